Background: an optimization exercise with open tools, aiming at small area, a short achievable clock period and few clock cycles. Do not read the settings as production practice. Function was checked by simulation only, so behaviour that the tests miss may differ from the original. Runs are listed by start time; runs that overlapped did not see each other's results, and the first one shown may already differ from the original design. Some runs may be left out. An edit can pass the tests and still lose a function that they never use. Power figures rest on the tool's default switching activity, not on a simulated workload.

### flow/run.sh
#!/bin/bash
# synth_recipe.tcl (not shown) runs the flow's synth.tcl, then flattens the netlist and writes it again
# the make line also repeats each setting of config.mk as NAME=value (left out here)
make -C /OpenROAD-flow-scripts/flow DESIGN_CONFIG=/design/flow/config.mk WORK_HOME=/design/flow/orfs CLKGATE_MAP_FILE= SYNTH_SCRIPT=/design/flow/synth_recipe.tcl finish
### flow/config.mk
export PLATFORM = sky130hd
export DESIGN_NAME = LASER
export DESIGN_NICKNAME = LASER
export VERILOG_FILES = /design/flow/design.v
export SDC_FILE = /design/flow/constraint.sdc
export NUM_CORES = 4
export LEC_CHECK = 0
export CAP_MARGIN = 20
export CORE_MARGIN = 2
export CORE_UTILIZATION = 40
export SLEW_MARGIN = 20
### flow/constraint.sdc
create_clock -name core_clock -period 13.0 [get_ports {CLK}]
set_input_delay 2.6000 -clock core_clock [delete_from_list [all_inputs] [get_ports {CLK}]]
set_output_delay 2.6000 -clock core_clock [all_outputs]
set_load 0.01 [all_outputs]
### flow/design.v
module LASER (
input CLK,
input RST,
input [3:0] X,
input [3:0] Y,
output reg [3:0] C1X,
output reg [3:0] C1Y,
output reg [3:0] C2X,
output reg [3:0] C2Y,
output reg DONE
);
parameter           LOAD    = 0;
parameter           FIND_C1 = 1;
parameter           FIND_C2 = 2;
parameter           RE_C1   = 3;
parameter           RE_C2   = 4;
parameter           FINISH  = 5;
reg         [4:0]   state, next_state;
reg         [5:0]   cnt, next_cnt;
reg	    	[3:0]	pointX	[0:39], pointY	[0:39], next_pointX	[0:39], next_pointY	[0:39];
reg         [3:0]   next_C1X, next_C2X, next_C1Y, next_C2Y;
reg         [3:0]   ptr_x, ptr_y, next_ptr_x, next_ptr_y;
reg         [5:0]   inside_number, next_inside_number, max_number, next_max_number;
reg         [3:0]   tmp_C1X, tmp_C1Y, tmp_C2X, tmp_C2Y;
reg         [3:0]   times;
wire signed [10:0]  product, product_C1, product_C2;
wire                is_inside, is_inside_C1, is_inside_C2;
integer             i;
always @ (posedge CLK or posedge RST)
    if (RST)
        state <= LOAD;
    else
        state <= next_state;
always @ (*) begin
    next_state = state;
    case (state)
        LOAD:    next_state = (cnt == 39)? FIND_C1 : LOAD;
        FIND_C1: next_state = ((cnt == 39) && (ptr_x == 13) && (ptr_y == 13))? FIND_C2 : FIND_C1;
        FIND_C2: next_state = ((cnt == 39) && (ptr_x == 13) && (ptr_y == 13))? RE_C1   : FIND_C2;
        RE_C1:   next_state = ((cnt == 39) && (ptr_x == 13) && (ptr_y == 13))? RE_C2   : RE_C1;
        RE_C2:   next_state = ((cnt == 39) && (ptr_x == 13) && (ptr_y == 13))? ((times == 1)? FINISH : RE_C1)  : RE_C2;
        FINISH: next_state = LOAD;
    endcase
end
always @ (posedge CLK or posedge RST)
	if (RST)
		for (i=0; i<40; i=i+1) begin
			pointX[i] <= 4'd0;
            pointY[i] <= 4'd0;
        end
	else
		for (i=0; i<40; i=i+1) begin
			pointX[i] <= next_pointX[i];
            pointY[i] <= next_pointY[i];
        end
always @ (*) begin
    for (i=0; i<40; i=i+1) begin
        next_pointX[i] = pointX[i];
        next_pointY[i] = pointY[i];
    end
    if (state == LOAD) begin
        next_pointX[cnt] = X;
        next_pointY[cnt] = Y;
    end
end
always @ (posedge CLK or posedge RST)
    if (RST)
        cnt <= 1'b0;
    else
        cnt <= (DONE)? 0 : next_cnt;
always @ (*) begin
    next_cnt = cnt;
    case (state)
        LOAD:    next_cnt = (cnt == 39)? 0 : cnt + 1;
        FIND_C1: next_cnt = (cnt == 39)? 0 : cnt + 1;
        FIND_C2: next_cnt = (cnt == 39)? 0 : cnt + 1;
        RE_C1:   next_cnt = (cnt == 39)? 0 : cnt + 1;
        RE_C2:   next_cnt = (cnt == 39)? 0 : cnt + 1;
        FINISH:  next_cnt = 0;
    endcase
end
always @ (posedge CLK or posedge RST)
    if (RST) begin
        C1X <= 4'd0;
        C1Y <= 4'd0;
        C2X <= 4'd0;
        C2Y <= 4'd0;
        DONE <= 1'b0;
    end else begin
        C1X <= next_C1X;
        C1Y <= next_C1Y;
        C2X <= next_C2X;
        C2Y <= next_C2Y;
        DONE <= (state == FINISH);
    end
always @ (*) begin
    next_C1X = C1X;
    next_C1Y = C1Y;
    next_C2X = C2X;
    next_C2Y = C2Y;
    case (state)
        LOAD: begin
            next_C1X = 4'd0;
            next_C1Y = 4'd0;
            next_C2X = 4'd0;
            next_C2Y = 4'd0;
        end
        FIND_C1: begin
            next_C1X = (cnt == 39)? (((inside_number + is_inside) >= max_number)? ptr_x : C1X) : C1X;
            next_C1Y = (cnt == 39)? (((inside_number + is_inside) >= max_number)? ptr_y : C1Y) : C1Y;
        end
        FIND_C2: begin
            next_C2X = (cnt == 39)? (((inside_number + (is_inside || is_inside_C1)) >= max_number)? ptr_x : C2X) : C2X;
            next_C2Y = (cnt == 39)? (((inside_number + (is_inside || is_inside_C1)) >= max_number)? ptr_y : C2Y) : C2Y;
        end
        RE_C1: begin
            next_C1X = (cnt == 39)? (((inside_number + (is_inside || is_inside_C2)) >= max_number)? ptr_x : C1X) : C1X;
            next_C1Y = (cnt == 39)? (((inside_number + (is_inside || is_inside_C2)) >= max_number)? ptr_y : C1Y) : C1Y;
        end
        RE_C2: begin
            next_C2X = (cnt == 39)? (((inside_number + (is_inside || is_inside_C1)) >= max_number)? ptr_x : C2X) : C2X;
            next_C2Y = (cnt == 39)? (((inside_number + (is_inside || is_inside_C1)) >= max_number)? ptr_y : C2Y) : C2Y;
        end
    endcase
end
always @ (posedge CLK or posedge RST)
    if (RST) begin
        ptr_x <= 4'd0;
        ptr_y <= 4'd0;
        inside_number <= 6'd0;
        max_number <= 6'd0;
    end else begin
        ptr_x <= next_ptr_x;
        ptr_y <= next_ptr_y;
        inside_number <= next_inside_number;
        max_number <= next_max_number;
    end
always @ (*) begin
    next_ptr_x = ptr_x;
    next_ptr_y = ptr_y;
    next_inside_number = inside_number;
    next_max_number = max_number;
    case (state)
        LOAD, FINISH: begin
            next_ptr_x = 2;
            next_ptr_y = 2;
            next_inside_number = 0;
            next_max_number = 0;
        end
        FIND_C1: begin
            next_ptr_x = (cnt == 39)? ((ptr_x == 13)? 2 : ptr_x + 1) : ptr_x;
            next_ptr_y = (cnt == 39)? ((ptr_x == 13)? ((ptr_y == 13)? 2 : ptr_y + 1) : ptr_y) : ptr_y;
            next_inside_number = (cnt == 39)? 0 : ((is_inside)? inside_number + 1 : inside_number);
            next_max_number = ((cnt == 39) && (ptr_x == 13) && (ptr_y == 13))? 0 : ((cnt == 39)? (((inside_number + is_inside) > max_number)? inside_number + is_inside : max_number) : max_number);
        end
        FIND_C2: begin
            next_ptr_x = (cnt == 39)? ((ptr_x == 13)? 2 : ptr_x + 1) : ptr_x;
            next_ptr_y = (cnt == 39)? ((ptr_x == 13)? ((ptr_y == 13)? 2 : ptr_y + 1) : ptr_y) : ptr_y;
            next_inside_number = (cnt == 39)? 0 : ((is_inside || is_inside_C1)? inside_number + 1 : inside_number);
            next_max_number = ((cnt == 39) && (ptr_x == 13) && (ptr_y == 13))? 0 : ((cnt == 39)? (((inside_number + (is_inside || is_inside_C1)) > max_number)? inside_number + (is_inside || is_inside_C1) : max_number) : max_number);
        end
        RE_C1: begin
            next_ptr_x = (cnt == 39)? ((ptr_x == 13)? 2 : ptr_x + 1) : ptr_x;
            next_ptr_y = (cnt == 39)? ((ptr_x == 13)? ((ptr_y == 13)? 2 : ptr_y + 1) : ptr_y) : ptr_y;
            next_inside_number = (cnt == 39)? 0 : ((is_inside || is_inside_C2)? inside_number + 1 : inside_number);
            next_max_number = ((cnt == 39) && (ptr_x == 13) && (ptr_y == 13))? 0 : ((cnt == 39)? (((inside_number + (is_inside || is_inside_C2)) > max_number)? inside_number + (is_inside || is_inside_C2) : max_number) : max_number);
        end
        RE_C2: begin
            next_ptr_x = (cnt == 39)? ((ptr_x == 13)? 2 : ptr_x + 1) : ptr_x;
            next_ptr_y = (cnt == 39)? ((ptr_x == 13)? ((ptr_y == 13)? 2 : ptr_y + 1) : ptr_y) : ptr_y;
            next_inside_number = (cnt == 39)? 0 : ((is_inside || is_inside_C1)? inside_number + 1 : inside_number);
            next_max_number = ((cnt == 39) && (ptr_x == 13) && (ptr_y == 13))? 0 : ((cnt == 39)? (((inside_number + (is_inside || is_inside_C1)) > max_number)? inside_number + (is_inside || is_inside_C1) : max_number) : max_number);
        end
    endcase
end
assign product = $signed({1'b0, ptr_x} - {1'b0, pointX[cnt]}) * $signed({1'b0, ptr_x} - {1'b0, pointX[cnt]}) + $signed({1'b0, ptr_y} - {1'b0, pointY[cnt]}) * $signed({1'b0, ptr_y} - {1'b0, pointY[cnt]});
assign product_C1 = $signed({1'b0, C1X} - {1'b0, pointX[cnt]}) * $signed({1'b0, C1X} - {1'b0, pointX[cnt]}) + $signed({1'b0, C1Y} - {1'b0, pointY[cnt]}) * $signed({1'b0, C1Y} - {1'b0, pointY[cnt]});
assign product_C2 = $signed({1'b0, C2X} - {1'b0, pointX[cnt]}) * $signed({1'b0, C2X} - {1'b0, pointX[cnt]}) + $signed({1'b0, C2Y} - {1'b0, pointY[cnt]}) * $signed({1'b0, C2Y} - {1'b0, pointY[cnt]});
assign is_inside    = ~(product > 16);
assign is_inside_C1 = ~(product_C1 > 16);
assign is_inside_C2 = ~(product_C2 > 16);
always @ (posedge CLK or posedge RST)
    if (RST) begin
        tmp_C1X <= 4'd0;
        tmp_C1Y <= 4'd0;
        tmp_C2X <= 4'd0;
        tmp_C2Y <= 4'd0;
        times <= 0;
    end else begin
        tmp_C1X <= (state == FIND_C2)? C1X : tmp_C1X;
        tmp_C1Y <= (state == FIND_C2)? C1Y : tmp_C1Y;
        tmp_C2X <= (state == RE_C2)?   C2X : tmp_C2X;
        tmp_C2Y <= (state == RE_C2)?   C2Y : tmp_C2Y;
        times <= (DONE)? 0 : ((cnt == 39) && (ptr_x == 13) && (ptr_y == 13) && (state == RE_C2))? times + 1 : times;
    end
endmodule
==> results.txt, run 1 <==
- Power spread over the standard cell area amounts to 233.5 mW/mm^2.
- In this run the horizontal extent of the chip is around 250 um.
- Post-synthesis share of cell area spent on and, or, nand and nor gates: between 8 and 9%
- DR vias: around 17,000
- Primary FF master, synth: sky130_fd_sc_hd__dfrtp_1
* Synth Area in Adders: about 18%
* Clock slew at reported path FFs: 0.06 ns
* Total routing resource utilization after global routing: ~23%
* CTS Hold Bufs: 0
- Top area cells in the synthesized netlist: sky130_fd_sc_hd__dfrtp_1 (39%), sky130_fd_sc_hd__mux2_2 (15%), sky130_fd_sc_hd__fa_1 (10%), sky130_fd_sc_hd__ha_1 (7.8%), sky130_fd_sc_hd__inv_1 (4.4%)
* Number of buffers between clock root and the deepest sink: 3
* Final Cycle Share: 92.98%
- In this run the most critical hold path is launched from pointY[32][0].
- Following the worst setup path forward leads to its endpoint at C1Y[1].
- Area of the placeable core: approximately 0.06 mm^2
* Clock root buffer: sky130_fd_sc_hd__clkbuf_16
- Top-area cell type share of the netlist area: 38.97%
- Dominant combinational cell family by area after synthesis: adder cells
* Timing startpoint of the critical path: cnt[5]
* Detailed-route vias per instance: 5.737
* Relative slew slack: 22.14%
- For this run, the post-layout net count is between 2,000 and 2,500.
- Area fraction in compound gates after synthesis: between 9 and 10%
* Type of the worst setup path: flop to flop
- Die height: between 200 and 250 um
- Worst path most repeated cell: sky130_fd_sc_hd__fa_1
- Detailed router's first-iteration violation count: 1,411
- At the worst endpoint, the required time is approximately 13 ns.
* TritonCTS clock tree: yes
* Antenna fix cells: 0
- Placement Cell Area: 0.02505 mm^2
- Worst path slowest cell: sky130_fd_sc_hd__nor4_1
* Yosys Warn Count: 5
- Row generation in the floorplan step produced 89 rows.
- Yosys mapped a number of flops with a built-in enable equal to 0.
- The worst hold path belongs to the class flop to flop.
- In this run the critical register-to-register path is captured at C1Y[1].
* Final worst path period need: roughly 12 ns
- For this design the top-level I/O count stands at 27.
- RSZ-0062 raised after global routing: false
- Delay of the slowest critical-path stage: 0.77 ns
- The startpoint identified for the worst register-to-register timing path is cnt[5].
* Sink Count: 370
- Number of setup buffers added after CTS: 0
* Post-synth net total: about 2,400
- The commonest cells after synthesis are sky130_fd_sc_hd__dfrtp_1 (370), sky130_fd_sc_hd__mux2_2 (323), sky130_fd_sc_hd__inv_1 (277).
* Worst Reg2Reg Path Length in Cells: between 40 and 50
- For the worst-skew pair, the clock arrives at the later sink with an insertion delay of 0.58 ns.
- Remaining antenna violation count after routing: 0
* Area of the mapped netlist: 0.02376 mm^2
* Global-route wire length before repair: ~110,000 um
* Setup crit end kind: flop
- DP HPWL: slightly below 50,000 um
- The die covers 0.06136 mm^2.
* Library cells used by synthesis: between 60 and 70
* Async S/R FF share, synth: 100.0%
* Setup violations, final: 0
* Total global routing overflow: 0
* Final Wtd Congestion: between 0.9 and 1
- The most common cell in the synthesized netlist is sky130_fd_sc_hd__dfrtp_1.
* Worst supply voltage drop on vdd: between 0.6 and 0.7 mV
- The filler cells instantiated in the layout total between 5,000 and 6,000.
* Worst hold slack: 0.5028 ns
- First-pass DRT Iterations: 6
- Relative to the synthesized area, the layout overhead comes to 11.22%.
- Synthesis handed over a netlist of 2,144 instances.
- Number of port buffers: 26
- In the synthesized netlist, mux cells make up roughly 16% of the area.
- After detailed routing, the average wire length per cell comes to between 20 and 25 um.
- STA classifies the critical path startpoint as a flop.
- Synthesized-area fraction occupied by xor and xnor cells: roughly 2.4%
- For the pin with the worst max-slew slack, the measured transition is 1.162 ns.
* Summed negative setup slack over all endpoints: 0 ns
* Arrival @ worst endpoint: between 10 and 15 ns
* Layout cell share with drive strength beyond 1: between 20% and 30%
- Between clock sinks in the finished design, the worst skew comes to around 0.025 ns.
- The tool flagged a number of max-cap violations equal to 0.
- Remaining DRCs: 0
- CTS H-tree lvls: 2
- Number of pins exceeding their max-slew limit in the final report: 0
- Starting utilization of the core area: 40.33%
- In this run the worst path has a maximum fanout of 14.
- The flow ran to the end and the layout has no timing, DRC or antenna violations.
- The final count of hold timing violations came to 0.
* Total CTS buffers: 42
- Share of the yosys chip area belonging to registers: between 30% and 40%
* Highest clock frequency the design can meet: ~83 MHz
- For flop-to-flop paths, the worst setup slack is 0.91 ns.
* Post-cts gate resize count: 0
- Flip-flop and latch count after synthesis: between 300 and 400
* Cell type with the highest aggregate area in the netlist: sky130_fd_sc_hd__dfrtp_1
- Syn avg cell area: between 10 and 15 um^2
- The initial antenna violation count came to 0.
- Cell area after layout: about 0.026 mm^2
- For this block, the routed nets add up to around 69,000 um of wire.
* Vias in the first global route: 17,882
- Maximum number of pins on one net before global-route repair: between 150 and 200
- The analysis attributes to cell leakage a power of 11.79 nW.
==> where the power goes <==
part,switching (mW),total (mW),internal [mW]
registers,0.0436,1.26,1.21
clock network,0.491,1.18,0.689
logic,2.11,3.73,1.62
total,2.65,6.17,3.52
==> registers in the layout (all words and copies together), names as in the netlist <==
signal / flops
max_number: 6
C2Y: 4
ptr_x: 4
pointX: 160
inside_number: 6
C1Y: 4
C1X: 4
ptr_y: 4
DONE: 1
times: 4
state: 3
pointY: 160
C2X: 4
cnt: 6
==> how the worst min path moves through the flow <==
| stage | end | slack, ns | depth (start not counted) |
|---|---|---|---|
| after floorplan | pointX[16][3] | 0.48 | 1 |
| after global placement | pointY[29][2] | 0.49 | 1 |
| after detailed placement | pointY[35][3] | 0.49 | 1 |
| after CTS | pointY[26][1] | 0.51 | 1 |
| after global routing | pointX[35][2] | 0.51 | 1 |
| final | pointY[32][0] | 0.50 | 1 |
==> area by class of cell <==
class,count,area [um^2],share of cell area (%)
multi-input combinational,1418,13180,49.89
sequential,370,9259,35.04
clock buffer,56,1164,4.404
inverter,277,1052,3.983
tap,773,967.2,3.661
timing repair buffer,74,618.1,2.339
clock inverter,15,180.2,0.6819
==> layer usage <==
| layer | global-route usage [%] | wire length [um] | up-vias |
|---|---|---|---|
| li1 | - | - | 7517 |
| met1 | 29.68 | 28970 | 8848 |
| met2 | 38.97 | 33090 | 593 |
| met3 | 3.644 | 4271 | 156 |
| met4 | 9.052 | 2892 | 0 |
| met5 | 0 | 0 | - |
==> kinds of logic after synthesis <==
| logic type | count (synthesis) |
|---|---|
| AOI/OAI and AO/OA | 322 |
| xor gates and xnor gates | 60 |
| adders and majority gates | 273 |
| buffers and inverters | 356 |
| DFF | 370 |
| muxes | 339 |
| and+or+nand+nor | 424 |
==> placed cells by master, fill, tap and decap left out, types with 12 or more instances in the layout <==
cell type and count:
sky130_fd_sc_hd__mux2_2 323, sky130_fd_sc_hd__xor2_1 21, sky130_fd_sc_hd__mux2i_1 16, sky130_fd_sc_hd__and3_1 15
sky130_fd_sc_hd__nor3_1 13, sky130_fd_sc_hd__clkdlybuf4s50_1 23, sky130_fd_sc_hd__nand2b_1 21, sky130_fd_sc_hd__a22oi_1 108
sky130_fd_sc_hd__a22o_1 23, sky130_fd_sc_hd__nand2_1 122, sky130_fd_sc_hd__nor2b_1 16, sky130_fd_sc_hd__nand3_1 29
sky130_fd_sc_hd__buf_4 47, sky130_fd_sc_hd__fa_1 123, sky130_fd_sc_hd__nand4_1 39, sky130_fd_sc_hd__a21oi_1 35
sky130_fd_sc_hd__clkbuf_16 42, sky130_fd_sc_hd__inv_1 276, sky130_fd_sc_hd__o21ai_0 53, sky130_fd_sc_hd__a221oi_1 18
sky130_fd_sc_hd__nor4_1 13, sky130_fd_sc_hd__nor2_1 98, sky130_fd_sc_hd__and2_1 12, sky130_fd_sc_hd__xnor2_1 35
sky130_fd_sc_hd__ha_1 149, sky130_fd_sc_hd__dfrtp_1 370, sky130_fd_sc_hd__a21o_1 13
==> worst max-delay path: cells and delay by family, from the launching register on <==
family,cells,cell delay (ns)
DFF,1,0.55
muxes,1,0.28
adders and majority gates,11,4.65
xor gates and xnor gates,1,0.42
and+or+nand+nor,12,2.66
buffers and inverters,8,0.99
AOI/OAI and AO/OA,11,2.41
==> through the flow <==
stage | power, mW | setup WS (ns) | utilization [%] | std cells
2_1_floorplan | 4.148 | 0.1261 | - | 2144
3_3_place_gp | 4.907 | 0.7356 | 42.51 | 2912
3_5_place_dp | 4.994 | 0.5718 | 42.52 | 2912
4_1_cts | 6.210 | 0.5077 | 44.80 | 2983
5_1_grt | 6.784 | 0.09027 | 44.85 | 2983
6_report | 6.169 | 0.9129 | 44.85 | 2983
Testbench counts, summed over its fixed seeds: cycles 4,429,056.
==> run 2, diff against run 1 <==
==> flow/design.v (replaced) <==
module LASER (
input CLK,
input RST,
input [3:0] X,
input [3:0] Y,
output reg [3:0] C1X,
output reg [3:0] C1Y,
output reg [3:0] C2X,
output reg [3:0] C2Y,
output reg DONE
);
integer i;
genvar gi, gj;
reg         ld;          
reg  [5:0]  lcnt;
reg         run;         
reg         mcyc;        
reg  [2:0]  pass;        
reg  [3:0]  row;
reg  [3:0]  mgx;
reg  [159:0] RX, RY;
reg  [39:0]  MK;
wire [39:0]  cov;
always @ (posedge CLK) begin
    RX <= {RX[155:0], ld ? X : RX[159:156]};
    RY <= {RY[155:0], ld ? Y : RY[159:156]};
    MK <= mcyc ? {cov[38:0], cov[39]} : {MK[38:0], MK[39] & ~ld};
end
localparam NC = 12;
wire [NC-1:0] colsel;
assign colsel = 12'd1 << (mgx - 4'd2);
wire [NC*40-1:0] hit;     
generate
for (gi = 0; gi < 40; gi = gi + 1) begin : pt
    wire [3:0] px = RX[4*gi+3:4*gi];
    wire [3:0] py = RY[4*gi+3:4*gi];
    wire [4:0] dy = {1'b0, py} - {1'b0, row};
    wire r4 = (dy == 5'd0);
    wire r3 = (dy == 5'd1) | (dy == 5'd2) | (dy == 5'd31) | (dy == 5'd30);
    wire r2 = (dy == 5'd3) | (dy == 5'd29);
    wire r0 = (dy == 5'd4) | (dy == 5'd28);
    wire [NC-1:0] ind;
    for (gj = 0; gj < NC; gj = gj + 1) begin : col
        localparam integer CX = gj + 2;
        assign ind[gj] = (r4 & ({1'b0, px} + 5'd4 >= CX) & ({1'b0, px} <= CX + 4)) |
                         (r3 & ({1'b0, px} + 5'd3 >= CX) & ({1'b0, px} <= CX + 3)) |
                         (r2 & ({1'b0, px} + 5'd2 >= CX) & ({1'b0, px} <= CX + 2)) |
                         (r0 & (px == CX));
        assign hit[gj*40+gi] = ind[gj] & ~MK[gi];
    end
    assign cov[gi] = |(ind & colsel);
end
endgenerate
wire [5:0] cnt [0:NC-1];
generate
for (gj = 0; gj < NC; gj = gj + 1) begin : pc
    laser_pc40 u (.in(hit[gj*40+39:gj*40]), .cnt(cnt[gj]));
end
endgenerate
reg  [5:0]  CNT [0:NC-1];
reg  [3:0]  r1row;
reg         r1v, r1first, r1last, r1eq;
always @ (posedge CLK)
    for (i = 0; i < NC; i = i + 1)
        CNT[i] <= cnt[i];
wire [3:0] oldx = pass[0] ? C2X : C1X;
wire [3:0] oldy = pass[0] ? C2Y : C1Y;
always @ (posedge CLK) begin
    r1row <= row;
    r1eq  <= (row == oldy);
end
always @ (posedge CLK or posedge RST)
    if (RST) begin
        r1v <= 1'b0;
        r1first <= 1'b0;
        r1last <= 1'b0;
    end else begin
        r1v <= run;
        r1first <= run & (row == 4'd2);
        r1last <= run & (row == 4'd13);
    end
wire [5:0] m1c [0:5];
wire [3:0] m1x [0:5];
generate
for (gj = 0; gj < 6; gj = gj + 1) begin : t1
    wire hi = CNT[2*gj+1] >= CNT[2*gj];
    assign m1c[gj] = hi ? CNT[2*gj+1] : CNT[2*gj];
    assign m1x[gj] = hi ? (2*gj+3) : (2*gj+2);
end
endgenerate
wire [5:0] m2c [0:2];
wire [3:0] m2x [0:2];
generate
for (gj = 0; gj < 3; gj = gj + 1) begin : t2
    wire hi = m1c[2*gj+1] >= m1c[2*gj];
    assign m2c[gj] = hi ? m1c[2*gj+1] : m1c[2*gj];
    assign m2x[gj] = hi ? m1x[2*gj+1] : m1x[2*gj];
end
endgenerate
wire       h3 = m2c[1] >= m2c[0];
wire [5:0] m3c = h3 ? m2c[1] : m2c[0];
wire [3:0] m3x = h3 ? m2x[1] : m2x[0];
wire       h4 = m2c[2] >= m3c;
wire [5:0] bestc = h4 ? m2c[2] : m3c;
wire [3:0] bestx = h4 ? m2x[2] : m3x;
reg  [5:0]  gmax;
reg  [3:0]  gx, gy;
reg         geq;
wire        upd   = r1v & (r1first | (bestc >= gmax));
wire [3:0]  gx_n  = upd ? bestx : gx;
wire [3:0]  gy_n  = upd ? r1row : gy;
wire        geq_n = upd ? (r1eq & (bestx == oldx)) : geq;
always @ (posedge CLK) begin
    if (upd) gmax <= bestc;
    gx  <= gx_n;
    gy  <= gy_n;
    geq <= geq_n;
end
wire pend = mcyc & r1last;      
wire fin  = pend & ((pass == 3'd5) | (pass[2] | pass[1]) & geq_n);
always @ (posedge CLK) begin
    if (pend & ~pass[0]) begin
        C1X <= gx_n;
        C1Y <= gy_n;
    end
    if (pend & pass[0]) begin
        C2X <= gx_n;
        C2Y <= gy_n;
    end
end
always @ (posedge CLK or posedge RST)
    if (RST) begin
        ld   <= 1'b1;
        lcnt <= 6'd0;
        run  <= 1'b0;
        mcyc <= 1'b0;
        pass <= 3'd0;
        row  <= 4'd0;
        mgx  <= 4'd2;
        DONE <= 1'b0;
    end else begin
        DONE <= fin;
        if (DONE) begin
            ld   <= 1'b1;
            lcnt <= 6'd0;
        end else if (ld) begin
            lcnt <= lcnt + 6'd1;
            if (lcnt == 6'd39) begin
                ld   <= 1'b0;
                run  <= 1'b1;
                row  <= 4'd2;
                pass <= 3'd0;
            end
        end else if (run) begin
            if (row == 4'd13) begin
                run  <= 1'b0;
                mcyc <= 1'b1;
                row  <= gy_n;
                mgx  <= gx_n;
            end else
                row <= row + 4'd1;
        end else if (mcyc) begin
            if (fin) begin
                mcyc <= 1'b0;
            end else if (pend & upd) begin
                row  <= gy_n;
                mgx  <= gx_n;
                pass <= pass + 3'd1;
            end else begin
                mcyc <= 1'b0;
                run  <= 1'b1;
                row  <= 4'd2;
                if (pend) pass <= pass + 3'd1;
            end
        end
    end
endmodule
module laser_fa (input a, input b, input c, output s, output co);
    assign s  = a ^ b ^ c;
    assign co = (a & b) | (c & (a ^ b));
endmodule
module laser_ha (input a, input b, output s, output co);
    assign s  = a ^ b;
    assign co = a & b;
endmodule
module laser_pc40 (input [39:0] in, output [5:0] cnt);
  wire s0, c0; laser_fa u0 (.a(in[0]), .b(in[1]), .c(in[2]), .s(s0), .co(c0));
  wire s1, c1; laser_fa u1 (.a(in[3]), .b(in[4]), .c(in[5]), .s(s1), .co(c1));
  wire s2, c2; laser_fa u2 (.a(in[6]), .b(in[7]), .c(in[8]), .s(s2), .co(c2));
  wire s3, c3; laser_fa u3 (.a(in[9]), .b(in[10]), .c(in[11]), .s(s3), .co(c3));
  wire s4, c4; laser_fa u4 (.a(in[12]), .b(in[13]), .c(in[14]), .s(s4), .co(c4));
  wire s5, c5; laser_fa u5 (.a(in[15]), .b(in[16]), .c(in[17]), .s(s5), .co(c5));
  wire s6, c6; laser_fa u6 (.a(in[18]), .b(in[19]), .c(in[20]), .s(s6), .co(c6));
  wire s7, c7; laser_fa u7 (.a(in[21]), .b(in[22]), .c(in[23]), .s(s7), .co(c7));
  wire s8, c8; laser_fa u8 (.a(in[24]), .b(in[25]), .c(in[26]), .s(s8), .co(c8));
  wire s9, c9; laser_fa u9 (.a(in[27]), .b(in[28]), .c(in[29]), .s(s9), .co(c9));
  wire s10, c10; laser_fa u10 (.a(in[30]), .b(in[31]), .c(in[32]), .s(s10), .co(c10));
  wire s11, c11; laser_fa u11 (.a(in[33]), .b(in[34]), .c(in[35]), .s(s11), .co(c11));
  wire s12, c12; laser_fa u12 (.a(in[36]), .b(in[37]), .c(in[38]), .s(s12), .co(c12));
  wire s13, c13; laser_fa u13 (.a(s0), .b(s1), .c(s2), .s(s13), .co(c13));
  wire s14, c14; laser_fa u14 (.a(s3), .b(s4), .c(s5), .s(s14), .co(c14));
  wire s15, c15; laser_fa u15 (.a(s6), .b(s7), .c(s8), .s(s15), .co(c15));
  wire s16, c16; laser_fa u16 (.a(s9), .b(s10), .c(s11), .s(s16), .co(c16));
  wire s17, c17; laser_fa u17 (.a(c0), .b(c1), .c(c2), .s(s17), .co(c17));
  wire s18, c18; laser_fa u18 (.a(c3), .b(c4), .c(c5), .s(s18), .co(c18));
  wire s19, c19; laser_fa u19 (.a(c6), .b(c7), .c(c8), .s(s19), .co(c19));
  wire s20, c20; laser_fa u20 (.a(c9), .b(c10), .c(c11), .s(s20), .co(c20));
  wire s21, c21; laser_fa u21 (.a(s13), .b(s14), .c(s15), .s(s21), .co(c21));
  wire s22, c22; laser_fa u22 (.a(s16), .b(s12), .c(in[39]), .s(s22), .co(c22));
  wire s23, c23; laser_fa u23 (.a(c13), .b(c14), .c(c15), .s(s23), .co(c23));
  wire s24, c24; laser_fa u24 (.a(c16), .b(s17), .c(s18), .s(s24), .co(c24));
  wire s25, c25; laser_fa u25 (.a(s19), .b(s20), .c(c12), .s(s25), .co(c25));
  wire s26, c26; laser_fa u26 (.a(c17), .b(c18), .c(c19), .s(s26), .co(c26));
  wire s27, c27; laser_fa u27 (.a(c21), .b(c22), .c(s23), .s(s27), .co(c27));
  wire s28, c28; laser_fa u28 (.a(c23), .b(c24), .c(c25), .s(s28), .co(c28));
  wire s29, c29; laser_fa u29 (.a(s27), .b(s24), .c(s25), .s(s29), .co(c29));
  wire s30, c30; laser_fa u30 (.a(c27), .b(s28), .c(s26), .s(s30), .co(c30));
  wire s31, c31; laser_fa u31 (.a(c29), .b(s30), .c(c20), .s(s31), .co(c31));
  wire s32, c32; laser_fa u32 (.a(c30), .b(c28), .c(c26), .s(s32), .co(c32));
  wire s33, c33; laser_ha u33 (.a(s21), .b(s22), .s(s33), .co(c33));
  wire s34, c34; laser_ha u34 (.a(s29), .b(c33), .s(s34), .co(c34));
  wire s35, c35; laser_ha u35 (.a(s31), .b(c34), .s(s35), .co(c35));
  wire s36, c36; laser_fa u36 (.a(c31), .b(s32), .c(c35), .s(s36), .co(c36));
  wire s37, c37; laser_ha u37 (.a(c32), .b(c36), .s(s37), .co(c37));
  assign cnt[0] = s33;
  assign cnt[1] = s34;
  assign cnt[2] = s35;
  assign cnt[3] = s36;
  assign cnt[4] = s37;
  assign cnt[5] = c37;
endmodule
==> run 2 against run 1 <==
Sequential share of layout area shrank 23 points. Wire length grew to 5.0 times the previous value. Register-to-register slack gained 1.4 ns. Worst hold slack lost 0.15 ns. Sequential cell count grew 122. Worst setup slack gained 1.4 ns. Count of clock-buffer cells in the layout grew 37. Final area grew to 3.3 times the previous value. Highest routed layer is now met5.
==> results.txt, run 2 <==
* Detailed-route vias per instance: approximately 6.5
- In the routed design, unresolved DRC markers number 0.
- By instance count, the cell type seen most on the critical path is sky130_fd_sc_hd__a21oi_1.
- Most frequent cells after synthesis: sky130_fd_sc_hd__a21oi_1 (1,182), sky130_fd_sc_hd__nand2_1 (1,056), sky130_fd_sc_hd__ha_1 (988)
- Clock slew at reported path FFs: roughly 0.060 ns
- Vias in the first global route: 80,444
- Total global routing overflow: 0
- CTS H-tree lvls: 3
* Final Wtd Congestion: 1.047
- Maximum capacitance violations: 0
- Layout overhead on the synthesized area: 6.083%
* Most frequently used cell type in the post-synthesis netlist: sky130_fd_sc_hd__a21oi_1
- The die is roughly 460 um wide.
- Starting utilization of the core area: 40.34%
* Fill cell count: 20,157
- Counting both buffers and inverters, the worst setup path holds a total of 3.
- For this block, the initial DRC count from the detailed router was roughly 12,000.
- Setup violations, final: 0
- At the end of the flow, the number of nets in the layout was ~12,000.
- First-pass DRT Iterations: 12
* Global-route wire length before repair: between 500,000 and 600,000 um
- Largest regs: RX x160, RY x160, CNT x72
* Number of port buffers: 26
* Highest clock frequency the design can meet: around 94 MHz
- Most common library cell in the layout ignoring fill and taps: sky130_fd_sc_hd__a21oi_1
* Outcome: complete, no violations
- The initialized floorplan defines between 150 and 200 standard-cell rows.
- The synthesized design contains 492 register bits.
- DP HPWL: approximately 260,000 um
- After synthesis, the largest area contributor takes up ~15% of total cell area.
- The clock passes through at most 3 buffers.
- Cell type with the highest aggregate area in the netlist: sky130_fd_sc_hd__ha_1
- Worst path slowest cell: sky130_fd_sc_hd__a21oi_1
- In the synthesized netlist, the number of instances is approximately 11,000.
* Kind of launch point of the worst setup path: flop
* Slew @ Worst Pin: approximately 1.3 ns
- The worst pin sits at a relative slew slack of 13.55%.
* DR vias: roughly 87,000
- For this run, the number of Yosys warnings is 3.
- Post-synth net total: 12,374
* Clock root buffer: sky130_fd_sc_hd__clkbuf_16
- The min-delay analysis places its worst path in the category flop to flop.
- Skew final: between 0.05 and 0.06 ns
- FF+latch area: between 0.01 and 0.015 mm^2
* Final hold violations: 0
- The multi-input combinational cells in the finished layout cover a total of about 0.067 mm^2.
- Sorting the synthesized cells by area gives the leading types as sky130_fd_sc_hd__ha_1 (15%), sky130_fd_sc_hd__fa_1 (11%), sky130_fd_sc_hd__dfxtp_1 (11%), sky130_fd_sc_hd__a21oi_1 (7.2%), sky130_fd_sc_hd__nand2_1 (4.9%).
- The final critical path takes up between 80% and 90% of the cycle.
- Setup crit end kind: flop
* Most frequent cells in the layout: sky130_fd_sc_hd__a21oi_1 (1,182), sky130_fd_sc_hd__nand2_1 (1,053), sky130_fd_sc_hd__ha_1 (988)
- Delay of the slowest critical-path stage: about 0.7 ns
* Maximum number of pins on one net before global-route repair: between 50 and 60
* Final worst path period need: 10.65 ns
- Share of the yosys chip area belonging to registers: approximately 12%
* Remaining antenna violation count after routing: 0
* Number of pins exceeding their max-slew limit in the final report: 0
- Type of the worst setup path: flop to flop
- Each instance of the synthesized netlist takes up on average around 7.5 um^2.
- The mapped netlist covers a little over 0.08 mm^2.
* Number of top-level pins: 27
- Post-cts gate resize count: 0
* Primary FF master, synth: sky130_fd_sc_hd__dfxtp_1
* Clock insertion delay at the later pin of the skew report: 0.76 ns
* Post-detailed-route wirelength per cell: roughly 26 um
- Buffers inserted during clock tree synthesis total 76.
- Of all flip-flops after synthesis, the portion carrying an async set or reset was 4.878%.
* Area of the placeable core: approximately 0.20 mm^2
- Adding up every negative setup slack in the final design gives 0 ns.
* TritonCTS clock tree: yes
- In this run, post-CTS hold repair placed 0 buffers.
- For this block, the routed nets add up to about 340,000 um of wire.
- The die is 455.9 um tall.
* Cell type group with the largest total delay on the critical path: compound AO/OA/AOI/OAI gates
- Of the cells placed in the final design, the portion with a size suffix greater than 1 is 6.707%.
- Counting flops with a built-in enable in the synthesized netlist gives 22.
- Number of antenna violations at the first check in global routing: 10
* RSZ-0062 raised after global routing: false
* Arrival @ worst endpoint: around 11 ns
- For the worst setup path, the data required time is 13.63 ns.
- Area of the die: 0.2079 mm^2
- Sink Count: 492
- Of all nets on the critical path, the largest fanout is 18.
* Library cells used by synthesis: 98
- Total routing resource utilization after global routing: 31.41%
- Number of setup buffers added after CTS: 0
[run 2: cell count changes after synthesis, sizes merged, moves of 446 or more]
| cell | delta |
|---|---|
| ha | +839 |
| nand2 | +933 |
| clkbuf | +497 |
| dfxtp | +446 |
| a21oi | +1147 |
| nor2 | +723 |
| o21ai | +631 |
[run 2: kinds of logic (layout without fill, tap and decap cells)]
kind of cell / count (synthesis) / after routing / synth area share (%)
flops: 492 / 492 / 12.48
mux: 80 / 80 / 1.046
compound gates: 3788 / 3788 / 30.03
fa+ha+maj: 1436 / 1436 / 26.11
buf+inv: 1202 / 890 / 5.527
other cells: 0 / 1 / 0
xor+xnor: 287 / 287 / 3.094
simple gates: 3643 / 3643 / 21.72
[run 2: final cells by class]
| class | instances | share of cell area, % |
|---|---|---|
| antenna | 1 | 0.002888 |
| timing repair buffer | 122 | 1.155 |
| tap | 2672 | 3.858 |
| inverter | 629 | 2.733 |
| multi-input combinational | 9234 | 77.48 |
| sequential | 492 | 11.77 |
| clock buffer | 93 | 2.418 |
| clock inverter | 46 | 0.5862 |
[run 2: final timing paths]
check | start | end | slack, ns | cells past startpoint
worst max register to register | CNT[2][2] | mgx[0] | 2.35 | 46
max in group asynchronous | RST | ld | 10.38 | 3
worst max-delay path | CNT[2][2] | mgx[0] | 2.35 | 46
worst min-delay path | RY[64] | RY[68] | 0.35 | 0
min in group asynchronous | RST | lcnt[4] | 2.11 | 2
worst min register to register | RY[64] | RY[68] | 0.35 | 0
[run 2: per-stage QoR]
stage | instance area [um^2] | hold slack [ns] | instances | util (%) | setup slack (ns)
after global routing | 86660 | 0.3607 | 13288 | 42.79 | 1.562
after global placement | 84010 | 0.3376 | 13148 | 41.48 | 2.420
after CTS | 86640 | 0.3550 | 13287 | 42.78 | 2.403
final | 86660 | 0.3534 | 13289 | 42.79 | 2.350
after detailed placement | 84030 | 0.3404 | 13148 | 41.49 | 2.500
after floorplan | 81690 | 0.3308 | 10928 | - | 3.323
[run 2: per-layer routing]
| layer | wire length, um | track usage [%] | up-vias | part of all wire (%) |
|---|---|---|---|---|
| met5 | 22 | 0 | - | 0.0064 |
| met4 | 20140 | 15.71 | 4 | 5.9 |
| met3 | 36860 | 6.434 | 962 | 11 |
| met2 | 148500 | 48.57 | 5671 | 43 |
| met1 | 138600 | 41.39 | 41351 | 40 |
| li1 | - | - | 38829 | - |
[run 2: worst reg2reg max path: cells and delay by family (launching register included)]
| family | cells | cell delay [ns] |
|---|---|---|
| mux | 4 | 1.26 |
| compound gates | 22 | 5.02 |
| simple gates | 12 | 1.90 |
| buf+inv | 3 | 0.57 |
| fa+ha+maj | 5 | 1.41 |
| flops | 1 | 0.33 |
Testbench counts for the RTL of run 2, summed over its fixed seeds: cycles 10,880.
Power of run 2 is not shown: the default activity estimate is doubtful for this run.
==> run 3, diff against run 2 <==
--- a/flow/design.v
+++ b/flow/design.v
@@ -10,44 +10,51 @@
 output reg DONE
 );
+localparam NC = 12;
 integer i;
-genvar gi, gj;
+genvar gj, gk;
 reg         ld;          
 reg  [5:0]  lcnt;
 reg         run;         
 reg         mcyc;        
+reg         redo;        
 reg  [2:0]  pass;        
 reg  [3:0]  row;
 reg  [3:0]  mgx;
+reg  [3:0]  gx, gy;
 reg  [159:0] RX, RY;
 reg  [39:0]  MK;
+reg  [119:0] CL;         
 wire [39:0]  cov;
+wire [39:0]  mk_n = mcyc ? {cov[38:0], cov[39]} : {MK[38:0], MK[39] & ~ld};
+wire [3:0]   hx = ld ? X : RX[159:156];
+wire [3:0]   hy = ld ? Y : RY[159:156];
+wire [159:0] ry_n = {RY[155:0], hy};
 always @ (posedge CLK) begin
-    RX <= {RX[155:0], ld ? X : RX[159:156]};
-    RY <= {RY[155:0], ld ? Y : RY[159:156]};
-    MK <= mcyc ? {cov[38:0], cov[39]} : {MK[38:0], MK[39] & ~ld};
+    RX <= {RX[155:0], hx};
+    RY <= ry_n;
+    MK <= mk_n;
 end
-localparam NC = 12;
-wire [NC-1:0] colsel;
-assign colsel = 12'd1 << (mgx - 4'd2);
+wire        s0mask = (run & (row == 4'd2)) | redo;
+wire [3:0]  s0row  = s0mask ? gy : (run ? row - 4'd1 : 4'd13);
+wire [119:0] cl_n;
+generate
+for (gj = 0; gj < 40; gj = gj + 1) begin : s0
+    wire [2:0] c;
+    laser_cls u (.py(ry_n[4*gj +: 4]), .row(s0row), .cl(c));
+    assign cl_n[3*gj +: 3] = {c[2] & ~(mk_n[gj] & ~s0mask), c[1:0]};
+end
+endgenerate
+always @ (posedge CLK)
+    CL <= cl_n;
+wire [NC-1:0] colsel = 12'd1 << (mgx - 4'd2);
 wire [NC*40-1:0] hit;     
 generate
-for (gi = 0; gi < 40; gi = gi + 1) begin : pt
-    wire [3:0] px = RX[4*gi+3:4*gi];
-    wire [3:0] py = RY[4*gi+3:4*gi];
-    wire [4:0] dy = {1'b0, py} - {1'b0, row};
-    wire r4 = (dy == 5'd0);
-    wire r3 = (dy == 5'd1) | (dy == 5'd2) | (dy == 5'd31) | (dy == 5'd30);
-    wire r2 = (dy == 5'd3) | (dy == 5'd29);
-    wire r0 = (dy == 5'd4) | (dy == 5'd28);
+for (gj = 0; gj < 40; gj = gj + 1) begin : s1
     wire [NC-1:0] ind;
-    for (gj = 0; gj < NC; gj = gj + 1) begin : col
-        localparam integer CX = gj + 2;
-        assign ind[gj] = (r4 & ({1'b0, px} + 5'd4 >= CX) & ({1'b0, px} <= CX + 4)) |
-                         (r3 & ({1'b0, px} + 5'd3 >= CX) & ({1'b0, px} <= CX + 3)) |
-                         (r2 & ({1'b0, px} + 5'd2 >= CX) & ({1'b0, px} <= CX + 2)) |
-                         (r0 & (px == CX));
-        assign hit[gj*40+gi] = ind[gj] & ~MK[gi];
+    laser_ind u (.px(RX[4*gj +: 4]), .cl(CL[3*gj +: 3]), .ind(ind));
+    for (gk = 0; gk < NC; gk = gk + 1) begin : h
+        assign hit[gk*40+gj] = ind[gk];
     end
-    assign cov[gi] = |(ind & colsel);
+    assign cov[gj] = |(ind & colsel);
 end
 endgenerate
@@ -77,35 +84,51 @@
     end else begin
         r1v <= run;
-        r1first <= run & (row == 4'd2);
-        r1last <= run & (row == 4'd13);
+        r1first <= run & (row == 4'd13);
+        r1last <= run & (row == 4'd2);
     end
-wire [5:0] m1c [0:5];
-wire [3:0] m1x [0:5];
+function ge6;        
+    input [5:0] a, b;
+    reg lt;
+    integer k;
+    begin
+        lt = 1'b0;
+        for (k = 0; k < 6; k = k + 1)
+            lt = (~a[k] & b[k]) | (~(a[k] & ~b[k]) & lt);
+        ge6 = ~lt;
+    end
+endfunction
+wire [5:0] wc [0:5];
+wire [3:0] wx [0:5];
 generate
 for (gj = 0; gj < 6; gj = gj + 1) begin : t1
-    wire hi = CNT[2*gj+1] >= CNT[2*gj];
-    assign m1c[gj] = hi ? CNT[2*gj+1] : CNT[2*gj];
-    assign m1x[gj] = hi ? (2*gj+3) : (2*gj+2);
-end
-endgenerate
-wire [5:0] m2c [0:2];
-wire [3:0] m2x [0:2];
-generate
-for (gj = 0; gj < 3; gj = gj + 1) begin : t2
-    wire hi = m1c[2*gj+1] >= m1c[2*gj];
-    assign m2c[gj] = hi ? m1c[2*gj+1] : m1c[2*gj];
-    assign m2x[gj] = hi ? m1x[2*gj+1] : m1x[2*gj];
+    wire hi = ge6(CNT[2*gj+1], CNT[2*gj]);
+    assign wc[gj] = hi ? CNT[2*gj+1] : CNT[2*gj];
+    assign wx[gj] = hi ? (2*gj+3) : (2*gj+2);
 end
 endgenerate
-wire       h3 = m2c[1] >= m2c[0];
-wire [5:0] m3c = h3 ? m2c[1] : m2c[0];
-wire [3:0] m3x = h3 ? m2x[1] : m2x[0];
-wire       h4 = m2c[2] >= m3c;
-wire [5:0] bestc = h4 ? m2c[2] : m3c;
-wire [3:0] bestx = h4 ? m2x[2] : m3x;
 reg  [5:0]  gmax;
-reg  [3:0]  gx, gy;
-reg         geq;
-wire        upd   = r1v & (r1first | (bestc >= gmax));
+reg         geq, u_prev;
+reg  [5:0]  win;
+reg  [5:0]  bestc;
+reg  [3:0]  bestx;
+reg         beat;
+integer a, b;
+always @ (*) begin
+    for (a = 0; a < 6; a = a + 1) begin
+        win[a] = 1'b1;
+        for (b = 0; b < 6; b = b + 1)
+            if (b < a) win[a] = win[a] & ge6(wc[a], wc[b]);
+            else if (b > a) win[a] = win[a] & ~ge6(wc[b], wc[a]);
+    end
+    bestc = 6'd0;
+    bestx = 4'd0;
+    beat  = 1'b0;
+    for (a = 0; a < 6; a = a + 1) begin
+        bestc = bestc | ({6{win[a]}} & wc[a]);
+        bestx = bestx | ({4{win[a]}} & wx[a]);
+        beat  = beat  | (win[a] & ~ge6(gmax, wc[a]));
+    end
+end
+wire        upd   = r1v & (r1first | beat);
 wire [3:0]  gx_n  = upd ? bestx : gx;
 wire [3:0]  gy_n  = upd ? r1row : gy;
@@ -116,7 +139,9 @@
     gy  <= gy_n;
     geq <= geq_n;
+    u_prev <= upd;
 end
 wire pend = mcyc & r1last;      
 wire fin  = pend & ((pass == 3'd5) | (pass[2] | pass[1]) & geq_n);
+wire miss = u_prev | upd;       
 always @ (posedge CLK) begin
     if (pend & ~pass[0]) begin
@@ -135,4 +160,5 @@
         run  <= 1'b0;
         mcyc <= 1'b0;
+        redo <= 1'b0;
         pass <= 3'd0;
         row  <= 4'd0;
@@ -149,27 +175,30 @@
                 ld   <= 1'b0;
                 run  <= 1'b1;
-                row  <= 4'd2;
+                row  <= 4'd13;
                 pass <= 3'd0;
             end
         end else if (run) begin
-            if (row == 4'd13) begin
+            if (row == 4'd2) begin
                 run  <= 1'b0;
                 mcyc <= 1'b1;
-                row  <= gy_n;
-                mgx  <= gx_n;
+                row  <= gy;
+                mgx  <= gx;
             end else
-                row <= row + 4'd1;
+                row <= row - 4'd1;
+        end else if (redo) begin
+            redo <= 1'b0;
+            mcyc <= 1'b1;
+            row  <= gy;
+            mgx  <= gx;
         end else if (mcyc) begin
-            if (fin) begin
-                mcyc <= 1'b0;
-            end else if (pend & upd) begin
-                row  <= gy_n;
-                mgx  <= gx_n;
+            mcyc <= 1'b0;
+            if (pend)
                 pass <= pass + 3'd1;
-            end else begin
-                mcyc <= 1'b0;
-                run  <= 1'b1;
-                row  <= 4'd2;
-                if (pend) pass <= pass + 3'd1;
+            if (pend & fin) begin
+            end else if (pend & miss)
+                redo <= 1'b1;
+            else begin
+                run <= 1'b1;
+                row <= 4'd13;
             end
         end
@@ -184,4 +213,201 @@
     assign co = a & b;
 endmodule
+module laser_cls(py, row, cl);
+input [3:0] py;
+wire [3:0] py;
+input [3:0] row;
+wire [3:0] row;
+output [2:0] cl;
+wire [2:0] cl;
+wire _00_;
+wire _01_;
+wire _02_;
+wire _03_;
+wire _04_;
+wire _05_;
+wire _06_;
+wire _07_;
+wire _08_;
+wire _09_;
+wire _10_;
+wire _11_;
+wire _12_;
+wire _13_;
+wire _14_;
+wire _15_;
+wire _16_;
+wire _17_;
+wire _18_;
+wire _19_;
+wire _20_;
+wire _21_;
+wire _22_;
+wire _23_;
+wire _24_;
+wire _25_;
+wire _26_;
+wire _27_;
+wire _28_;
+wire _29_;
+  assign _00_ = (~(py[2]));
+  assign _01_ = (~(row[2])&~(_00_));
+  assign _02_ = (~(_00_)) | (~(row[2]));
+  assign _03_ = (~(_02_));
+  assign _04_ = (~(py[3]));
+  assign _05_ = (~(row[3])&~(_04_));
+  assign _06_ = (~(_05_));
+  assign _07_ = (~(_04_)) | (~(row[3]));
+  assign _08_ = (~(py[0]));
+  assign _09_ = (~(_01_)&~(_03_));
+  assign _10_ = (~(row[1]));
+  assign _11_ = (~(py[1])&~(_10_));
+  assign _12_ = (~(_10_)) | (~(py[1]));
+  assign _13_ = (~(_08_)&~(_11_)&~(_09_)) | (~(_12_)&~(_11_)&~(_09_));
+  assign _14_ = (~(_02_)&~(_05_)) | (~(_07_)&~(_05_));
+  assign _15_ = (~(row[0])&~(_08_));
+  assign _16_ = (~(_08_)) | (~(row[0]));
+  assign _17_ = (~(_16_));
+  assign _18_ = (~(_15_)&~(_17_));
+  assign _19_ = (~(py[1])&~(_10_)&~(_15_));
+  assign _20_ = (~(py[1])&~(_19_)) | (~(_10_)&~(_19_)) | (~(_16_)&~(_19_));
+  assign _21_ = (~(_18_)&~(_13_)) | (~(_18_)&~(_14_)) | (~(_20_)&~(_13_)) | (~(_20_)&~(_14_));
+  assign _22_ = (~(_13_)&~(_14_)) | (~(_21_));
+  assign _23_ = (~(_03_)&~(_06_)) | (~(_01_)&~(_07_)) | (~(_22_));
+  assign _24_ = (~(_01_)&~(_03_)&~(_18_));
+  assign _25_ = (~(_20_)) | (~(_09_));
+  assign _26_ = (~(_20_)&~(_24_)) | (~(_25_));
+  assign _27_ = (~(_26_));
+  assign cl[1] = (~(_27_)&~(_23_));
+  assign _28_ = (~(_20_)) | (~(_18_));
+  assign _29_ = (~(_09_)&~(_28_));
+  assign cl[0] = (~(_28_)&~(_29_)&~(_23_)) | (~(_26_)&~(_29_)&~(_23_));
+  assign cl[2] = (~(_23_));
+endmodule
+module laser_ind(px, cl, ind);
+input [3:0] px;
+wire [3:0] px;
+input [2:0] cl;
+wire [2:0] cl;
+output [11:0] ind;
+wire [11:0] ind;
+wire _000_;
+wire _001_;
+wire _002_;
+wire _003_;
+wire _004_;
+wire _005_;
+wire _006_;
+wire _007_;
+wire _008_;
+wire _009_;
+wire _010_;
+wire _011_;
+wire _012_;
+wire _013_;
+wire _014_;
+wire _015_;
+wire _016_;
+wire _017_;
+wire _018_;
+wire _019_;
+wire _020_;
+wire _021_;
+wire _022_;
+wire _023_;
+wire _024_;
+wire _025_;
+wire _026_;
+wire _027_;
+wire _028_;
+wire _029_;
+wire _030_;
+wire _031_;
+wire _032_;
+wire _033_;
+wire _034_;
+wire _035_;
+wire _036_;
+wire _037_;
+wire _038_;
+wire _039_;
+wire _040_;
+wire _041_;
+wire _042_;
+wire _043_;
+wire _044_;
+wire _045_;
+wire _046_;
+wire _047_;
+wire _048_;
+wire _049_;
+wire _050_;
+wire [31:0] dx;
+wire [31:0] j;
+  assign _000_ = (~(px[3]));
+  assign _001_ = (~(px[2]));
+  assign _002_ = (~(cl[0]));
+  assign _003_ = (~(cl[1]));
+  assign _004_ = (~(px[0]));
+  assign _005_ = (~(_002_)&~(_003_)) | (~(_004_)&~(_003_));
+  assign _006_ = (~(px[1])&~(_005_));
+  assign _007_ = (~(_006_)) | (~(_001_));
+  assign _008_ = (~(px[1]));
+  assign _009_ = (~(_008_)&~(_004_));
+  assign _010_ = (~(_009_)) | (~(px[2]));
+  assign _011_ = (~(cl[2]));
+  assign _012_ = (~(px[1])&~(px[0]));
+  assign _013_ = (~(_012_));
+  assign _014_ = (~(cl[0])&~(cl[1]));
+  assign _015_ = (~(_013_)&~(_011_)) | (~(_014_)&~(_011_));
+  assign _016_ = (~(cl[1])&~(_010_)) | (~(_015_)) | (~(_007_));
+  assign ind[10] = (~(_000_)&~(_016_));
+  assign _017_ = (~(cl[1])&~(_013_));
+  assign _018_ = (~(_017_));
+  assign _019_ = (~(_009_));
+  assign _020_ = (~(_019_)&~(_011_)) | (~(_014_)&~(_011_));
+  assign _021_ = (~(_020_));
+  assign _022_ = (~(_002_)&~(_003_)) | (~(px[0])&~(_003_));
+  assign _023_ = (~(_008_)&~(_022_));
+  assign _024_ = (~(_023_)&~(_021_)) | (~(px[2])&~(_021_));
+  assign _025_ = (~(px[2])&~(_018_)) | (~(_024_));
+  assign ind[9] = (~(_000_)&~(_025_)) | (~(_010_)&~(_025_));
+  assign _026_ = (~(_005_));
+  assign _027_ = (~(px[3])&~(_001_));
+  assign _028_ = (~(_009_)&~(px[2])&~(_000_)) | (~(_009_)&~(_013_)&~(_000_)) | (~(_003_)&~(px[2])&~(_000_)) | (~(_003_)&~(_013_)&~(_000_));
+  assign _029_ = (~(_027_)&~(_028_)) | (~(_015_));
+  assign _030_ = (~(px[0])&~(_008_)) | (~(_014_));
+  assign _031_ = (~(_002_)&~(px[0])&~(_023_));
+  assign _032_ = (~(cl[1])&~(_031_)) | (~(_008_)&~(_031_));
+  assign _033_ = (~(_001_)&(_032_)) | (~(_030_)&(_032_));
+  assign _034_ = (~(_000_)&~(_011_));
+  assign _035_ = (~(_034_));
+  assign ind[8] = (~(_008_)&~(_026_)&~(_029_)) | (~(_035_)&~(_033_));
+  assign _036_ = (~(_002_)&~(_004_)&~(_006_));
+  assign _037_ = (~(cl[1])&~(_036_)) | (~(px[1])&~(_036_));
+  assign _038_ = (~(_022_)) | (~(_008_));
+  assign _039_ = (~(_038_)) | (~(px[2]));
+  assign _040_ = (~(px[1])&~(_004_)) | (~(_014_));
+  assign _041_ = (~(_039_)) | (~(_034_)) | (~(_040_));
+  assign ind[7] = (~(_029_)&~(_037_)) | (~(_041_));
+  assign ind[6] = (~(px[2])&~(_029_)) | (~(_006_)&~(_029_));
+  assign _042_ = (~(_018_)) | (~(_027_));
+  assign _043_ = (~(_008_)&~(_022_)) | (~(px[3])&~(_009_)) | (~(_001_));
+  assign ind[5] = (~(_043_)&~(_021_)) | (~(_042_)&~(_021_));
+  assign _044_ = (~(_034_)) | (~(_001_));
+  assign _045_ = (~(_008_)&~(_026_)) | (~(_001_));
+  assign _046_ = (~(px[3])&~(_011_));
+  assign _047_ = (~(_045_)) | (~(_030_)) | (~(_046_));
+  assign ind[4] = (~(_044_)&~(_032_)) | (~(_047_));
+  assign _048_ = (~(_046_));
+  assign _049_ = (~(px[2])&(_037_)) | (~(_040_)&(_037_));
+  assign ind[3] = (~(_048_)&~(_049_)) | (~(_038_)&~(_044_));
+  assign _050_ = (~(_012_)&~(_000_)) | (~(_001_)&~(_000_));
+  assign ind[2] = (~(_050_)&~(_016_));
+  assign ind[11] = (~(_035_)&~(_049_));
+  assign ind[1] = (~(px[3])&~(_025_));
+  assign ind[0] = (~(_048_)&~(_033_));
+assign { dx[30:24], dx[22:16], dx[14:12], dx[10:8], dx[6] } = { dx[23], dx[23], dx[15], dx[23], dx[15], dx[15], dx[11], dx[15], dx[15], dx[11], dx[15], dx[11], dx[11], dx[7], dx[11], dx[11], dx[7], dx[7], dx[7], dx[5], dx[5] };
+assign j = 32'd12;
+endmodule
 module laser_pc40 (input [39:0] in, output [5:0] cnt);
   wire s0, c0; laser_fa u0 (.a(in[0]), .b(in[1]), .c(in[2]), .s(s0), .co(c0));
==> run 3 against run 2 <==
Still clean. Count of clock-buffer cells in the layout rose by 11. Worst hold slack improved by 0.018 ns. Sequential share of layout area rose by 9.4 points. Via count fell by 37%. Non-clock buffer count fell by 58. Largest cell class unchanged.
==> results.txt, run 3 <==
- The run finished with no timing, DRC or antenna violations.
- The slowest stage of the critical path is the sky130_fd_sc_hd__dfxtp_1 cell.
- Clock root buffer: sky130_fd_sc_hd__clkbuf_16
- FF+latch area: about 0.013 mm^2
- CTS H-tree lvls: 3
* Wire length reported by the detailed router: about 210,000 um
* Highest clock frequency the design can meet: about 160 MHz
* Worst min path class: flop to flop
* CTS Hold Bufs: 0
* DP HPWL: ~160,000 um
* Global-route wire length before repair: between 300,000 and 400,000 um
* Detailed router's first-iteration violation count: slightly below 7,000
* Relative slew slack: approximately 17%
- Maximum capacitance violations: 0
- Total routing resource utilization after global routing: about 29%
* Remaining DRCs: 0
- On the worst path, the slowest cell contributes a delay of roughly 0.65 ns.
- Post-layout instance count excluding filler cells: 8,902
- Final Net Count: approximately 7,600
- At the worst endpoint, the required time is approximately 14 ns.
* Timing startpoint of the critical path: CL[16]
* Slew @ Worst Pin: about 1.2 ns
- Type of the worst setup path: flop to flop
- Async S/R FF share, synth: 4.072%
* Core Util, Final: between 40% and 50%
* Final hold violations: 0
* Largest regs: RX x160, RY x160, CL x120
- The number of nets handed over by synthesis was roughly 8,000.
- Die height: approximately 380 um
- Most common library cell in the layout ignoring fill and taps: sky130_fd_sc_hd__nand2_1
- Among all cell types in the netlist, the one instantiated most often is sky130_fd_sc_hd__nand2_1.
- Skew final: 0.04044 ns
* Share of the yosys chip area belonging to registers: between 20 and 25%
* Primary FF master, synth: sky130_fd_sc_hd__dfxtp_1
- In this run the critical register-to-register path is captured at CNT[6][4].
- Detailed-route vias per instance: 6.144
* Final worst path period need: roughly 6.3 ns
- Area of the placeable core: 0.1394 mm^2
- TritonCTS built the clock tree.
* Number of pins exceeding their max-slew limit in the final report: 0
* Total CTS buffers: 77
- In this run the core area contains approximately 140 standard-cell rows.
- Total global routing overflow: 0
- Compared with the post-synthesis result, the final layout area differs by 6.649%.
* Area of the die: 0.1433 mm^2
- The detailed router placed 54,696 vias in this run.
- Setup violations remaining at the end of the flow were counted as 0.
- Number of port buffers: 26
- Largest driver fanout on the critical path: 17
- Die X-Extent: 378.5 um
* Top-area cell type share of the netlist area: approximately a fifth
- Setup crit end: CNT[6][4]
- The first TritonRoute pass finished after 8 iterations.
- Each instance of the synthesized netlist takes up on average between 7 and 8 um^2.
- Number of flops mapped to enable cells by yosys: 22
- Post-cts gate resize count: 0
- Most frequent cells after synthesis: sky130_fd_sc_hd__nand2_1 (812), sky130_fd_sc_hd__nor2_1 (735), sky130_fd_sc_hd__o21ai_0 (708)
- Post-synthesis instance total: 7,342
- The signal on the critical path passes through inv_1 -> a21oi_1 -> o211ai_1 -> o21ai_0 -> o311a_1 -> a21boi_0 -> fa_1 -> inv_1 -> fa_1 -> fa_1 -> fa_1 -> fa_1 -> fa_1 -> inv_1 -> ha_1 -> inv_1 -> fa_1 -> inv_1 -> ha_1.
- The netlist uses between 100 and 150 different library cells.
- Number of setup buffers added after CTS: 0
- Worst reg2reg startpoint: CL[16]
* Reg-to-reg setup timing slack: 6.71 ns
- Summed negative setup slack over all endpoints: 0 ns
* Arrival @ worst endpoint: between 6 and 7 ns
- Final Cycle Share: 48.41%
* Number of placed instances with taps included: slightly below 9,000
* Area of the mapped netlist: between 0.05 and 0.06 mm^2
* Top area cells in the synthesized netlist: sky130_fd_sc_hd__dfxtp_1 (20%), sky130_fd_sc_hd__fa_1 (15%), sky130_fd_sc_hd__o21ai_0 (6.3%), sky130_fd_sc_hd__a21oi_1 (6.0%), sky130_fd_sc_hd__nand2_1 (5.4%)
* Number of cells traversed by the worst hold path: 0
* Clock insertion delay at the later pin of the skew report: approximately 0.7 ns
- Sink Count: just over 600
- Worst path most repeated cell: sky130_fd_sc_hd__fa_1
* Kind of launch point of the worst setup path: flop
- For this run, the number of Yosys warnings is 3.
- Summing all multi-input logic gate instances after layout gives 0.03934 mm^2.
- In this run the remaining antenna-violating nets after routing total 0.
- The number of cells on the worst reg-to-reg path is 19.
- Post-detailed-route wirelength per cell: around 24 um
* Antenna fix cells: 0
* Final Wtd Congestion: 1.053
* Cell type with the highest aggregate area in the netlist: sky130_fd_sc_hd__dfxtp_1
- Maximum number of pins on one net before global-route repair: between 100 and 150
* Starting utilization of the core area: 40.27%
- After synthesis the netlist holds a flip-flop and latch count of around 610.
- Vias in the first global route: around 49,000
- Fill cell count: approximately 14,000
* Layout cell share with drive strength beyond 1: around 4.2%
- RSZ-0062 raised after global routing: false
* Number of buffers between clock root and the deepest sink: 3
- In the layout the commonest cells are sky130_fd_sc_hd__nand2_1 (812), sky130_fd_sc_hd__nor2_1 (733), sky130_fd_sc_hd__o21ai_0 (708).
* Number of antenna violations at the first check in global routing: 10
* Clock slew at reported path FFs: 0.06 ns
* Number of top-level pins: 27
- STA classifies the critical path endpoint as a flop.
[run 3: cell count changes after synthesis, sizes merged, moves of 88 or more]
cell	change
nand2	-244
nor2	-88
or2	-296
dfxtp	+121
nand3	-159
a32oi	-91
o22ai	-94
a21o	-156
a31oi	-165
a21oi	-509
xor2	-113
nor2b	-125
ha	-773
nand2b	-267
[run 3: worst min-delay path by stage]
stage | start | to | slack [ns]
floorplan | RX[97] | RX[101] | 0.33
global placement | RY[90] | RY[94] | 0.36
detailed placement | RY[90] | RY[94] | 0.36
CTS | RY[90] | RY[94] | 0.37
global route | RY[118] | RY[122] | 0.38
finish | RY[118] | RY[122] | 0.37
[run 3: kinds of logic after synthesis]
kind of cell,Yosys count,share of synthesized area [%]
compound gates,2493,28.32
xor+xnor,96,1.498
fa+ha+maj,689,20.55
buf+inv,1099,7.570
flops,614,22.52
mux,48,0.8830
simple gates,2303,18.66
[run 3: per-layer routing]
| layer | part of all wire, % | global-route usage [%] |
|---|---|---|
| met3 | 10 | 7.158 |
| met5 | 0.0061 | 0 |
| met4 | 4.7 | 12.41 |
| met1 | 42 | 39.54 |
| met2 | 43 | 43.14 |
[run 3: per-stage QoR]
| step | area (um^2) | setup WS (ns) | hold WS [ns] |
|---|---|---|---|
| after floorplan | 56110 | 7.667 | 0.3290 |
| after CTS | 59840 | 6.824 | 0.3723 |
| final | 59840 | 6.706 | 0.3710 |
| after global placement | 57080 | 6.805 | 0.3611 |
| after global routing | 59840 | 6.510 | 0.3790 |
| after detailed placement | 57080 | 6.843 | 0.3637 |
[run 3: critical path, delay by kind of cell (launching register included)]
kind                       cells  cell delay, ns
adders and majority gates      9            3.80
AOI/OAI and AO/OA              5            1.13
DFF                            1            0.65
buffers and inverters          5            0.55
[run 3: area by class of cell]
cell class,instances,area share (%)
clock inverter,32,0.9701
inverter,583,3.659
timing repair buffer,64,0.9534
multi-input combinational,5629,65.73
tap,1876,3.922
clock buffer,104,3.642
sequential,614,21.12
Testbench counts for the RTL of run 3, summed over its fixed seeds: cycles 10,951.
Power of run 3 is not shown: the default activity estimate is doubtful for this run.
==> run 4, diff against run 3 <==
--- a/flow/config.mk
+++ b/flow/config.mk
@@ -6,4 +6,5 @@
 export NUM_CORES = 4
 export LEC_CHECK = 0
+export ABC_AREA = 1
 export CAP_MARGIN = 20
 export CORE_MARGIN = 2
==> run 4 against run 3 <==
Still clean. Critical path depth rose by 1. Die area fell by 9.9%. Synthesized area fell by 10%. Final cell count fell by 1.2%. Global-route usage fell by 1.2 points. Clock skew fell by 0.0026 ns. Count of clock-buffer cells in the layout rose by 2. Sequential share of layout area rose by 1.8 points. Synthesized cell count fell by 3.2%. Non-clock buffer count fell by 4. Core utilization rose by 1.0 points. Fmax rose by 5.8%. Critical path type unchanged. Critical endpoint is now CNT[8][4]. Highest routed layer is now met4.
==> results.txt, run 4 <==
- CTS H-tree lvls: 3
- Number of placement rows: 130
- Maximum capacitance violations: 0
* Post-synth net total: 7,742
- Async S/R FF share, synth: under 10%
* Worst reg2reg startpoint: RX[36]
- Final worst path period need: about 6 ns
- Die X-Extent: around 360 um
- For the worst setup path, the data arrival time is 6.50 ns.
* CTS Hold Bufs: 0
* Number of cells traversed by the worst hold path: 0
- TritonCTS built the clock tree.
* Highest clock frequency the design can meet: ~170 MHz
- The area growth from synthesis to layout is 9.137%.
* Largest regs: RX x160, RY x160, CL x120
- A synthesized cell averages roughly 7.1 um^2.
- Most frequent cells in the layout: sky130_fd_sc_hd__inv_1 (1,458), sky130_fd_sc_hd__nand2_1 (1,386), sky130_fd_sc_hd__nor2_1 (663)
- In the post-synthesis netlist, the biggest area contributors are sky130_fd_sc_hd__dfxtp_1 (22%), sky130_fd_sc_hd__fa_1 (16%), sky130_fd_sc_hd__inv_1 (11%), sky130_fd_sc_hd__nand2_1 (10%), sky130_fd_sc_hd__ha_1 (5.3%).
- Summed over its instances, the top area cell type makes up between 20% and 30% of the synthesized netlist area.
* Die height: around 360 um
- Kind of launch point of the worst setup path: flop
- During synthesis, Yosys emitted a total of 3 warnings.
- Worst path most repeated cell: sky130_fd_sc_hd__fa_1
* Relative slew slack: between 30% and 40%
* Number of setup buffers added after CTS: 0
* Post-detailed-route wirelength per cell: approximately 21 um
- The layout has 12,780 filler cells.
- The critical path goes through inv_1 -> o21ai_0 -> nand2_1 -> nand3_1 -> o21ai_0 -> or2_2 -> o2bb2ai_1 -> fa_1 -> inv_1 -> fa_1 -> fa_1 -> fa_1 -> fa_1 -> fa_1 -> inv_1 -> ha_1 -> inv_1 -> fa_1 -> inv_1 -> ha_1.
- Slew @ Worst Pin: 1.028 ns
- The region available for standard cell placement spans around 0.13 mm^2.
* DR vias: just under 50,000
* Primary FF master, synth: sky130_fd_sc_hd__dfxtp_1
- Remaining DRCs: 0
- Summed over all layers, the routed wires come to between 150,000 and 200,000 um.
- Skew final: between 0.03 and 0.04 ns
* Starting utilization of the core area: between 40% and 50%
- Number of port buffers: 26
- The number of buffers and inverters on the critical path is 5.
* Post-synthesis instance total: about 7,000
- Most frequent cells after synthesis: sky130_fd_sc_hd__inv_1 (1,462), sky130_fd_sc_hd__nand2_1 (1,386), sky130_fd_sc_hd__nor2_1 (668)
- Number of flops mapped to enable cells by yosys: 22
- TritonCTS created 77 clock buffers.
- Summed negative setup slack over all endpoints: 0 ns
- Crit Reg-Reg Endpoint: CNT[8][4]
* Final Wtd Congestion: about 1
- DP HPWL: around 140,000 um
* Setup crit end: CNT[8][4]
- Detailed router's first-iteration violation count: slightly below 5,000
* Final Net Count: between 7,000 and 8,000
- For flop-to-flop paths, the worst setup slack is 7.05 ns.
- The library cell used most frequently in the layout, excluding fill and tap cells, is sky130_fd_sc_hd__inv_1.
- Number of top-level pins: 27
- Cell type group with the largest total delay on the critical path: adder cells
- The largest single stage delay on the critical path is between 0.6 and 0.7 ns.
* Final hold violations: 0
- Setup violations remaining at the end of the flow were counted as 0.
- Final Cycle Share: between 40 and 50%
- The synthesized netlist contains 72 unique library cells.
- Area of the die: about 0.13 mm^2
- Number of buffers between clock root and the deepest sink: 3
- In this run the number of cells on the critical path is 20.
* Worst path slowest cell: sky130_fd_sc_hd__fa_1
- Entering global routing, the biggest net connects 43 pins.
* Most frequently used cell type in the post-synthesis netlist: sky130_fd_sc_hd__inv_1
* Timing startpoint of the critical path: RX[36]
- Setup crit end kind: flop
- Remaining antenna violation count after routing: 0
- Cell type with the highest aggregate area in the netlist: sky130_fd_sc_hd__dfxtp_1
- Detailed-route vias per instance: between 5 and 6
- RSZ-0062 raised after global routing: false
* Worst min path class: flop to flop
- The first global-routing pass estimated between 200,000 and 300,000 um of wire.
* Total global routing overflow: 0
- Vias in the first global route: 45,781
- Number of pins exceeding their max-slew limit in the final report: 0
- Global routing used between 20% and 30% of the available tracks across all layers.
- The worst setup path is of the flop to flop kind.
* Sink Count: 614
* Flip-flop and latch count after synthesis: between 600 and 700
- The cell sitting at the root of the clock tree is a sky130_fd_sc_hd__clkbuf_16.
- Layout cell share with drive strength beyond 1: around 4.7%
- For the worst flop-to-flop path, the logic depth is 20.
* Largest driver fanout on the critical path: 7
* Share of the yosys chip area belonging to registers: between 20% and 30%
* Clock slew at reported path FFs: about 0.060 ns
- Gates resized during post-CTS repair numbered 0.
* Outcome: complete, no violations
* Area of the mapped netlist: slightly above 0.05 mm^2
- The first detailed-routing pass took 8 iterations.
- At the worst endpoint, the required time is around 14 ns.
* Clock insertion delay at the later pin of the skew report: roughly 0.7 ns
* Number of antenna violations at the first check in global routing: 5
==> run 4: per-stage QoR <==
step	utilization, %	hold WS (ns)	instances	worst slack [ns]	cell area, um^2
3_3_place_gp	41.86	0.3584	8651	7.083	52500
2_1_floorplan	-	0.3290	7109	7.235	50490
5_1_grt	43.93	0.3701	8793	6.736	55090
4_1_cts	43.89	0.3672	8791	7.112	55050
3_5_place_dp	41.86	0.3596	8651	7.147	52500
6_report	43.94	0.3615	8797	7.050	55100
==> run 4: logic make-up after synthesis <==
logic type | count (synthesis) | synth area share (%)
buf+inv | 1685 | 12.59
xor+xnor | 35 | 0.6072
mux | 2 | 0.04213
simple gates | 2535 | 20.66
compound gates | 1615 | 19.55
flops | 614 | 25.03
fa+ha+maj | 623 | 21.51
==> run 4: layer usage <==
layer / share of wire, % / routed length, um / track usage [%]
met3: 8.3 / 15170 / 4.902
met1: 42 / 77500 / 36.45
met2: 44 / 81330 / 44.65
met4: 5.0 / 9239 / 12.24
met5: 0 / 0 / 0
==> run 4: worst min-delay path by stage <==
| stage | endpoint | startpoint |
|---|---|---|
| final | RY[67] | RY[63] |
| after global routing | RY[67] | RY[63] |
| after CTS | RY[149] | RY[145] |
| after detailed placement | RY[149] | RY[145] |
| after global placement | RY[57] | RY[53] |
| after floorplan | RX[101] | RX[97] |
==> run 4: layout make-up <==
type	count	area (um^2)	area share [%]
Multi-Input combinational cell	4810	31580	57.31
Sequential cell	614	12640	22.94
Inverter	1519	5709	10.36
Clock buffer	106	2197	3.987
Tap cell	1650	2064	3.747
Timing Repair Buffer	60	548.0	0.9946
Clock inverter	34	352.8	0.6403
Antenna cell	4	10.01	0.01817
Power of run 4 is not shown: the default activity estimate is doubtful for this run.
==> run 5, diff against run 4 <==
--- a/flow/design.v
+++ b/flow/design.v
@@ -11,14 +11,35 @@
 );
 localparam NC = 12;
+localparam PW = 11;    
+localparam [3:0] LASTROW = 4'd5;
 integer i;
 genvar gj, gk;
+function [3:0] nextrow;
+    input [3:0] r;
+    case (r)
+        4'd13: nextrow = 4'd12;
+        4'd12: nextrow = 4'd11;
+        4'd11: nextrow = 4'd2;
+        4'd2:  nextrow = 4'd3;
+        4'd3:  nextrow = 4'd4;
+        4'd4:  nextrow = 4'd9;
+        4'd9:  nextrow = 4'd8;
+        4'd8:  nextrow = 4'd7;
+        4'd7:  nextrow = 4'd10;
+        4'd10: nextrow = 4'd6;
+        4'd6:  nextrow = 4'd5;
+        default: nextrow = 4'd13;
+    endcase
+endfunction
 reg         ld;          
 reg  [5:0]  lcnt;
+reg         srun;        
+reg         smask;       
+reg  [3:0]  row0;
 reg         run;         
 reg         mcyc;        
-reg         redo;        
-reg  [2:0]  pass;        
 reg  [3:0]  row;
-reg  [3:0]  mgx;
+reg  [NC-1:0] colsel;
+reg  [2:0]  pass;        
 reg  [3:0]  gx, gy;
 reg  [159:0] RX, RY;
@@ -35,17 +56,14 @@
     MK <= mk_n;
 end
-wire        s0mask = (run & (row == 4'd2)) | redo;
-wire [3:0]  s0row  = s0mask ? gy : (run ? row - 4'd1 : 4'd13);
 wire [119:0] cl_n;
 generate
 for (gj = 0; gj < 40; gj = gj + 1) begin : s0
     wire [2:0] c;
-    laser_cls u (.py(ry_n[4*gj +: 4]), .row(s0row), .cl(c));
-    assign cl_n[3*gj +: 3] = {c[2] & ~(mk_n[gj] & ~s0mask), c[1:0]};
+    laser_cls u (.py(ry_n[4*gj +: 4]), .row(row0), .cl(c));
+    assign cl_n[3*gj +: 3] = {c[2] & ~(mk_n[gj] & ~smask), c[1:0]};
 end
 endgenerate
 always @ (posedge CLK)
     CL <= cl_n;
-wire [NC-1:0] colsel = 12'd1 << (mgx - 4'd2);
 wire [NC*40-1:0] hit;     
 generate
@@ -59,21 +77,44 @@
 end
 endgenerate
-wire [5:0] cnt [0:NC-1];
+reg  [PW-1:0] P [0:NC-1];
+reg  [3:0]  p1row;
+reg         p1v, p1first, p1last;
+wire        squash;
 generate
-for (gj = 0; gj < NC; gj = gj + 1) begin : pc
-    laser_pc40 u (.in(hit[gj*40+39:gj*40]), .cnt(cnt[gj]));
+for (gj = 0; gj < NC; gj = gj + 1) begin : pa
+    wire [PW-1:0] part;
+    laser_pc40a u (.in(hit[gj*40+39:gj*40]), .out(part));
+    always @ (posedge CLK)
+        P[gj] <= part;
 end
 endgenerate
+always @ (posedge CLK)
+    p1row <= row;
+always @ (posedge CLK or posedge RST)
+    if (RST) begin
+        p1v <= 1'b0;
+        p1first <= 1'b0;
+        p1last <= 1'b0;
+    end else begin
+        p1v <= run & ~squash;
+        p1first <= run & (row == 4'd13);
+        p1last <= run & (row == LASTROW);
+    end
 reg  [5:0]  CNT [0:NC-1];
 reg  [3:0]  r1row;
 reg         r1v, r1first, r1last, r1eq;
-always @ (posedge CLK)
-    for (i = 0; i < NC; i = i + 1)
-        CNT[i] <= cnt[i];
+generate
+for (gj = 0; gj < NC; gj = gj + 1) begin : pb
+    wire [5:0] c;
+    laser_pc40b u (.in(P[gj]), .cnt(c));
+    always @ (posedge CLK)
+        CNT[gj] <= c;
+end
+endgenerate
 wire [3:0] oldx = pass[0] ? C2X : C1X;
 wire [3:0] oldy = pass[0] ? C2Y : C1Y;
 always @ (posedge CLK) begin
-    r1row <= row;
-    r1eq  <= (row == oldy);
+    r1row <= p1row;
+    r1eq  <= (p1row == oldy);
 end
 always @ (posedge CLK or posedge RST)
@@ -83,17 +124,17 @@
         r1last <= 1'b0;
     end else begin
-        r1v <= run;
-        r1first <= run & (row == 4'd13);
-        r1last <= run & (row == 4'd2);
+        r1v <= p1v;
+        r1first <= p1v & p1first;
+        r1last <= p1v & p1last;
     end
-function ge6;        
+function gt6;        
     input [5:0] a, b;
-    reg lt;
+    reg gt;
     integer k;
     begin
-        lt = 1'b0;
+        gt = 1'b0;
         for (k = 0; k < 6; k = k + 1)
-            lt = (~a[k] & b[k]) | (~(a[k] & ~b[k]) & lt);
-        ge6 = ~lt;
+            gt = (a[k] & ~b[k]) | (~(~a[k] & b[k]) & gt);
+        gt6 = gt;
     end
 endfunction
@@ -102,15 +143,16 @@
 generate
 for (gj = 0; gj < 6; gj = gj + 1) begin : t1
-    wire hi = ge6(CNT[2*gj+1], CNT[2*gj]);
-    assign wc[gj] = hi ? CNT[2*gj+1] : CNT[2*gj];
-    assign wx[gj] = hi ? (2*gj+3) : (2*gj+2);
+    wire lo = gt6(CNT[2*gj], CNT[2*gj+1]);
+    assign wc[gj] = lo ? CNT[2*gj] : CNT[2*gj+1];
+    assign wx[gj] = lo ? (2*gj+2) : (2*gj+3);
 end
 endgenerate
 reg  [5:0]  gmax;
-reg         geq, u_prev;
+reg         geq, usnap;
 reg  [5:0]  win;
 reg  [5:0]  bestc;
 reg  [3:0]  bestx;
 reg         beat;
+wire        rowgt = r1row > gy;
 integer a, b;
 always @ (*) begin
@@ -118,6 +160,6 @@
         win[a] = 1'b1;
         for (b = 0; b < 6; b = b + 1)
-            if (b < a) win[a] = win[a] & ge6(wc[a], wc[b]);
-            else if (b > a) win[a] = win[a] & ~ge6(wc[b], wc[a]);
+            if (b < a) win[a] = win[a] & ~gt6(wc[b], wc[a]);
+            else if (b > a) win[a] = win[a] & gt6(wc[a], wc[b]);
     end
     bestc = 6'd0;
@@ -127,5 +169,5 @@
         bestc = bestc | ({6{win[a]}} & wc[a]);
         bestx = bestx | ({4{win[a]}} & wx[a]);
-        beat  = beat  | (win[a] & ~ge6(gmax, wc[a]));
+        beat  = beat  | (win[a] & (gt6(wc[a], gmax) | rowgt & ~gt6(gmax, wc[a])));
     end
 end
@@ -139,9 +181,10 @@
     gy  <= gy_n;
     geq <= geq_n;
-    u_prev <= upd;
 end
-wire pend = mcyc & r1last;      
-wire fin  = pend & ((pass == 3'd5) | (pass[2] | pass[1]) & geq_n);
-wire miss = u_prev | upd;       
+wire pend   = r1v & r1last;     
+wire fin    = pend & ((pass == 3'd5) | (pass[2] | pass[1]) & geq_n);
+wire miss   = pend & (usnap | upd);   
+wire snap   = srun & (row0 == LASTROW);
+assign squash = fin | miss;
 always @ (posedge CLK) begin
     if (pend & ~pass[0]) begin
@@ -153,18 +196,27 @@
         C2Y <= gy_n;
     end
+    if (snap | miss)
+        colsel <= 12'd1 << (gx_n - 4'd2);
+    usnap <= ~snap & (usnap | upd);
 end
 always @ (posedge CLK or posedge RST)
     if (RST) begin
-        ld   <= 1'b1;
-        lcnt <= 6'd0;
-        run  <= 1'b0;
-        mcyc <= 1'b0;
-        redo <= 1'b0;
-        pass <= 3'd0;
-        row  <= 4'd0;
-        mgx  <= 4'd2;
-        DONE <= 1'b0;
+        ld    <= 1'b1;
+        lcnt  <= 6'd0;
+        srun  <= 1'b0;
+        smask <= 1'b0;
+        row0  <= 4'd13;
+        run   <= 1'b0;
+        mcyc  <= 1'b0;
+        row   <= 4'd13;
+        pass  <= 3'd0;
+        DONE  <= 1'b0;
     end else begin
         DONE <= fin;
+        run  <= (ld & (lcnt == 6'd39)) | (srun & ~squash);
+        mcyc <= smask & ~squash;
+        row  <= row0;
+        if (pend)
+            pass <= pass + 3'd1;
         if (DONE) begin
             ld   <= 1'b1;
@@ -174,33 +226,22 @@
             if (lcnt == 6'd39) begin
                 ld   <= 1'b0;
-                run  <= 1'b1;
-                row  <= 4'd13;
+                srun <= 1'b1;
+                row0 <= nextrow(4'd13);
                 pass <= 3'd0;
             end
-        end else if (run) begin
-            if (row == 4'd2) begin
-                run  <= 1'b0;
-                mcyc <= 1'b1;
-                row  <= gy;
-                mgx  <= gx;
-            end else
-                row <= row - 4'd1;
-        end else if (redo) begin
-            redo <= 1'b0;
-            mcyc <= 1'b1;
-            row  <= gy;
-            mgx  <= gx;
-        end else if (mcyc) begin
-            mcyc <= 1'b0;
-            if (pend)
-                pass <= pass + 3'd1;
-            if (pend & fin) begin
-            end else if (pend & miss)
-                redo <= 1'b1;
-            else begin
-                run <= 1'b1;
-                row <= 4'd13;
-            end
-        end
+        end else if (fin) begin
+            srun  <= 1'b0;
+            smask <= 1'b0;
+            row0  <= 4'd13;
+        end else if (miss | snap) begin
+            srun  <= 1'b0;
+            smask <= 1'b1;
+            row0  <= gy_n;
+        end else if (smask) begin
+            smask <= 1'b0;
+            srun  <= 1'b1;
+            row0  <= 4'd13;
+        end else if (srun)
+            row0 <= nextrow(row0);
     end
 endmodule
@@ -410,5 +451,5 @@
 assign j = 32'd12;
 endmodule
-module laser_pc40 (input [39:0] in, output [5:0] cnt);
+module laser_pc40a (input [39:0] in, output [10:0] out);
   wire s0, c0; laser_fa u0 (.a(in[0]), .b(in[1]), .c(in[2]), .s(s0), .co(c0));
   wire s1, c1; laser_fa u1 (.a(in[3]), .b(in[4]), .c(in[5]), .s(s1), .co(c1));
@@ -440,18 +481,31 @@
   wire s27, c27; laser_fa u27 (.a(c21), .b(c22), .c(s23), .s(s27), .co(c27));
   wire s28, c28; laser_fa u28 (.a(c23), .b(c24), .c(c25), .s(s28), .co(c28));
-  wire s29, c29; laser_fa u29 (.a(s27), .b(s24), .c(s25), .s(s29), .co(c29));
-  wire s30, c30; laser_fa u30 (.a(c27), .b(s28), .c(s26), .s(s30), .co(c30));
-  wire s31, c31; laser_fa u31 (.a(c29), .b(s30), .c(c20), .s(s31), .co(c31));
-  wire s32, c32; laser_fa u32 (.a(c30), .b(c28), .c(c26), .s(s32), .co(c32));
-  wire s33, c33; laser_ha u33 (.a(s21), .b(s22), .s(s33), .co(c33));
-  wire s34, c34; laser_ha u34 (.a(s29), .b(c33), .s(s34), .co(c34));
-  wire s35, c35; laser_ha u35 (.a(s31), .b(c34), .s(s35), .co(c35));
-  wire s36, c36; laser_fa u36 (.a(c31), .b(s32), .c(c35), .s(s36), .co(c36));
-  wire s37, c37; laser_ha u37 (.a(c32), .b(c36), .s(s37), .co(c37));
-  assign cnt[0] = s33;
-  assign cnt[1] = s34;
-  assign cnt[2] = s35;
-  assign cnt[3] = s36;
-  assign cnt[4] = s37;
-  assign cnt[5] = c37;
+  assign out[0] = s21;    
+  assign out[1] = s22;    
+  assign out[2] = s27;    
+  assign out[3] = s24;    
+  assign out[4] = s25;    
+  assign out[5] = c27;    
+  assign out[6] = s28;    
+  assign out[7] = s26;    
+  assign out[8] = c20;    
+  assign out[9] = c28;    
+  assign out[10] = c26;    
+endmodule
+module laser_pc40b (input [10:0] in, output [5:0] cnt);
+  wire s0, c0; laser_fa u0 (.a(in[2]), .b(in[3]), .c(in[4]), .s(s0), .co(c0));
+  wire s1, c1; laser_fa u1 (.a(in[5]), .b(in[6]), .c(in[7]), .s(s1), .co(c1));
+  wire s2, c2; laser_fa u2 (.a(c0), .b(s1), .c(in[8]), .s(s2), .co(c2));
+  wire s3, c3; laser_fa u3 (.a(c1), .b(in[9]), .c(in[10]), .s(s3), .co(c3));
+  wire s4, c4; laser_ha u4 (.a(in[0]), .b(in[1]), .s(s4), .co(c4));
+  wire s5, c5; laser_ha u5 (.a(s0), .b(c4), .s(s5), .co(c5));
+  wire s6, c6; laser_ha u6 (.a(s2), .b(c5), .s(s6), .co(c6));
+  wire s7, c7; laser_fa u7 (.a(c2), .b(s3), .c(c6), .s(s7), .co(c7));
+  wire s8, c8; laser_ha u8 (.a(c3), .b(c7), .s(s8), .co(c8));
+  assign cnt[0] = s4;
+  assign cnt[1] = s5;
+  assign cnt[2] = s6;
+  assign cnt[3] = s7;
+  assign cnt[4] = s8;
+  assign cnt[5] = c8;
 endmodule
==> run 5 against run 4 <==
Still clean on timing, DRC and antenna. Via count grew 5.0%. Count of clock-buffer cells in the layout grew 19. Wire length grew 7.8%. Final area grew 9.0%. Critical path type unchanged. Highest routed layer unchanged.
==> results.txt, run 5 <==
- Total global routing overflow: 0
* Sink Count: 766
- The worst setup path is launched from a flop.
- In this run the number of H-tree levels came out at 3.
- Pin placement for this block handled 27 I/O pins.
- For this run, the register share of the synthesized area comes to 28.99%.
- The count of nets left with antenna violations once routing finished came out at 0.
- Setup violations remaining at the end of the flow were counted as 0.
- The worst register-to-register path begins at CNT[5][1].
* Post-synthesis instance total: around 7,600
* Top routing layer in use: met4
- At the pin with the least slew margin, the transition time is 1.141 ns.
- Summed over all nets, the half-perimeter wirelength after detailed placement is about 150,000 um.
* Summed negative setup slack over all endpoints: 0 ns
- Number of setup buffers added after CTS: 0
- By startpoint and endpoint, the worst setup path is classified as flop to flop.
* CTS Hold Bufs: 0
- Counting along the longest clock path gives a buffer depth of 3.
- After synthesis, the largest family of logic cells by area is simple AND/OR/NAND/NOR gates.
* Cell depth of the worst setup path: 34
* Starting utilization of the core area: approximately 40%
- During placement, the flow inserted port buffers numbering 26.
- Total CTS buffers: roughly 90
* Post-detailed-route wirelength per cell: approximately 21 um
* Core Util, Final: around 44%
- In the synthesized netlist, the cells that appear most often are sky130_fd_sc_hd__nand2_1 (1,576), sky130_fd_sc_hd__inv_1 (1,558), sky130_fd_sc_hd__dfxtp_1 (703).
* Synthesized-area fraction occupied by xor and xnor cells: less than 1%
- Worst path most repeated cell: sky130_fd_sc_hd__nand2_1
* Post-synthesis share of cell area spent on and, or, nand and nor gates: approximately a fifth
- Number of flops mapped to enable cells by yosys: 34
- Summed over all nets, wire length on met3 after detailed routing comes to about 16,000 um.
* Number of placement rows: 135
- Entering global routing, the biggest net connects slightly below 50 pins.
- The kind of cell with the highest combined delay along the critical path is simple AND/OR/NAND/NOR gates.
* Die X-Extent: around 370 um
* Skew final: ~0.04 ns
- Area of the die: ~0.14 mm^2
- Final worst path period need: roughly 4.6 ns
- Crit path required time: ~14 ns
- The area growth from synthesis to layout is 9.998%.
- The die is 373.5 um tall.
- Total routing resource utilization after global routing: between 20% and 30%
- Vias in the first global route: approximately 48,000
- The largest individual stage delay along the critical path comes from the cell sky130_fd_sc_hd__dfxtp_1.
- Detailed router's first-iteration violation count: approximately 5,200
* Fill cell count: between 10,000 and 15,000
- The later pin in the worst-skew pair is clocked with a latency of around 0.73 ns.
* Cell type with the highest aggregate area in the netlist: sky130_fd_sc_hd__dfxtp_1
- Summed over all nets, wire length on met2 after detailed routing comes to between 80,000 and 90,000 um.
- Wire length the detailed router placed on met1: between 80,000 and 90,000 um
* Final Cycle Share: 35.10%
- WP buf/inv: 6
- Remaining DRCs: 0
- Yosys attributes the largest share of cell area to sky130_fd_sc_hd__dfxtp_1 (26%), sky130_fd_sc_hd__fa_1 (15%), sky130_fd_sc_hd__nand2_1 (11%), sky130_fd_sc_hd__inv_1 (11%), sky130_fd_sc_hd__a21oi_1 (5.3%).
* Yosys Warn Count: 5
* Most frequent cells in the layout: sky130_fd_sc_hd__nand2_1 (1,576), sky130_fd_sc_hd__inv_1 (1,554), sky130_fd_sc_hd__dfxtp_1 (703)
- The setup check on the worst reg-to-reg path leaves a slack of approximately 8.4 ns.
- Area of the placeable core: about 0.14 mm^2
- RSZ-0062 raised after global routing: false
- The first global-routing pass estimated between 200,000 and 300,000 um of wire.
- The final count of hold timing violations was 0.
- The number of cells on the worst reg-to-reg path is 34.
- Summing the areas of all fa, ha and maj instances in the mapped netlist gives between 20 and 25% of the synthesized area.
- In this run the worst setup path begins at CNT[5][1].
- Delay of the slowest critical-path stage: between 0.3 and 0.4 ns
* Clock root buffer: sky130_fd_sc_hd__clkbuf_16
* Maximum capacitance violations: 0
- Setup crit end kind: flop
- Number of antenna violations at the first check in global routing: 0
- In this run the worst setup path terminates at colsel[6].
- For this run, the detailed router's first-pass iteration total came to 6.
* Syn avg cell area: around 7 um^2
* Final Net Count: between 8,000 and 9,000
- For this run, the leading register cell type out of synthesis is sky130_fd_sc_hd__dfxtp_1.
* Wire length reported by the detailed router: approximately 200,000 um
- The largest registers in the layout are RX x160, RY x160, P x132.
* Layout cell share with drive strength beyond 1: between 4 and 5%
* TritonCTS clock tree: yes
* Relative slew slack: between 20% and 30%
- Async S/R FF share, synth: 3.786%
- Summing every instance area after synthesis gives about 0.055 mm^2.
- Arrival @ worst endpoint: ~5.1 ns
* Flip-flop and latch count after synthesis: 766
- Along the worst path, the maximum fanout reaches 15.
* Final Wtd Congestion: ~1.0
- Counting every net in the synthesized netlist gives slightly above 8,000.
* Detailed-route vias per instance: between 5 and 6
- DR vias: 50,420
- The final-report max-slew violation count is 0.
- By instance count, the leading cell after synthesis is sky130_fd_sc_hd__nand2_1.
- The run finished with no timing, DRC or antenna violations.
* Clock slew at reported path FFs: approximately 0.07 ns
- Proportion of synthesized area in mux cells: 0%
- The number of different library cells used by synthesis comes to 67.
- Top-area cell type share of the netlist area: between 20% and 30%
* Worst min path class: flop to flop
* Post-cts gate resize count: 0
- Highest clock frequency the design can meet: 219.2 MHz
* Crit Reg-Reg Endpoint: colsel[6]
- Most common library cell in the layout ignoring fill and taps: sky130_fd_sc_hd__nand2_1
* Area fraction in compound gates after synthesis: 17.26%
## run 5: cell types whose count changed in the layout (fill, tap and decap cells not counted), moves of 33 or more
| cell | delta |
|---|---|
| sky130_fd_sc_hd__dfxtp_1 | +136 |
| sky130_fd_sc_hd__o21ai_0 | +35 |
| sky130_fd_sc_hd__o31ai_1 | +33 |
| sky130_fd_sc_hd__a21oi_1 | +56 |
| sky130_fd_sc_hd__a211oi_1 | -33 |
| sky130_fd_sc_hd__nand2_1 | +190 |
| sky130_fd_sc_hd__nor2_1 | +37 |
| sky130_fd_sc_hd__inv_1 | +96 |
## run 5: how the worst min path moves through the flow
stage,start,to,slack [ns],cells past startpoint
floorplan,RX[97],RX[101],0.33,0
global placement,row[1],p1row[1],0.35,0
detailed placement,row[1],p1row[1],0.35,0
CTS,RY[51],RY[55],0.37,0
global route,RY[87],RY[91],0.38,0
finish,RY[51],RY[55],0.37,0
## run 5: layout make-up
type / count / area (um^2) / share of cell area [%]
antenna: 2 / 5.005 / 0.008333
sequential: 766 / 15830 / 26.36
multi-input combinational: 5050 / 32000 / 53.28
tap: 1781 / 2228 / 3.710
clock inverter: 44 / 698.2 / 1.163
inverter: 1627 / 6111 / 10.17
clock buffer: 125 / 2638 / 4.392
timing repair buffer: 64 / 545.5 / 0.9083
## run 5: logic make-up after synthesis
family	count (synthesis)
flip-flops	766
AND/OR/NAND/NOR	2794
adder cells (fa/ha/maj)	630
AO/OA/AOI/OAI	1600
buffers and inverters	1790
XOR/XNOR	26
## run 5: layer usage
metal	vias to the layer above	GRT usage, %
met5	-	0
met4	0	13.39
met3	444	5.330
met2	2143	44.05
met1	23679	36.52
li1	24154	-
## run 5: through the flow
stage	cells	setup WS, ns	hold slack, ns	area (um^2)
after detailed placement	9288	8.302	0.3527	56720
final	9459	8.437	0.3654	60060
after global routing	9457	7.942	0.3786	60050
after CTS	9457	8.474	0.3686	60050
after floorplan	7606	8.859	0.3290	54600
after global placement	9288	8.237	0.3542	56720
Testbench counts for the RTL of run 5, summed over its fixed seeds: cycles 11,210.
Power of run 5 is not shown: the default activity estimate is doubtful for this run.
==> run 6, diff against run 5 <==
--- a/flow/design.v
+++ b/flow/design.v
@@ -59,7 +59,5 @@
 generate
 for (gj = 0; gj < 40; gj = gj + 1) begin : s0
-    wire [2:0] c;
-    laser_cls u (.py(ry_n[4*gj +: 4]), .row(row0), .cl(c));
-    assign cl_n[3*gj +: 3] = {c[2] & ~(mk_n[gj] & ~smask), c[1:0]};
+    laser_cls u (.py(ry_n[4*gj +: 4]), .row(row0), .g(~(mk_n[gj] & ~smask)), .cl(cl_n[3*gj +: 3]));
 end
 endgenerate
@@ -254,9 +252,11 @@
     assign co = a & b;
 endmodule
-module laser_cls(py, row, cl);
+module laser_cls(py, row, g, cl);
 input [3:0] py;
 wire [3:0] py;
 input [3:0] row;
 wire [3:0] row;
+input g;
+wire g;
 output [2:0] cl;
 wire [2:0] cl;
@@ -291,37 +291,37 @@
 wire _28_;
 wire _29_;
-  assign _00_ = (~(py[2]));
-  assign _01_ = (~(row[2])&~(_00_));
-  assign _02_ = (~(_00_)) | (~(row[2]));
-  assign _03_ = (~(_02_));
-  assign _04_ = (~(py[3]));
-  assign _05_ = (~(row[3])&~(_04_));
-  assign _06_ = (~(_05_));
-  assign _07_ = (~(_04_)) | (~(row[3]));
-  assign _08_ = (~(py[0]));
-  assign _09_ = (~(_01_)&~(_03_));
-  assign _10_ = (~(row[1]));
-  assign _11_ = (~(py[1])&~(_10_));
-  assign _12_ = (~(_10_)) | (~(py[1]));
-  assign _13_ = (~(_08_)&~(_11_)&~(_09_)) | (~(_12_)&~(_11_)&~(_09_));
-  assign _14_ = (~(_02_)&~(_05_)) | (~(_07_)&~(_05_));
-  assign _15_ = (~(row[0])&~(_08_));
-  assign _16_ = (~(_08_)) | (~(row[0]));
-  assign _17_ = (~(_16_));
-  assign _18_ = (~(_15_)&~(_17_));
-  assign _19_ = (~(py[1])&~(_10_)&~(_15_));
-  assign _20_ = (~(py[1])&~(_19_)) | (~(_10_)&~(_19_)) | (~(_16_)&~(_19_));
-  assign _21_ = (~(_18_)&~(_13_)) | (~(_18_)&~(_14_)) | (~(_20_)&~(_13_)) | (~(_20_)&~(_14_));
-  assign _22_ = (~(_13_)&~(_14_)) | (~(_21_));
-  assign _23_ = (~(_03_)&~(_06_)) | (~(_01_)&~(_07_)) | (~(_22_));
-  assign _24_ = (~(_01_)&~(_03_)&~(_18_));
-  assign _25_ = (~(_20_)) | (~(_09_));
-  assign _26_ = (~(_20_)&~(_24_)) | (~(_25_));
-  assign _27_ = (~(_26_));
-  assign cl[1] = (~(_27_)&~(_23_));
-  assign _28_ = (~(_20_)) | (~(_18_));
-  assign _29_ = (~(_09_)&~(_28_));
-  assign cl[0] = (~(_28_)&~(_29_)&~(_23_)) | (~(_26_)&~(_29_)&~(_23_));
-  assign cl[2] = (~(_23_));
+  assign _00_ = (~(py[3]));
+  assign _01_ = (~(_00_)) | (~(row[3]));
+  assign _02_ = (~(py[2]));
+  assign _03_ = (~(row[2])&~(_02_));
+  assign _04_ = (~(row[3])&~(_00_));
+  assign _05_ = (~(_03_)&~(_04_)) | (~(_01_));
+  assign _06_ = (~(py[1]));
+  assign _07_ = (~(row[0]));
+  assign _08_ = (~(_07_)) | (~(py[0]));
+  assign _09_ = ((_06_)&(_08_)) | ((_06_)&(row[1])) | ((_08_)&(row[1]));
+  assign _10_ = (~(py[0])&~(_07_));
+  assign _11_ = (~(_06_)&~(row[1])&~(_10_));
+  assign _12_ = (~(_06_)&~(_11_)) | (~(row[1])&~(_11_)) | (~(_08_)&~(_11_));
+  assign _13_ = (~(_12_));
+  assign _14_ = (~(_08_));
+  assign _15_ = (~(_10_)&~(_14_));
+  assign _16_ = (~(_15_));
+  assign _17_ = (~(_16_)&~(_13_));
+  assign _18_ = (~(_17_));
+  assign _19_ = (~(_02_)) | (~(row[2]));
+  assign _20_ = (~(_19_));
+  assign _21_ = (~(_03_)&~(_20_)) | (~(_05_)) | (~(_09_)) | (~(_18_));
+  assign _22_ = (~(_01_)&~(_03_)) | (~(g));
+  assign _23_ = (~(_04_)&~(_22_)) | (~(_19_)&~(_22_));
+  assign _24_ = (~(_05_)&~(_09_)) | (~(_23_)) | (~(_21_));
+  assign _25_ = (~(_03_)&~(_20_));
+  assign _26_ = (~(_13_)) | (~(_16_)) | (~(_25_));
+  assign _27_ = (~(_13_)&~(_25_)) | (~(_26_));
+  assign cl[1] = (~(_27_)&~(_24_));
+  assign _28_ = (~(_17_)) | (~(_25_));
+  assign _29_ = (~(_18_)) | (~(_27_));
+  assign cl[0] = (~(_28_)&~(_24_)) | (~(_29_)&~(_24_));
+  assign cl[2] = (~(_24_));
 endmodule
 module laser_ind(px, cl, ind);
@@ -332,120 +332,102 @@
 output [11:0] ind;
 wire [11:0] ind;
-wire _000_;
-wire _001_;
-wire _002_;
-wire _003_;
-wire _004_;
-wire _005_;
-wire _006_;
-wire _007_;
-wire _008_;
-wire _009_;
-wire _010_;
-wire _011_;
-wire _012_;
-wire _013_;
-wire _014_;
-wire _015_;
-wire _016_;
-wire _017_;
-wire _018_;
-wire _019_;
-wire _020_;
-wire _021_;
-wire _022_;
-wire _023_;
-wire _024_;
-wire _025_;
-wire _026_;
-wire _027_;
-wire _028_;
-wire _029_;
-wire _030_;
-wire _031_;
-wire _032_;
-wire _033_;
-wire _034_;
-wire _035_;
-wire _036_;
-wire _037_;
-wire _038_;
-wire _039_;
-wire _040_;
-wire _041_;
-wire _042_;
-wire _043_;
-wire _044_;
-wire _045_;
-wire _046_;
-wire _047_;
-wire _048_;
-wire _049_;
-wire _050_;
+wire _00_;
+wire _01_;
+wire _02_;
+wire _03_;
+wire _04_;
+wire _05_;
+wire _06_;
+wire _07_;
+wire _08_;
+wire _09_;
+wire _10_;
+wire _11_;
+wire _12_;
+wire _13_;
+wire _14_;
+wire _15_;
+wire _16_;
+wire _17_;
+wire _18_;
+wire _19_;
+wire _20_;
+wire _21_;
+wire _22_;
+wire _23_;
+wire _24_;
+wire _25_;
+wire _26_;
+wire _27_;
+wire _28_;
+wire _29_;
+wire _30_;
+wire _31_;
+wire _32_;
+wire _33_;
+wire _34_;
+wire _35_;
+wire _36_;
+wire _37_;
+wire _38_;
+wire _39_;
+wire _40_;
+wire _41_;
 wire [31:0] dx;
 wire [31:0] j;
-  assign _000_ = (~(px[3]));
-  assign _001_ = (~(px[2]));
-  assign _002_ = (~(cl[0]));
-  assign _003_ = (~(cl[1]));
-  assign _004_ = (~(px[0]));
-  assign _005_ = (~(_002_)&~(_003_)) | (~(_004_)&~(_003_));
-  assign _006_ = (~(px[1])&~(_005_));
-  assign _007_ = (~(_006_)) | (~(_001_));
-  assign _008_ = (~(px[1]));
-  assign _009_ = (~(_008_)&~(_004_));
-  assign _010_ = (~(_009_)) | (~(px[2]));
-  assign _011_ = (~(cl[2]));
-  assign _012_ = (~(px[1])&~(px[0]));
-  assign _013_ = (~(_012_));
-  assign _014_ = (~(cl[0])&~(cl[1]));
-  assign _015_ = (~(_013_)&~(_011_)) | (~(_014_)&~(_011_));
-  assign _016_ = (~(cl[1])&~(_010_)) | (~(_015_)) | (~(_007_));
-  assign ind[10] = (~(_000_)&~(_016_));
-  assign _017_ = (~(cl[1])&~(_013_));
-  assign _018_ = (~(_017_));
-  assign _019_ = (~(_009_));
-  assign _020_ = (~(_019_)&~(_011_)) | (~(_014_)&~(_011_));
-  assign _021_ = (~(_020_));
-  assign _022_ = (~(_002_)&~(_003_)) | (~(px[0])&~(_003_));
-  assign _023_ = (~(_008_)&~(_022_));
-  assign _024_ = (~(_023_)&~(_021_)) | (~(px[2])&~(_021_));
-  assign _025_ = (~(px[2])&~(_018_)) | (~(_024_));
-  assign ind[9] = (~(_000_)&~(_025_)) | (~(_010_)&~(_025_));
-  assign _026_ = (~(_005_));
-  assign _027_ = (~(px[3])&~(_001_));
-  assign _028_ = (~(_009_)&~(px[2])&~(_000_)) | (~(_009_)&~(_013_)&~(_000_)) | (~(_003_)&~(px[2])&~(_000_)) | (~(_003_)&~(_013_)&~(_000_));
-  assign _029_ = (~(_027_)&~(_028_)) | (~(_015_));
-  assign _030_ = (~(px[0])&~(_008_)) | (~(_014_));
-  assign _031_ = (~(_002_)&~(px[0])&~(_023_));
-  assign _032_ = (~(cl[1])&~(_031_)) | (~(_008_)&~(_031_));
-  assign _033_ = (~(_001_)&(_032_)) | (~(_030_)&(_032_));
-  assign _034_ = (~(_000_)&~(_011_));
-  assign _035_ = (~(_034_));
-  assign ind[8] = (~(_008_)&~(_026_)&~(_029_)) | (~(_035_)&~(_033_));
-  assign _036_ = (~(_002_)&~(_004_)&~(_006_));
-  assign _037_ = (~(cl[1])&~(_036_)) | (~(px[1])&~(_036_));
-  assign _038_ = (~(_022_)) | (~(_008_));
-  assign _039_ = (~(_038_)) | (~(px[2]));
-  assign _040_ = (~(px[1])&~(_004_)) | (~(_014_));
-  assign _041_ = (~(_039_)) | (~(_034_)) | (~(_040_));
-  assign ind[7] = (~(_029_)&~(_037_)) | (~(_041_));
-  assign ind[6] = (~(px[2])&~(_029_)) | (~(_006_)&~(_029_));
-  assign _042_ = (~(_018_)) | (~(_027_));
-  assign _043_ = (~(_008_)&~(_022_)) | (~(px[3])&~(_009_)) | (~(_001_));
-  assign ind[5] = (~(_043_)&~(_021_)) | (~(_042_)&~(_021_));
-  assign _044_ = (~(_034_)) | (~(_001_));
-  assign _045_ = (~(_008_)&~(_026_)) | (~(_001_));
-  assign _046_ = (~(px[3])&~(_011_));
-  assign _047_ = (~(_045_)) | (~(_030_)) | (~(_046_));
-  assign ind[4] = (~(_044_)&~(_032_)) | (~(_047_));
-  assign _048_ = (~(_046_));
-  assign _049_ = (~(px[2])&(_037_)) | (~(_040_)&(_037_));
-  assign ind[3] = (~(_048_)&~(_049_)) | (~(_038_)&~(_044_));
-  assign _050_ = (~(_012_)&~(_000_)) | (~(_001_)&~(_000_));
-  assign ind[2] = (~(_050_)&~(_016_));
-  assign ind[11] = (~(_035_)&~(_049_));
-  assign ind[1] = (~(px[3])&~(_025_));
-  assign ind[0] = (~(_048_)&~(_033_));
+  assign _00_ = (~(cl[0]));
+  assign _01_ = (~(cl[1]));
+  assign _02_ = (~(px[0]));
+  assign _03_ = (~(_00_)&~(_01_)) | (~(_02_)&~(_01_));
+  assign _04_ = (~(px[2])&~(px[1]));
+  assign _05_ = (~(cl[0])&~(cl[1]));
+  assign _06_ = (~(_05_)&~(_04_)) | (~(px[1])&~(_04_));
+  assign _07_ = ((_03_)) | ((_06_));
+  assign _08_ = (~(px[2]));
+  assign _09_ = (~(_05_));
+  assign _10_ = (~(px[0])&~(_09_)) | (~(cl[2])&~(_09_));
+  assign _11_ = (~(_01_)&~(_10_)) | (~(_08_)&~(_10_)) | (~(_02_)&~(_10_));
+  assign _12_ = (~(_00_)&~(_01_)) | (~(px[0])&~(_01_));
+  assign _13_ = (~(px[1]));
+  assign _14_ = (~(_08_)&~(_13_));
+  assign _15_ = (~(_13_)&~(_14_)) | (~(_05_)&~(_14_));
+  assign _16_ = ((_12_)) | ((_15_));
+  assign _17_ = (~(_07_)&~(_11_)) | (~(_16_));
+  assign _18_ = (~(px[3])&~(_14_));
+  assign _19_ = (~(px[3])&~(px[0]));
+  assign ind[9] = (~(_18_)&~(_19_)&~(_17_));
+  assign _20_ = (~(_02_)&~(_09_)) | (~(cl[2])&~(_09_));
+  assign _21_ = (~(_01_)&~(_20_)) | (~(px[2])&~(_20_)) | (~(px[0])&~(_20_));
+  assign _22_ = (~(_03_)&~(_15_)) | (~(_21_));
+  assign _23_ = (~(px[3]));
+  assign _24_ = (~(_23_)&~(_02_));
+  assign ind[8] = (~(_14_)&~(_18_)&~(_22_)) | (~(_24_)&~(_18_)&~(_22_));
+  assign _25_ = (~(px[2])&~(_18_)) | (~(px[3])&~(_18_));
+  assign _26_ = (~(cl[1])&~(_25_)) | (~(px[2])&~(_25_)) | (~(_13_)&~(_25_));
+  assign _27_ = (~(_00_)&~(_19_)) | (~(px[0])&~(_19_));
+  assign _28_ = (~(_01_)&~(_13_)) | ((_04_));
+  assign _29_ = (~(_27_)&~(_28_));
+  assign ind[7] = (~(_10_)&~(_29_)&~(_26_));
+  assign _30_ = (~(_00_)&~(_24_)) | (~(_02_)&~(_24_));
+  assign _31_ = (~(_28_)&~(_30_));
+  assign ind[6] = (~(_20_)&~(_31_)&~(_26_));
+  assign _32_ = (~(_23_)&~(_04_));
+  assign _33_ = (~(_08_)&~(_32_)) | (~(_23_)&~(_32_));
+  assign _34_ = (~(cl[1])&~(_33_)) | (~(_08_)&~(_33_)) | (~(px[1])&~(_33_));
+  assign _35_ = (~(_01_)&~(px[1])) | ((_14_));
+  assign _36_ = (~(_27_)&~(_35_));
+  assign ind[5] = (~(_10_)&~(_36_)&~(_34_));
+  assign _37_ = (~(_30_)&~(_35_));
+  assign ind[4] = (~(_20_)&~(_37_)&~(_34_));
+  assign _38_ = (~(_06_)&~(_12_)) | (~(_11_));
+  assign ind[3] = (~(_04_)&~(_32_)&~(_38_)) | (~(_19_)&~(_32_)&~(_38_));
+  assign _39_ = (~(_21_)&~(_16_)) | (~(_07_));
+  assign ind[2] = (~(_24_)&~(_32_)&~(_39_));
+  assign ind[10] = (~(_23_)&~(_39_));
+  assign ind[1] = (~(px[3])&~(_17_));
+  assign _40_ = (~(_19_)&~(_18_));
+  assign ind[0] = (~(_40_)&~(_22_));
+  assign _41_ = (~(_24_)&~(_32_));
+  assign ind[11] = (~(_41_)&~(_38_));
 assign { dx[30:24], dx[22:16], dx[14:12], dx[10:8], dx[6] } = { dx[23], dx[23], dx[15], dx[23], dx[15], dx[15], dx[11], dx[15], dx[15], dx[11], dx[15], dx[11], dx[11], dx[7], dx[11], dx[11], dx[7], dx[7], dx[7], dx[5], dx[5] };
 assign j = 32'd12;
==> flow/flow/run.sh (new file) <==
#!/bin/bash
# The standard layout (standard.sh), except that synthesis swaps in
# cell netlists for the per-point blocks and the adders (swap.tcl).
set -euo pipefail
here=$(cd "$(dirname "$0")" && pwd)
work=$(dirname "$here")
cd "$work"
sed "s#^make -C #make SYNTH_CANONICALIZE_TCL=$here/swap.tcl -C #" standard.sh > swapped_standard.sh
grep -q "SYNTH_CANONICALIZE_TCL=" swapped_standard.sh
bash swapped_standard.sh > make.log 2>&1
==> flow/flow/gates.v (new file) <==
// Cell netlists of the per-point blocks and the adders, swapped in for the
// RTL modules of the same names (made by gen/premap.sh from gen/blocks.v).
module laser_fa (input a, input b, input c, output s, output co);
    sky130_fd_sc_hd__fa_1 u (.A(a), .B(b), .CIN(c), .SUM(s), .COUT(co));
endmodule

module laser_ha (input a, input b, output s, output co);
    sky130_fd_sc_hd__ha_1 u (.A(a), .B(b), .SUM(s), .COUT(co));
endmodule

module laser_cls(py, row, g, cl);
  input [3:0] py;
  wire [3:0] py;
  input [3:0] row;
  wire [3:0] row;
  input g;
  wire g;
  output [2:0] cl;
  wire [2:0] cl;
  wire _00_;
  wire _01_;
  wire _02_;
  wire _03_;
  wire _04_;
  wire _05_;
  wire _06_;
  wire _07_;
  wire _08_;
  wire _09_;
  wire _10_;
  wire _11_;
  wire _12_;
  wire _13_;
  wire _14_;
  wire _15_;
  wire _16_;
  wire _17_;
  wire _18_;
  wire _19_;
  wire _20_;
  wire _21_;
  wire _22_;
  wire _23_;
  wire _24_;
  wire _25_;
  wire _26_;
  wire _27_;
  wire _28_;
  wire _29_;
  sky130_fd_sc_hd__clkinv_1 _30_ (
    .A(py[3]),
    .Y(_00_)
  );
  sky130_fd_sc_hd__nand2_1 _31_ (
    .A(_00_),
    .B(row[3]),
    .Y(_01_)
  );
  sky130_fd_sc_hd__clkinv_1 _32_ (
    .A(py[2]),
    .Y(_02_)
  );
  sky130_fd_sc_hd__nor2_1 _33_ (
    .A(row[2]),
    .B(_02_),
    .Y(_03_)
  );
  sky130_fd_sc_hd__nor2_1 _34_ (
    .A(row[3]),
    .B(_00_),
    .Y(_04_)
  );
  sky130_fd_sc_hd__o21ai_0 _35_ (
    .A1(_03_),
    .A2(_04_),
    .B1(_01_),
    .Y(_05_)
  );
  sky130_fd_sc_hd__clkinv_1 _36_ (
    .A(py[1]),
    .Y(_06_)
  );
  sky130_fd_sc_hd__clkinv_1 _37_ (
    .A(row[0]),
    .Y(_07_)
  );
  sky130_fd_sc_hd__nand2_1 _38_ (
    .A(_07_),
    .B(py[0]),
    .Y(_08_)
  );
  sky130_fd_sc_hd__maj3_1 _39_ (
    .A(_06_),
    .B(_08_),
    .C(row[1]),
    .X(_09_)
  );
  sky130_fd_sc_hd__nor2_1 _40_ (
    .A(py[0]),
    .B(_07_),
    .Y(_10_)
  );
  sky130_fd_sc_hd__nor3_1 _41_ (
    .A(_06_),
    .B(row[1]),
    .C(_10_),
    .Y(_11_)
  );
  sky130_fd_sc_hd__a31oi_1 _42_ (
    .A1(_06_),
    .A2(row[1]),
    .A3(_08_),
    .B1(_11_),
    .Y(_12_)
  );
  sky130_fd_sc_hd__clkinv_1 _43_ (
    .A(_12_),
    .Y(_13_)
  );
  sky130_fd_sc_hd__clkinv_1 _44_ (
    .A(_08_),
    .Y(_14_)
  );
  sky130_fd_sc_hd__nor2_1 _45_ (
    .A(_10_),
    .B(_14_),
    .Y(_15_)
  );
  sky130_fd_sc_hd__clkinv_1 _46_ (
    .A(_15_),
    .Y(_16_)
  );
  sky130_fd_sc_hd__nor2_1 _47_ (
    .A(_16_),
    .B(_13_),
    .Y(_17_)
  );
  sky130_fd_sc_hd__clkinv_1 _48_ (
    .A(_17_),
    .Y(_18_)
  );
  sky130_fd_sc_hd__nand2_1 _49_ (
    .A(_02_),
    .B(row[2]),
    .Y(_19_)
  );
  sky130_fd_sc_hd__clkinv_1 _50_ (
    .A(_19_),
    .Y(_20_)
  );
  sky130_fd_sc_hd__o2111ai_1 _51_ (
    .A1(_03_),
    .A2(_20_),
    .B1(_05_),
    .C1(_09_),
    .D1(_18_),
    .Y(_21_)
  );
  sky130_fd_sc_hd__o21ai_0 _52_ (
    .A1(_01_),
    .A2(_03_),
    .B1(g),
    .Y(_22_)
  );
  sky130_fd_sc_hd__a21oi_1 _53_ (
    .A1(_04_),
    .A2(_19_),
    .B1(_22_),
    .Y(_23_)
  );
  sky130_fd_sc_hd__o211ai_1 _54_ (
    .A1(_05_),
    .A2(_09_),
    .B1(_23_),
    .C1(_21_),
    .Y(_24_)
  );
  sky130_fd_sc_hd__nor2_1 _55_ (
    .A(_03_),
    .B(_20_),
    .Y(_25_)
  );
  sky130_fd_sc_hd__nand3_1 _56_ (
    .A(_13_),
    .B(_16_),
    .C(_25_),
    .Y(_26_)
  );
  sky130_fd_sc_hd__o21ai_0 _57_ (
    .A1(_13_),
    .A2(_25_),
    .B1(_26_),
    .Y(_27_)
  );
  sky130_fd_sc_hd__nor2_1 _58_ (
    .A(_27_),
    .B(_24_),
    .Y(cl[1])
  );
  sky130_fd_sc_hd__nand2_1 _59_ (
    .A(_17_),
    .B(_25_),
    .Y(_28_)
  );
  sky130_fd_sc_hd__nand2_1 _60_ (
    .A(_18_),
    .B(_27_),
    .Y(_29_)
  );
  sky130_fd_sc_hd__a21oi_1 _61_ (
    .A1(_28_),
    .A2(_29_),
    .B1(_24_),
    .Y(cl[0])
  );
  sky130_fd_sc_hd__clkinv_1 _62_ (
    .A(_24_),
    .Y(cl[2])
  );
endmodule

module laser_ind(px, cl, ind);
  input [3:0] px;
  wire [3:0] px;
  input [2:0] cl;
  wire [2:0] cl;
  output [11:0] ind;
  wire [11:0] ind;
  wire _00_;
  wire _01_;
  wire _02_;
  wire _03_;
  wire _04_;
  wire _05_;
  wire _06_;
  wire _07_;
  wire _08_;
  wire _09_;
  wire _10_;
  wire _11_;
  wire _12_;
  wire _13_;
  wire _14_;
  wire _15_;
  wire _16_;
  wire _17_;
  wire _18_;
  wire _19_;
  wire _20_;
  wire _21_;
  wire _22_;
  wire _23_;
  wire _24_;
  wire _25_;
  wire _26_;
  wire _27_;
  wire _28_;
  wire _29_;
  wire _30_;
  wire _31_;
  wire _32_;
  wire _33_;
  wire _34_;
  wire _35_;
  wire _36_;
  wire _37_;
  wire _38_;
  wire _39_;
  wire _40_;
  wire _41_;
  wire [31:0] dx;
  wire [31:0] j;
  sky130_fd_sc_hd__clkinv_1 _42_ (
    .A(cl[0]),
    .Y(_00_)
  );
  sky130_fd_sc_hd__clkinv_1 _43_ (
    .A(cl[1]),
    .Y(_01_)
  );
  sky130_fd_sc_hd__clkinv_1 _44_ (
    .A(px[0]),
    .Y(_02_)
  );
  sky130_fd_sc_hd__a21oi_1 _45_ (
    .A1(_00_),
    .A2(_02_),
    .B1(_01_),
    .Y(_03_)
  );
  sky130_fd_sc_hd__nor2_1 _46_ (
    .A(px[2]),
    .B(px[1]),
    .Y(_04_)
  );
  sky130_fd_sc_hd__nor2_1 _47_ (
    .A(cl[0]),
    .B(cl[1]),
    .Y(_05_)
  );
  sky130_fd_sc_hd__a21oi_1 _48_ (
    .A1(_05_),
    .A2(px[1]),
    .B1(_04_),
    .Y(_06_)
  );
  sky130_fd_sc_hd__or2_2 _49_ (
    .A(_03_),
    .B(_06_),
    .X(_07_)
  );
  sky130_fd_sc_hd__clkinv_1 _50_ (
    .A(px[2]),
    .Y(_08_)
  );
  sky130_fd_sc_hd__clkinv_1 _51_ (
    .A(_05_),
    .Y(_09_)
  );
  sky130_fd_sc_hd__a21oi_1 _52_ (
    .A1(px[0]),
    .A2(cl[2]),
    .B1(_09_),
    .Y(_10_)
  );
  sky130_fd_sc_hd__a31oi_1 _53_ (
    .A1(_01_),
    .A2(_08_),
    .A3(_02_),
    .B1(_10_),
    .Y(_11_)
  );
  sky130_fd_sc_hd__a21oi_1 _54_ (
    .A1(_00_),
    .A2(px[0]),
    .B1(_01_),
    .Y(_12_)
  );
  sky130_fd_sc_hd__clkinv_1 _55_ (
    .A(px[1]),
    .Y(_13_)
  );
  sky130_fd_sc_hd__nor2_1 _56_ (
    .A(_08_),
    .B(_13_),
    .Y(_14_)
  );
  sky130_fd_sc_hd__a21oi_1 _57_ (
    .A1(_13_),
    .A2(_05_),
    .B1(_14_),
    .Y(_15_)
  );
  sky130_fd_sc_hd__or2_2 _58_ (
    .A(_12_),
    .B(_15_),
    .X(_16_)
  );
  sky130_fd_sc_hd__o21ai_0 _59_ (
    .A1(_07_),
    .A2(_11_),
    .B1(_16_),
    .Y(_17_)
  );
  sky130_fd_sc_hd__nor2_1 _60_ (
    .A(px[3]),
    .B(_14_),
    .Y(_18_)
  );
  sky130_fd_sc_hd__nor2_1 _61_ (
    .A(px[3]),
    .B(px[0]),
    .Y(_19_)
  );
  sky130_fd_sc_hd__nor3_1 _62_ (
    .A(_18_),
    .B(_19_),
    .C(_17_),
    .Y(ind[9])
  );
  sky130_fd_sc_hd__a21oi_1 _63_ (
    .A1(_02_),
    .A2(cl[2]),
    .B1(_09_),
    .Y(_20_)
  );
  sky130_fd_sc_hd__a31oi_1 _64_ (
    .A1(_01_),
    .A2(px[2]),
    .A3(px[0]),
    .B1(_20_),
    .Y(_21_)
  );
  sky130_fd_sc_hd__o21ai_0 _65_ (
    .A1(_03_),
    .A2(_15_),
    .B1(_21_),
    .Y(_22_)
  );
  sky130_fd_sc_hd__clkinv_1 _66_ (
    .A(px[3]),
    .Y(_23_)
  );
  sky130_fd_sc_hd__nor2_1 _67_ (
    .A(_23_),
    .B(_02_),
    .Y(_24_)
  );
  sky130_fd_sc_hd__a211oi_1 _68_ (
    .A1(_14_),
    .A2(_24_),
    .B1(_18_),
    .C1(_22_),
    .Y(ind[8])
  );
  sky130_fd_sc_hd__a21oi_1 _69_ (
    .A1(px[2]),
    .A2(px[3]),
    .B1(_18_),
    .Y(_25_)
  );
  sky130_fd_sc_hd__a31oi_1 _70_ (
    .A1(cl[1]),
    .A2(px[2]),
    .A3(_13_),
    .B1(_25_),
    .Y(_26_)
  );
  sky130_fd_sc_hd__a21oi_1 _71_ (
    .A1(_00_),
    .A2(px[0]),
    .B1(_19_),
    .Y(_27_)
  );
  sky130_fd_sc_hd__o21bai_1 _72_ (
    .A1(_01_),
    .A2(_13_),
    .B1_N(_04_),
    .Y(_28_)
  );
  sky130_fd_sc_hd__nor2_1 _73_ (
    .A(_27_),
    .B(_28_),
    .Y(_29_)
  );
  sky130_fd_sc_hd__nor3_1 _74_ (
    .A(_10_),
    .B(_29_),
    .C(_26_),
    .Y(ind[7])
  );
  sky130_fd_sc_hd__a21oi_1 _75_ (
    .A1(_00_),
    .A2(_02_),
    .B1(_24_),
    .Y(_30_)
  );
  sky130_fd_sc_hd__nor2_1 _76_ (
    .A(_28_),
    .B(_30_),
    .Y(_31_)
  );
  sky130_fd_sc_hd__nor3_1 _77_ (
    .A(_20_),
    .B(_31_),
    .C(_26_),
    .Y(ind[6])
  );
  sky130_fd_sc_hd__nor2_1 _78_ (
    .A(_23_),
    .B(_04_),
    .Y(_32_)
  );
  sky130_fd_sc_hd__a21oi_1 _79_ (
    .A1(_08_),
    .A2(_23_),
    .B1(_32_),
    .Y(_33_)
  );
  sky130_fd_sc_hd__a31oi_1 _80_ (
    .A1(cl[1]),
    .A2(_08_),
    .A3(px[1]),
    .B1(_33_),
    .Y(_34_)
  );
  sky130_fd_sc_hd__o21bai_1 _81_ (
    .A1(_01_),
    .A2(px[1]),
    .B1_N(_14_),
    .Y(_35_)
  );
  sky130_fd_sc_hd__nor2_1 _82_ (
    .A(_27_),
    .B(_35_),
    .Y(_36_)
  );
  sky130_fd_sc_hd__nor3_1 _83_ (
    .A(_10_),
    .B(_36_),
    .C(_34_),
    .Y(ind[5])
  );
  sky130_fd_sc_hd__nor2_1 _84_ (
    .A(_30_),
    .B(_35_),
    .Y(_37_)
  );
  sky130_fd_sc_hd__nor3_1 _85_ (
    .A(_20_),
    .B(_37_),
    .C(_34_),
    .Y(ind[4])
  );
  sky130_fd_sc_hd__o21ai_0 _86_ (
    .A1(_06_),
    .A2(_12_),
    .B1(_11_),
    .Y(_38_)
  );
  sky130_fd_sc_hd__a211oi_1 _87_ (
    .A1(_04_),
    .A2(_19_),
    .B1(_32_),
    .C1(_38_),
    .Y(ind[3])
  );
  sky130_fd_sc_hd__o21ai_0 _88_ (
    .A1(_21_),
    .A2(_16_),
    .B1(_07_),
    .Y(_39_)
  );
  sky130_fd_sc_hd__nor3_1 _89_ (
    .A(_24_),
    .B(_32_),
    .C(_39_),
    .Y(ind[2])
  );
  sky130_fd_sc_hd__nor2_1 _90_ (
    .A(_23_),
    .B(_39_),
    .Y(ind[10])
  );
  sky130_fd_sc_hd__nor2_1 _91_ (
    .A(px[3]),
    .B(_17_),
    .Y(ind[1])
  );
  sky130_fd_sc_hd__nor2_1 _92_ (
    .A(_19_),
    .B(_18_),
    .Y(_40_)
  );
  sky130_fd_sc_hd__nor2_1 _93_ (
    .A(_40_),
    .B(_22_),
    .Y(ind[0])
  );
  sky130_fd_sc_hd__nor2_1 _94_ (
    .A(_24_),
    .B(_32_),
    .Y(_41_)
  );
  sky130_fd_sc_hd__nor2_1 _95_ (
    .A(_41_),
    .B(_38_),
    .Y(ind[11])
  );
  assign { dx[30:24], dx[22:16], dx[14:12], dx[10:8], dx[6] } = { dx[23], dx[23], dx[15], dx[23], dx[15], dx[15], dx[11], dx[15], dx[15], dx[11], dx[15], dx[11], dx[11], dx[7], dx[11], dx[11], dx[7], dx[7], dx[7], dx[5], dx[5] };
  assign j = 32'd12;
endmodule
==> flow/flow/swap.tcl (new file) <==
# Sourced by ORFS's synthesis (SYNTH_CANONICALIZE_TCL), after reading the
# design: replaces the RTL of the per-point blocks and of the adders with
# their cell netlists in gates.v (the same logic, mapped by gen/premap.sh),
# so that synthesis keeps those cells as they are.  The top module, and so
# every register, is untouched.
foreach m {laser_fa laser_ha laser_cls laser_ind} {
    delete $m
}
read_verilog [file join [file dirname [info script]] gates.v]
hierarchy -check -top $::env(DESIGN_NAME)
==> flow/standard.sh (new file) <==
#!/bin/bash
# synth_recipe.tcl (not shown) runs the flow's synth.tcl, then flattens the netlist and writes it again
# the make line also repeats each setting of config.mk as NAME=value (left out here)
make -C /OpenROAD-flow-scripts/flow DESIGN_CONFIG=/design/flow/config.mk WORK_HOME=/design/flow/orfs CLKGATE_MAP_FILE= SYNTH_SCRIPT=/design/flow/synth_recipe.tcl "${@:-finish}"
removed: flow/run.sh
==> run 6 against run 5 <==
Fmax rose by 1.5%. Worst setup slack improved by 0.066 ns. Final cell count shrank 13%. Synthesized cell count fell by 16%. Count of clock-buffer cells in the layout shrank 5. Largest cell class unchanged. Non-clock buffer count decreased by 13.
==> results.txt, run 6 <==
- Primary FF master, synth: sky130_fd_sc_hd__dfxtp_1
* Area of the mapped netlist: between 0.04 and 0.05 mm^2
- Number of top-level pins: 27
- Final hold violations: 0
* Skew final: roughly 0.034 ns
* Clock insertion delay at the later pin of the skew report: just under 0.7 ns
- In this run the worst setup path begins at CNT[9][1].
- First-pass DRT Iterations: 6
- After clock tree synthesis, the clock-pin slew on the worst setup and hold paths is ~0.06 ns.
* Worst Reg2Reg Path Length in Cells: 34
* Post-synthesis instance total: between 6,000 and 7,000
- Setup crit end: colsel[4]
* Arrival @ worst endpoint: 5.01 ns
* CTS Hold Bufs: 0
- STA classifies the critical path startpoint as a flop.
* TritonCTS clock tree: yes
* Detailed-route vias per instance: 5.624
- At the end of routability-driven placement, the weighted congestion stood at between 0.9 and 1.
* Reg-to-reg setup timing slack: 8.50 ns
* Library cells used by synthesis: 64
* Number of setup buffers added after CTS: 0
- After synthesis, the largest area contributor takes up around 29% of total cell area.
- Die height: roughly 360 um
- Worst path most repeated cell: sky130_fd_sc_hd__nand2_1
* Most frequently used cell type in the post-synthesis netlist: sky130_fd_sc_hd__nor2_1
- The die is approximately 360 um wide.
- Maximum number of pins on one net before global-route repair: 57
* Area of the placeable core: 0.1220 mm^2
- RSZ-0062 raised after global routing: false
- After synthesis, the cell types taking the most area are sky130_fd_sc_hd__dfxtp_1 (29%), sky130_fd_sc_hd__fa_1 (17%), sky130_fd_sc_hd__nor2_1 (8.1%), sky130_fd_sc_hd__nand2_1 (7.3%), sky130_fd_sc_hd__a21oi_1 (5.4%).
- Most frequent cells in the layout: sky130_fd_sc_hd__nor2_1 (1,070), sky130_fd_sc_hd__nand2_1 (964), sky130_fd_sc_hd__dfxtp_1 (703)
- Post-detailed-route wirelength per cell: roughly 21 um
- Counting flops and latches in the post-synthesis netlist gives between 700 and 800.
- Largest regs: RX x160, RY x160, P x132
- Most common library cell in the layout ignoring fill and taps: sky130_fd_sc_hd__nor2_1
* Total global routing overflow: 0
* Post-synth net total: roughly 7,000
* Share of the yosys chip area belonging to registers: between 30% and 40%
- Setup crit end kind: flop
- TritonCTS created around 90 clock buffers.
* Type of the worst setup path: flop to flop
* Total routing resource utilization after global routing: between 20% and 30%
- For this run, the number of Yosys warnings is 5.
- Remaining antenna violation count after routing: 0
- In this run the critical register-to-register path is launched from CNT[9][1].
- CTS H-tree lvls: 3
- Across the run, the number of max-cap violations was 0.
- Headroom to the max-slew limit came out at 37.00%.
- Crit Reg-Reg Endpoint: colsel[4]
- The cell sitting at the root of the clock tree is a sky130_fd_sc_hd__clkbuf_16.
- For the final routed database, the setup TNS stands at 0 ns.
* Detailed router's first-iteration violation count: ~5,000
- Cells with a size suffix above 1 make up approximately 5.4% of the layout.
* Wire length reported by the detailed router: 174,200 um
* DP HPWL: 135,700 um
- In this design, the stage delay of the slowest critical-path cell is 0.36 ns.
- For this configuration, the core starts out at a cell density of 40.40%.
* Number of antenna violations at the first check in global routing: 2
* Largest driver fanout on the critical path: 17
- Number of placement rows: 128
- Final worst path period need: roughly 4.5 ns
* Number of pins exceeding their max-slew limit in the final report: 0
- At the pin with the least slew margin, the transition time is approximately 0.94 ns.
* Cell type with the highest aggregate area in the netlist: sky130_fd_sc_hd__dfxtp_1
* Remaining DRCs: 0
- The floorplan step defined a die boundary enclosing 0.1261 mm^2.
* Worst path slowest cell: sky130_fd_sc_hd__dfxtp_1
* Setup violations, final: 0
- Outcome: complete, no violations
- The via count of the first global-routing pass came to about 43,000.
- STA puts the critical path data required time at approximately 14 ns.
- Worst min path class: flop to flop
- Final Net Count: around 7,000
- Sink Count: approximately 770
- The area growth from synthesis to layout is 10.73%.
- Global-route wire length before repair: between 200,000 and 300,000 um
* DR vias: 46,018
- Number of buffers between clock root and the deepest sink: 3
* Number of flops mapped to enable cells by yosys: 34
- Most frequent cells after synthesis: sky130_fd_sc_hd__nor2_1 (1,070), sky130_fd_sc_hd__nand2_1 (964), sky130_fd_sc_hd__dfxtp_1 (703)
- Async S/R FF share, synth: 3.786%
- Post-cts gate resize count: 0
* Number of port buffers: 26
* Highest clock frequency the design can meet: ~220 MHz
- The worst path uses about a third of the clock period.
- Syn avg cell area: ~7.7 um^2
## run 6: cell types whose count changed after synthesis, sizes merged, moves of 159 or more
cell | before | now
clkinv | 32 | 681
ha | 222 | 62
inv | 1595 | 203
nand2 | 1627 | 1003
nand3 | 306 | 147
nor2 | 704 | 1075
nor3 | 84 | 289
o21ai | 511 | 341
## run 6: how the worst min path moves through the flow
stage | cells after the start | slack (ns) | end | startpoint
2_1_floorplan | 0 | 0.34 | RY[101] | RY[97]
3_3_place_gp | 0 | 0.34 | RY[121] | RY[117]
3_5_place_dp | 0 | 0.34 | RY[121] | RY[117]
4_1_cts | 0 | 0.35 | RY[130] | RY[126]
5_1_grt | 0 | 0.36 | RY[85] | RY[81]
6_report | 0 | 0.35 | RY[121] | RY[117]
## run 6: critical path: cells and delay by family (launching register included)
family	cells	cell delay, ns
AOI/OAI and AO/OA	1	0.18
xor gates and xnor gates	1	0.23
adders and majority gates	1	0.26
buffers and inverters	5	0.58
DFF	1	0.36
and+or+nand+nor	26	2.71
## run 6: stage by stage
step	hold WS (ns)	util (%)	setup slack (ns)	std cells	cell area, um^2
6_report	0.3514	44.74	8.503	8183	54600
4_1_cts	0.3452	44.74	8.496	8182	54590
3_5_place_dp	0.3438	42.19	8.533	8024	51490
5_1_grt	0.3588	44.74	8.019	8182	54590
2_1_floorplan	0.3380	-	9.048	6422	49300
3_3_place_gp	0.3432	42.19	8.618	8024	51490
## run 6: layer usage
layer,global-route usage [%],vias up,wire (um)
met2,43.04,2324,77240
li1,-,21757,-
met3,4.908,406,15000
met5,0,-,0
met4,12.18,0,8136
met1,36.26,21531,73860
## run 6: area by class of cell
cell class,instances,area [um^2]
Multi-Input combinational cell,4698,29850
Tap cell,1625,2033
Clock buffer,120,2525
Sequential cell,766,15840
Fill cell,12055,67440
Antenna cell,1,2.502
Clock inverter,38,575.6
Timing Repair Buffer,51,447.9
Inverter,884,3319
## run 6: cells by family (layout without fill, tap and decap cells)
kind of cell	count (synthesis)	count (layout)	synth area share [%]
DFF	766	766	32.10
AOI/OAI and AO/OA	1536	1536	19.03
xor gates and xnor gates	6	6	0.1447
buffers and inverters	958	1093	7.352
muxes	1	1	0.02030
adders and majority gates	510	510	18.95
and+or+nand+nor	2645	2645	22.40
other	0	1	0
Testbench counts for the RTL of run 6, summed over its fixed seeds: cycles 11,210.
Power of run 6 is not shown: the default activity estimate is doubtful for this run.
==> run 7, diff against run 6 <==
==> flow/flow/run.sh (replaced) <==
#!/bin/bash
# The standard layout (standard.sh), except that
#  * synthesis swaps in cell netlists for the per-point blocks and the
#    adders (swap.tcl), and
#  * ORFS's timing repair (after floorplan, CTS and global routing) works
#    towards a setup slack of MARGIN ns at the design's clock period,
#    instead of only to a slack of 0, so that it sizes up the cells of the
#    longest paths.
set -euo pipefail
MARGIN=8.9
here=$(cd "$(dirname "$0")" && pwd)
work=$(dirname "$here")
cd "$work"
sed "s#^make -C #make SYNTH_CANONICALIZE_TCL=$here/swap.tcl SETUP_SLACK_MARGIN=$MARGIN MATCH_CELL_FOOTPRINT=0 -C #" standard.sh > swapped_standard.sh
grep -q "SYNTH_CANONICALIZE_TCL=" swapped_standard.sh
bash swapped_standard.sh > make.log 2>&1
==> run 7 against run 6 <==
Still clean. Synthesized area stayed put. Fmax rose by 13%. Non-clock buffer count rose by 10. Sequential cell count unchanged. Via count rose by 0.24%. Core utilization up 0.35 points. Final cell count is 0.15% higher. First-iteration DRC count decreased by 0.54%. Wire length increased by 0.27%. Worst hold slack worse by 0.0023 ns.
==> results.txt, run 7 <==
- The flow ran to the end and the layout has no timing, DRC or antenna violations.
- For this configuration, the core starts out at a cell density of ~40%.
- Summing the areas of all fa, ha and maj instances in the mapped netlist gives 18.95% of the synthesized area.
* Type of the worst setup path: flop to flop
- Global-route wire length before repair: about 260,000 um
* Clock root buffer: sky130_fd_sc_hd__clkbuf_16
- The final layout contains approximately 7,000 nets.
- Die X-Extent: ~360 um
- Once routing completed, OpenROAD measured the worst setup slack at 9.012 ns.
- Summed negative setup slack over all endpoints: 0 ns
* Arrival @ worst endpoint: approximately 4.5 ns
- Number of top-level pins: 27
- Yosys Warn Count: 5
- Setup violations remaining at the end of the flow were counted as 0.
- Post-place setup slack: ~8.5 ns
* Sink Count: around 770
- In the synthesized netlist, mux cells make up 0.02030% of the area.
* Area of the placeable core: ~0.12 mm^2
- The clock passes through at most 3 buffers.
- Cell area after layout: roughly 0.055 mm^2
- After synthesis the netlist holds a flip-flop and latch count of 766.
* Placement Cell Area: 0.05149 mm^2
- Relative slew slack: a little over a third
- Synthesized-area fraction occupied by xor and xnor cells: less than 1%
- Wire length reported by the detailed router: ~170,000 um
* Most common library cell in the layout ignoring fill and taps: sky130_fd_sc_hd__nor2_1
- The floorplan step defined a die boundary enclosing around 0.13 mm^2.
- Setup crit end kind: flop
- Among all flip-flop cells after synthesis, the most frequent one is sky130_fd_sc_hd__dfxtp_1.
* Post-synthesis instance total: about 6,400
* Cell type with the highest aggregate area in the netlist: sky130_fd_sc_hd__dfxtp_1
- Remaining antenna violation count after routing: 0
- Total global routing overflow: 0
- Largest regs: RX x160, RY x160, P x132
- Before antenna repair, the detailed router went through 7 iterations.
- The count of buffers added on input and output ports is 26.
- Final hold violations: 0
* Skew final: 0.03459 ns
- After layout, the minimum clock period comes to about 4 ns.
- CTS H-tree lvls: 3
- The final-report max-slew violation count came to 0.
* Maximum number of pins on one net before global-route repair: 57
* Post-synthesis share of cell area spent on and, or, nand and nor gates: around 22%
- Final Cycle Share: roughly 31%
* Post-detailed-route wirelength per cell: between 20 and 25 um
- Ranked by total cell area, the synthesized netlist is headed by sky130_fd_sc_hd__dfxtp_1 (29%), sky130_fd_sc_hd__fa_1 (17%), sky130_fd_sc_hd__nor2_1 (8.1%), sky130_fd_sc_hd__nand2_1 (7.3%), sky130_fd_sc_hd__a21oi_1 (5.4%).
- Detailed-route vias per instance: 5.629
- Async S/R FF share, synth: ~3.8%
- Total routing resource utilization after global routing: roughly 27%
- Counting every net in the synthesized netlist gives roughly 6,900.
- Most frequent cells after synthesis: sky130_fd_sc_hd__nor2_1 (1,070), sky130_fd_sc_hd__nand2_1 (964), sky130_fd_sc_hd__dfxtp_1 (703)
- Setup repair after global routing could not meet its margin everywhere.
- The area growth from synthesis to layout is 11.60%.
- Number of placement rows: ~130
- Largest driver fanout on the critical path: 6
* TritonCTS clock tree: yes
- After synthesis, the largest family of logic cells by area is simple AND/OR/NAND/NOR gates.
- The tightest min-delay check is of the flop to flop type.
- The initial antenna violation count came to 2.
* Fill cell count: 12,033
- Final Wtd Congestion: around 1.0
- Based on the critical path, the design can be clocked at up to 250.7 MHz.
- The routed layout has 46,128 vias.
- The via count of the first global-routing pass was between 40,000 and 50,000.
* Total CTS buffers: 88
* Layout cell share with drive strength beyond 1: about 6.6%
- Clock latency on the worst-skew pair, taken at its later pin, is just under 0.7 ns.
- In this run the mean area of a mapped cell was around 7.7 um^2.
- Top-area cell type share of the netlist area: about 29%
- Remaining DRCs: 0
- Summing every instance area after synthesis gives about 0.049 mm^2.
- CTS Hold Bufs: 0
- Area fraction in compound gates after synthesis: between 10% and 20%
- For the pin with the worst max-slew slack, the measured transition is approximately 0.96 ns.
* Number of flops mapped to enable cells by yosys: 34
- Most frequent cells in the layout: sky130_fd_sc_hd__nor2_1 (1,053), sky130_fd_sc_hd__nand2_1 (946), sky130_fd_sc_hd__dfxtp_1 (699)
- Maximum capacitance violations: 0
* Detailed router's first-iteration violation count: 5,017
- In this run the vertical extent of the chip is ~360 um.
- Kind of launch point of the worst setup path: flop
- Crit path required time: ~14 ns
- After legalization and detailed placement, the total HPWL measured approximately 140,000 um.
- Summing the sequential cell areas from Yosys gives 32.10% of the chip area.
- Clock-pin slew was measured on the worst setup and hold paths at around 0.060 ns.
- Most frequently used cell type in the post-synthesis netlist: sky130_fd_sc_hd__nor2_1
- Library cells used by synthesis: 64
## run 7: cells by family (layout without fill, tap and decap cells)
group / Yosys count / in the layout
AOI/OAI and AO/OA: 1536 / 1537
xor gates and xnor gates: 6 / 6
adders and majority gates: 510 / 510
buffers and inverters: 958 / 1103
DFF: 766 / 766
muxes: 1 / 1
other: 0 / 1
and+or+nand+nor: 2645 / 2646
## run 7: area by class of cell
class                      count  area (um^2)  area share [%]
clock buffer                 120         2525           4.589
inverter                     884         3334           6.060
multi-input combinational   4700        30130           54.76
tap                         1625         2033           3.695
timing repair buffer          61        578.1           1.051
clock inverter                38        575.6           1.046
sequential                   766        15850           28.80
antenna                        1        2.502        0.004548
## run 7: stage by stage
stage	hold WS (ns)	utilization [%]	instances
after floorplan	0.3380	-	6422
after global placement	0.3432	42.19	8024
after detailed placement	0.3438	42.19	8024
after CTS	0.3452	44.82	8185
after global routing	0.3588	45.09	8194
final	0.3491	45.09	8195
## run 7: critical path, cell delays in order (launching register included)
cell and delay, ns:
sky130_fd_sc_hd__dfxtp_1 0.44, sky130_fd_sc_hd__clkinv_1 0.17, sky130_fd_sc_hd__nor2_1 0.27, sky130_fd_sc_hd__nor2_1 0.13, sky130_fd_sc_hd__a21oi_1 0.16, sky130_fd_sc_hd__a31oi_1 0.07, sky130_fd_sc_hd__nor3_1 0.54, sky130_fd_sc_hd__fa_1 0.58
sky130_fd_sc_hd__fa_1 0.54, sky130_fd_sc_hd__fa_1 0.50, sky130_fd_sc_hd__fa_1 0.46
## run 7: what timing repair did
action	4_1_cts	5_1_grt
pin swaps	1	7
endpoints found under the setup margin	32	36
gates resized for setup	34	81
buffers inserted	3	7
gates cloned	0	2
## run 7: final timing paths
path	start	end	slack, ns	cells past startpoint
min reg2reg	RY[126]	RY[130]	0.35	0
max in group asynchronous	RST	row[0]	10.38	3
max	RX[126]	P[7][2]	9.01	10
min	RY[126]	RY[130]	0.35	0
min in group asynchronous	RST	pass[0]	2.30	3
max reg2reg	RX[126]	P[7][2]	9.01	10
## run 7: per-layer routing
| layer | GRT usage (%) | wire [um] |
|---|---|---|
| met4 | 12.03 | 8371 |
| met2 | 43.14 | 77540 |
| met3 | 4.903 | 14830 |
| met5 | 0 | 0 |
| met1 | 36.28 | 73960 |
Power of run 7 is not shown: the default activity estimate is doubtful for this run.
==> run 8, diff against run 7 <==
--- a/flow/design.v
+++ b/flow/design.v
@@ -12,5 +12,5 @@
 localparam NC = 12;
 localparam PW = 11;    
-localparam [3:0] LASTROW = 4'd5;
+localparam [3:0] LASTROW = 4'd7;
 integer i;
 genvar gj, gk;
@@ -20,13 +20,13 @@
         4'd13: nextrow = 4'd12;
         4'd12: nextrow = 4'd11;
-        4'd11: nextrow = 4'd2;
-        4'd2:  nextrow = 4'd3;
-        4'd3:  nextrow = 4'd4;
-        4'd4:  nextrow = 4'd9;
+        4'd11: nextrow = 4'd10;
+        4'd10: nextrow = 4'd9;
         4'd9:  nextrow = 4'd8;
-        4'd8:  nextrow = 4'd7;
-        4'd7:  nextrow = 4'd10;
-        4'd10: nextrow = 4'd6;
-        4'd6:  nextrow = 4'd5;
+        4'd8:  nextrow = 4'd6;
+        4'd6:  nextrow = 4'd3;
+        4'd3:  nextrow = 4'd2;
+        4'd2:  nextrow = 4'd5;
+        4'd5:  nextrow = 4'd4;
+        4'd4:  nextrow = 4'd7;
         default: nextrow = 4'd13;
     endcase
--- a/flow/flow/run.sh
+++ b/flow/flow/run.sh
@@ -8,5 +8,5 @@
 #    longest paths.
 set -euo pipefail
-MARGIN=8.9
+MARGIN=9.2
 here=$(cd "$(dirname "$0")" && pwd)
 work=$(dirname "$here")
==> run 8 against run 7 <==
First-iteration DRC count shrank 3.6%. Still clean. Largest cell class unchanged. Critical endpoint is now DONE. Final cell count grew 0.56%. Critical path depth shrank 9.
==> results.txt, run 8 <==
- The flow ran to the end and the layout has no timing, DRC or antenna violations.
* Final Wtd Congestion: ~0.99
- CTS saw approximately 770 sinks.
- For this run, asynchronously set or reset flops after synthesis account for under 10%.
* Setup violations, final: 0
* Skew final: 0.03197 ns
- Clock insertion delay at the later pin of the skew report: roughly 0.69 ns
* Number of flops mapped to enable cells by yosys: 34
* Total routing resource utilization after global routing: 27.71%
- Most frequent cells after synthesis: sky130_fd_sc_hd__nor2_1 (1,064), sky130_fd_sc_hd__nand2_1 (940), sky130_fd_sc_hd__dfxtp_1 (703)
- Most frequently used cell type in the post-synthesis netlist: sky130_fd_sc_hd__nor2_1
- The cell count after synthesis came out at 6,412.
- The final-report max-slew violation count is 0.
- Number of placement rows: around 130
- Wires add up to between 150,000 and 200,000 um.
- Walking the worst path, the cells encountered are buf_6.
* Cell type group with the largest total delay on the critical path: flip-flops
* Slew @ Worst Pin: 1.079 ns
- The detailed router placed between 40,000 and 50,000 vias in this run.
- The final layout contains between 7,000 and 8,000 nets.
* Type of the worst setup path: flop to primary output
* Final worst path period need: ~3.8 ns
- met2 is the most crowded layer.
- Most frequent cells in the layout: sky130_fd_sc_hd__nor2_1 (1,010), sky130_fd_sc_hd__nand2_1 (892), sky130_fd_sc_hd__clkinv_1 (663)
- The worst pin sits at a relative slew slack of roughly 28%.
- Area of the placeable core: 0.1220 mm^2
- Post-detailed-route wirelength per cell: 21.75 um
* Global-route wire length before repair: about 270,000 um
* Number of antenna violations at the first check in global routing: 4
- GRT met2 Usage: between 40 and 50%
* Clock root buffer: sky130_fd_sc_hd__clkbuf_16
- The via count of the first global-routing pass was roughly 43,000.
* Die height: ~360 um
- Largest regs: RX x160, RY x160, P x132
- Library cells used by synthesis: between 50 and 60
- The wire-length estimate of the detail-placed layout is ~140,000 um.
* TritonCTS clock tree: yes
- WP buf/inv: 1
- Cell type with the highest aggregate area in the netlist: sky130_fd_sc_hd__dfxtp_1
- The first routing iteration left approximately 4,800 violations.
* Summed negative setup slack over all endpoints: 0 ns
- Total global routing overflow: 0
- Layout cell share with drive strength beyond 1: about an eighth
- Sequential cells were found to cover 32.12% of the synthesized design area.
- Remaining DRCs: 0
* Total CTS buffers: roughly 90
- Highest clock frequency the design can meet: ~260 MHz
* Final hold violations: 0
* Layout overhead on the synthesized area: 15.21%
* Delay of the slowest critical-path stage: approximately 0.42 ns
* Flip-flop and latch count after synthesis: between 700 and 800
- Arrival @ worst endpoint: 1.23 ns
- Using the TritonRoute via totals, the vias-per-cell ratio works out to 5.621.
* Largest driver fanout on the critical path: 2
- Primary FF master, synth: sky130_fd_sc_hd__dfxtp_1
- Top-area cell type share of the netlist area: 28.56%
- Met3 track demand over resource: ~5.3%
- Reg-to-reg setup timing slack: just over 9 ns
* Remaining antenna violation count after routing: 0
- By area the synthesized netlist is led by sky130_fd_sc_hd__dfxtp_1 (29%), sky130_fd_sc_hd__fa_1 (17%), sky130_fd_sc_hd__nor2_1 (8.1%), sky130_fd_sc_hd__nand2_1 (7.2%), sky130_fd_sc_hd__a21oi_1 (5.5%).
* CTS H-tree lvls: 3
- STA classifies the critical path startpoint as a flop.
- Once the floorplan was initialized, standard cells occupied about two fifths of the core.
* Final Cycle Share: roughly 30%
* Crit path required time: between 10 and 15 ns
- Area of the mapped netlist: around 0.049 mm^2
- For this run, global-route usage on met1 was measured as a little under two fifths.
- The first detailed-routing pass took 6 iterations.
- The repair_antennas step left the layout with diodes totalling 0.
* Post-synth net total: around 7,000
- Setup repair after global routing could not meet its margin everywhere.
- The die covers 0.1260 mm^2.
- Along the worst hold path, the cell count comes to 0.
* Number of buffers between clock root and the deepest sink: 3
* Setup crit end kind: primary output
- In this run the horizontal extent of the chip is 355.0 um.
- Port buffering added 26 buffers.
* Worst min path class: flop to flop
- Measured in cells, the most critical reg-to-reg path has a length of 10.
- In this run the number of cells on the critical path is 1.
- Syn avg cell area: between 7 and 8 um^2
* Maximum capacitance violations: 0
- Clock-pin slew was measured on the worst setup and hold paths at 0.06 ns.
- During synthesis, Yosys emitted a total of 5 warnings.
- Leaving out fill and tap cells, the most frequent cell in the layout is sky130_fd_sc_hd__nor2_1.
- Entering global routing, the biggest net connects 59 pins.
- Number of top-level pins: 27
* Worst path slowest cell: sky130_fd_sc_hd__dfrtp_2
==> run 8: cell count changes after synthesis, moves of 9 or more <==
cell                      change
sky130_fd_sc_hd__a22o_1       -9
sky130_fd_sc_hd__o21ai_1     +12
sky130_fd_sc_hd__o21ai_0     +12
sky130_fd_sc_hd__nand3_1     -21
sky130_fd_sc_hd__a21oi_1     +15
sky130_fd_sc_hd__nand2_1     -24
==> run 8: worst paths after layout <==
kind | to | start
max in group asynchronous | row[0] | RST
min | RY[57] | RY[53]
min reg2reg | RY[57] | RY[53]
max reg2reg | P[2][2] | RX[38]
max | DONE | DONE
min in group asynchronous | pass[1] | RST
==> run 8: final cells by class <==
cell class	instances	area (um^2)
Clock buffer	122	2492
Tap cell	1625	2033
Multi-Input combinational cell	4684	31650
Timing Repair Buffer	116	870.8
Inverter	889	3385
Sequential cell	766	15910
Clock inverter	39	446.7
Fill cell	12021	65260
==> run 8: what timing repair did <==
action | CTS | global route
setup buffers | 19 | 46
hold buffers | 0 | 0
resized for setup | 200 | 406
setup endpoints to repair | 93 | 106
cloned | 1 | 2
pin swaps | 11 | 66
==> run 8: cell families after synthesis <==
| kind of cell | Yosys count | synth area share (%) |
|---|---|---|
| AO/OA/AOI/OAI | 1571 | 19.31 |
| XOR/XNOR | 6 | 0.1447 |
| buffers and inverters | 965 | 7.454 |
| adder cells (fa/ha/maj) | 513 | 19.04 |
| AND/OR/NAND/NOR | 2591 | 21.94 |
| flip-flops | 766 | 32.12 |
==> run 8: per-stage QoR <==
stage	setup WS (ns)	hold WS (ns)	util, %	instance area (um^2)	instances
global route	8.949	0.3534	46.53	56780	8241
finish	9.173	0.3510	46.53	56780	8241
floorplan	9.219	0.3380	-	49290	6412
detailed placement	8.304	0.3458	42.16	51450	8012
global placement	8.453	0.3434	42.16	51450	8012
CTS	9.112	0.3512	45.08	55020	8193
==> run 8: layer usage <==
layer | vias up | share of wire, %
met4 | 0 | 4.9
li1 | 21870 | -
met1 | 21929 | 43
met2 | 2093 | 45
met3 | 428 | 7.9
met5 | - | 0
Testbench counts for the RTL of run 8, summed over its fixed seeds: cycles 11,144.
Power of run 8 is not shown: the default activity estimate is doubtful for this run.
==> run 9, diff against run 8 <==
--- a/flow/flow/run.sh
+++ b/flow/flow/run.sh
@@ -8,5 +8,5 @@
 #    longest paths.
 set -euo pipefail
-MARGIN=9.2
+MARGIN=9.5
 here=$(cd "$(dirname "$0")" && pwd)
 work=$(dirname "$here")
==> run 9 against run 8 <==
Still clean. Wire length grew 4.3%. Final area grew 11%. First-iteration DRC count is 3.2% higher. Synthesized area is the same. Non-clock buffer count is 141 higher. Synthesized cell count unchanged. Die area did not move. Fmax is 0.95% lower. Critical endpoint is now C1X[1]. Largest cell class unchanged. Highest routed layer unchanged.
==> results.txt, run 9 <==
- Detailed-route vias per instance: approximately 5.7
* Layout cell share with drive strength beyond 1: between 20% and 30%
- Routability-driven placement finished with a final weighted congestion of 0.9912.
- Setup violations remaining at the end of the flow were counted as 0.
- TritonCTS clock tree: yes
- DR vias: approximately 48,000
- For this run, the number of Yosys warnings is 5.
* Type of the worst setup path: flop to primary output
- The largest registers in the layout are RX x160, RY x160, P x132.
* Syn avg cell area: 7.686 um^2
- Clock insertion delay at the later pin of the skew report: between 0.7 and 0.8 ns
- Total global routing overflow: 0
- On the critical path the largest part of the delay comes from flip-flops.
* Share of the yosys chip area belonging to registers: 32.12%
* Primary FF master, synth: sky130_fd_sc_hd__dfxtp_1
- RSZ-0062 raised after global routing: true
- Number of top-level pins: 27
* Crit path required time: about 10 ns
* Clock root buffer: sky130_fd_sc_hd__clkbuf_16
- Setup slack on the critical path of the routed design comes to 9.137 ns.
- Total CTS buffers: 90
- Max-cap violations in this run came to 0.
* Worst min path class: flop to flop
- Relative to the synthesized area, the layout overhead comes to 27.73%.
- For the final database, setup skew stands at about 0.042 ns.
- The final-report max-slew violation count came to 0.
* Starting utilization of the core area: slightly above 40%
- The first global-routing pass estimated 273,200 um of wire.
- Number of buffers between clock root and the deepest sink: 3
- Leaving out fill and tap cells, the most frequent cells in the layout are sky130_fd_sc_hd__nand2_1 (865), sky130_fd_sc_hd__nor2_1 (780), sky130_fd_sc_hd__dfxtp_1 (523).
- Final Cycle Share: 29.72%
- Summed negative setup slack over all endpoints: 0 ns
- Relative slew slack: 31.05%
- Arrival @ worst endpoint: between 1 and 1.5 ns
- In this run the tool buffered the top-level ports with 26 buffer cells.
- The share of synthesized area in the top cell type comes to between 20 and 30%.
* Post-detailed-route wirelength per cell: 22.28 um
- The commonest cells after synthesis are sky130_fd_sc_hd__nor2_1 (1,064), sky130_fd_sc_hd__nand2_1 (940), sky130_fd_sc_hd__dfxtp_1 (703).
- Number of flops mapped to enable cells by yosys: 34
- Once detail routing completed, the nets flagged for antenna violations numbered 0.
- For this run, asynchronously set or reset flops after synthesis account for under 10%.
- Final Net Count: roughly 7,000
* Total routing resource utilization after global routing: between 20% and 30%
- Series of cell instances along the critical path: clkbuf_2
- Synthesis inferred 766 register bits.
- At the pin with the least slew margin, the transition time is ~1 ns.
* CTS H-tree lvls: 3
* DP HPWL: 138,000 um
- Area of the die: 0.1260 mm^2
* Setup crit end kind: primary output
* Die X-Extent: 355.0 um
* Number of placement rows: ~130
* Clock slew at reported path FFs: around 0.060 ns
* Final hold violations: 0
- Cells fill between 50% and 60% of the core in the end.
- Outcome: complete, no violations
- Antenna fix cells: 0
- Cell type with the highest aggregate area in the netlist: sky130_fd_sc_hd__dfxtp_1
* Delay of the slowest critical-path stage: ~0.4 ns
- Leaving out fill and tap cells, the most frequent cell in the layout is sky130_fd_sc_hd__nand2_1.
- The initial antenna violation count was 1.
- Detailed router's first-iteration violation count: about 5,000
- Post-synthesis instance total: 6,412
- Top area cells in the synthesized netlist: sky130_fd_sc_hd__dfxtp_1 (29%), sky130_fd_sc_hd__fa_1 (17%), sky130_fd_sc_hd__nor2_1 (8.1%), sky130_fd_sc_hd__nand2_1 (7.2%), sky130_fd_sc_hd__a21oi_1 (5.5%)
- The worst setup path is launched from a flop.
- The die is 355.0 um tall.
- Area of the placeable core: 0.1220 mm^2
* Placement Cell Area: 0.05146 mm^2
- The via count of the first global-routing pass came to around 45,000.
- After detailed routing, the number of remaining DRC violations is 0.
- Final worst path period need: just under 4 ns
- Sink Count: between 700 and 800
- Maximum number of pins on one net before global-route repair: 58
* Cell area after layout: about 0.063 mm^2
* Area of the mapped netlist: about 0.049 mm^2
- Highest clock frequency the design can meet: 258.8 MHz
- Synthesis produced a netlist with a net count of approximately 6,900.
- Along the worst path, the maximum fanout reaches 2.
* Library cells used by synthesis: between 50 and 60
- Wire length reported by the detailed router: around 190,000 um
- First-pass DRT Iterations: 7
- Together, buffers and inverters on the worst path number 1.
- Worst path slowest cell: sky130_fd_sc_hd__edfxtp_1
* Most frequently used cell type in the post-synthesis netlist: sky130_fd_sc_hd__nor2_1
- Post-place setup slack: roughly 8.4 ns
[run 9: changes by cell type in the layout (fill, tap and decap cells not counted), sizes merged]
cell           before  now
clkinv            690  523
buf                91  231
inv               225  337
clkinvlp            6   67
clkbuf            138  133
nand2             978  983
bufinv              7   11
clkdlybuf4s50       8    7
dlymetal6s2s        1    2
o21ai             372  371
[run 9: area by class of cell]
cell class / instances / area, um^2
multi-input combinational: 4688 / 35770
sequential: 766 / 16280
fill: 11296 / 59090
inverter: 889 / 3592
tap: 1625 / 2033
clock inverter: 49 / 635.6
clock buffer: 116 / 2501
timing repair buffer: 257 / 2146
[run 9: layer usage]
metal / share of wire, % / GRT usage, % / vias to the layer above
met5: 0 / 0 / -
met4: 5.7 / 14.42 / 0
met3: 7.5 / 4.651 / 480
met2: 45 / 44.79 / 2190
met1: 42 / 37.53 / 23025
li1: - / - / 22179
[run 9: kinds of logic after synthesis]
logic type	synth area share (%)
AOI/OAI and AO/OA	19.31
xor gates and xnor gates	0.1447
adders and majority gates	19.04
buffers and inverters	7.454
DFF	32.12
and+or+nand+nor	21.94
[run 9: stage by stage]
step	std cells	hold WS, ns
after floorplan	6412	0.3380
after global placement	8008	0.3417
final	8390	0.3383
after global routing	8390	0.3446
after detailed placement	8008	0.3425
after CTS	8253	0.3397
[run 9: worst paths after layout]
check | to | slack (ns) | from | cells past startpoint
max in group asynchronous | row0[1] | 10.28 | RST | 2
setup reg to reg | colsel[4] | 9.23 | CNT[4][1] | 33
hold reg to reg | RY[105] | 0.34 | RY[101] | 0
min in group asynchronous | r1v | 2.28 | RST | 2
setup / recovery | C1X[1] | 9.14 | C1X[1] | 1
hold / removal | RY[105] | 0.34 | RY[101] | 0
[run 9: worst reg2reg max path: cells and delay by family (launching register included)]
family,cells,cell delay [ns]
fa+ha+maj,1,0.18
flops,1,0.33
xor+xnor,1,0.12
simple gates,20,1.90
compound gates,3,0.46
buf+inv,8,0.64
[run 9: repair_timing]
item,CTS,global route
setup endpoints to repair,140,128
gates cloned,2,6
setup buffers,78,131
pin swaps,97,276
resized for setup,889,1130
hold buffers,0,0
Power of run 9 is not shown: the default activity estimate is doubtful for this run.
==> run 10, diff against run 9 <==
--- a/flow/design.v
+++ b/flow/design.v
@@ -48,5 +48,5 @@
 wire [39:0]  cov;
 wire [39:0]  mk_n = mcyc ? {cov[38:0], cov[39]} : {MK[38:0], MK[39] & ~ld};
-wire [3:0]   hx = ld ? X : RX[159:156];
+wire [3:0]   hx = ld ? (X ^ {1'b0, X[3:1]}) : RX[159:156];    
 wire [3:0]   hy = ld ? Y : RY[159:156];
 wire [159:0] ry_n = {RY[155:0], hy};
@@ -68,5 +68,5 @@
 for (gj = 0; gj < 40; gj = gj + 1) begin : s1
     wire [NC-1:0] ind;
-    laser_ind u (.px(RX[4*gj +: 4]), .cl(CL[3*gj +: 3]), .ind(ind));
+    laser_ind u (.e(RX[4*gj +: 4]), .cl(CL[3*gj +: 3]), .ind(ind));
     for (gk = 0; gk < NC; gk = gk + 1) begin : h
         assign hit[gk*40+gj] = ind[gk];
@@ -325,7 +325,7 @@
   assign cl[2] = (~(_24_));
 endmodule
-module laser_ind(px, cl, ind);
-input [3:0] px;
-wire [3:0] px;
+module laser_ind(e, cl, ind);
+input [3:0] e;
+wire [3:0] e;
 input [2:0] cl;
 wire [2:0] cl;
@@ -365,71 +365,49 @@
 wire _31_;
 wire _32_;
-wire _33_;
-wire _34_;
-wire _35_;
-wire _36_;
-wire _37_;
-wire _38_;
-wire _39_;
-wire _40_;
-wire _41_;
-wire [31:0] dx;
-wire [31:0] j;
-  assign _00_ = (~(cl[0]));
-  assign _01_ = (~(cl[1]));
-  assign _02_ = (~(px[0]));
-  assign _03_ = (~(_00_)&~(_01_)) | (~(_02_)&~(_01_));
-  assign _04_ = (~(px[2])&~(px[1]));
-  assign _05_ = (~(cl[0])&~(cl[1]));
-  assign _06_ = (~(_05_)&~(_04_)) | (~(px[1])&~(_04_));
-  assign _07_ = ((_03_)) | ((_06_));
-  assign _08_ = (~(px[2]));
-  assign _09_ = (~(_05_));
-  assign _10_ = (~(px[0])&~(_09_)) | (~(cl[2])&~(_09_));
-  assign _11_ = (~(_01_)&~(_10_)) | (~(_08_)&~(_10_)) | (~(_02_)&~(_10_));
-  assign _12_ = (~(_00_)&~(_01_)) | (~(px[0])&~(_01_));
-  assign _13_ = (~(px[1]));
-  assign _14_ = (~(_08_)&~(_13_));
-  assign _15_ = (~(_13_)&~(_14_)) | (~(_05_)&~(_14_));
-  assign _16_ = ((_12_)) | ((_15_));
-  assign _17_ = (~(_07_)&~(_11_)) | (~(_16_));
-  assign _18_ = (~(px[3])&~(_14_));
-  assign _19_ = (~(px[3])&~(px[0]));
-  assign ind[9] = (~(_18_)&~(_19_)&~(_17_));
-  assign _20_ = (~(_02_)&~(_09_)) | (~(cl[2])&~(_09_));
-  assign _21_ = (~(_01_)&~(_20_)) | (~(px[2])&~(_20_)) | (~(px[0])&~(_20_));
-  assign _22_ = (~(_03_)&~(_15_)) | (~(_21_));
-  assign _23_ = (~(px[3]));
-  assign _24_ = (~(_23_)&~(_02_));
-  assign ind[8] = (~(_14_)&~(_18_)&~(_22_)) | (~(_24_)&~(_18_)&~(_22_));
-  assign _25_ = (~(px[2])&~(_18_)) | (~(px[3])&~(_18_));
-  assign _26_ = (~(cl[1])&~(_25_)) | (~(px[2])&~(_25_)) | (~(_13_)&~(_25_));
-  assign _27_ = (~(_00_)&~(_19_)) | (~(px[0])&~(_19_));
-  assign _28_ = (~(_01_)&~(_13_)) | ((_04_));
-  assign _29_ = (~(_27_)&~(_28_));
-  assign ind[7] = (~(_10_)&~(_29_)&~(_26_));
-  assign _30_ = (~(_00_)&~(_24_)) | (~(_02_)&~(_24_));
-  assign _31_ = (~(_28_)&~(_30_));
-  assign ind[6] = (~(_20_)&~(_31_)&~(_26_));
-  assign _32_ = (~(_23_)&~(_04_));
-  assign _33_ = (~(_08_)&~(_32_)) | (~(_23_)&~(_32_));
-  assign _34_ = (~(cl[1])&~(_33_)) | (~(_08_)&~(_33_)) | (~(px[1])&~(_33_));
-  assign _35_ = (~(_01_)&~(px[1])) | ((_14_));
-  assign _36_ = (~(_27_)&~(_35_));
-  assign ind[5] = (~(_10_)&~(_36_)&~(_34_));
-  assign _37_ = (~(_30_)&~(_35_));
-  assign ind[4] = (~(_20_)&~(_37_)&~(_34_));
-  assign _38_ = (~(_06_)&~(_12_)) | (~(_11_));
-  assign ind[3] = (~(_04_)&~(_32_)&~(_38_)) | (~(_19_)&~(_32_)&~(_38_));
-  assign _39_ = (~(_21_)&~(_16_)) | (~(_07_));
-  assign ind[2] = (~(_24_)&~(_32_)&~(_39_));
-  assign ind[10] = (~(_23_)&~(_39_));
-  assign ind[1] = (~(px[3])&~(_17_));
-  assign _40_ = (~(_19_)&~(_18_));
-  assign ind[0] = (~(_40_)&~(_22_));
-  assign _41_ = (~(_24_)&~(_32_));
-  assign ind[11] = (~(_41_)&~(_38_));
-assign { dx[30:24], dx[22:16], dx[14:12], dx[10:8], dx[6] } = { dx[23], dx[23], dx[15], dx[23], dx[15], dx[15], dx[11], dx[15], dx[15], dx[11], dx[15], dx[11], dx[11], dx[7], dx[11], dx[11], dx[7], dx[7], dx[7], dx[5], dx[5] };
-assign j = 32'd12;
+  assign _00_ = (~(e[3]));
+  assign _01_ = (~(e[2]));
+  assign _02_ = (~(cl[0]));
+  assign _03_ = (~(e[0]));
+  assign _04_ = (~(_03_)) | (~(_02_));
+  assign _05_ = (~(_04_)&~(cl[1])) | (~(e[1])&~(cl[1]));
+  assign _06_ = (~(e[1])&~(e[0]));
+  assign _07_ = (~(_02_)&~(_05_)) | (~(_06_)&~(_05_));
+  assign _08_ = (~(e[1]));
+  assign _09_ = (~(cl[1]));
+  assign _10_ = (~(_03_)&~(_02_));
+  assign _11_ = (~(_10_));
+  assign _12_ = (~(e[0])&~(_11_)) | (~(e[0])&~(_08_)) | (~(_09_)&~(_11_)) | (~(_09_)&~(_08_));
+  assign _13_ = (~(_11_)) | (~(_09_));
+  assign _14_ = (~(_13_)&~(_12_)) | (~(cl[2]));
+  assign _15_ = (~(_01_)&~(_07_)) | ((_14_));
+  assign ind[10] = (~(_00_)&~(_15_));
+  assign _16_ = (~(e[2])&~(_07_)) | ((_14_));
+  assign _17_ = (~(_08_)) | (~(_03_)) | (~(e[2])) | (~(cl[0]));
+  assign ind[9] = (~(_00_)&~(_16_)) | (~(_17_)&~(_16_));
+  assign _18_ = (~(cl[2]));
+  assign _19_ = (~(_05_)&~(_18_)) | (~(_02_)&~(_18_));
+  assign _20_ = (~(e[2])&~(_12_)) | (~(_19_));
+  assign _21_ = (~(_02_)&~(_09_)) | (~(e[0])&~(_09_));
+  assign _22_ = (~(_21_)) | (~(e[2])) | (~(_08_));
+  assign ind[8] = (~(_00_)&~(_20_)) | (~(_22_)&~(_20_));
+  assign _23_ = (~(_01_)&~(_09_));
+  assign _24_ = (~(_03_)&~(_23_)) | (~(_08_)&~(_10_));
+  assign _25_ = (~(_22_)) | (~(_03_)) | (~(_02_));
+  assign _26_ = (~(_08_)&~(_23_)) | (~(_25_));
+  assign _27_ = (~(_26_)) | (~(_02_));
+  assign _28_ = (~(_01_)&~(_18_));
+  assign _29_ = (~(e[1])&~(_27_)) | (~(e[1])&~(_28_)) | (~(cl[2])&~(_27_)) | (~(_21_)&~(_27_)) | (~(cl[2])&~(_28_)) | (~(_21_)&~(_28_));
+  assign ind[7] = (~(_00_)&~(_29_)) | (~(_24_)&~(_29_));
+  assign _30_ = (~(e[0])&~(_08_)&~(_02_)&~(_18_));
+  assign _31_ = (~(_06_)&~(_13_)) | (~(_28_)&~(_30_));
+  assign ind[6] = (~(_26_)&~(_31_)) | (~(_00_)&~(_31_));
+  assign ind[5] = (~(_26_)&~(_31_)) | (~(e[3])&~(_31_));
+  assign ind[4] = (~(e[3])&~(_29_)) | (~(_24_)&~(_29_));
+  assign ind[3] = (~(e[3])&~(_20_)) | (~(_22_)&~(_20_));
+  assign ind[2] = (~(e[3])&~(_16_)) | (~(_17_)&~(_16_));
+  assign ind[1] = (~(e[3])&~(_15_));
+  assign _32_ = (~(_01_)&~(_12_)) | (~(_19_));
+  assign ind[0] = (~(e[3])&~(_32_));
+  assign ind[11] = (~(_00_)&~(_32_));
 endmodule
 module laser_pc40a (input [39:0] in, output [10:0] out);
--- a/flow/flow/run.sh
+++ b/flow/flow/run.sh
@@ -8,5 +8,5 @@
 #    longest paths.
 set -euo pipefail
-MARGIN=9.5
+MARGIN=9.2
 here=$(cd "$(dirname "$0")" && pwd)
 work=$(dirname "$here")
==> flow/flow/gates.v (replaced) <==
// Cell netlists of the per-point blocks and the adders, swapped in for the
// RTL modules of the same names (made by gen/premap.sh from gen/blocks.v).
module laser_fa (input a, input b, input c, output s, output co);
    sky130_fd_sc_hd__fa_1 u (.A(a), .B(b), .CIN(c), .SUM(s), .COUT(co));
endmodule

module laser_ha (input a, input b, output s, output co);
    sky130_fd_sc_hd__ha_1 u (.A(a), .B(b), .SUM(s), .COUT(co));
endmodule

module laser_cls(py, row, g, cl);
  input [3:0] py;
  wire [3:0] py;
  input [3:0] row;
  wire [3:0] row;
  input g;
  wire g;
  output [2:0] cl;
  wire [2:0] cl;
  wire _00_;
  wire _01_;
  wire _02_;
  wire _03_;
  wire _04_;
  wire _05_;
  wire _06_;
  wire _07_;
  wire _08_;
  wire _09_;
  wire _10_;
  wire _11_;
  wire _12_;
  wire _13_;
  wire _14_;
  wire _15_;
  wire _16_;
  wire _17_;
  wire _18_;
  wire _19_;
  wire _20_;
  wire _21_;
  wire _22_;
  wire _23_;
  wire _24_;
  wire _25_;
  wire _26_;
  wire _27_;
  wire _28_;
  wire _29_;
  sky130_fd_sc_hd__clkinv_1 _30_ (
    .A(py[3]),
    .Y(_00_)
  );
  sky130_fd_sc_hd__nand2_1 _31_ (
    .A(_00_),
    .B(row[3]),
    .Y(_01_)
  );
  sky130_fd_sc_hd__clkinv_1 _32_ (
    .A(py[2]),
    .Y(_02_)
  );
  sky130_fd_sc_hd__nor2_1 _33_ (
    .A(row[2]),
    .B(_02_),
    .Y(_03_)
  );
  sky130_fd_sc_hd__nor2_1 _34_ (
    .A(row[3]),
    .B(_00_),
    .Y(_04_)
  );
  sky130_fd_sc_hd__o21ai_0 _35_ (
    .A1(_03_),
    .A2(_04_),
    .B1(_01_),
    .Y(_05_)
  );
  sky130_fd_sc_hd__clkinv_1 _36_ (
    .A(py[1]),
    .Y(_06_)
  );
  sky130_fd_sc_hd__clkinv_1 _37_ (
    .A(row[0]),
    .Y(_07_)
  );
  sky130_fd_sc_hd__nand2_1 _38_ (
    .A(_07_),
    .B(py[0]),
    .Y(_08_)
  );
  sky130_fd_sc_hd__maj3_1 _39_ (
    .A(_06_),
    .B(_08_),
    .C(row[1]),
    .X(_09_)
  );
  sky130_fd_sc_hd__nor2_1 _40_ (
    .A(py[0]),
    .B(_07_),
    .Y(_10_)
  );
  sky130_fd_sc_hd__nor3_1 _41_ (
    .A(_06_),
    .B(row[1]),
    .C(_10_),
    .Y(_11_)
  );
  sky130_fd_sc_hd__a31oi_1 _42_ (
    .A1(_06_),
    .A2(row[1]),
    .A3(_08_),
    .B1(_11_),
    .Y(_12_)
  );
  sky130_fd_sc_hd__clkinv_1 _43_ (
    .A(_12_),
    .Y(_13_)
  );
  sky130_fd_sc_hd__clkinv_1 _44_ (
    .A(_08_),
    .Y(_14_)
  );
  sky130_fd_sc_hd__nor2_1 _45_ (
    .A(_10_),
    .B(_14_),
    .Y(_15_)
  );
  sky130_fd_sc_hd__clkinv_1 _46_ (
    .A(_15_),
    .Y(_16_)
  );
  sky130_fd_sc_hd__nor2_1 _47_ (
    .A(_16_),
    .B(_13_),
    .Y(_17_)
  );
  sky130_fd_sc_hd__clkinv_1 _48_ (
    .A(_17_),
    .Y(_18_)
  );
  sky130_fd_sc_hd__nand2_1 _49_ (
    .A(_02_),
    .B(row[2]),
    .Y(_19_)
  );
  sky130_fd_sc_hd__clkinv_1 _50_ (
    .A(_19_),
    .Y(_20_)
  );
  sky130_fd_sc_hd__o2111ai_1 _51_ (
    .A1(_03_),
    .A2(_20_),
    .B1(_05_),
    .C1(_09_),
    .D1(_18_),
    .Y(_21_)
  );
  sky130_fd_sc_hd__o21ai_0 _52_ (
    .A1(_01_),
    .A2(_03_),
    .B1(g),
    .Y(_22_)
  );
  sky130_fd_sc_hd__a21oi_1 _53_ (
    .A1(_04_),
    .A2(_19_),
    .B1(_22_),
    .Y(_23_)
  );
  sky130_fd_sc_hd__o211ai_1 _54_ (
    .A1(_05_),
    .A2(_09_),
    .B1(_23_),
    .C1(_21_),
    .Y(_24_)
  );
  sky130_fd_sc_hd__nor2_1 _55_ (
    .A(_03_),
    .B(_20_),
    .Y(_25_)
  );
  sky130_fd_sc_hd__nand3_1 _56_ (
    .A(_13_),
    .B(_16_),
    .C(_25_),
    .Y(_26_)
  );
  sky130_fd_sc_hd__o21ai_0 _57_ (
    .A1(_13_),
    .A2(_25_),
    .B1(_26_),
    .Y(_27_)
  );
  sky130_fd_sc_hd__nor2_1 _58_ (
    .A(_27_),
    .B(_24_),
    .Y(cl[1])
  );
  sky130_fd_sc_hd__nand2_1 _59_ (
    .A(_17_),
    .B(_25_),
    .Y(_28_)
  );
  sky130_fd_sc_hd__nand2_1 _60_ (
    .A(_18_),
    .B(_27_),
    .Y(_29_)
  );
  sky130_fd_sc_hd__a21oi_1 _61_ (
    .A1(_28_),
    .A2(_29_),
    .B1(_24_),
    .Y(cl[0])
  );
  sky130_fd_sc_hd__clkinv_1 _62_ (
    .A(_24_),
    .Y(cl[2])
  );
endmodule

module laser_ind(e, cl, ind);
  input [3:0] e;
  wire [3:0] e;
  input [2:0] cl;
  wire [2:0] cl;
  output [11:0] ind;
  wire [11:0] ind;
  wire _00_;
  wire _01_;
  wire _02_;
  wire _03_;
  wire _04_;
  wire _05_;
  wire _06_;
  wire _07_;
  wire _08_;
  wire _09_;
  wire _10_;
  wire _11_;
  wire _12_;
  wire _13_;
  wire _14_;
  wire _15_;
  wire _16_;
  wire _17_;
  wire _18_;
  wire _19_;
  wire _20_;
  wire _21_;
  wire _22_;
  wire _23_;
  wire _24_;
  wire _25_;
  wire _26_;
  wire _27_;
  wire _28_;
  wire _29_;
  wire _30_;
  wire _31_;
  wire _32_;
  sky130_fd_sc_hd__clkinv_1 _33_ (
    .A(e[3]),
    .Y(_00_)
  );
  sky130_fd_sc_hd__clkinv_1 _34_ (
    .A(e[2]),
    .Y(_01_)
  );
  sky130_fd_sc_hd__clkinv_1 _35_ (
    .A(cl[0]),
    .Y(_02_)
  );
  sky130_fd_sc_hd__clkinv_1 _36_ (
    .A(e[0]),
    .Y(_03_)
  );
  sky130_fd_sc_hd__nand2_1 _37_ (
    .A(_03_),
    .B(_02_),
    .Y(_04_)
  );
  sky130_fd_sc_hd__a21oi_1 _38_ (
    .A1(_04_),
    .A2(e[1]),
    .B1(cl[1]),
    .Y(_05_)
  );
  sky130_fd_sc_hd__nor2_1 _39_ (
    .A(e[1]),
    .B(e[0]),
    .Y(_06_)
  );
  sky130_fd_sc_hd__a21oi_1 _40_ (
    .A1(_02_),
    .A2(_06_),
    .B1(_05_),
    .Y(_07_)
  );
  sky130_fd_sc_hd__clkinv_1 _41_ (
    .A(e[1]),
    .Y(_08_)
  );
  sky130_fd_sc_hd__clkinv_1 _42_ (
    .A(cl[1]),
    .Y(_09_)
  );
  sky130_fd_sc_hd__nor2_1 _43_ (
    .A(_03_),
    .B(_02_),
    .Y(_10_)
  );
  sky130_fd_sc_hd__clkinv_1 _44_ (
    .A(_10_),
    .Y(_11_)
  );
  sky130_fd_sc_hd__a22oi_1 _45_ (
    .A1(e[0]),
    .A2(_09_),
    .B1(_11_),
    .B2(_08_),
    .Y(_12_)
  );
  sky130_fd_sc_hd__nand2_1 _46_ (
    .A(_11_),
    .B(_09_),
    .Y(_13_)
  );
  sky130_fd_sc_hd__o21ai_0 _47_ (
    .A1(_13_),
    .A2(_12_),
    .B1(cl[2]),
    .Y(_14_)
  );
  sky130_fd_sc_hd__o21bai_1 _48_ (
    .A1(_01_),
    .A2(_07_),
    .B1_N(_14_),
    .Y(_15_)
  );
  sky130_fd_sc_hd__nor2_1 _49_ (
    .A(_00_),
    .B(_15_),
    .Y(ind[10])
  );
  sky130_fd_sc_hd__o21bai_1 _50_ (
    .A1(e[2]),
    .A2(_07_),
    .B1_N(_14_),
    .Y(_16_)
  );
  sky130_fd_sc_hd__nand4_1 _51_ (
    .A(_08_),
    .B(_03_),
    .C(e[2]),
    .D(cl[0]),
    .Y(_17_)
  );
  sky130_fd_sc_hd__a21oi_1 _52_ (
    .A1(_00_),
    .A2(_17_),
    .B1(_16_),
    .Y(ind[9])
  );
  sky130_fd_sc_hd__clkinv_1 _53_ (
    .A(cl[2]),
    .Y(_18_)
  );
  sky130_fd_sc_hd__a21oi_1 _54_ (
    .A1(_05_),
    .A2(_02_),
    .B1(_18_),
    .Y(_19_)
  );
  sky130_fd_sc_hd__o21ai_0 _55_ (
    .A1(e[2]),
    .A2(_12_),
    .B1(_19_),
    .Y(_20_)
  );
  sky130_fd_sc_hd__a21oi_1 _56_ (
    .A1(_02_),
    .A2(e[0]),
    .B1(_09_),
    .Y(_21_)
  );
  sky130_fd_sc_hd__nand3_1 _57_ (
    .A(_21_),
    .B(e[2]),
    .C(_08_),
    .Y(_22_)
  );
  sky130_fd_sc_hd__a21oi_1 _58_ (
    .A1(_00_),
    .A2(_22_),
    .B1(_20_),
    .Y(ind[8])
  );
  sky130_fd_sc_hd__nor2_1 _59_ (
    .A(_01_),
    .B(_09_),
    .Y(_23_)
  );
  sky130_fd_sc_hd__o22ai_1 _60_ (
    .A1(_08_),
    .A2(_10_),
    .B1(_03_),
    .B2(_23_),
    .Y(_24_)
  );
  sky130_fd_sc_hd__nand3_1 _61_ (
    .A(_22_),
    .B(_03_),
    .C(_02_),
    .Y(_25_)
  );
  sky130_fd_sc_hd__o21ai_0 _62_ (
    .A1(_08_),
    .A2(_23_),
    .B1(_25_),
    .Y(_26_)
  );
  sky130_fd_sc_hd__nand2_1 _63_ (
    .A(_26_),
    .B(_02_),
    .Y(_27_)
  );
  sky130_fd_sc_hd__nor2_1 _64_ (
    .A(_01_),
    .B(_18_),
    .Y(_28_)
  );
  sky130_fd_sc_hd__a32oi_1 _65_ (
    .A1(e[1]),
    .A2(cl[2]),
    .A3(_21_),
    .B1(_27_),
    .B2(_28_),
    .Y(_29_)
  );
  sky130_fd_sc_hd__a21oi_1 _66_ (
    .A1(_00_),
    .A2(_24_),
    .B1(_29_),
    .Y(ind[7])
  );
  sky130_fd_sc_hd__nor4_1 _67_ (
    .A(e[0]),
    .B(_08_),
    .C(_02_),
    .D(_18_),
    .Y(_30_)
  );
  sky130_fd_sc_hd__o22ai_1 _68_ (
    .A1(_28_),
    .A2(_30_),
    .B1(_06_),
    .B2(_13_),
    .Y(_31_)
  );
  sky130_fd_sc_hd__a21oi_1 _69_ (
    .A1(_26_),
    .A2(_00_),
    .B1(_31_),
    .Y(ind[6])
  );
  sky130_fd_sc_hd__a21oi_1 _70_ (
    .A1(_26_),
    .A2(e[3]),
    .B1(_31_),
    .Y(ind[5])
  );
  sky130_fd_sc_hd__a21oi_1 _71_ (
    .A1(e[3]),
    .A2(_24_),
    .B1(_29_),
    .Y(ind[4])
  );
  sky130_fd_sc_hd__a21oi_1 _72_ (
    .A1(e[3]),
    .A2(_22_),
    .B1(_20_),
    .Y(ind[3])
  );
  sky130_fd_sc_hd__a21oi_1 _73_ (
    .A1(e[3]),
    .A2(_17_),
    .B1(_16_),
    .Y(ind[2])
  );
  sky130_fd_sc_hd__nor2_1 _74_ (
    .A(e[3]),
    .B(_15_),
    .Y(ind[1])
  );
  sky130_fd_sc_hd__o21ai_0 _75_ (
    .A1(_01_),
    .A2(_12_),
    .B1(_19_),
    .Y(_32_)
  );
  sky130_fd_sc_hd__nor2_1 _76_ (
    .A(e[3]),
    .B(_32_),
    .Y(ind[0])
  );
  sky130_fd_sc_hd__nor2_1 _77_ (
    .A(_00_),
    .B(_32_),
    .Y(ind[11])
  );
endmodule
==> run 10 against run 9 <==
Still clean. Final cell count decreased by 7.3%. Count of clock-buffer cells in the layout is 4 lower. Clock skew decreased by 0.0055 ns. Worst setup slack better by 0.024 ns. Critical path depth rose by 11. Final area shrank 12%. Worst hold slack about the same. Critical endpoint is now P[7][2].
==> results.txt, run 10 <==
- The flow ran to the end and the layout has no timing, DRC or antenna violations.
- Arrival @ worst endpoint: between 4 and 5 ns
- Post-synthesis instance total: between 6,000 and 7,000
- TritonCTS clock tree: yes
- The initial antenna violation count is 1.
- First-pass DRT Iterations: 6
* Most common library cell in the layout ignoring fill and taps: sky130_fd_sc_hd__nand2_1
- Leaving out fill and tap cells, the most frequent cells in the layout are sky130_fd_sc_hd__nand2_1 (999), sky130_fd_sc_hd__dfxtp_1 (663), sky130_fd_sc_hd__clkinv_1 (655).
- The critical path in this run is classified as flop to flop.
* Syn avg cell area: 7.924 um^2
- After floorplanning, the core was sized to cover roughly 0.12 mm^2.
- Counting the fill cells in the layout gives 11,359.
- Number of buffers between clock root and the deepest sink: 3
- In this run the worst path has a maximum fanout of 7.
- During I/O placement, the number of pins put on the boundary was 27.
* Most frequent cells after synthesis: sky130_fd_sc_hd__nand2_1 (1,033), sky130_fd_sc_hd__clkinv_1 (721), sky130_fd_sc_hd__nor2_1 (706)
- Vias in the first global route: between 40,000 and 50,000
- During synthesis, Yosys emitted a total of 5 warnings.
- After floorplanning, the core was divided into 126 placement rows.
- Total routing resource utilization after global routing: between 20 and 30%
- The worst path needs 3.839 ns of the cycle, external delays included.
- The slowest stage of the critical path belongs to the cell sky130_fd_sc_hd__fa_2.
- Library cells used by synthesis: 62
* Remaining DRCs: 0
- After global routing the overflow that remains totals 0.
- The net count of the finished layout is between 6,000 and 7,000.
- CTS H-tree lvls: 3
* Layout overhead on the synthesized area: 16.14%
- The tool flagged a number of max-cap violations equal to 0.
- Relative slew slack: a little over a third
- The largest registers in the layout are RX x160, RY x160, P x132.
- In the final routed layout, each cell accounts on average for between 20 and 25 um.
- Flip-flop and latch count after synthesis: approximately 770
- In this run the remaining antenna-violating nets after routing total 0.
* Maximum number of pins on one net before global-route repair: 65
- Yosys attributes the largest share of cell area to sky130_fd_sc_hd__dfxtp_1 (29%), sky130_fd_sc_hd__fa_1 (17%), sky130_fd_sc_hd__nand2_1 (8.1%), sky130_fd_sc_hd__a21oi_1 (6.3%), sky130_fd_sc_hd__clkinv_1 (5.7%).
* Number of pins exceeding their max-slew limit in the final report: 0
- The synthesized design contains 34 enable-type register cells.
- Detailed router's first-iteration violation count: around 4,300
* Worst path most repeated cell: sky130_fd_sc_hd__fa_1
* Clock insertion delay at the later pin of the skew report: approximately 0.69 ns
- Starting utilization of the core area: between 40% and 50%
- Delay of the slowest critical-path stage: between 0.5 and 0.6 ns
- Wire length reported by the detailed router: 168,500 um
- Top-area cell type share of the netlist area: between 20% and 30%
- Die X-Extent: approximately 350 um
- Summed negative setup slack over all endpoints: 0 ns
* Post-synth net total: between 6,000 and 7,000
- STA puts the critical path data required time at 13.54 ns.
* Area of the die: between 0.1 and 0.15 mm^2
- Clock-pin slew was measured on the worst setup and hold paths at about 0.060 ns.
- Cell type group with the largest total delay on the critical path: adder cells
* Layout cell share with drive strength beyond 1: ~14%
* Global-route wire length before repair: between 200,000 and 250,000 um
- Between clock sinks in the finished design, the worst skew comes to about 0.037 ns.
* Final hold violations: 0
* Primary FF master, synth: sky130_fd_sc_hd__dfxtp_1
* DR vias: roughly 44,000
* Final Cycle Share: around 30%
* DP HPWL: between 100,000 and 150,000 um
- sky130_fd_sc_hd__nand2_1 is the most common cell in the netlist.
- The repair_antennas step left the layout with diodes totalling 0.
- Number of port buffers: 26
- Worst min path class: flop to flop
- The congestion estimate from routability-driven global placement came to 1.049.
- Number of cells traversed by the worst hold path: 0
- Summed over all instances, the cell type with the most area after synthesis is sky130_fd_sc_hd__dfxtp_1.
* Setup crit end kind: flop
- Slew @ Worst Pin: around 0.96 ns
- Highest clock frequency the design can meet: between 200 and 300 MHz
- Total CTS buffers: approximately 90
- Series of cell instances along the critical path: clkinvlp_4 -> a21oi_2 -> nand3_2 -> nand3_1 -> o21ai_0 -> nand2_1 -> a32oi_2 -> a21oi_2 -> fa_1 -> fa_2 -> fa_1 -> fa_1
* Worst Reg2Reg Path Length in Cells: 12
- For this design, the sink count on the clock tree is between 700 and 800.
* Detailed-route vias per instance: approximately 5.7
- Setup repair after global routing could not meet its margin everywhere.
- Clock root buffer: sky130_fd_sc_hd__clkbuf_16
- Share of the yosys chip area belonging to registers: 33.13%
* Area of the mapped netlist: 0.04777 mm^2
- Cell depth of the worst setup path: 12
- Setup violations remaining at the end of the flow were counted as 0.
- WP buf/inv: 1
- Counting flops with an async set or reset pin after synthesis yields a share of 3.786%.
- The die is ~350 um tall.
* CTS Hold Bufs: 0
- Kind of launch point of the worst setup path: flop
-- run 10: timing repair --
item                       4_1_cts  5_1_grt
buffers inserted                 9       57
pin swaps                        7       42
setup endpoints to repair       91      101
gates cloned                     1        6
gates resized for setup        239      405
-- run 10: layer usage --
| layer | vias up | routed length [um] | global-route usage, % |
|---|---|---|---|
| met3 | 411 | 13110 | 4.773 |
| met2 | 1981 | 75210 | 42.72 |
| met1 | 20890 | 71510 | 35.43 |
| li1 | 20708 | - | - |
| met5 | - | 0 | 0 |
| met4 | 0 | 8652 | 12.47 |
-- run 10: kinds of logic after synthesis --
group                      count (synthesis)  share of synthesized area, %
AOI/OAI and AO/OA                       1568                         20.00
xor gates and xnor gates                   9                        0.2043
adders and majority gates                513                         19.64
buffers and inverters                    993                         7.917
DFF                                      766                         33.13
and+or+nand+nor                         2180                         19.11
-- run 10: area by class of cell --
class                      count  area (um^2)  area share, %
clock inverter                52        641.9          1.157
sequential                   766        15900          28.65
multi-input combinational   4277        30090          54.23
clock buffer                 112         2465          4.442
timing repair buffer         117        922.1          1.662
tap                         1536         1922          3.464
inverter                     920         3546          6.391
-- run 10: worst register-to-register path, delay by kind of cell (launching register included) --
kind,cells,cell delay [ns]
fa+ha+maj,4,2.00
simple gates,3,0.37
buf+inv,1,0.18
flops,1,0.38
compound gates,4,0.75
-- run 10: metrics by stage --
step	hold slack (ns)	utilization (%)	std cells	setup WS [ns]	cell area, um^2
6_report	0.3383	46.93	7780	9.161	55490
5_1_grt	0.3503	46.93	7780	8.929	55490
4_1_cts	0.3358	45.33	7717	9.135	53600
3_5_place_dp	0.3445	42.15	7543	8.500	49840
3_3_place_gp	0.3441	42.15	7543	8.534	49840
2_1_floorplan	0.3380	-	6029	9.222	47780
-- run 10: path summary, 6_finish.rpt --
kind                       startpoint       to  slack [ns]
setup / recovery               CL[30]  P[7][2]        9.16
max in group asynchronous         RST       ld       10.37
min in group asynchronous         RST  pass[2]        2.31
setup reg to reg               CL[30]  P[7][2]        9.16
hold / removal                RY[115]  RY[119]        0.34
hold reg to reg               RY[115]  RY[119]        0.34
Testbench counts for the RTL of run 10, summed over its fixed seeds: cycles 11,144.
Power of run 10 is not shown: the default activity estimate is doubtful for this run.
==> run 11, diff against run 10 <==
--- a/flow/config.mk
+++ b/flow/config.mk
@@ -10,3 +10,5 @@
 export CORE_MARGIN = 2
 export CORE_UTILIZATION = 40
+export CTS_CLUSTER_DIAMETER = 100
+export CTS_CLUSTER_SIZE = 22
 export SLEW_MARGIN = 20
==> run 11 against run 10 <==
Register-to-register slack got worse by 0.05 ns. Synthesized cell count did not move. Wire length fell by 0.93%. Sequential share of layout area rose by 0.82 points. Clock skew fell by 0.0093 ns. Count of clock-buffer cells in the layout fell by 58. Worst hold slack improved by 0.014 ns. Critical endpoint is now P[4][2]. Highest routed layer unchanged.
==> results.txt, run 11 <==
- Outcome: complete, no violations
* Clock root buffer: sky130_fd_sc_hd__clkbuf_16
- Clock slew at reported path FFs: approximately 0.09 ns
- Clock insertion delay at the later pin of the skew report: about 0.67 ns
- STA classifies the critical path startpoint as a flop.
- The routed design has 166,900 um of wire.
* TritonCTS clock tree: yes
- Data on the critical path arrives at its endpoint at roughly 4.4 ns.
- Vias in the first global route: around 41,000
- Synthesized-area fraction occupied by xor and xnor cells: less than 1%
- The die covers roughly 0.12 mm^2.
- In the finished design, the share of the clock period the worst path needs comes to 29.88%.
- At the pin with the least slew margin, the transition time is 1.041 ns.
* Post-synthesis share of cell area spent on and, or, nand and nor gates: a little under a fifth
- Area of the mapped netlist: approximately 0.048 mm^2
- Dominant combinational cell family by area after synthesis: compound AO/OA/AOI/OAI gates
- Entering global routing, the biggest net connects 65 pins.
- The critical path goes through clkinvlp_4 -> a21oi_1 -> nand3_2 -> nand3_1 -> o21ai_0 -> nand2_1 -> a32oi_2 -> a21oi_2 -> fa_1 -> fa_2 -> fa_1 -> fa_1.
* Die height: 349.6 um
- The startpoint identified for the worst register-to-register timing path is CL[90].
- Max-cap violations in this run came to 0.
- The startpoint identified for the worst hold timing path is RY[115].
- Worst min path class: flop to flop
* Number of placement rows: roughly 130
- The clock passes through at most 3 buffers.
* Yosys Warn Count: 5
- Layout cell share with drive strength beyond 1: between 10 and 15%
- By instance count, the leading cell after synthesis is sky130_fd_sc_hd__nand2_1.
* Post-detailed-route wirelength per cell: roughly 22 um
* Worst path slowest cell: sky130_fd_sc_hd__fa_1
- Die X-Extent: between 300 and 400 um
- At the worst endpoint, the required time is between 10 and 15 ns.
* First-pass DRT Iterations: 8
- Along the worst path, the maximum fanout reaches 5.
* Summed negative setup slack over all endpoints: 0 ns
* Top-area cell type share of the netlist area: 29.46%
- Setup violations, final: 0
- DR vias: 43,570
* Final Wtd Congestion: around 1.0
* Area of the placeable core: between 0.1 and 0.15 mm^2
- Total global routing overflow: 0
- Layout overhead on the synthesized area: 13.16%
- Post-synth net total: between 6,000 and 7,000
* Syn avg cell area: 7.924 um^2
* Final Net Count: about 6,600
- The final count of hold timing violations was 0.
* Share of the yosys chip area belonging to registers: ~33%
* Async S/R FF share, synth: between 3 and 4%
* CTS Hold Bufs: 0
- Worst Reg2Reg Path Length in Cells: 12
- Number of antenna violations at the first check in global routing: 2
* Proportion of synthesized area in mux cells: 0%
- Summed over all instances, the cell type with the most area after synthesis is sky130_fd_sc_hd__dfxtp_1.
* Number of cells traversed by the worst hold path: 0
* Most common library cell in the layout ignoring fill and taps: sky130_fd_sc_hd__nand2_1
- After technology mapping, the gate count stands at between 6,000 and 7,000.
- RSZ-0062 raised after global routing: true
* Highest clock frequency the design can meet: around 260 MHz
- Primary FF master, synth: sky130_fd_sc_hd__dfxtp_1
- Delay of the slowest critical-path stage: between 0.5 and 0.6 ns
- Remaining DRCs: 0
- In this design, the critical path's most frequently occurring cell is sky130_fd_sc_hd__fa_1.
- For this block, the initial DRC count from the detailed router was about 4,200.
- Sink Count: approximately 770
* Number of flops mapped to enable cells by yosys: 34
* Number of top-level pins: 27
- After filler insertion, the fill cell instance count of the layout stands at about 12,000.
- In this run the remaining antenna-violating nets after routing total 0.
- Total routing resource utilization after global routing: a little over a quarter
- Type of the worst setup path: flop to flop
* Crit Reg-Reg Endpoint: P[4][2]
- After synthesis, the cell types taking the most area are sky130_fd_sc_hd__dfxtp_1 (29%), sky130_fd_sc_hd__fa_1 (17%), sky130_fd_sc_hd__nand2_1 (8.1%), sky130_fd_sc_hd__a21oi_1 (6.3%), sky130_fd_sc_hd__clkinv_1 (5.7%).
- Detailed placement finished with a half-perimeter wire length of 128,400 um.
* Flip-flop and latch count after synthesis: between 700 and 800
- Ranked by instance count, the synthesized netlist is headed by sky130_fd_sc_hd__nand2_1 (1,033), sky130_fd_sc_hd__clkinv_1 (721), sky130_fd_sc_hd__nor2_1 (706).
- Area fraction in compound gates after synthesis: approximately a fifth
- Number of pins exceeding their max-slew limit in the final report: 0
- Subtracting the final worst setup slack from the clock period gives around 4 ns.
* Timing startpoint of the critical path: CL[90]
- Library cells used by synthesis: 62
* Relative slew slack: a little under a third
- Total CTS buffers: 45
- Starting utilization of the core area: around two fifths
- Antenna fix cells: 0
* Most frequent cells in the layout: sky130_fd_sc_hd__nand2_1 (990), sky130_fd_sc_hd__clkinv_1 (652), sky130_fd_sc_hd__dfxtp_1 (649)
* CTS H-tree lvls: 2
- Reg-to-reg setup timing slack: between 9 and 10 ns
- Setup crit end kind: flop
- Port buffering added 26 buffers.
- Clock skew on the completed layout was measured at between 0.02 and 0.03 ns.
- Worst Hold Path EP: RY[119]
- Global-route wire length before repair: about 250,000 um
- Detailed-route vias per instance: ~5.7
* Synth Area in Adders: between 15 and 20%
- Largest regs: RX x160, RY x160, P x132
==> run 11: cell counts after synthesis <==
Identical to the previous run, type by type.
==> run 11: cell type report <==
cell class,instances,area [um^2],area share (%)
inverter,920,3590,6.640
sequential,766,15930,29.47
clock inverter,16,247.7,0.4582
clock buffer,54,1222,2.261
multi-input combinational,4276,30030,55.55
tap,1536,1922,3.555
timing repair buffer,143,1115,2.062
==> run 11: routing by layer <==
layer  track usage [%]  vias to the layer above  share of wire, %
li1                  -                    20582                 -
met1             35.35                    20723                43
met2             42.32                     1893                45
met3             4.194                      372               7.4
met4             12.46                        0               5.2
met5                 0                        -                 0
==> run 11: worst max path at each step <==
stage | depth (start not counted) | end | slack, ns
floorplan | 11 | CL[0] | 9.22
global placement | 28 | colsel[3] | 8.53
detailed placement | 28 | colsel[0] | 8.50
CTS | 1 | C1Y[2] | 9.14
global route | 32 | colsel[5] | 9.00
finish | 12 | P[4][2] | 9.12
==> run 11: critical path: cells and delay by family (launching register included) <==
family,cells,cell delay (ns)
AOI/OAI and AO/OA,4,0.80
buffers and inverters,1,0.15
DFF,1,0.40
adders and majority gates,4,1.99
and+or+nand+nor,3,0.43
==> run 11: metrics by stage <==
step	utilization [%]	area (um^2)	hold WS (ns)	instances	worst slack (ns)
global route	45.72	54060	0.3603	7711	8.999
CTS	43.88	51880	0.3473	7623	9.138
finish	45.72	54060	0.3528	7711	9.115
detailed placement	42.15	49840	0.3445	7543	8.500
global placement	42.15	49840	0.3441	7543	8.534
floorplan	-	47780	0.3380	6029	9.222
==> run 11: kinds of logic (layout without fill, tap and decap cells) <==
logic type,Yosys count,count (layout)
flops,766,766
simple gates,2180,2184
fa+ha+maj,513,513
xor+xnor,9,9
buf+inv,993,1133
compound gates,1568,1570
==> run 11: repair_timing <==
item | CTS | global route
gates cloned | 1 | 5
endpoints found under the setup margin | 92 | 103
setup buffers | 9 | 83
resized for setup | 219 | 441
pin swaps | 6 | 40
Power of run 11 is not shown: the default activity estimate is doubtful for this run.
==> run 12, diff against run 11 <==
--- a/flow/flow/run.sh
+++ b/flow/flow/run.sh
@@ -8,5 +8,5 @@
 #    longest paths.
 set -euo pipefail
-MARGIN=9.2
+MARGIN=9.35
 here=$(cd "$(dirname "$0")" && pwd)
 work=$(dirname "$here")
==> run 12 against run 11 <==
Synthesized area did not move. Synthesized cell count unchanged. Sequential share of layout area down 0.57 points. Register-to-register slack gained 0.11 ns. Final cell count increased by 0.64%. Worst setup slack improved by 0.078 ns. Critical path depth shrank 11. Global-route usage up 0.33 points. Count of clock-buffer cells in the layout shrank 1.
==> results.txt, run 12 <==
* Syn avg cell area: slightly below 8 um^2
- Yosys Warn Count: 5
- In the final layout, the registers with the most flip-flops are RX x160, RY x160, P x132.
* Global-route wire length before repair: roughly 250,000 um
* Area of the die: 0.1222 mm^2
- After detailed routing, the average wire length per cell comes to between 20 and 25 um.
- Slew @ Worst Pin: a little under 1 ns
- STA classifies the critical path endpoint as a primary output.
- Post-synth net total: roughly 6,500
* Number of pins exceeding their max-slew limit in the final report: 0
* Number of buffers between clock root and the deepest sink: 3
- Detailed placement ended at an HPWL of around 130,000 um.
- Summed negative setup slack over all endpoints: 0 ns
- On the final layout, the worst clock skew is between 0.06 and 0.07 ns.
- The routed layout has approximately 44,000 vias.
- Maximum number of pins on one net before global-route repair: between 50 and 60
* Kind of launch point of the worst setup path: flop
* Setup violations, final: 0
- Remaining DRCs: 0
- The final count of hold timing violations is 0.
* Async S/R FF share, synth: 3.786%
- Detailed-route vias per instance: roughly 5.7
- Across every metal layer, demand over resource in global routing totals roughly 27%.
* Most frequent cells in the layout: sky130_fd_sc_hd__nand2_1 (982), sky130_fd_sc_hd__dfxtp_1 (613), sky130_fd_sc_hd__clkinv_1 (599)
- Primary FF master, synth: sky130_fd_sc_hd__dfxtp_1
* Final worst path period need: approximately 3.8 ns
- Final Cycle Share: between 20% and 30%
* Outcome: complete, no violations
- Layout overhead on the synthesized area: 16.25%
* Total CTS buffers: 44
* Largest driver fanout on the critical path: 2
- For this design, the slowest cell found on the critical path is sky130_fd_sc_hd__edfxtp_1.
* Number of port buffers: 26
- 27 I/O pins were placed.
- The congestion estimate from routability-driven global placement came to around 1.
- The floorplan step set the die width to roughly 350 um.
* RSZ-0062 raised after global routing: true
- Cell type with the highest aggregate area in the netlist: sky130_fd_sc_hd__dfxtp_1
* Clock root buffer: sky130_fd_sc_hd__clkbuf_16
- Detailed router's first-iteration violation count: approximately 4,700
- Crit path required time: roughly 10 ns
* Die height: ~350 um
* WP buf/inv: 1
- Yosys attributes the largest share of cell area to sky130_fd_sc_hd__dfxtp_1 (29%), sky130_fd_sc_hd__fa_1 (17%), sky130_fd_sc_hd__nand2_1 (8.1%), sky130_fd_sc_hd__a21oi_1 (6.3%), sky130_fd_sc_hd__clkinv_1 (5.7%).
- Cell type group with the largest total delay on the critical path: flip-flops
* Number of placement rows: approximately 130
- Yosys mapped a number of flops with a built-in enable equal to 34.
- Most frequent cells after synthesis: sky130_fd_sc_hd__nand2_1 (1,033), sky130_fd_sc_hd__clkinv_1 (721), sky130_fd_sc_hd__nor2_1 (706)
- In this run the remaining antenna-violating nets after routing total 0.
- The tree built by TritonCTS fans out to 766 sinks.
* Area of the placeable core: 0.1182 mm^2
* Library cells used by synthesis: slightly above 60
- The library cell used most frequently in the layout, excluding fill and tap cells, is sky130_fd_sc_hd__nand2_1.
- First-pass DRT Iterations: 8
* Antenna fix cells: 0
* Most frequently used cell type in the post-synthesis netlist: sky130_fd_sc_hd__nand2_1
- Post-synthesis instance total: about 6,000
* Wire length reported by the detailed router: approximately 170,000 um
- Max-cap violations in this run came to 0.
* Highest clock frequency the design can meet: approximately 260 MHz
- The initial antenna violation count was 2.
- Flip-flop and latch count after synthesis: ~770
* Clock insertion delay at the later pin of the skew report: 0.67 ns
- Headroom to the max-slew limit came out at a little over a third.
- Sequential elements use 33.13% of the synthesized area.
- CTS H-tree lvls: 2
- The via count of the first global-routing pass is between 40,000 and 50,000.
- Of the cells placed in the final design, the portion with a size suffix greater than 1 is around a fifth.
- Type of the worst setup path: flop to primary output
- Worst min path class: flop to flop
* Clock slew at reported path FFs: around 0.090 ns
- The share of synthesized area in the top cell type comes to approximately 29%.
* Total global routing overflow: 0
- Delay of the slowest critical-path stage: 0.41 ns
- Starting utilization of the core area: ~40%
* TritonCTS clock tree: yes
* Area of the mapped netlist: between 0.04 and 0.05 mm^2
- Series of cell instances along the critical path: buf_2
- Final Net Count: about 6,700
* Fill cell count: about 11,000
- Arrival @ worst endpoint: around 1.2 ns
==> run 12: worst paths after layout <==
check / startpoint / to / slack, ns / depth (start not counted)
setup / recovery: C2Y[3] / C2Y[3] / 9.19 / 1
hold / removal: RY[91] / RY[95] / 0.35 / 0
setup reg to reg: CNT[11][1] / colsel[7] / 9.23 / 32
hold reg to reg: RY[91] / RY[95] / 0.35 / 0
max in group asynchronous: RST / row[3] / 10.35 / 3
min in group asynchronous: RST / p1v / 2.34 / 3
==> run 12: layout make-up <==
cell class	instances	area (um^2)	share of cell area (%)
Clock buffer	53	1176	2.118
Clock inverter	11	145.1	0.2613
Inverter	920	3600	6.481
Multi-Input combinational cell	4279	31100	56.00
Sequential cell	766	16050	28.91
Tap cell	1536	1922	3.460
Timing Repair Buffer	195	1539	2.771
==> run 12: cells by family (layout without fill, tap and decap cells) <==
| logic type | after synthesis | after routing | synth area share [%] |
|---|---|---|---|
| flops | 766 | 766 | 33.13 |
| xor+xnor | 9 | 9 | 0.2043 |
| buf+inv | 993 | 1179 | 7.917 |
| compound gates | 1568 | 1569 | 20.00 |
| fa+ha+maj | 513 | 513 | 19.64 |
| simple gates | 2180 | 2188 | 19.11 |
==> run 12: per-stage QoR <==
| step | setup WS (ns) | utilization (%) | std cells | hold slack [ns] | area (um^2) |
|---|---|---|---|---|---|
| after CTS | 9.159 | 44.82 | 7659 | 0.3521 | 52990 |
| after floorplan | 9.315 | - | 6029 | 0.3380 | 47790 |
| after global routing | 8.967 | 46.97 | 7760 | 0.3623 | 55540 |
| final | 9.194 | 46.97 | 7760 | 0.3544 | 55540 |
| after global placement | 8.517 | 42.15 | 7542 | 0.3423 | 49840 |
| after detailed placement | 8.487 | 42.15 | 7542 | 0.3439 | 49840 |
==> run 12: what timing repair did <==
item,4_1_cts,5_1_grt
endpoints found under the setup margin,114,109
resized for setup,514,575
hold buffers,0,0
setup buffers,49,96
pin swaps,43,131
cloned,4,5
==> run 12: metal layers <==
metal  global-route usage, %  vias to the layer above  part of all wire, %  wire (um)
li1                        -                    20719                    -          -
met1                   36.11                    20926                   43      72750
met2                   42.71                     1871                   45      75890
met3                   4.587                      349                  7.5      12690
met4                   11.51                        0                  4.8       8206
met5                       0                        -                    0          0
Power of run 12 is not shown: the default activity estimate is doubtful for this run.
==> run 13, diff against run 12 <==
--- a/flow/flow/run.sh
+++ b/flow/flow/run.sh
@@ -8,5 +8,5 @@
 #    longest paths.
 set -euo pipefail
-MARGIN=9.35
+MARGIN=9.2
 here=$(cd "$(dirname "$0")" && pwd)
 work=$(dirname "$here")
--- a/flow/config.mk
+++ b/flow/config.mk
@@ -9,5 +9,5 @@
 export CAP_MARGIN = 20
 export CORE_MARGIN = 2
-export CORE_UTILIZATION = 40
+export CORE_UTILIZATION = 60
 export CTS_CLUSTER_DIAMETER = 100
 export CTS_CLUSTER_SIZE = 22
==> run 13 against run 12 <==
First-iteration DRC count up 16%. Fmax fell by 1.0%. Critical path type is now flop to flop. Global-route usage grew 12 points. Worst hold slack gained 0.0022 ns. Largest cell class unchanged. Register-to-register slack worse by 0.08 ns. Highest routed layer unchanged.
==> results.txt, run 13 <==
* Number of cells traversed by the worst hold path: 0
- The finished layout holds around 7,200 standard cells, fillers aside.
- At the pin with the least slew margin, the transition time is 1.006 ns.
- For the final routed database, the setup TNS stands at 0 ns.
* Post-detailed-route wirelength per cell: about 22 um
* Vias in the first global route: about 41,000
- The first global-routing pass estimated about 240,000 um of wire.
* Clock root buffer: sky130_fd_sc_hd__clkbuf_16
- DP HPWL: approximately 120,000 um
- The largest registers in the layout are RX x160, RY x160, P x132.
- Of the synthesized area, sequential elements account for between 30 and 40%.
- Yosys Warn Count: 5
- Across the routed clock network, the largest skew measured is between 0.05 and 0.06 ns.
- Number of buffers between clock root and the deepest sink: 3
* Flip-flop and latch count after synthesis: 766
- Largest driver fanout on the critical path: 6
- Layout overhead on the synthesized area: 12.93%
- The synthesized netlist contains between 60 and 70 unique library cells.
- Measured against its own limit, the worst slew margin works out to about 33%.
* Total CTS buffers: between 40 and 50
- RSZ-0062 raised after global routing: true
- Number of flops mapped to enable cells by yosys: 34
- Final Cycle Share: a little under 30%
- Type of the worst setup path: flop to flop
- Among all stages on the critical path, the largest delay is contributed by sky130_fd_sc_hd__fa_1.
* TritonCTS clock tree: yes
- DR vias: between 40,000 and 50,000
- Top routing layer in use: met4
- In this run the cell area of the synthesized design comes to between 0.04 and 0.05 mm^2.
- Area of the die: 0.08190 mm^2
* Number of placed instances with taps included: ~7,100
- The library cell used most frequently in the layout, excluding fill and tap cells, is sky130_fd_sc_hd__nand2_1.
- For the finished layout, the period the worst path requires is a little under 4 ns.
- In the final layout, the share of cells above drive strength 1 is ~15%.
* Most frequently used cell type in the post-synthesis netlist: sky130_fd_sc_hd__nand2_1
- Wire length the detailed router placed on met1: between 60,000 and 70,000 um
- Together, buffers and inverters on the worst path number 1.
* Top-area cell type share of the netlist area: 29.46%
- STA classifies the critical path endpoint as a flop.
* Sink Count: 766
- The initial utilization of the core area, before any placement, comes to between 60 and 70%.
- Highest clock frequency the design can meet: 260.0 MHz
* CTS H-tree lvls: 2
- Antenna fix cells: 0
- Entering global routing, the biggest net connects 65 pins.
- Placement Cell Area: ~0.05 mm^2
- Number of pins exceeding their max-slew limit in the final report: 0
* Outcome: complete, no violations
* Amount of wire on met3 after detailed routing: 16,290 um
* Cell type group with the largest total delay on the critical path: adder cells
* Worst Reg2Reg Path Length in Cells: 11
* First-pass DRT Iterations: 9
* Detailed route wirelength on metal2: approximately 71,000 um
* Remaining DRCs: 0
- Counting stages on the worst path, the most repeated cell is sky130_fd_sc_hd__fa_1.
- The critical path crosses 11 cells after its start point.
- Wire length reported by the detailed router: ~160,000 um
- Kind of launch point of the worst setup path: flop
* Total routing resource utilization after global routing: 38.43%
- The tool flagged a number of max-cap violations equal to 0.
- For this run the aggregate overflow at the end of global routing stands at 0.
- Final hold violations: 0
- Clock insertion delay at the later pin of the skew report: between 0.6 and 0.7 ns
- For this block, the initial DRC count from the detailed router was about 5,400.
* Detailed-route vias per instance: just over 6
- Post-synth net total: between 6,000 and 7,000
- Data arrives at the worst endpoint at around 4.3 ns.
- Number of placement rows: slightly above 100
- The largest total area in the synthesized netlist belongs to sky130_fd_sc_hd__dfxtp_1.
* Final Wtd Congestion: about 1.1
* Die X-Extent: roughly 290 um
- After clock tree synthesis, the clock-pin slew on the worst setup and hold paths is ~0.09 ns.
* Syn avg cell area: roughly 7.9 um^2
- Async S/R FF share, synth: 3.786%
- Leaving out fill and tap cells, the most frequent cells in the layout are sky130_fd_sc_hd__nand2_1 (971), sky130_fd_sc_hd__clkinv_1 (651), sky130_fd_sc_hd__dfxtp_1 (637).
- Number of antenna violations at the first check in global routing: 1
- Remaining antenna violation count after routing: 0
- Die height: 286.2 um
* Top area cells in the synthesized netlist: sky130_fd_sc_hd__dfxtp_1 (29%), sky130_fd_sc_hd__fa_1 (17%), sky130_fd_sc_hd__nand2_1 (8.1%), sky130_fd_sc_hd__a21oi_1 (6.3%), sky130_fd_sc_hd__clkinv_1 (5.7%)
- At the worst endpoint, the required time is ~13 ns.
- Input and output buffers added on the ports amount to 26.
* Delay of the slowest critical-path stage: approximately 0.66 ns
- Primary FF master, synth: sky130_fd_sc_hd__dfxtp_1
- Hold repair after CTS inserted 0 buffers.
- Area of the placeable core: ~0.079 mm^2
- Post-synthesis instance total: about 6,000
- The path class of the tightest hold or removal check is flop to flop.
* Final Net Count: 6,669
- Most frequent cells after synthesis: sky130_fd_sc_hd__nand2_1 (1,033), sky130_fd_sc_hd__clkinv_1 (721), sky130_fd_sc_hd__nor2_1 (706)
- The critical path goes through clkinvlp_4 -> nand3_1 -> nand3_1 -> o21ai_0 -> nand2_1 -> a32oi_2 -> a21oi_2 -> fa_1 -> fa_2 -> fa_1 -> fa_1.
- Setup violations remaining at the end of the flow were counted as 0.
- For this design the top-level I/O count stands at 27.
- With fillers left out, the area of the finished cells amounts to 0.05395 mm^2.
run 13: final cells by class:
type                    count  area [um^2]
clock buffers              49         1141
clock inverters             6        111.4
fillers                  6451        24920
inverters                 920         3588
multi-input cells        4277        30490
flip-flops and latches    766        15950
well taps                1050         1314
repair buffers            178         1361
run 13: worst reg2reg max path, cell delays in order, from the launching register on:
cell and delay, ns:
sky130_fd_sc_hd__dfxtp_2 0.42, sky130_fd_sc_hd__clkinvlp_4 0.17, sky130_fd_sc_hd__nand3_1 0.18, sky130_fd_sc_hd__nand3_1 0.09, sky130_fd_sc_hd__o21ai_0 0.19, sky130_fd_sc_hd__nand2_1 0.16, sky130_fd_sc_hd__a32oi_2 0.28, sky130_fd_sc_hd__a21oi_2 0.11
sky130_fd_sc_hd__fa_1 0.66, sky130_fd_sc_hd__fa_2 0.51, sky130_fd_sc_hd__fa_1 0.44, sky130_fd_sc_hd__fa_1 0.49
run 13: cells by family (layout without fill, tap and decap cells):
| kind of cell | count (synthesis) | count (layout) | synth area share [%] |
|---|---|---|---|
| DFF | 766 | 766 | 33.13 |
| and+or+nand+nor | 2180 | 2186 | 19.11 |
| buffers and inverters | 993 | 1153 | 7.917 |
| adders and majority gates | 513 | 513 | 19.64 |
| AOI/OAI and AO/OA | 1568 | 1569 | 20.00 |
| xor gates and xnor gates | 9 | 9 | 0.2043 |
run 13: path summary, 6_finish.rpt:
check                         from       to  slack (ns)
min in group asynchronous      RST      run        2.36
setup / recovery            RX[37]  P[4][2]        9.15
setup reg to reg            RX[37]  P[4][2]        9.15
hold / removal             RY[114]  RY[118]        0.36
hold reg to reg            RY[114]  RY[118]        0.36
max in group asynchronous      RST       ld       10.32
run 13: per-stage QoR:
| stage | setup WS [ns] | util [%] | hold WS, ns |
|---|---|---|---|
| after CTS | 9.153 | 64.98 | 0.3542 |
| final | 9.154 | 68.41 | 0.3566 |
| after global placement | 8.684 | 62.42 | 0.3433 |
| after global routing | 9.043 | 68.41 | 0.3592 |
| after detailed placement | 8.647 | 62.42 | 0.3442 |
| after floorplan | 9.222 | - | 0.3380 |
run 13: what timing repair did:
| action | 4_1_cts | 5_1_grt |
|---|---|---|
| setup endpoints to repair | 82 | 100 |
| pin swaps | 11 | 84 |
| gates cloned | 0 | 7 |
| resized for setup | 211 | 590 |
| buffers inserted | 29 | 98 |
| endpoints found under the hold margin | 0 | 0 |
run 13: layer usage:
layer	vias up	global-route usage [%]
met5	-	0
met4	0	19.99
met3	554	7.727
met2	2611	59.04
met1	20892	51.65
li1	20625	-
Power of run 13 is not shown: the default activity estimate is doubtful for this run.
==> run 14, diff against run 13 <==
--- a/flow/config.mk
+++ b/flow/config.mk
@@ -6,8 +6,8 @@
 export NUM_CORES = 4
 export LEC_CHECK = 0
-export ABC_AREA = 1
+export ABC_AREA = 0
 export CAP_MARGIN = 20
 export CORE_MARGIN = 2
-export CORE_UTILIZATION = 60
+export CORE_UTILIZATION = 40
 export CTS_CLUSTER_DIAMETER = 100
 export CTS_CLUSTER_SIZE = 22
==> run 14 against run 13 <==
Global-route usage decreased by 12 points. Highest routed layer unchanged. Largest cell class unchanged. Worst setup slack got worse by 0.81 ns. Still clean on timing, DRC and antenna. Fmax decreased by 17%.
==> results.txt, run 14 <==
* Outcome: complete, no violations
- After synthesis, the cell types taking the most area are sky130_fd_sc_hd__dfxtp_1 (29%), sky130_fd_sc_hd__fa_1 (17%), sky130_fd_sc_hd__a21oi_1 (6.4%), sky130_fd_sc_hd__nor2_1 (5.7%), sky130_fd_sc_hd__clkinv_1 (5.6%).
- Post-synthesis instance total: 5,650
- The floorplan has roughly 130 rows.
- Area of the mapped netlist: 0.04814 mm^2
* DR vias: between 40,000 and 50,000
* Crit path required time: 13.58 ns
- Setup repair after global routing could not meet its margin everywhere.
* First-pass DRT Iterations: 8
- The die is about 350 um wide.
- Yosys instantiated no cell more often than sky130_fd_sc_hd__nor2_1.
- For this run, the number of Yosys warnings is 5.
- Top-area cell type share of the netlist area: roughly 29%
- Area of the placeable core: 0.1197 mm^2
- Timing startpoint of the critical path: CNT[0][0]
- Setup slack closes at 8.344 ns.
- Antenna fix cells: 0
- Cell area after layout: 0.05562 mm^2
- Layout cell share with drive strength beyond 1: roughly 18%
* Worst reg2reg startpoint: CNT[0][0]
- The wire-length estimate of the detail-placed layout is 129,000 um.
- Vias in the first global route: ~41,000
- Data on the critical path arrives at its endpoint at between 5 and 6 ns.
* Post-synth net total: about 6,000
- Worst Reg2Reg Path Length in Cells: 20
* TritonCTS clock tree: yes
- Area of the die: 0.1231 mm^2
* Number of pins exceeding their max-slew limit in the final report: 0
* Sink Count: between 700 and 800
* Number of top-level pins: 27
- Post-place setup slack: between 7 and 8 ns
- CTS H-tree lvls: 2
- From bottom edge to top edge, the die measures between 300 and 400 um.
- Core Util, Final: 46.49%
* Share of the yosys chip area belonging to registers: between 30% and 40%
* Cell type with the highest aggregate area in the netlist: sky130_fd_sc_hd__dfxtp_1
- Starting utilization of the core area: between 40 and 50%
- Kind of launch point of the worst setup path: flop
- The clock period could shrink to roughly 4.7 ns.
- Clock insertion delay at the later pin of the skew report: between 0.6 and 0.7 ns
* Maximum capacitance violations: 0
* Clock root buffer: sky130_fd_sc_hd__clkbuf_16
- Largest driver fanout on the critical path: 6
- Relative slew slack: between 20% and 30%
- Number of antenna violations at the first check in global routing: 4
* Detailed-route vias per instance: just under 6
* Number of flops mapped to enable cells by yosys: 34
- For this run, the top clock speed supported by timing is roughly 210 MHz.
- Total global routing overflow: 0
- The detailed router finished its first iteration with roughly 4,600 violations.
- Total CTS buffers: 45
- In the final layout, the registers with the most flip-flops are RX x160, RY x160, P x132.
* Final Cycle Share: ~36%
- Counting flops with an async set or reset pin after synthesis yields a share of under 10%.
- The synthesized design contains around 770 register bits.
- Total routing resource utilization after global routing: a little over a quarter
* Final hold violations: 0
- Wires add up to around 170,000 um.
- Most frequent cells after synthesis: sky130_fd_sc_hd__nor2_1 (729), sky130_fd_sc_hd__clkinv_1 (720), sky130_fd_sc_hd__dfxtp_1 (703)
- Final Wtd Congestion: between 1 and 1.5
* Most common library cell in the layout ignoring fill and taps: sky130_fd_sc_hd__clkinv_1
- Maximum number of pins on one net before global-route repair: 63
- CTS Hold Bufs: 0
* Reg-to-reg setup timing slack: about 8.3 ns
- Setup crit end kind: flop
* Number of buffers between clock root and the deepest sink: 3
- For this run, the post-layout net count is 6,283.
- Clock-pin slew was measured on the worst setup and hold paths at about 0.090 ns.
- Skew final: approximately 0.040 ns
- Remaining antenna violation count after routing: 0
- Global-route wire length before repair: between 200,000 and 250,000 um
* Slew @ Worst Pin: 1.057 ns
* Crit Reg-Reg Endpoint: row0[1]
* Number of port buffers: 26
- Worst min path class: flop to flop
- Syn avg cell area: 8.521 um^2
* Placement Cell Area: around 0.050 mm^2
* Type of the worst setup path: flop to flop
- The synthesized netlist contains roughly 110 unique library cells.
- Setup violations remaining at the end of the flow were counted as 0.
* Post-detailed-route wirelength per cell: 22.55 um
- In the layout the commonest cells are sky130_fd_sc_hd__clkinv_1 (645), sky130_fd_sc_hd__dfxtp_1 (639), sky130_fd_sc_hd__nor2_1 (632).
* Remaining DRCs: 0
* Setup crit end: row0[1]
- Compared with the post-synthesis result, the final layout area differs by 15.54%.
- In the synthesized netlist the dominant register cell turns out to be sky130_fd_sc_hd__dfxtp_1.
* Summed negative setup slack over all endpoints: 0 ns
run 14: routing by layer:
metal / vias to the layer above / global-route usage [%] / wire length, um
met4: 0 / 10.84 / 8054
li1: 20259 / - / -
met1: 21142 / 34.61 / 71180
met3: 443 / 4.749 / 12750
met5: - / 0 / 0
met2: 1997 / 42.45 / 75620
run 14: worst min-delay path by stage:
stage / startpoint / endpoint / slack [ns] / cells past startpoint
6_report: RY[114] / RY[118] / 0.36 / 0
3_3_place_gp: RY[114] / RY[118] / 0.34 / 0
2_1_floorplan: RY[97] / RY[101] / 0.34 / 0
5_1_grt: RY[45] / RY[49] / 0.37 / 0
4_1_cts: RY[127] / RY[131] / 0.35 / 0
3_5_place_dp: RY[94] / RY[98] / 0.34 / 0
run 14: area by class of cell:
type | count | area, um^2
Multi-Input combinational cell | 4021 | 31620
Fill cell | 11268 | 64030
Inverter | 764 | 2958
Timing Repair Buffer | 202 | 1652
Clock buffer | 51 | 1169
Clock inverter | 17 | 247.7
Sequential cell | 766 | 15960
Tap cell | 1612 | 2017
run 14: kinds of logic after synthesis:
| logic type | after synthesis | synth area share (%) |
|---|---|---|
| AOI/OAI and AO/OA | 1829 | 24.61 |
| buffers and inverters | 863 | 6.778 |
| adders and majority gates | 535 | 19.96 |
| and+or+nand+nor | 1613 | 14.80 |
| DFF | 766 | 32.88 |
| muxes | 29 | 0.6939 |
| xor gates and xnor gates | 15 | 0.2729 |
run 14: per-stage QoR:
stage / hold WS (ns) / cells
floorplan: 0.3380 / 5650
global placement: 0.3423 / 7216
detailed placement: 0.3417 / 7216
CTS: 0.3517 / 7362
global route: 0.3664 / 7433
finish: 0.3579 / 7433
run 14: what timing repair did:
item                                    CTS  global route
pin swaps                                40            67
buffers inserted                         78            70
endpoints found under the setup margin  118           141
resized for setup                       347           489
hold endpoints to repair                  0             0
cloned                                    0             1
run 14: critical path, cell delays in order (launching register included):
cell                        delay [ns]
sky130_fd_sc_hd__dfxtp_2          0.33
sky130_fd_sc_hd__nor2b_4          0.11
sky130_fd_sc_hd__maj3_2           0.33
sky130_fd_sc_hd__o2111a_2         0.36
sky130_fd_sc_hd__o21ai_4          0.31
sky130_fd_sc_hd__buf_6            0.15
sky130_fd_sc_hd__a221oi_2         0.07
sky130_fd_sc_hd__a2111oi_4        0.38
sky130_fd_sc_hd__a221oi_2         0.06
sky130_fd_sc_hd__a211o_1          0.32
sky130_fd_sc_hd__and4bb_2         0.28
sky130_fd_sc_hd__buf_4            0.15
sky130_fd_sc_hd__and3_4           0.17
sky130_fd_sc_hd__buf_4            0.15
sky130_fd_sc_hd__o21ai_2          0.14
sky130_fd_sc_hd__o2111ai_2        0.18
sky130_fd_sc_hd__nor4b_4          0.24
sky130_fd_sc_hd__buf_4            0.18
sky130_fd_sc_hd__o21ai_4          0.09
sky130_fd_sc_hd__a31o_4           0.26
sky130_fd_sc_hd__mux2_4           0.29
Power of run 14 is not shown: the default activity estimate is doubtful for this run.
==> run 15, diff against run 14 <==
--- a/flow/flow/run.sh
+++ b/flow/flow/run.sh
@@ -8,5 +8,5 @@
 #    longest paths.
 set -euo pipefail
-MARGIN=9.2
+MARGIN=9.25
 here=$(cd "$(dirname "$0")" && pwd)
 work=$(dirname "$here")
--- a/flow/config.mk
+++ b/flow/config.mk
@@ -6,9 +6,9 @@
 export NUM_CORES = 4
 export LEC_CHECK = 0
-export ABC_AREA = 0
+export ABC_AREA = 1
 export CAP_MARGIN = 20
 export CORE_MARGIN = 2
-export CORE_UTILIZATION = 40
+export CORE_UTILIZATION = 55
 export CTS_CLUSTER_DIAMETER = 100
-export CTS_CLUSTER_SIZE = 22
+export CTS_CLUSTER_SIZE = 26
 export SLEW_MARGIN = 20
==> run 15 against run 14 <==
Sequential share of layout area increased by 0.98 points. Core utilization increased by 16 points. Worst hold slack got worse by 0.017 ns. First-iteration DRC count increased by 13%. Synthesized area decreased by 0.76%. Wire length decreased by 2.5%. Non-clock buffer count decreased by 59. Critical path type unchanged. Largest cell class unchanged. Highest routed layer is now met5.
==> results.txt, run 15 <==
- The finished cells cover between 0.05 and 0.06 mm^2.
- At the worst endpoint, the required time is about 13 ns.
* Worst Reg2Reg Path Length in Cells: 26
* DP HPWL: approximately 120,000 um
- After detailed routing, the number of vias per cell comes to 6.016.
- Sink Count: ~770
- Of all nets on the critical path, the largest fanout is 8.
- In this run the critical register-to-register path is captured at colsel[6].
- The worst hold path terminates at RY[19].
- Relative slew slack: 36.32%
- Global-route wire length before repair: roughly 240,000 um
- Minimum setup slack in the final design: just over 9 ns
- The die is between 200 and 300 um wide.
* Skew final: about 0.046 ns
* Flip-flop and latch count after synthesis: 766
- Number of top-level pins: 27
- The flow ran to the end and the layout has no timing, DRC or antenna violations.
* Number of placed instances with taps included: around 7,200
- Based on the critical path, the design can be clocked at up to roughly 260 MHz.
- Cell type with the highest aggregate area in the netlist: sky130_fd_sc_hd__dfxtp_1
* HP Start: RY[15]
* Number of buffers between clock root and the deepest sink: 3
- Worst min path class: flop to flop
* Post-detailed-route wirelength per cell: between 20 and 25 um
- The cell sitting at the root of the clock tree is a sky130_fd_sc_hd__clkbuf_16.
- At the end of routability-driven placement, the weighted congestion stood at roughly 1.1.
* Library cells used by synthesis: between 60 and 70
- Worst reg2reg startpoint: CNT[11][0]
* Remaining antenna violation count after routing: 0
* Type of the worst setup path: flop to flop
- Layout overhead on the synthesized area: 12.54%
- The commonest cells after synthesis are sky130_fd_sc_hd__nand2_1 (1,033), sky130_fd_sc_hd__clkinv_1 (721), sky130_fd_sc_hd__nor2_1 (706).
* Number of antenna violations at the first check in global routing: 1
- Setup violations, final: 0
- Post-place setup slack: 8.592 ns
* Post-synth net total: roughly 6,500
- The share of synthesized area in the top cell type comes to about 29%.
* Maximum number of pins on one net before global-route repair: 63
* Clock insertion delay at the later pin of the skew report: between 0.6 and 0.7 ns
- TritonCTS clock tree: yes
* Area of the placeable core: 0.08648 mm^2
* Number of port buffers: 26
* Vias in the first global route: between 40,000 and 50,000
* Layout cell share with drive strength beyond 1: 15.88%
- Once placement finished, the instance area stood at 0.04935 mm^2.
* Most common library cell in the layout ignoring fill and taps: sky130_fd_sc_hd__nand2_1
- The die covers just under 0.09 mm^2.
- TritonCTS created 39 clock buffers.
- Primary FF master, synth: sky130_fd_sc_hd__dfxtp_1
- A synthesized cell averages roughly 7.9 um^2.
- After technology mapping, the gate count stands at roughly 6,000.
* DR vias: 44,034
- Detailed router's first-iteration violation count: around 5,100
- Largest regs: RX x160, RY x160, P x132
- Die height: about 300 um
* Final Net Count: between 6,000 and 7,000
- The synthesized design contains 34 enable-type register cells.
- By area the synthesized netlist is led by sky130_fd_sc_hd__dfxtp_1 (29%), sky130_fd_sc_hd__fa_1 (17%), sky130_fd_sc_hd__nand2_1 (8.1%), sky130_fd_sc_hd__a21oi_1 (6.3%), sky130_fd_sc_hd__clkinv_1 (5.7%).
* Antenna fix cells: 0
- Most frequent cells in the layout: sky130_fd_sc_hd__nand2_1 (999), sky130_fd_sc_hd__dfxtp_1 (638), sky130_fd_sc_hd__clkinv_1 (626)
- CTS H-tree lvls: 2
* Final hold violations: 0
- STA classifies the critical path startpoint as a flop.
* Total global routing overflow: 0
- For this run, the detailed router's first-pass iteration total came to 8.
- The tool flagged a number of max-cap violations equal to 0.
- Data arrives at the worst endpoint at 4.25 ns.
- Number of placement rows: 108
- Area of the mapped netlist: about 0.048 mm^2
* Yosys Warn Count: 5
* Final Cycle Share: slightly below 30%
- For this block, the routed nets add up to about 160,000 um of wire.
* Share of the yosys chip area belonging to registers: about a third
- Along the worst hold path, the cell count comes to 0.
* Starting utilization of the core area: a little under three fifths
* Remaining DRCs: 0
* Most frequently used cell type in the post-synthesis netlist: sky130_fd_sc_hd__nand2_1
- Summed negative setup slack over all endpoints: 0 ns
- Final worst path period need: 3.804 ns
* Slew @ Worst Pin: about 0.95 ns
- After clock tree synthesis, the clock-pin slew on the worst setup and hold paths is 0.11 ns.
- Global routing consumed, over all layers together, between 30 and 40% of the routing resources.
- Async S/R FF share, synth: about 3.8%
- Setup repair after global routing could not meet its margin everywhere.
- Number of pins exceeding their max-slew limit in the final report: 0
* Post-layout instance count excluding filler cells: roughly 7,300
- Setup crit end kind: flop
- Reg-to-reg setup timing slack: 9.20 ns
[run 15: worst max path at each step]
stage | cells past startpoint | slack, ns | start | endpoint
2_1_floorplan | 11 | 9.25 | Y[0] | CL[0]
3_3_place_gp | 31 | 8.64 | CNT[11][0] | colsel[3]
3_5_place_dp | 27 | 8.59 | CNT[6][3] | colsel[11]
4_1_cts | 1 | 9.19 | C1X[0] | C1X[0]
5_1_grt | 33 | 8.91 | CNT[11][3] | colsel[5]
6_report | 26 | 9.20 | CNT[11][0] | colsel[6]
[run 15: repair_timing]
item,CTS,global route
cloned,1,6
pin swaps,13,73
hold endpoints to repair,0,0
hold buffers,0,0
setup endpoints to repair,90,106
gates resized for setup,311,520
buffers inserted,25,69
[run 15: area by class of cell]
type / count / area [um^2]
flip-flops and latches: 766 / 15960
clock buffers: 44 / 994.7
inverters: 920 / 3581
repair buffers: 143 / 1109
clock inverters: 14 / 196.4
fillers: 7633 / 32720
multi-input cells: 4277 / 30480
well taps: 1155 / 1445
[run 15: worst max-delay path: stages (launching register included)]
cell and delay [ns]:
sky130_fd_sc_hd__dfxtp_1 0.32, sky130_fd_sc_hd__inv_1 0.07, sky130_fd_sc_hd__nand2_1 0.05, sky130_fd_sc_hd__nand2_1 0.06, sky130_fd_sc_hd__nand3_1 0.07, sky130_fd_sc_hd__nand2_1 0.07
sky130_fd_sc_hd__nand2_1 0.06, sky130_fd_sc_hd__nand2_2 0.09, sky130_fd_sc_hd__nand2_4 0.10, sky130_fd_sc_hd__buf_4 0.16, sky130_fd_sc_hd__o21a_4 0.23, sky130_fd_sc_hd__inv_2 0.15
sky130_fd_sc_hd__a22oi_1 0.13, sky130_fd_sc_hd__a21oi_4 0.24, sky130_fd_sc_hd__nand2_2 0.11, sky130_fd_sc_hd__nor2_4 0.16, sky130_fd_sc_hd__nand2_4 0.10, sky130_fd_sc_hd__nor2_2 0.11
sky130_fd_sc_hd__nor2_1 0.06, sky130_fd_sc_hd__nand2_2 0.11, sky130_fd_sc_hd__nand2_8 0.09, sky130_fd_sc_hd__o21ai_4 0.19, sky130_fd_sc_hd__inv_2 0.07, sky130_fd_sc_hd__ha_4 0.18
sky130_fd_sc_hd__xnor2_4 0.26, sky130_fd_sc_hd__clkinv_4 0.20, sky130_fd_sc_hd__nor4_4 0.16
[run 15: per-layer routing]
metal	up-vias	GRT usage, %	wire length, um
met5	-	0	11
met4	2	16.93	8818
met3	478	5.983	14210
met2	2230	54.43	71490
met1	20763	49.03	68840
li1	20561	-	-
[run 15: cells by family (layout without fill, tap and decap cells)]
kind of cell,Yosys count,after routing,synth area share (%)
XOR/XNOR,9,9,0.2043
buffers and inverters,993,1121,7.917
flip-flops,766,766,33.13
AND/OR/NAND/NOR,2180,2186,19.11
AO/OA/AOI/OAI,1568,1569,20.00
adder cells (fa/ha/maj),513,513,19.64
[run 15: stage by stage]
stage | util, % | hold WS (ns)
floorplan | - | 0.3380
finish | 62.17 | 0.3413
global placement | 57.06 | 0.3418
detailed placement | 57.06 | 0.3437
global route | 62.17 | 0.3629
CTS | 59.60 | 0.3563
Power of run 15 is not shown: the default activity estimate is doubtful for this run.

[re-timing with driven ports]
The flow's constraints put no driver on any port. The routed layouts listed below were extracted and timed again, unchanged, in two steps.
Step 1 sets driving cells, clkbuf_16 on the clock port and buf_2 on the other inputs (assumed; they add their load-dependent delay and slew).
Step 2, shift: input delay + t, output delay - t, t = (earliest + latest rising clock arrival at the registers) / 2. This alone moves slack from input paths to output paths.
a / b / c = ideal / step 1 / step 2; a / b = the first two.
| run | t (ns) | setup WS [ns] | worst setup path at the end | clock arrival spread, ns |
|---|---|---|---|---|
| run 1 | 0.625 | 0.913 / 0.913 / 0.913 | register to register | 0.025 / 0.026 |
| run 2 | 0.833 | 2.350 / 2.350 / 2.350 | register to register | 0.052 / 0.052 |
| run 3 | 0.774 | 6.706 / 6.706 / 6.706 | register to register | 0.041 / 0.041 |
| run 4 | 0.738 | 7.050 / 7.050 / 7.050 | register to register | 0.038 / 0.038 |
| run 5 | 0.784 | 8.437 / 8.437 / 8.289 | input to register | 0.041 / 0.041 |
| run 6 | 0.747 | 8.503 / 8.503 / 8.503 | register to register | 0.043 / 0.044 |
| run 7 | 0.746 | 9.012 / 9.012 / 8.634 | input to register | 0.045 / 0.045 |
| run 8 | 0.747 | 9.173 / 9.095 / 8.604 | input to register | 0.034 / 0.034 |
| run 9 | 0.775 | 9.137 / 9.062 / 8.839 | input to register | 0.046 / 0.046 |
| run 10 | 0.750 | 9.161 / 9.092 / 8.657 | input to register | 0.039 / 0.039 |
| run 11 | 0.736 | 9.115 / 9.100 / 8.662 | input to register | 0.028 / 0.029 |
| run 12 | 0.719 | 9.194 / 9.117 / 8.808 | input to register | 0.068 / 0.067 |
| run 13 | 0.685 | 9.154 / 9.147 / 8.758 | input to register | 0.055 / 0.055 |
| run 14 | 0.744 | 8.344 / 8.344 / 8.344 | register to register | 0.042 / 0.043 |
| run 15 | 0.693 | 9.196 / 9.135 / 8.730 | input to register | 0.048 / 0.048 |
After both steps setup and hold are still met in every run listed. For run 8, which loses most, drivers alone change the setup slack by -0.078 ns; drivers and shift together by -0.569 ns.
